This is an optimization exercise on Yosys and OpenROAD, whose aim is small area, not a production implementation.
At most, simulation tests tie the RTL to the original design; equivalence was not proved.
The runs stand in the order in which they began. Some may have run side by side, so a run need not build on the results above it, and the first need not be the original design.
The series may have gaps, and a smaller design here may also do less where the tests do not look.
The RTL of run 1 was laid out without a check of its function.
Power figures rest on the tool's default switching activity, not on a simulated workload.

### flow/design.v
module system_bus
	#(parameter DATA_WIDTH = 8, 
	parameter ADDR_WIDTH = 14, 
	parameter NO_OF_MASTER = 4, 
	parameter NO_OF_SLAVE = 8,
	parameter [NO_OF_SLAVE*ADDR_WIDTH-1:0] SLAVE_BASE_ADDR = {14'd10, 14'd20, 14'd30, 14'd40, 14'd50, 14'd60, 14'd70, 14'd80}, 
	parameter [NO_OF_SLAVE*ADDR_WIDTH-1:0] SLAVE_END_ADDR = {14'd19, 14'd29, 14'd39, 14'd49, 14'd59, 14'd69, 14'd79, 14'd89}
	) 
	(
	input clk,
	input reset_n,
	input [ADDR_WIDTH*NO_OF_MASTER-1:0]  addr_avm, 
	output [DATA_WIDTH*NO_OF_MASTER-1:0]  readdata_avm,
	input [DATA_WIDTH*NO_OF_MASTER-1:0]  writedata_avm, 
	input [NO_OF_MASTER-1:0]  readen_avm,
	input [NO_OF_MASTER-1:0]  writeen_avm,
	output [NO_OF_MASTER-1:0]  readvalid_avm,
	output [NO_OF_MASTER-1:0]  writevalid_avm,
	input [NO_OF_MASTER-1:0]  waitrequest_avm,
	input [4*NO_OF_MASTER-1:0]priority_no,
	output [ADDR_WIDTH*NO_OF_SLAVE-1:0]  addr_avs,
	input [DATA_WIDTH*NO_OF_SLAVE-1:0]  readdata_avs,
	output [DATA_WIDTH*NO_OF_SLAVE-1:0]  writedata_avs,
	output [NO_OF_SLAVE-1:0]  readen_avs,
	output [NO_OF_SLAVE-1:0]  writeen_avs,
	input [NO_OF_SLAVE-1:0]  readvalid_avs,
	input [NO_OF_SLAVE-1:0]  writevalid_avs,
	output reg [NO_OF_SLAVE-1:0]  waitrequest_avs
	);
	reg [NO_OF_MASTER-1:0] readen_avm_last, writeen_avm_last, readen_avm_reg, writeen_avm_reg;
	reg [NO_OF_MASTER-1:0]  readvalid_avm_reg, readvalid_avm_reg_out, writevalid_avm_reg_out;
	reg [DATA_WIDTH-1:0]  readdata_avm_reg [NO_OF_MASTER-1:0];
	reg [7:0] readvalid_avs_last, writevalid_avs_last;
	reg [DATA_WIDTH-1:0]  readdata_avs_reg [NO_OF_SLAVE-1:0];
	reg [NO_OF_SLAVE-1:0] readvalid_avs_reg;
	reg [NO_OF_SLAVE-1:0] writevalid_avs_reg;
	wire [NO_OF_SLAVE:0] readvalid_avs_reg_x = {1'b0, readvalid_avs_reg};
	wire [NO_OF_SLAVE:0] writevalid_avs_reg_x = {1'b0, writevalid_avs_reg};
	reg [ADDR_WIDTH-1:0] addr_avs_reg [NO_OF_SLAVE-1:0];
	reg [DATA_WIDTH-1:0]  writedata_avs_reg [NO_OF_SLAVE-1:0];
	reg [NO_OF_SLAVE-1:0]  readen_avs_reg, writeen_avs_reg, readen_avs_reg_out, writeen_avs_reg_out;
	wire [ADDR_WIDTH-1:0] addr_avm_wire [NO_OF_MASTER-1:0];
	wire [DATA_WIDTH-1:0] writedata_avm_wire [NO_OF_MASTER-1:0];
	wire [3:0] priority_wire [NO_OF_MASTER-1:0];
	wire [4*NO_OF_MASTER-1:0] priority_no_with_active;
	reg [7:0] free_slaves;
	reg [3:0] last_state_stage_1_2;
	reg [1:0] master_slave_mux_master;
	reg [7:0] slave_master_demux_slave;
	reg [3:0] counter_s_p_master [NO_OF_MASTER-1:0];
	reg [3:0] value_s_p_master [NO_OF_MASTER-1:0];
	reg [7:0] slave_en_flag;
	reg [4:0] s_p_conversion_counter;
	reg [4:0] s_p_conversion_value;
	reg [3:0] s_p_conversion_counter_4;
	reg [3:0] s_p_conversion_value_4;
	reg stage_2_state;
	reg stage_4_state;
	reg [DATA_WIDTH + 2 - 1:0] shift_reg_slave;
	reg [DATA_WIDTH + ADDR_WIDTH + 2-1:0] shift_reg_master;
	reg [3:0] master_enable;
	reg [7:0] last_state_stage_3_4;
	reg [7:0] last_state_stage_3_4_single;
	reg [7:0] slave_active_stage_3;
	wire [31:0] slave_master_priority;
	wire [31:0] slave_master_priority_with_active;
	wire [3:0] master_enable_wire;
	wire m2s_serial_bus,s2m_serial_bus;
	wire [7:0] master_corresponding_slave [3:0];
	wire [3:0] master_active_stage_1;
	reg [3:0] mux_demux_slave_corresponding_master [7:0] ;
	reg [1:0] mux_demux_slave_corresponding_master_2bit [7:0] ;
	reg [2:0] master_corresponding_slave_3bit [NO_OF_MASTER-1:0];
	reg [4:0] counter_s_p_slave [NO_OF_SLAVE-1:0];
	reg [4:0] value_s_p_slave [NO_OF_SLAVE-1:0];
	reg [1:0] state_master_interface [NO_OF_MASTER-1:0];
	reg [1:0] state_slave_interface [NO_OF_SLAVE-1:0];
	reg [7:0] slave_master_mux_slave;
	reg [3:0] slave_master_mux_slave_3b;
	reg [3:0] slave_master_mux_slave_3b_tem;
	reg [3:0] master_releaser_stage;
	reg [7:0] slave_releaser_stage;
	assign master_active_stage_1=(readen_avm_reg | writeen_avm_reg) & (~last_state_stage_1_2) & (~{((master_corresponding_slave[3] & free_slaves) == 8'b0),((master_corresponding_slave[2] & free_slaves) == 8'b0),((master_corresponding_slave[1] & free_slaves) == 8'b0),((master_corresponding_slave[0] & free_slaves) == 8'b0)});
	assign slave_master_priority={priority_wire[mux_demux_slave_corresponding_master_2bit[7]],priority_wire[mux_demux_slave_corresponding_master_2bit[6]],priority_wire[mux_demux_slave_corresponding_master_2bit[5]],priority_wire[mux_demux_slave_corresponding_master_2bit[4]],priority_wire[mux_demux_slave_corresponding_master_2bit[3]],priority_wire[mux_demux_slave_corresponding_master_2bit[2]],priority_wire[mux_demux_slave_corresponding_master_2bit[1]],priority_wire[mux_demux_slave_corresponding_master_2bit[0]]};
	assign readen_avs = readen_avs_reg_out;
	assign writeen_avs = writeen_avs_reg_out;
	assign readvalid_avm=readvalid_avm_reg_out;
	assign writevalid_avm=writevalid_avm_reg_out;
	assign master_enable_wire=master_enable;
	assign m2s_serial_bus=shift_reg_master[DATA_WIDTH + ADDR_WIDTH + 1];
	assign s2m_serial_bus=shift_reg_slave[DATA_WIDTH + 1];
	genvar i, j, k;
	generate
		for ( i=0;i<NO_OF_MASTER;i=i+1)  
			begin : VECTORIZE_INTERFACE_SIGNALS
				assign priority_wire[i]=priority_no[i*4+3:i*4];
				assign addr_avm_wire[i]=addr_avm[(i+1)*ADDR_WIDTH-1:i*ADDR_WIDTH];
				assign writedata_avm_wire[i]=writedata_avm[(i+1)*DATA_WIDTH-1:i*DATA_WIDTH];
			end
		for ( k=0;k<NO_OF_MASTER;k=k+1)  
			begin : ADDRESS_DECODING_0  
				for ( i=0;i<NO_OF_SLAVE;i=i+1)
					begin : ADDRESS_DECODING_1
						assign master_corresponding_slave[k][i]=(addr_avm[ADDR_WIDTH*k-1+ADDR_WIDTH:ADDR_WIDTH*k] >= SLAVE_BASE_ADDR[(i+1)*ADDR_WIDTH-1:i*ADDR_WIDTH])? ((addr_avm[ADDR_WIDTH*k-1+ADDR_WIDTH:ADDR_WIDTH*k] <= SLAVE_END_ADDR[(i+1)*ADDR_WIDTH-1:i*ADDR_WIDTH])? 1'b1:1'b0):1'b0 ;
					end
			end
		for ( i=0;i<NO_OF_MASTER;i=i+1)  
			begin : BIT_CONVERSION_8_3
				always @(*)
					begin
						case(master_corresponding_slave[i])
							8'b00000001:
								begin
									master_corresponding_slave_3bit[i]=3'b000;
								end
							8'b00000010:
								begin
									master_corresponding_slave_3bit[i]=3'b001;
								end
							8'b00000100:
								begin
									master_corresponding_slave_3bit[i]=3'b010;
								end
							8'b00001000:
								begin
									master_corresponding_slave_3bit[i]=3'b011;
								end
							8'b00010000:
								begin
									master_corresponding_slave_3bit[i]=3'b100;
								end
							8'b00100000:
								begin
									master_corresponding_slave_3bit[i]=3'b101;
								end
							8'b01000000:
								begin
									master_corresponding_slave_3bit[i]=3'b110;
								end
							8'b10000000:
								begin
									master_corresponding_slave_3bit[i]=3'b111;
								end
							default:
								begin
									master_corresponding_slave_3bit[i]=3'b00;
								end
						endcase
					end
			end
		for ( i=0;i<NO_OF_MASTER;i=i+1)  
			begin : IDENTIFY_MASTER_REQUEST_DECTING_WITH_EDGE
				always @(posedge clk or negedge reset_n)
					if (~reset_n)
						begin
							readen_avm_reg[i]<=1'b0;
							writeen_avm_reg[i]<=1'b0;
						end
					else
					begin
						case({((~readen_avm_last[i]) & readen_avm[i]), master_releaser_stage[i]})
							2'b10,2'b11:
								begin
									readen_avm_reg[i]<=1'b1;
								end
							2'b01:
								begin
									readen_avm_reg[i]<=1'b0;
								end
							2'b00:
								begin
									readen_avm_reg[i]<=readen_avm_reg[i];
								end
							default:
								begin
									readen_avm_reg[i]<=1'b0;
								end
						endcase
						case({((~writeen_avm_last[i]) & writeen_avm[i]), master_releaser_stage[i]})
							2'b10,2'b11:
								begin
									writeen_avm_reg[i]<=1'b1;
								end
							2'b01:
								begin
									writeen_avm_reg[i]<=1'b0;
								end
							2'b00:
								begin
									writeen_avm_reg[i]<=writeen_avm_reg[i];
								end
							default:
								begin
									writeen_avm_reg[i]<=1'b0;
								end
						endcase
					end
			end
		for ( i=0;i<NO_OF_SLAVE;i=i+1)  
			begin : BIT_CONVERSION_4_2
				always @(*)
					begin
						case(mux_demux_slave_corresponding_master[i])
							4'b0001:
								begin
									mux_demux_slave_corresponding_master_2bit[i]=2'b00;
								end
							4'b0010:
								begin
									mux_demux_slave_corresponding_master_2bit[i]=2'b01;
								end
							4'b0100:
								begin
									mux_demux_slave_corresponding_master_2bit[i]=2'b10;
								end
							4'b1000:
								begin
									mux_demux_slave_corresponding_master_2bit[i]=2'b11;
								end
							default:
								begin
									mux_demux_slave_corresponding_master_2bit[i]=2'b00;
								end
						endcase
					end
			end
		for ( i=0;i<NO_OF_MASTER;i=i+1)  
			begin : DETECT_MASTER_REQUESTS_WITH_PRIORITY
				assign priority_no_with_active[i*4]=priority_no[i*4] & master_active_stage_1[i];
				assign priority_no_with_active[i*4+1]=priority_no[i*4+1] & master_active_stage_1[i];
				assign priority_no_with_active[i*4+2]=priority_no[i*4+2] & master_active_stage_1[i];
				assign priority_no_with_active[i*4+3]=priority_no[i*4+3] & master_active_stage_1[i];
			end
		for ( i=0;i<NO_OF_SLAVE;i=i+1)  
			begin : DETECT_SLAVE_READY_WITH_PRIORITY
				assign slave_master_priority_with_active[i*4]=slave_master_priority[i*4] & slave_active_stage_3[i];
				assign slave_master_priority_with_active[i*4+1]=slave_master_priority[i*4+1] & slave_active_stage_3[i];
				assign slave_master_priority_with_active[i*4+2]=slave_master_priority[i*4+2] & slave_active_stage_3[i];
				assign slave_master_priority_with_active[i*4+3]=slave_master_priority[i*4+3] & slave_active_stage_3[i];
			end
		for (i=0;i<NO_OF_SLAVE;i=i+1)  
			begin : SAMPLE_DATA_FROM_SLAVE_INTERFACE
				assign writedata_avs[(i+1)*DATA_WIDTH-1:i*DATA_WIDTH] = writedata_avs_reg[i];
				assign addr_avs[(i+1)*ADDR_WIDTH-1:i*ADDR_WIDTH]=addr_avs_reg[i]-SLAVE_BASE_ADDR[i];
				always @(posedge clk or negedge reset_n)	
					begin
						if (~reset_n)
							begin
								readvalid_avs_reg[i]<=1'b0;
								writevalid_avs_reg[i]<=1'b0;
								readdata_avs_reg[i]<=8'b0;
								waitrequest_avs[i]<=1'b0;
							end
						else	
							begin
								case ({(readvalid_avs[i] & (~readvalid_avs_last[i])),(writevalid_avs[i] & (~writevalid_avs_last[i]))})
									2'b11:
										begin
											readvalid_avs_reg[i]<=readvalid_avs[i];
											writevalid_avs_reg[i]<=writevalid_avs[i];
											readdata_avs_reg[i]<=readdata_avs[i*8+7:i*8];
											waitrequest_avs[i]<=1'b1;
										end
									2'b10:
										begin
											readvalid_avs_reg[i]<=readvalid_avs[i];
											writevalid_avs_reg[i]<=writevalid_avs[i];
											readdata_avs_reg[i]<=readdata_avs[i*8+7:i*8];
											waitrequest_avs[i]<=1'b1;
										end
									2'b01:
										begin
											readvalid_avs_reg[i]<=readvalid_avs[i];
											writevalid_avs_reg[i]<=writevalid_avs[i];
											readdata_avs_reg[i]<=readdata_avs_reg[i];
											waitrequest_avs[i]<=1'b1;
										end
									2'b00:
										begin
											readvalid_avs_reg[i]<=readvalid_avs_reg[i];
											writevalid_avs_reg[i]<=writevalid_avs_reg[i];
											readdata_avs_reg[i]<=readdata_avs_reg[i];
											waitrequest_avs[i]<=1'b0;
										end
									default:
										begin
											readvalid_avs_reg[i]<=1'b0;
											writevalid_avs_reg[i]<=1'b0;
											readdata_avs_reg[i]<=8'b0;
											waitrequest_avs[i]<=1'b0;
										end
								endcase
							end
					end
			end
		for (j=0;j<NO_OF_SLAVE;j=j+1)  
			begin : SERIAL_TO_PARALLEL_CONVERSION_AT_SLAVE_INTERFACES
				always @(posedge clk or negedge reset_n) 
					begin
						if(~reset_n)
							begin
								counter_s_p_slave[j]<=5'b0;
								value_s_p_slave[j]<=5'b0;	
								state_slave_interface[j]<=2'b0;
								writeen_avs_reg[j] <= 1'b0;
								readen_avs_reg[j] <= 1'b0;
								addr_avs_reg[j]<={ADDR_WIDTH{1'b0}};
								writedata_avs_reg[j]<=8'b0;
								writeen_avs_reg_out[j]<=1'b0;
								readen_avs_reg_out[j] <=1'b0;
							end
						else	
							begin
								case(state_slave_interface[j])
									2'b0:
										begin
											writeen_avs_reg[j] <= writeen_avs_reg[j];
											counter_s_p_slave[j]<=5'b0;
											writedata_avs_reg[j]<=writedata_avs_reg[j];
											addr_avs_reg[j]<=addr_avs_reg[j];
											value_s_p_slave[j]<=value_s_p_slave[j];
											if (slave_en_flag[j])
												begin
													state_slave_interface[j] <=2'b1;
													readen_avs_reg[j] <= m2s_serial_bus;
												end
											else
												begin
													state_slave_interface[j] <=2'b0;
													readen_avs_reg[j] <= 1'b0;
												end
											if (writeen_avs_reg_out[j] & writevalid_avs[j])
												begin
													writeen_avs_reg_out[j]<=1'b0;
												end
											else
												begin
													writeen_avs_reg_out[j]<=writeen_avs_reg_out[j];
												end
											if (readen_avs_reg_out[j] & readvalid_avs[j])
												begin
													readen_avs_reg_out[j] <=1'b0;
												end
											else
												begin
													readen_avs_reg_out[j] <=readen_avs_reg_out[j];
												end		
										end
									2'b01:
										begin
											writeen_avs_reg[j] <= m2s_serial_bus;
											readen_avs_reg[j] <= readen_avs_reg[j];			
											counter_s_p_slave[j]<=5'b0;
											state_slave_interface[j] <=2'b10;			
											writedata_avs_reg[j]<=writedata_avs_reg[j];
											addr_avs_reg[j]<=addr_avs_reg[j];			
											if(readen_avs_reg[j])
												begin
													value_s_p_slave[j]<=ADDR_WIDTH-1'b1;
												end
											else
												begin
													value_s_p_slave[j]<=ADDR_WIDTH+DATA_WIDTH-1'b1;
												end
											if (writeen_avs_reg_out[j] & writevalid_avs[j])
												begin
													writeen_avs_reg_out[j]<=1'b0;
												end
											else
												begin
													writeen_avs_reg_out[j]<=writeen_avs_reg_out[j];
												end
											if (readen_avs_reg_out[j] & readvalid_avs[j])
												begin
													readen_avs_reg_out[j] <=1'b0;
												end
											else
												begin
													readen_avs_reg_out[j] <=readen_avs_reg_out[j];
												end
										end
									2'b10:
										begin
											writeen_avs_reg[j] <= writeen_avs_reg[j];
											readen_avs_reg[j] <= readen_avs_reg[j];
											value_s_p_slave[j]<=value_s_p_slave[j];
											writedata_avs_reg[j]<={writedata_avs_reg[j],addr_avs_reg[j][ADDR_WIDTH-1]};			
											addr_avs_reg[j]<={addr_avs_reg[j],m2s_serial_bus};			
										if(value_s_p_slave[j] == counter_s_p_slave[j] )
											begin
												counter_s_p_slave[j]<=5'd0;
												writeen_avs_reg_out[j]<=writeen_avs_reg[j];
												readen_avs_reg_out[j] <= readen_avs_reg[j];
												state_slave_interface[j] <=2'b0;
											end
										else			
											begin
												counter_s_p_slave[j]<=counter_s_p_slave[j]+5'd1;
												writeen_avs_reg_out[j]<=writeen_avs_reg_out[j];
												readen_avs_reg_out[j] <=readen_avs_reg_out[j];
												state_slave_interface[j] <=2'b10;
											end					
										end
									default:
										begin
											counter_s_p_slave[j]<=5'b0;
											value_s_p_slave[j]<=5'b0;	
											state_slave_interface[j]<=2'b0;
											writeen_avs_reg[j] <= 1'b0;
											readen_avs_reg[j] <= 1'b0;
											addr_avs_reg[j]<={ADDR_WIDTH{1'b0}};
											writedata_avs_reg[j]<=8'b0;
											writeen_avs_reg_out[j]<=1'b0;
											readen_avs_reg_out[j] <=1'b0;
										end		
								endcase
							end
					end
		end
		for (j=0;j<NO_OF_MASTER;j=j+1) 
			begin : SERIAL_TO_PARALLEL_CONVERSION_AT_MASTER_INTERFACES
				assign readdata_avm[(j+1)*DATA_WIDTH-1:j*DATA_WIDTH]=readdata_avm_reg[j];
				always @(posedge clk or negedge reset_n) 
					begin
						if(~reset_n)
							begin
								counter_s_p_master[j]<=4'b0;
								value_s_p_master[j]<=4'b0;	
								state_master_interface[j]<=2'b0;
								readdata_avm_reg[j] <= 8'b0;
								readvalid_avm_reg[j] <= 1'b0;
								readvalid_avm_reg_out[j] <= 1'b0;
								writevalid_avm_reg_out[j] <= 1'b0;
							end
						else	
							begin
								case(state_master_interface[j])
									2'b0:
										begin
											counter_s_p_master[j]<=4'b0;
											value_s_p_master[j]<=value_s_p_master[j];
											readdata_avm_reg[j] <= readdata_avm_reg[j];
											if (master_enable_wire[j])
												begin
													state_master_interface[j] <=2'b1;
												end
											else
												begin
													state_master_interface[j] <=2'b0;
												end
											casex({master_enable_wire[j],(readen_avm[j] | writeen_avm[j] | waitrequest_avm[j])})
												2'b1x:
													begin
														readvalid_avm_reg[j] <= s2m_serial_bus;
														readvalid_avm_reg_out[j] <= 1'b0;
														writevalid_avm_reg_out[j] <= 1'b0;
													end
												2'b01:
													begin
														readvalid_avm_reg[j] <= readvalid_avm_reg[j];
														readvalid_avm_reg_out[j] <= readvalid_avm_reg_out[j];
														writevalid_avm_reg_out[j] <= writevalid_avm_reg_out[j];
													end
												2'b00:
													begin
														readvalid_avm_reg[j] <= 1'b0;
														readvalid_avm_reg_out[j] <= 1'b0;
														writevalid_avm_reg_out[j] <= 1'b0;
													end
												default:
													begin
														readvalid_avm_reg[j] <= 1'b0;
														readvalid_avm_reg_out[j] <= 1'b0;
														writevalid_avm_reg_out[j] <= 1'b0;
													end
											endcase
										end
									2'b01:
										begin
											counter_s_p_master[j]<=4'b0;
											readvalid_avm_reg[j] <= readvalid_avm_reg[j];
											if(readvalid_avm_reg[j])
												begin
													value_s_p_master[j]<=DATA_WIDTH-1'b1;
													state_master_interface[j] <=2'b10;
													writevalid_avm_reg_out[j] <= s2m_serial_bus;
												end
											else													
												begin
													value_s_p_master[j]<=4'd0;
													state_master_interface[j] <=2'b0;
													writevalid_avm_reg_out[j] <= s2m_serial_bus;
												end
											readvalid_avm_reg_out[j] <= 1'b0;
											readdata_avm_reg[j] <= readdata_avm_reg[j];
										end
									2'b10:
										begin
											value_s_p_master[j]<=value_s_p_master[j];
											readvalid_avm_reg[j] <= readvalid_avm_reg[j];
											readdata_avm_reg[j] <= {readdata_avm_reg[j],s2m_serial_bus}; 
											writevalid_avm_reg_out[j] <= 1'b0;
											if(value_s_p_master[j] == counter_s_p_master[j] )
												begin
													counter_s_p_master[j]<=4'd0;
													readvalid_avm_reg_out[j] <= readvalid_avm_reg[j];
													state_master_interface[j] <=2'b0;
												end
											else
												begin
													counter_s_p_master[j]<=counter_s_p_master[j]+4'd1;
													readvalid_avm_reg_out[j] <= 1'b0;
													state_master_interface[j] <=2'b10;
												end	
										end
									default:
										begin
											readdata_avm_reg[j] <= 8'b0;
											counter_s_p_master[j]<=4'b0;
											value_s_p_master[j]<=4'b0;	
											state_master_interface[j]<=2'b0;
											readvalid_avm_reg[j] <= 1'b0;
											readvalid_avm_reg_out[j] <= 1'b0;
											writevalid_avm_reg_out[j] <= 1'b0;
										end
								endcase
							end
					end
		end
	endgenerate
	always @(posedge clk or negedge reset_n)
		begin
			if(~reset_n)
				begin
					readvalid_avs_last<=8'b0;
					writevalid_avs_last<=8'b0;
					readen_avm_last<=8'b0;
					writeen_avm_last<=8'b0;
				end
			else
				begin
					readvalid_avs_last<=readvalid_avs;
					writevalid_avs_last<=writevalid_avs;
					readen_avm_last<=readen_avm;
					writeen_avm_last<=writeen_avm;
				end
		end
	always @(posedge clk or negedge reset_n) 
		begin
			if (~reset_n)
				begin
					master_slave_mux_master <=2'b0;
					slave_master_demux_slave<=8'b0;
					mux_demux_slave_corresponding_master[0] <= 4'b0;
					mux_demux_slave_corresponding_master[1] <= 4'b0;
					mux_demux_slave_corresponding_master[2] <= 4'b0;
					mux_demux_slave_corresponding_master[3] <= 4'b0;
					mux_demux_slave_corresponding_master[4] <= 4'b0;
					mux_demux_slave_corresponding_master[5] <= 4'b0;
					mux_demux_slave_corresponding_master[6] <= 4'b0;
					mux_demux_slave_corresponding_master[7] <= 4'b0;
				end
			else
				begin      
					casex({priority_no_with_active}) 
						16'b1000xxxxxxxxxxxx:
							begin
								master_slave_mux_master <=2'b11;
								slave_master_demux_slave<=master_corresponding_slave[3];
								mux_demux_slave_corresponding_master[master_corresponding_slave_3bit[3]] <= 4'b1000; 
							end
						16'b0xxx1000xxxxxxxx:
							begin
								master_slave_mux_master <=2'b10;
								slave_master_demux_slave<=master_corresponding_slave[2];
								mux_demux_slave_corresponding_master[master_corresponding_slave_3bit[2]] <= 4'b0100;
							end
						16'b0xxx0xxx1000xxxx:
							begin
								master_slave_mux_master <=2'b01;
								slave_master_demux_slave<=master_corresponding_slave[1];
								mux_demux_slave_corresponding_master[master_corresponding_slave_3bit[1]] <= 4'b0010;
							end
						16'b0xxx0xxx0xxx1000:
							begin
								master_slave_mux_master <=2'b0;
								slave_master_demux_slave<=master_corresponding_slave[0];
								mux_demux_slave_corresponding_master[master_corresponding_slave_3bit[0]] <= 4'b0001;
							end
						16'b01000xxx0xxx0xxx:
							begin
								master_slave_mux_master <=2'b11;
								slave_master_demux_slave<=master_corresponding_slave[3];
								mux_demux_slave_corresponding_master[master_corresponding_slave_3bit[3]] <= 4'b1000;
							end
						16'b00xx01000xxx0xxx:
							begin
								master_slave_mux_master <=2'b10;
								slave_master_demux_slave<=master_corresponding_slave[2];
								mux_demux_slave_corresponding_master[master_corresponding_slave_3bit[2]] <= 4'b0100;
							end
						16'b00xx00xx01000xxx:
							begin
								master_slave_mux_master <=2'b01;
								slave_master_demux_slave<=master_corresponding_slave[1];
								mux_demux_slave_corresponding_master[master_corresponding_slave_3bit[1]] <= 4'b0010;
							end
						16'b00xx00xx00xx0100:
							begin
								master_slave_mux_master <=2'b0;
								slave_master_demux_slave<=master_corresponding_slave[0];
								mux_demux_slave_corresponding_master[master_corresponding_slave_3bit[0]] <= 4'b0001;
							end
						16'b001000xx00xx00xx:
							begin
								master_slave_mux_master <=2'b11;
								slave_master_demux_slave<=master_corresponding_slave[3];
								mux_demux_slave_corresponding_master[master_corresponding_slave_3bit[3]] <= 4'b1000;
							end
						16'b000x001000xx00xx:
							begin
								master_slave_mux_master <=2'b10;
								slave_master_demux_slave<=master_corresponding_slave[2];
								mux_demux_slave_corresponding_master[master_corresponding_slave_3bit[2]] <= 4'b0100;
							end
						16'b000x000x001000xx:
							begin
								master_slave_mux_master <=2'b01;
								slave_master_demux_slave<=master_corresponding_slave[1];
								mux_demux_slave_corresponding_master[master_corresponding_slave_3bit[1]] <= 4'b0010;
							end
						16'b000x000x000x0010:
							begin
								master_slave_mux_master <=2'b0;
								slave_master_demux_slave<=master_corresponding_slave[0];
								mux_demux_slave_corresponding_master[master_corresponding_slave_3bit[0]] <= 4'b0001;
							end
						16'b0001000x000x000x:
							begin
								master_slave_mux_master <=2'b11;
								slave_master_demux_slave<=master_corresponding_slave[3];
								mux_demux_slave_corresponding_master[master_corresponding_slave_3bit[3]] <= 4'b1000;
							end
						16'b00000001000x000x:
							begin
								master_slave_mux_master <=2'b10;
								slave_master_demux_slave<=master_corresponding_slave[2];
								mux_demux_slave_corresponding_master[master_corresponding_slave_3bit[2]] <= 4'b0100;
							end
						16'b000000000001000x:
							begin
								master_slave_mux_master <=2'b01;  
								slave_master_demux_slave<=master_corresponding_slave[1];
								mux_demux_slave_corresponding_master[master_corresponding_slave_3bit[1]] <= 4'b0010;
							end
						16'b0000000000000001:
							begin
								master_slave_mux_master <=2'b0;
								slave_master_demux_slave<=master_corresponding_slave[0];
								mux_demux_slave_corresponding_master[master_corresponding_slave_3bit[0]] <= 4'b0001;
							end
						default:
							begin
								master_slave_mux_master <=2'b0;
								slave_master_demux_slave<=8'b0;
							end
					endcase
				end
		end
	always @(posedge clk or negedge reset_n) 
		begin
			if(~reset_n)
				begin
					slave_en_flag <= 8'b0;
					s_p_conversion_counter <= 5'b0;
					s_p_conversion_value<=5'b0;
					shift_reg_master<={(DATA_WIDTH+ADDR_WIDTH+2){1'b0}};
					last_state_stage_1_2<=4'b0;
					stage_2_state<=1'b0;
					free_slaves<=8'hff;
				end
			else
				begin
					case(stage_2_state)
						1'b0:  
							begin
								s_p_conversion_counter <= 5'b0;
								if (writeen_avm[master_slave_mux_master])
									begin
										s_p_conversion_value <= DATA_WIDTH+ADDR_WIDTH+1'b1; 
										shift_reg_master <= {readen_avm[master_slave_mux_master],writeen_avm[master_slave_mux_master] ,writedata_avm_wire[master_slave_mux_master], addr_avm_wire[master_slave_mux_master]};
									end
								else
									begin
										s_p_conversion_value <= ADDR_WIDTH+1'b1;
										shift_reg_master <= {readen_avm[master_slave_mux_master],writeen_avm[master_slave_mux_master] , addr_avm_wire[master_slave_mux_master], {DATA_WIDTH{1'b0}}};
									end
								if(slave_master_demux_slave!=8'b0)  
									begin 
										slave_en_flag <= slave_master_demux_slave;
										last_state_stage_1_2 <= (last_state_stage_1_2 ^ master_releaser_stage) | (1'b1 << master_slave_mux_master);
										stage_2_state <= 1'b1;
										free_slaves <= ((free_slaves|slave_releaser_stage) ^ slave_master_demux_slave);
									end
								else
									begin
										slave_en_flag<=8'b0;
										stage_2_state <= stage_2_state;
										last_state_stage_1_2 <= (last_state_stage_1_2 ^ master_releaser_stage);
										free_slaves <=(free_slaves|slave_releaser_stage);
									end
							end
						1'b1:
							begin
								s_p_conversion_value<=s_p_conversion_value;  
								slave_en_flag<=8'b0;
								last_state_stage_1_2 <= (last_state_stage_1_2 ^ master_releaser_stage);
								free_slaves<=(free_slaves|slave_releaser_stage);
								shift_reg_master<= {shift_reg_master[DATA_WIDTH+ADDR_WIDTH:0],1'b0};
								if(s_p_conversion_counter == s_p_conversion_value)
									begin
										stage_2_state <= 1'b0;
										s_p_conversion_counter <= 5'b0;
									end
								else
									begin
										stage_2_state <= stage_2_state;
										s_p_conversion_counter <= s_p_conversion_counter + 5'b1;
									end
							end
						default:
							begin
								slave_en_flag <= 8'b0;
								s_p_conversion_counter <= 5'b0;
								s_p_conversion_value<=5'b0;
								shift_reg_master<={(DATA_WIDTH+ADDR_WIDTH+2){1'b0}};
								last_state_stage_1_2<=4'b0;
								stage_2_state<=1'b0;
								free_slaves<=8'hff;
							end
					endcase
				end
		end
	always @(posedge clk or negedge reset_n)
		begin 
			if (~reset_n)
				begin
					slave_active_stage_3<=8'b0;
				end
			else
				begin
					slave_active_stage_3<=(slave_active_stage_3|(((~readvalid_avs_last) & readvalid_avs) |  ((~writevalid_avs_last) & writevalid_avs))) & (~last_state_stage_3_4);
				end
		end
	always @(posedge clk or negedge reset_n) 
		begin
			if (~reset_n)
				begin
					slave_master_mux_slave<=8'b0;
					slave_master_mux_slave_3b <= 4'b0;
				end
			else
				begin          
					if ((slave_master_priority_with_active & 32'b11110000000000000000000000000000) == 32'b10000000000000000000000000000000)
						begin
							slave_master_mux_slave<=8'b10000000; slave_master_mux_slave_3b <= 4'b111;
						end
					else if ((slave_master_priority_with_active & 32'b10001111000000000000000000000000) == 32'b00001000000000000000000000000000)
						begin
							slave_master_mux_slave<=8'b01000000; slave_master_mux_slave_3b <= 4'b110;
						end
					else if ((slave_master_priority_with_active & 32'b10001000111100000000000000000000) == 32'b00000000100000000000000000000000)
						begin
							slave_master_mux_slave<=8'b00100000; slave_master_mux_slave_3b <= 4'b101;
						end
					else if ((slave_master_priority_with_active & 32'b10001000100011110000000000000000) == 32'b00000000000010000000000000000000)
						begin
							slave_master_mux_slave<=8'b00010000; slave_master_mux_slave_3b <= 4'b100;
						end
					else if ((slave_master_priority_with_active & 32'b10001000100010001111000000000000) == 32'b00000000000000001000000000000000)
						begin
							slave_master_mux_slave<=8'b00001000; slave_master_mux_slave_3b <= 4'b011;
						end
					else if ((slave_master_priority_with_active & 32'b10001000100010001000111100000000) == 32'b00000000000000000000100000000000)
						begin
							slave_master_mux_slave<=8'b00000100; slave_master_mux_slave_3b <= 4'b010;
						end
					else if ((slave_master_priority_with_active & 32'b10001000100010001000100011110000) == 32'b00000000000000000000000010000000)
						begin
							slave_master_mux_slave<=8'b00000010; slave_master_mux_slave_3b <= 4'b001;
						end
					else if ((slave_master_priority_with_active & 32'b10001000100010001000100010001111) == 32'b00000000000000000000000000001000)
						begin
							slave_master_mux_slave<=8'b00000001; slave_master_mux_slave_3b <= 4'b000;
						end
					else if ((slave_master_priority_with_active & 32'b11111000100010001000100010001000) == 32'b01000000000000000000000000000000)
						begin
							slave_master_mux_slave<=8'b10000000; slave_master_mux_slave_3b <= 4'b111;
						end
					else if ((slave_master_priority_with_active & 32'b11001111100010001000100010001000) == 32'b00000100000000000000000000000000)
						begin
							slave_master_mux_slave<=8'b01000000; slave_master_mux_slave_3b <= 4'b110;
						end
					else if ((slave_master_priority_with_active & 32'b11001100111110001000100010001000) == 32'b00000000010000000000000000000000)
						begin
							slave_master_mux_slave<=8'b00100000; slave_master_mux_slave_3b <= 4'b101;
						end
					else if ((slave_master_priority_with_active & 32'b11001100110011111000100010001000) == 32'b00000000000001000000000000000000)
						begin
							slave_master_mux_slave<=8'b00010000; slave_master_mux_slave_3b <= 4'b100;
						end
					else if ((slave_master_priority_with_active & 32'b11001100110011001111100010001000) == 32'b00000000000000000100000000000000)
						begin
							slave_master_mux_slave<=8'b00001000; slave_master_mux_slave_3b <= 4'b011;
						end
					else if ((slave_master_priority_with_active & 32'b11001100110011001100111110001000) == 32'b00000000000000000000010000000000)
						begin
							slave_master_mux_slave<=8'b00000100; slave_master_mux_slave_3b <= 4'b010;
						end
					else if ((slave_master_priority_with_active & 32'b11001100110011001100110011111000) == 32'b00000000000000000000000001000000)
						begin
							slave_master_mux_slave<=8'b00000010; slave_master_mux_slave_3b <= 4'b001;
						end
					else if ((slave_master_priority_with_active & 32'b11001100110011001100110011001111) == 32'b00000000000000000000000000000100)
						begin
							slave_master_mux_slave<=8'b00000001; slave_master_mux_slave_3b <= 4'b000;
						end
					else if ((slave_master_priority_with_active & 32'b11111100110011001100110011001100) == 32'b00100000000000000000000000000000)
						begin
							slave_master_mux_slave<=8'b10000000; slave_master_mux_slave_3b <= 4'b111;
						end
					else if ((slave_master_priority_with_active & 32'b11101111110011001100110011001100) == 32'b00000010000000000000000000000000)
						begin
							slave_master_mux_slave<=8'b01000000; slave_master_mux_slave_3b <= 4'b110;
						end
					else if ((slave_master_priority_with_active & 32'b11101110111111001100110011001100) == 32'b00000000001000000000000000000000)
						begin
							slave_master_mux_slave<=8'b00100000; slave_master_mux_slave_3b <= 4'b101;
						end
					else if ((slave_master_priority_with_active & 32'b11101110111011111100110011001100) == 32'b00000000000000100000000000000000)
						begin
							slave_master_mux_slave<=8'b00010000; slave_master_mux_slave_3b <= 4'b100;
						end
					else if ((slave_master_priority_with_active & 32'b11101110111011101111110011001100) == 32'b00000000000000000010000000000000)
						begin
							slave_master_mux_slave<=8'b00001000; slave_master_mux_slave_3b <= 4'b011;
						end
					else if ((slave_master_priority_with_active & 32'b11101110111011101110111111001100) == 32'b00000000000000000000001000000000)
						begin
							slave_master_mux_slave<=8'b00000100; slave_master_mux_slave_3b <= 4'b010;
						end
					else if ((slave_master_priority_with_active & 32'b11101110111011101110111011111100) == 32'b00000000000000000000000000100000)
						begin
							slave_master_mux_slave<=8'b00000010; slave_master_mux_slave_3b <= 4'b001;
						end
					else if ((slave_master_priority_with_active & 32'b11101110111011101110111011101111) == 32'b00000000000000000000000000000010)
						begin
							slave_master_mux_slave<=8'b00000001; slave_master_mux_slave_3b <= 4'b000;
						end
					else if ((slave_master_priority_with_active & 32'b11111110111011101110111011101110) == 32'b00010000000000000000000000000000)
						begin
							slave_master_mux_slave<=8'b10000000; slave_master_mux_slave_3b <= 4'b111;
						end
					else if ((slave_master_priority_with_active & 32'b11111111111011101110111011101110) == 32'b00000001000000000000000000000000)
						begin
							slave_master_mux_slave<=8'b01000000; slave_master_mux_slave_3b <= 4'b110;
						end
					else if ((slave_master_priority_with_active & 32'b11111111111111101110111011101110) == 32'b00000000000100000000000000000000)
						begin
							slave_master_mux_slave<=8'b00100000; slave_master_mux_slave_3b <= 4'b101;
						end
					else if ((slave_master_priority_with_active & 32'b11111111111111111110111011101110) == 32'b00000000000000010000000000000000)
						begin
							slave_master_mux_slave<=8'b00010000; slave_master_mux_slave_3b <= 4'b100;
						end
					else if ((slave_master_priority_with_active & 32'b11111111111111111111111011101110) == 32'b00000000000000000001000000000000)
						begin
							slave_master_mux_slave<=8'b00001000; slave_master_mux_slave_3b <= 4'b011;
						end
					else if ((slave_master_priority_with_active & 32'b11111111111111111111111111101110) == 32'b00000000000000000000000100000000)
						begin
							slave_master_mux_slave<=8'b00000100; slave_master_mux_slave_3b <= 4'b010;
						end
					else if ((slave_master_priority_with_active & 32'b11111111111111111111111111111110) == 32'b00000000000000000000000000010000)
						begin
							slave_master_mux_slave<=8'b00000010; slave_master_mux_slave_3b <= 4'b001;
						end
					else if ((slave_master_priority_with_active & 32'b11111111111111111111111111111111) == 32'b00000000000000000000000000000001)
						begin
							slave_master_mux_slave<=8'b00000001; slave_master_mux_slave_3b <= 4'b000;
						end
					else
						begin
							slave_master_mux_slave<=8'b0; slave_master_mux_slave_3b <= 4'b1000;
						end
				end
		end
	always @(posedge clk or negedge reset_n) 
		begin
			if(!reset_n)
				begin
					s_p_conversion_counter_4 <= 4'b0;
					s_p_conversion_value_4 <= 4'b0;
					stage_4_state <= 1'b0;
					shift_reg_slave <= {(DATA_WIDTH + 2){1'b0}}; 
					last_state_stage_3_4<=8'b0;
					last_state_stage_3_4_single<=8'b0;
					master_enable<=4'b0;
					slave_master_mux_slave_3b_tem<=4'b0;
				end
			else
				begin
					case(stage_4_state)
						1'b0:
							begin
								last_state_stage_3_4_single<=8'b0;
								s_p_conversion_counter_4 <= 4'b0;
								if (readvalid_avs_reg_x[slave_master_mux_slave_3b])
									begin
										shift_reg_slave <= {readvalid_avs_reg_x[slave_master_mux_slave_3b], writevalid_avs_reg_x[slave_master_mux_slave_3b], readdata_avs_reg[slave_master_mux_slave_3b]};
										s_p_conversion_value_4 <= DATA_WIDTH+1'b1;
									end
								else
									begin
										shift_reg_slave <= {readvalid_avs_reg_x[slave_master_mux_slave_3b], writevalid_avs_reg_x[slave_master_mux_slave_3b],{DATA_WIDTH{1'b0}}};
										s_p_conversion_value_4 <= 4'd1;
									end
								if(slave_master_mux_slave!=8'b0)
									begin
										stage_4_state <= 1'b1;
										last_state_stage_3_4<=(last_state_stage_3_4^slave_releaser_stage)| (1'b1 << slave_master_mux_slave_3b);
										master_enable<=mux_demux_slave_corresponding_master[slave_master_mux_slave_3b];
									end
								else
									begin
										stage_4_state <= stage_4_state;
										last_state_stage_3_4<=(last_state_stage_3_4^slave_releaser_stage);
										master_enable<=4'b0;
									end
								slave_master_mux_slave_3b_tem<=slave_master_mux_slave_3b;
							end
						1'b1:
							begin
								slave_master_mux_slave_3b_tem<=slave_master_mux_slave_3b_tem;
								master_enable<=4'b0;
								shift_reg_slave[DATA_WIDTH + 1:0] <= {shift_reg_slave[DATA_WIDTH:0],1'b0};
								last_state_stage_3_4<=(last_state_stage_3_4^slave_releaser_stage);
								if(s_p_conversion_counter_4 == s_p_conversion_value_4)
									begin
										stage_4_state <= 1'b0;
										s_p_conversion_counter_4 <= 4'b0;
										last_state_stage_3_4_single<=(1'b1 << slave_master_mux_slave_3b_tem);
									end
								else
									begin
										stage_4_state <= stage_4_state;
										s_p_conversion_counter_4 <= s_p_conversion_counter_4 + 4'b1;
										last_state_stage_3_4_single<=8'b0;
									end
							end
					endcase
				end
		end
		always @(posedge clk or negedge reset_n)  
			begin
				if (~reset_n)
					begin
						master_releaser_stage<=4'b0;
						slave_releaser_stage<=8'b0;
					end
				else
					begin
						case(last_state_stage_3_4_single)
							8'b10000000:
								begin
									master_releaser_stage<=mux_demux_slave_corresponding_master[7];
									slave_releaser_stage<=8'b10000000;
								end
							8'b01000000:
								begin
									master_releaser_stage<=mux_demux_slave_corresponding_master[6];
									slave_releaser_stage<=8'b01000000;
								end
							8'b00100000:
								begin
									master_releaser_stage<=mux_demux_slave_corresponding_master[5];
									slave_releaser_stage<=8'b00100000;
								end
							8'b00010000:
								begin
									master_releaser_stage<=mux_demux_slave_corresponding_master[4];
									slave_releaser_stage<=8'b00010000;
								end
							8'b00001000:
								begin
									master_releaser_stage<=mux_demux_slave_corresponding_master[3];
									slave_releaser_stage<=8'b00001000;
								end
							8'b00000100:
								begin
									master_releaser_stage<=mux_demux_slave_corresponding_master[2];
									slave_releaser_stage<=8'b00000100;
								end
							8'b00000010:
								begin
									master_releaser_stage<=mux_demux_slave_corresponding_master[1];
									slave_releaser_stage<=8'b00000010;
								end
							8'b00000001:
								begin
									master_releaser_stage<=mux_demux_slave_corresponding_master[0];
									slave_releaser_stage<=8'b00000001;
								end
							default:
								begin
									master_releaser_stage<=4'b0;
									slave_releaser_stage<=8'b0;
								end
						endcase		
					end
			end
endmodule
### flow/run.sh
#!/bin/bash
# synth_recipe.tcl (not shown) runs the flow's synth.tcl, then flattens the netlist and writes it again
# the make line also repeats each setting of config.mk as NAME=value (left out here)
make -C /OpenROAD-flow-scripts/flow DESIGN_CONFIG=/design/flow/config.mk WORK_HOME=/design/flow/orfs CLKGATE_MAP_FILE= SYNTH_SCRIPT=/design/flow/synth_recipe.tcl finish
### flow/config.mk
export PLATFORM = sky130hd
export DESIGN_NAME = system_bus
export DESIGN_NICKNAME = system_bus
export VERILOG_FILES = /design/flow/design.v
export SDC_FILE = /design/flow/constraint.sdc
export NUM_CORES = 4
export LEC_CHECK = 0
export CAP_MARGIN = 20
export CORE_MARGIN = 2
export CORE_UTILIZATION = 40
export PLACE_DENSITY = 0.6
export SLEW_MARGIN = 20
### flow/constraint.sdc
create_clock -name core_clock -period 7.0 [get_ports {clk}]
set_input_delay 1.4000 -clock core_clock [delete_from_list [all_inputs] [get_ports {clk}]]
set_output_delay 1.4000 -clock core_clock [all_outputs]
set_load 0.01 [all_outputs]
==> out/summary.txt, run 1 <==
dpl cells: 4746
unrepaired setup endpoints after global routing: no
CTS max path bufs: 3
endpoint class of the critical path: flop
CTS Hold Buffers Added: 0
TritonRoute pass-1 iters: 7
fin. max-slew vios: 0
Setup Skew: 0.0590 ns
clock root buffer: clkbuf_16
vias per inst: 5.35
Final Hold Viols: 0
sinks on the clock net: 648
DP HPWL: 68500 um
# DRC: 0
Reg-to-Reg Start: mux_demux_slave_corresponding_master[6][3]
Seq pwr share: 0.440
WP buf/inv: 1
drt first-iter violations: 2258
post-synthesis register bit count: 648
final std cells w/o fill: 4886
Arrival @ worst endpoint: 5.49 ns
worst r2r dst: slave_master_mux_slave_3b[3]
Hold Path End: slave_active_stage_3[2]
num rows: 103
startpoint type of the worst setup path: input port
status: timing/DRC/antenna clean
syn_nets: 3678
Hold Crit Class: reg -> reg
Placed Area: 0.0372 mm2
Final Instance Area: 0.0398 mm2
io pins: 438
clock latency (worst-skew pair): 0.63 ns
Mapped Avg Cell Area: 9.37 um2
setup violators final: 0
power share of the combinational group: 0.159
delay of the slowest critical-path stage: 0.82 ns
post-synth cell types: 104
worst path required time: 7.50 ns
H-tree Lvls: 3
Clock transition at path regs: 0.06 ns
Crit path max-delay family: compound AO/OA/AOI/OAI gates
cells after synthesis: 3416
routed wire length: 94800 um
Resized cells post-CTS: 0
die area: 0.0823 mm2
share of the yosys chip area belonging to registers: 0.507
largest net degree at the start of global routing: 161
layout cells sized above 1: 0.0687
ys flop type: dfrtp_1
P&R area growth vs syn: 24.3%
Final #Nets: 4033
Syn. warnings: 14
all-layer global routing usage: 0.227
setup repair bufs after CTS: 0
Final period util: 0.713
PortBufs: 437
ANT nets after route: 0
Starting Density: 0.405
initial antenna violation count: 8
Crit Path Class: in -> reg
WHS Path Cells: 1
asr flop ratio synth: 1.00
clock share of power: 0.400
mapped cell area: 0.0320 mm2
Placer Congestion: 0.897
Hold Startpoint: last_state_stage_3_4[2]
CP Cell Sequence: clkdlybuf4s50_1 -> and2_1 -> a2111oi_1 -> a32oi_1 -> a31oi_4 -> a21oi_1 -> a31oi_1 -> o221a_2 -> nor2_1 -> a2111oi_4 -> mux2_1
switching part of the total power: 0.292
relative slew slack: 0.264
first-pass GRT wire length: 147000 um
Max Cap Viol: 0
number of synthesized flops with an enable pin: 0
R2R depth: 11
Worst path slowest cell: a2111oi_1
internal power: 7.03 mW
fmax: 200 MHz
grt total ovfl: 0
Pwr Density: 250 mW/mm2
Lkg Pwr: 18.2 nW
CTS tree: built
WL/cell: 19.4 um
vias: 26100
reg2reg setup slack: 3.09 ns
core area: 0.0791 mm2
Period minus WS final: 4.99 ns
Chip Width: 287 um
Worst-Margin Slew: 1.10 ns
max reg flops: 112
number of buffers created by CTS: 73
Sw Pwr: 2.90 mW
Setup TNS: 0 ns
Die Span Y: 287 um
critical path fanouts, max: 12
VDD IR-drop max: 0.000188 V
vias in the first global route: 25000
## layout make-up
class	instances	area, um2
Clock inverter	30	460
Multi-Input combinational cell	2493	14700
Inverter	91	342
Antenna cell	8	20.0
Sequential cell	648	16200
Timing Repair Buffer	464	4620
Clock buffer	102	2070
Fill cell	7440	39300
Tap cell	1050	1310
## layout by cell type (no fill, tap or decap), drive strengths merged, types with 27 or more instances in the layout
| cell type | n |
|---|---|
| nor2 | 219 |
| nand3 | 254 |
| nor4 | 28 |
| inv | 92 |
| mux2i | 33 |
| dfrtp | 640 |
| a22oi | 31 |
| nand2b | 65 |
| a22o | 39 |
| clkbuf | 102 |
| ha | 64 |
| o21ai | 179 |
| mux4 | 35 |
| mux2 | 27 |
| a21oi | 94 |
| xor2 | 44 |
| nor3 | 50 |
| nand2 | 820 |
| nor2b | 61 |
| nand3b | 34 |
| xnor2 | 61 |
| clkdlybuf4s50 | 436 |
| and2 | 29 |
| buf | 28 |
## cell usage after synthesis, types with 19 or more instances
| library cell | instances | area (um2) |
|---|---|---|
| a21oi_1 | 94 | 470 |
| mux4_2 | 35 | 788 |
| nand2b_1 | 64 | 400 |
| dfrtp_1 | 640 | 16000 |
| nand2_1 | 820 | 3080 |
| nor2_1 | 218 | 818 |
| xor2_1 | 44 | 385 |
| o21ai_0 | 166 | 831 |
| a22o_1 | 39 | 342 |
| and2_1 | 28 | 175 |
| clkbuf_1 | 152 | 571 |
| a22oi_1 | 28 | 210 |
| mux2i_1 | 33 | 330 |
| nor4_1 | 26 | 163 |
| xnor2_1 | 61 | 534 |
| and3_1 | 20 | 125 |
| nor3_1 | 50 | 250 |
| mux2_2 | 24 | 270 |
| nand3_1 | 252 | 1260 |
| a222oi_1 | 19 | 190 |
| nand3b_1 | 34 | 255 |
| inv_1 | 91 | 342 |
| nor2b_1 | 61 | 382 |
| ha_1 | 64 | 801 |
## worst max path at each step
| stage | end | startpoint | slack [ns] | cells after the start |
|---|---|---|---|---|
| 5_1_grt | mux_demux_slave_corresponding_master[0][2] | addr_avm[6] | 1.75 | 12 |
| 6_report | mux_demux_slave_corresponding_master[0][2] | addr_avm[31] | 2.01 | 11 |
| 3_5_place_dp | mux_demux_slave_corresponding_master[0][2] | addr_avm[31] | 1.47 | 11 |
| 4_1_cts | mux_demux_slave_corresponding_master[0][2] | addr_avm[31] | 2.11 | 11 |
| 3_3_place_gp | mux_demux_slave_corresponding_master[0][2] | addr_avm[31] | 1.52 | 11 |
| 2_1_floorplan | mux_demux_slave_corresponding_master[0][2] | addr_avm[40] | 2.59 | 11 |
## metrics by stage
| stage | power, mW | utilization | setup slack (ns) | hold slack [ns] |
|---|---|---|---|---|
| after CTS | 10.0 | 0.502 | 2.11 | 0.429 |
| final | 9.94 | 0.503 | 2.01 | 0.429 |
| after detailed placement | 6.02 | 0.470 | 1.47 | 0.421 |
| after floorplan | 5.31 | - | 2.59 | 0.410 |
| after global routing | 10.4 | 0.503 | 1.75 | 0.436 |
| after global placement | 6.00 | 0.470 | 1.52 | 0.415 |
## logic make-up (layout without fill, tap and decap cells)
| kind of cell | Yosys count | in the layout | synth area share |
|---|---|---|---|
| AO/OA/AOI/OAI | 537 | 537 | 0.115 |
| XOR/XNOR | 105 | 105 | 0.0287 |
| adder cells (fa/ha/maj) | 64 | 64 | 0.0250 |
| buffers and inverters | 275 | 687 | 0.0334 |
| flip-flops | 648 | 648 | 0.507 |
| multiplexers | 95 | 95 | 0.0446 |
| other | 0 | 8 | 0 |
| AND/OR/NAND/NOR | 1692 | 1692 | 0.246 |
## metal layers
metal,share of wire,track usage,up-vias,wire (um)
met2,0.47,0.361,719,45000
met1,0.45,0.320,12700,42700
met4,0.022,0.0637,2,2070
li1,-,-,12500,-
met5,0.00013,0,-,12
met3,0.053,0.0367,135,5020
## power groups by stage
stage / combinational, mW / clock (mW) / sequential [mW]
after CTS: 1.59 / 4.07 / 4.37
after detailed placement: 1.59 / 0 / 4.43
after global placement: 1.57 / 0 / 4.43
after floorplan: 1.05 / 0 / 4.26
final: 1.58 / 3.98 / 4.38
after global routing: 1.77 / 4.23 / 4.41
==> run 2, diff against run 1 <==
==> flow/design.v (replaced) <==
module system_bus
	#(parameter DATA_WIDTH = 8,
	parameter ADDR_WIDTH = 14,
	parameter NO_OF_MASTER = 4,
	parameter NO_OF_SLAVE = 8,
	parameter [NO_OF_SLAVE*ADDR_WIDTH-1:0] SLAVE_BASE_ADDR = {14'd10, 14'd20, 14'd30, 14'd40, 14'd50, 14'd60, 14'd70, 14'd80},
	parameter [NO_OF_SLAVE*ADDR_WIDTH-1:0] SLAVE_END_ADDR = {14'd19, 14'd29, 14'd39, 14'd49, 14'd59, 14'd69, 14'd79, 14'd89}
	)
	(
	input clk,
	input reset_n,
	input [ADDR_WIDTH*NO_OF_MASTER-1:0]  addr_avm,
	output [DATA_WIDTH*NO_OF_MASTER-1:0]  readdata_avm,
	input [DATA_WIDTH*NO_OF_MASTER-1:0]  writedata_avm,
	input [NO_OF_MASTER-1:0]  readen_avm,
	input [NO_OF_MASTER-1:0]  writeen_avm,
	output [NO_OF_MASTER-1:0]  readvalid_avm,
	output [NO_OF_MASTER-1:0]  writevalid_avm,
	input [NO_OF_MASTER-1:0]  waitrequest_avm,
	input [4*NO_OF_MASTER-1:0] priority_no,
	output [ADDR_WIDTH*NO_OF_SLAVE-1:0]  addr_avs,
	input [DATA_WIDTH*NO_OF_SLAVE-1:0]  readdata_avs,
	output [DATA_WIDTH*NO_OF_SLAVE-1:0]  writedata_avs,
	output [NO_OF_SLAVE-1:0]  readen_avs,
	output [NO_OF_SLAVE-1:0]  writeen_avs,
	input [NO_OF_SLAVE-1:0]  readvalid_avs,
	input [NO_OF_SLAVE-1:0]  writevalid_avs,
	output reg [NO_OF_SLAVE-1:0]  waitrequest_avs
	);
	genvar i;
	reg [3:0] readen_avm_last, writeen_avm_last;
	reg [7:0] readvalid_avs_last, writevalid_avs_last;
	always @(posedge clk or negedge reset_n)
		if (~reset_n) begin
			readen_avm_last <= 4'b0; writeen_avm_last <= 4'b0;
			readvalid_avs_last <= 8'b0; writevalid_avs_last <= 8'b0;
		end else begin
			readen_avm_last <= readen_avm; writeen_avm_last <= writeen_avm;
			readvalid_avs_last <= readvalid_avs; writevalid_avs_last <= writevalid_avs;
		end
	wire [7:0] rv_rise = readvalid_avs & ~readvalid_avs_last;
	wire [7:0] wv_rise = writevalid_avs & ~writevalid_avs_last;
	wire [7:0] v_rise = rv_rise | wv_rise;
	reg [3:0] master_rel;           
	reg       srel_v;               
	reg [2:0] srel_i;               
	wire [7:0] slave_rel = srel_v ? (8'b1 << srel_i) : 8'b0;
	reg [3:0] readen_avm_reg, writeen_avm_reg;
	always @(posedge clk or negedge reset_n)
		if (~reset_n) begin
			readen_avm_reg <= 4'b0; writeen_avm_reg <= 4'b0;
		end else begin
			readen_avm_reg <= (readen_avm & ~readen_avm_last) | (readen_avm_reg & ~master_rel);
			writeen_avm_reg <= (writeen_avm & ~writeen_avm_last) | (writeen_avm_reg & ~master_rel);
		end
	wire [7:0] mcs [0:3];           
	wire [2:0] mcs_idx [0:3];
	generate
		for (i = 0; i < 4; i = i + 1) begin : DEC
			wire [13:0] a = addr_avm[i*14 +: 14];
			assign mcs[i][0] = (a >= 14'd80) && (a <= 14'd89);
			assign mcs[i][1] = (a >= 14'd70) && (a <= 14'd79);
			assign mcs[i][2] = (a >= 14'd60) && (a <= 14'd69);
			assign mcs[i][3] = (a >= 14'd50) && (a <= 14'd59);
			assign mcs[i][4] = (a >= 14'd40) && (a <= 14'd49);
			assign mcs[i][5] = (a >= 14'd30) && (a <= 14'd39);
			assign mcs[i][6] = (a >= 14'd20) && (a <= 14'd29);
			assign mcs[i][7] = (a >= 14'd10) && (a <= 14'd19);
			assign mcs_idx[i] = {mcs[i][4] | mcs[i][5] | mcs[i][6] | mcs[i][7],
			                     mcs[i][2] | mcs[i][3] | mcs[i][6] | mcs[i][7],
			                     mcs[i][1] | mcs[i][3] | mcs[i][5] | mcs[i][7]};
		end
	endgenerate
	reg [3:0] ls12;                 
	reg [7:0] free_slaves;
	wire [3:0] act1;
	generate
		for (i = 0; i < 4; i = i + 1) begin : ACT1
			assign act1[i] = (readen_avm_reg[i] | writeen_avm_reg[i]) & ~ls12[i] & (|(mcs[i] & free_slaves));
		end
	endgenerate
	wire [15:0] pna = priority_no & {{4{act1[3]}}, {4{act1[2]}}, {4{act1[1]}}, {4{act1[0]}}};
	reg       g1;
	reg [1:0] gm1;
	always @(*) begin
		g1 = 1'b1;
		casex (pna)
			16'b1000xxxxxxxxxxxx: gm1 = 2'd3;
			16'b0xxx1000xxxxxxxx: gm1 = 2'd2;
			16'b0xxx0xxx1000xxxx: gm1 = 2'd1;
			16'b0xxx0xxx0xxx1000: gm1 = 2'd0;
			16'b01000xxx0xxx0xxx: gm1 = 2'd3;
			16'b00xx01000xxx0xxx: gm1 = 2'd2;
			16'b00xx00xx01000xxx: gm1 = 2'd1;
			16'b00xx00xx00xx0100: gm1 = 2'd0;
			16'b001000xx00xx00xx: gm1 = 2'd3;
			16'b000x001000xx00xx: gm1 = 2'd2;
			16'b000x000x001000xx: gm1 = 2'd1;
			16'b000x000x000x0010: gm1 = 2'd0;
			16'b0001000x000x000x: gm1 = 2'd3;
			16'b00000001000x000x: gm1 = 2'd2;
			16'b000000000001000x: gm1 = 2'd1;
			16'b0000000000000001: gm1 = 2'd0;
			default: begin g1 = 1'b0; gm1 = 2'd0; end
		endcase
	end
	reg [1:0] msm;                  
	reg       sdd_v;                
	reg [2:0] sdd_i;                
	reg [7:0] mdm_v;                
	reg [1:0] mdm_m [0:7];          
	wire [2:0] g_slave = mcs_idx[gm1];
	always @(posedge clk or negedge reset_n)
		if (~reset_n) begin
			msm <= 2'b0; sdd_v <= 1'b0;
		end else begin
			msm <= gm1; sdd_v <= g1;
		end
	always @(posedge clk) sdd_i <= g_slave;
	generate
		for (i = 0; i < 8; i = i + 1) begin : MDM
			always @(posedge clk or negedge reset_n)
				if (~reset_n) begin
					mdm_v[i] <= 1'b0; mdm_m[i] <= 2'b0;
				end else if (g1 && g_slave == i) begin
					mdm_v[i] <= 1'b1; mdm_m[i] <= gm1;
				end
		end
	endgenerate
	reg        s2_busy;
	reg [4:0]  s2_cnt;
	reg        s2_w;                
	reg [23:0] sr_m;
	reg [2:0]  cur_tgt;
	reg        cur_ren;
	reg        cur_ok;
	wire m2s = sr_m[23];
	wire [13:0] sel_addr = addr_avm[msm*14 +: 14];
	wire [7:0]  sel_wd = writedata_avm[msm*8 +: 8];
	wire        sel_ren = readen_avm[msm];
	wire        sel_wen = writeen_avm[msm];
	wire        s2_last = (s2_cnt == {s2_w, ~s2_w, 3'b111});    
	wire        s2_start = ~s2_busy & sdd_v;
	always @(posedge clk or negedge reset_n)
		if (~reset_n) begin
			s2_busy <= 1'b0;
			ls12 <= 4'b0;
			free_slaves <= 8'hff;
		end else begin
			if (s2_start) begin
				s2_busy <= 1'b1;
				ls12 <= (ls12 ^ master_rel) | (4'b1 << msm);
				free_slaves <= (free_slaves | slave_rel) & ~(8'b1 << sdd_i);
			end else begin
				if (s2_busy && s2_last) s2_busy <= 1'b0;
				ls12 <= ls12 ^ master_rel;
				free_slaves <= free_slaves | slave_rel;
			end
		end
	always @(posedge clk) begin
		if (~s2_busy) begin
			s2_cnt <= 5'd0;
			s2_w <= sel_wen;
			sr_m <= sel_wen ? {sel_ren, sel_wen, sel_wd, sel_addr} : {sel_ren, sel_wen, sel_addr, 8'b0};
			cur_ren <= sel_ren;
			cur_tgt <= sdd_i;
		end else begin
			s2_cnt <= s2_cnt + 5'd1;
			sr_m <= {sr_m[22:0], 1'b0};
		end
	end
	reg       ov_act;
	reg [2:0] ov_tgt;
	reg [2:0] ov_cnt;
	wire s2_cnt0 = s2_busy & (s2_cnt == 5'd0);
	wire ov_start = s2_busy & cur_ok & ~s2_w & ~cur_ren & (s2_cnt == 5'd15);
	always @(posedge clk or negedge reset_n)
		if (~reset_n) ov_act <= 1'b0;
		else ov_act <= ov_start | (ov_act & (ov_cnt != 3'd7));
	always @(posedge clk) begin
		if (s2_cnt0) cur_ok <= ~(ov_act & (ov_tgt == cur_tgt));
		if (ov_start) begin
			ov_tgt <= cur_tgt; ov_cnt <= 3'd0;
		end else
			ov_cnt <= ov_cnt + 3'd1;
	end
	wire cur_on = s2_busy & cur_ok;
	wire cur_shift = cur_on & (s2_cnt >= 5'd2) & (~cur_ren | (s2_cnt <= 5'd15));
	wire cur_end = cur_on & (cur_ren ? (s2_cnt == 5'd15) : (s2_w & (s2_cnt == 5'd23)));
	wire ov_end = ov_act & (ov_cnt == 3'd7);
	reg [13:0] addr_avs_reg [0:7];
	reg [7:0]  writedata_avs_reg [0:7];
	reg [7:0]  readen_avs_reg_out, writeen_avs_reg_out;
	reg [7:0]  readvalid_avs_reg, writevalid_avs_reg;
	reg [7:0]  readdata_avs_reg [0:7];
	reg [7:0]  slave_active;
	reg [7:0]  ls34;                
	assign readen_avs = readen_avs_reg_out;
	assign writeen_avs = writeen_avs_reg_out;
	generate
		for (i = 0; i < 8; i = i + 1) begin : SLV
			wire is_cur = (cur_tgt == i);
			wire is_ov = ov_act & (ov_tgt == i);
			wire shift = (cur_shift & is_cur) | is_ov;
			wire endc = cur_end & is_cur;
			wire endo = ov_end & (ov_tgt == i);
			always @(posedge clk or negedge reset_n)
				if (~reset_n) begin
					addr_avs_reg[i] <= 14'b0;
					writedata_avs_reg[i] <= 8'b0;
					readen_avs_reg_out[i] <= 1'b0;
					writeen_avs_reg_out[i] <= 1'b0;
				end else begin
					if (shift) begin
						writedata_avs_reg[i] <= {writedata_avs_reg[i][6:0], addr_avs_reg[i][13]};
						addr_avs_reg[i] <= {addr_avs_reg[i][12:0], m2s};
					end
					if (endc) begin
						readen_avs_reg_out[i] <= cur_ren;
						writeen_avs_reg_out[i] <= s2_w;
					end else if (endo) begin
						readen_avs_reg_out[i] <= 1'b0;
						writeen_avs_reg_out[i] <= 1'b0;
					end else if (~shift) begin
						readen_avs_reg_out[i] <= readen_avs_reg_out[i] & ~readvalid_avs[i];
						writeen_avs_reg_out[i] <= writeen_avs_reg_out[i] & ~writevalid_avs[i];
					end
				end
			assign writedata_avs[i*8 +: 8] = writedata_avs_reg[i];
			assign addr_avs[i*14 +: 14] = addr_avs_reg[i] - SLAVE_BASE_ADDR[i];
			always @(posedge clk or negedge reset_n)
				if (~reset_n) begin
					readvalid_avs_reg[i] <= 1'b0;
					writevalid_avs_reg[i] <= 1'b0;
					waitrequest_avs[i] <= 1'b0;
				end else begin
					waitrequest_avs[i] <= v_rise[i];
					if (v_rise[i]) begin
						readvalid_avs_reg[i] <= readvalid_avs[i];
						writevalid_avs_reg[i] <= writevalid_avs[i];
					end
				end
			always @(posedge clk)
				if (rv_rise[i]) readdata_avs_reg[i] <= readdata_avs[i*8 +: 8];
		end
	endgenerate
	always @(posedge clk or negedge reset_n)
		if (~reset_n) slave_active <= 8'b0;
		else slave_active <= (slave_active | v_rise) & ~ls34;
	wire [31:0] smpa;
	generate
		for (i = 0; i < 8; i = i + 1) begin : SMP
			assign smpa[i*4 +: 4] = priority_no[mdm_m[i]*4 +: 4] & {4{slave_active[i]}};
		end
	endgenerate
	reg       g3;
	reg [2:0] gs3;
	always @(*) begin
		g3 = 1'b1;
		if      ((smpa & 32'b11110000000000000000000000000000) == 32'b10000000000000000000000000000000) gs3 = 3'd7;
		else if ((smpa & 32'b10001111000000000000000000000000) == 32'b00001000000000000000000000000000) gs3 = 3'd6;
		else if ((smpa & 32'b10001000111100000000000000000000) == 32'b00000000100000000000000000000000) gs3 = 3'd5;
		else if ((smpa & 32'b10001000100011110000000000000000) == 32'b00000000000010000000000000000000) gs3 = 3'd4;
		else if ((smpa & 32'b10001000100010001111000000000000) == 32'b00000000000000001000000000000000) gs3 = 3'd3;
		else if ((smpa & 32'b10001000100010001000111100000000) == 32'b00000000000000000000100000000000) gs3 = 3'd2;
		else if ((smpa & 32'b10001000100010001000100011110000) == 32'b00000000000000000000000010000000) gs3 = 3'd1;
		else if ((smpa & 32'b10001000100010001000100010001111) == 32'b00000000000000000000000000001000) gs3 = 3'd0;
		else if ((smpa & 32'b11111000100010001000100010001000) == 32'b01000000000000000000000000000000) gs3 = 3'd7;
		else if ((smpa & 32'b11001111100010001000100010001000) == 32'b00000100000000000000000000000000) gs3 = 3'd6;
		else if ((smpa & 32'b11001100111110001000100010001000) == 32'b00000000010000000000000000000000) gs3 = 3'd5;
		else if ((smpa & 32'b11001100110011111000100010001000) == 32'b00000000000001000000000000000000) gs3 = 3'd4;
		else if ((smpa & 32'b11001100110011001111100010001000) == 32'b00000000000000000100000000000000) gs3 = 3'd3;
		else if ((smpa & 32'b11001100110011001100111110001000) == 32'b00000000000000000000010000000000) gs3 = 3'd2;
		else if ((smpa & 32'b11001100110011001100110011111000) == 32'b00000000000000000000000001000000) gs3 = 3'd1;
		else if ((smpa & 32'b11001100110011001100110011001111) == 32'b00000000000000000000000000000100) gs3 = 3'd0;
		else if ((smpa & 32'b11111100110011001100110011001100) == 32'b00100000000000000000000000000000) gs3 = 3'd7;
		else if ((smpa & 32'b11101111110011001100110011001100) == 32'b00000010000000000000000000000000) gs3 = 3'd6;
		else if ((smpa & 32'b11101110111111001100110011001100) == 32'b00000000001000000000000000000000) gs3 = 3'd5;
		else if ((smpa & 32'b11101110111011111100110011001100) == 32'b00000000000000100000000000000000) gs3 = 3'd4;
		else if ((smpa & 32'b11101110111011101111110011001100) == 32'b00000000000000000010000000000000) gs3 = 3'd3;
		else if ((smpa & 32'b11101110111011101110111111001100) == 32'b00000000000000000000001000000000) gs3 = 3'd2;
		else if ((smpa & 32'b11101110111011101110111011111100) == 32'b00000000000000000000000000100000) gs3 = 3'd1;
		else if ((smpa & 32'b11101110111011101110111011101111) == 32'b00000000000000000000000000000010) gs3 = 3'd0;
		else if ((smpa & 32'b11111110111011101110111011101110) == 32'b00010000000000000000000000000000) gs3 = 3'd7;
		else if ((smpa & 32'b11111111111011101110111011101110) == 32'b00000001000000000000000000000000) gs3 = 3'd6;
		else if ((smpa & 32'b11111111111111101110111011101110) == 32'b00000000000100000000000000000000) gs3 = 3'd5;
		else if ((smpa & 32'b11111111111111111110111011101110) == 32'b00000000000000010000000000000000) gs3 = 3'd4;
		else if ((smpa & 32'b11111111111111111111111011101110) == 32'b00000000000000000001000000000000) gs3 = 3'd3;
		else if ((smpa & 32'b11111111111111111111111111101110) == 32'b00000000000000000000000100000000) gs3 = 3'd2;
		else if ((smpa & 32'b11111111111111111111111111111110) == 32'b00000000000000000000000000010000) gs3 = 3'd1;
		else if ((smpa & 32'b11111111111111111111111111111111) == 32'b00000000000000000000000000000001) gs3 = 3'd0;
		else begin g3 = 1'b0; gs3 = 3'd0; end
	end
	reg       sms_v;                
	reg [2:0] sms_i;                
	always @(posedge clk or negedge reset_n)
		if (~reset_n) sms_v <= 1'b0;
		else sms_v <= g3;
	always @(posedge clk) sms_i <= gs3;
	reg       s4_busy;
	reg [3:0] s4_cnt;
	reg       s4_rd;                
	reg [9:0] sr_s;
	reg [3:0] me;                   
	reg [2:0] tem;                  
	reg       rel_p;                
	wire s2m = sr_s[9];
	wire       sel_rv = readvalid_avs_reg[sms_i];
	wire       sel_wv = writevalid_avs_reg[sms_i];
	wire [7:0] sel_rd = readdata_avs_reg[sms_i];
	wire [3:0] sel_me = mdm_v[sms_i] ? (4'b1 << mdm_m[sms_i]) : 4'b0;
	wire       s4_last = (s4_cnt == {s4_rd, 2'b00, 1'b1});    
	always @(posedge clk or negedge reset_n)
		if (~reset_n) begin
			s4_busy <= 1'b0;
			ls34 <= 8'b0;
			rel_p <= 1'b0;
		end else begin
			rel_p <= s4_busy & s4_last;
			if (~s4_busy) begin
				if (sms_v) begin
					s4_busy <= 1'b1;
					ls34 <= (ls34 ^ slave_rel) | (8'b1 << sms_i);
				end else
					ls34 <= ls34 ^ slave_rel;
			end else begin
				if (s4_last) s4_busy <= 1'b0;
				ls34 <= ls34 ^ slave_rel;
			end
		end
	always @(posedge clk) begin
		if (~s4_busy) begin
			s4_cnt <= 4'd0;
			s4_rd <= sel_rv;
			sr_s <= sel_rv ? {1'b1, sel_wv, sel_rd} : {1'b0, sel_wv, 8'b0};
			me <= sel_me;
			tem <= sms_i;
		end else begin
			s4_cnt <= s4_cnt + 4'd1;
			sr_s <= {sr_s[8:0], 1'b0};
		end
	end
	wire [3:0] rel_m = mdm_v[tem] ? (4'b1 << mdm_m[tem]) : 4'b0;
	always @(posedge clk or negedge reset_n)
		if (~reset_n) begin
			master_rel <= 4'b0;
			srel_v <= 1'b0;
		end else begin
			master_rel <= rel_p ? rel_m : 4'b0;
			srel_v <= rel_p;
		end
	always @(posedge clk) srel_i <= tem;
	reg [7:0] readdata_avm_reg [0:3];
	reg [3:0] readvalid_avm_reg_out, writevalid_avm_reg_out;
	assign readvalid_avm = readvalid_avm_reg_out;
	assign writevalid_avm = writevalid_avm_reg_out;
	wire s4_c1 = (s4_cnt == 4'd1);
	wire s4_c2p = (s4_cnt >= 4'd2);
	wire s4_c9 = (s4_cnt == 4'd9);
	generate
		for (i = 0; i < 4; i = i + 1) begin : MST
			wire a = s4_busy & me[i];
			wire hold = readen_avm[i] | writeen_avm[i] | waitrequest_avm[i];
			always @(posedge clk or negedge reset_n)
				if (~reset_n) begin
					readdata_avm_reg[i] <= 8'b0;
					readvalid_avm_reg_out[i] <= 1'b0;
					writevalid_avm_reg_out[i] <= 1'b0;
				end else begin
					if (a & s4_c2p) readdata_avm_reg[i] <= {readdata_avm_reg[i][6:0], s2m};
					readvalid_avm_reg_out[i] <= a ? s4_c9 : (hold & readvalid_avm_reg_out[i]);
					writevalid_avm_reg_out[i] <= a ? (s4_c1 & s2m) : (hold & writevalid_avm_reg_out[i]);
				end
			assign readdata_avm[i*8 +: 8] = readdata_avm_reg[i];
		end
	endgenerate
endmodule
==> out/summary.txt, run 2 <==
Mapped Avg Cell Area: 10.9 um2
max reg flops: 112
Period minus WS final: 5.91 ns
grt total ovfl: 0
Die Span Y: 250 um
routed wire length: 77000 um
asr flop ratio synth: 0.722
Final period util: 0.844
H-tree Lvls: 2
Hold Crit Class: reg -> reg
cells after synthesis: 2213
CTS tree: built
sinks on the clock net: 489
all-layer global routing usage: 0.243
Setup Skew: 0.0194 ns
P&R area growth vs syn: 27.7%
Pwr Density: 259 mW/mm2
Chip Width: 250 um
Starting Density: 0.402
layout cells sized above 1: 0.148
Final Hold Viols: 0
Worst-Margin Slew: 1.09 ns
post-synthesis register bit count: 489
Finished Core Util: 0.513
worst path required time: 7.47 ns
CTS max path bufs: 3
Fill cells: 5373
vias per inst: 5.64
CTS Hold Buffers Added: 0
critical path fanouts, max: 16
vias: 19300
core area: 0.0600 mm2
PortBufs: 437
drt first-iter violations: 1396
dpl cells: 3333
final std cells w/o fill: 3426
Placer Congestion: 0.918
number of synthesized flops with an enable pin: 81
TritonRoute pass-1 iters: 5
clock root buffer: clkbuf_16
ant diodes: 0
unrepaired setup endpoints after global routing: no
top post-synthesis cells by area: dfrtp_1, edfxtp_1, mux2_2, mux4_2, nand2_1
# DRC: 0
largest net degree at the start of global routing: 156
Max Cap Viol: 0
ys flop type: dfrtp_1
VDD IR-drop max: 0.000175 V
clock latency (worst-skew pair): 0.60 ns
leading area contributor after synthesis: dfrtp_1
status: timing/DRC/antenna clean
Crit Path Class: in -> reg
fmax: 169 MHz
setup violators final: 0
share of the synthesized area in the top cell type: 0.358
Final #Nets: 2814
startpoint type of the worst setup path: input port
share of the yosys chip area belonging to registers: 0.513
endpoint class of the critical path: flop
Syn. warnings: 6
most frequent cells after synthesis: nand2_1, dfrtp_1, mux2_2
initial antenna violation count: 4
WL/cell: 22.5 um
Min Hold Slack: 0.424 ns
area of the multi-input gates: 0.0110 mm2
flip-flop and latch area: 0.0124 mm2
Setup TNS: 0 ns
Resized cells post-CTS: 0
io pins: 438
most frequent cells in the layout: clkdlybuf4s50_1, nand2_1, dfrtp_1
relative slew slack: 0.272
ANT nets after route: 0
post-synth cell types: 106
num rows: 90
vias in the first global route: 19300
first-pass GRT wire length: 118000 um
die area: 0.0623 mm2
syn_nets: 2422
DP HPWL: 57400 um
fin. max-slew vios: 0
number of buffers created by CTS: 52
most frequent cell after synthesis: nand2_1
pre-CTS setup slack: 0.604 ns
mapped cell area: 0.0241 mm2
setup repair bufs after CTS: 0
Arrival @ worst endpoint: 6.38 ns
PnR worst setup slack: 1.09 ns
Clock transition at path regs: 0.06 ns
Lkg Pwr: 12.9 nW
most common cell after layout, fill and taps aside: clkdlybuf4s50_1
run 2: cell count changes in the layout (fill, tap and decap cells not counted), sizes merged, moves of 53 or more:
cell / before / now
o21ai: 179 / 80
nand2: 820 / 395
mux2: 27 / 170
dfrtp: 640 / 345
ha: 64 / 11
nand3: 254 / 37
edfxtp: 0 / 81
dfxtp: 0 / 55
nor2: 219 / 131
run 2: worst paths after layout:
path	from	endpoint	slack, ns	cells after the start
hold reg to reg	ov_cnt[0]	ov_cnt[0]	0.42	1
max in group asynchronous	reset_n	msm[0]	4.72	2
setup / recovery	addr_avm[31]	mdm_m[2][0]	1.09	12
min in group asynchronous	reset_n	addr_avs_reg[4][12]	0.91	1
hold / removal	ov_cnt[0]	ov_cnt[0]	0.42	1
setup reg to reg	free_slaves[7]	mdm_m[2][0]	2.37	11
run 2: worst max-delay path, cell delays in order:
cell and delay [ns]:
clkdlybuf4s50_1 0.68, and3_1 0.36, a22oi_1 0.21, o22ai_1 0.12
or4b_1 0.84, a32o_1 0.39, o21ai_0 0.55, nand3_1 0.35
and4_2 0.36, a2111oi_4 0.48, nand4_1 0.26, mux2_1 0.36
run 2: power breakdown:
| group | leakage [nW] | switching, mW | internal [mW] |
|---|---|---|---|
| Clock | 0.790 | 1.14 | 1.52 |
| Sequential | 5.88 | 0.349 | 3.25 |
| Combinational | 6.27 | 0.924 | 0.789 |
| Total | 12.9 | 2.41 | 5.56 |
run 2: per-stage QoR:
step           cell area (um2)  total power, mW
2_1_floorplan            24100             4.55
3_3_place_gp             29200             5.33
3_5_place_dp             29200             5.37
4_1_cts                  30800             8.05
5_1_grt                  30800             8.36
6_report                 30800             7.97
run 2: layer usage:
metal / part of all wire / global-route usage / vias up
met4: 0.025 / 0.0654 / 4
met5: 0.00042 / 0 / -
li1: - / - / 8879
met1: 0.42 / 0.319 / 9722
met3: 0.071 / 0.0585 / 122
met2: 0.48 / 0.404 / 607
run 2: area by class of cell:
type / count / area share
flip-flops and latches: 489 / 0.402
multi-input cells: 1525 / 0.357
repair buffers: 456 / 0.147
clock buffers: 84 / 0.0494
well taps: 782 / 0.0318
inverters: 81 / 0.00987
clock inverters: 9 / 0.00329
run 2: logic make-up (layout without fill, tap and decap cells):
family | Yosys count | in the layout | share of synthesized area
buffers and inverters | 199 | 630 | 0.0329
adder cells (fa/ha/maj) | 11 | 11 | 0.00570
AO/OA/AOI/OAI | 372 | 372 | 0.113
multiplexers | 267 | 267 | 0.155
XOR/XNOR | 43 | 43 | 0.0156
AND/OR/NAND/NOR | 832 | 832 | 0.165
flip-flops | 489 | 489 | 0.513
==> run 3, diff against run 2 <==
--- a/flow/design.v
+++ b/flow/design.v
@@ -111,12 +111,11 @@
 	reg [1:0] mdm_m [0:7];          
 	wire [2:0] g_slave = mcs_idx[gm1];
 	always @(posedge clk or negedge reset_n)
-		if (~reset_n) begin
-			msm <= 2'b0; sdd_v <= 1'b0;
-		end else begin
-			msm <= gm1; sdd_v <= g1;
-		end
-	always @(posedge clk) sdd_i <= g_slave;
+		if (~reset_n) sdd_v <= 1'b0;
+		else sdd_v <= g1;
+	always @(posedge clk) begin
+		msm <= gm1; sdd_i <= g_slave;
+	end
 	generate
 		for (i = 0; i < 8; i = i + 1) begin : MDM
 			always @(posedge clk or negedge reset_n)
@@ -134,7 +133,7 @@
 	reg [2:0]  cur_tgt;
 	reg        cur_ren;
 	reg        cur_ok;
-	wire m2s = sr_m[23];
+	wire m2s = (~s2_w & (s2_cnt[4:1] != 4'd0)) ? sr_m[15] : sr_m[23];
 	wire [13:0] sel_addr = addr_avm[msm*14 +: 14];
 	wire [7:0]  sel_wd = writedata_avm[msm*8 +: 8];
 	wire        sel_ren = readen_avm[msm];
@@ -161,7 +160,7 @@
 		if (~s2_busy) begin
 			s2_cnt <= 5'd0;
 			s2_w <= sel_wen;
-			sr_m <= sel_wen ? {sel_ren, sel_wen, sel_wd, sel_addr} : {sel_ren, sel_wen, sel_addr, 8'b0};
+			sr_m <= {sel_ren, sel_wen, sel_wd, sel_addr};
 			cur_ren <= sel_ren;
 			cur_tgt <= sdd_i;
 		end else begin
@@ -229,19 +228,15 @@
 			assign writedata_avs[i*8 +: 8] = writedata_avs_reg[i];
 			assign addr_avs[i*14 +: 14] = addr_avs_reg[i] - SLAVE_BASE_ADDR[i];
 			always @(posedge clk or negedge reset_n)
-				if (~reset_n) begin
-					readvalid_avs_reg[i] <= 1'b0;
-					writevalid_avs_reg[i] <= 1'b0;
-					waitrequest_avs[i] <= 1'b0;
-				end else begin
-					waitrequest_avs[i] <= v_rise[i];
-					if (v_rise[i]) begin
-						readvalid_avs_reg[i] <= readvalid_avs[i];
-						writevalid_avs_reg[i] <= writevalid_avs[i];
-					end
+				if (~reset_n) waitrequest_avs[i] <= 1'b0;
+				else waitrequest_avs[i] <= v_rise[i];
+			always @(posedge clk) begin
+				if (v_rise[i]) begin
+					readvalid_avs_reg[i] <= readvalid_avs[i];
+					writevalid_avs_reg[i] <= writevalid_avs[i];
 				end
-			always @(posedge clk)
 				if (rv_rise[i]) readdata_avs_reg[i] <= readdata_avs[i*8 +: 8];
+			end
 		end
 	endgenerate
 	always @(posedge clk or negedge reset_n)
@@ -332,7 +327,7 @@
 		if (~s4_busy) begin
 			s4_cnt <= 4'd0;
 			s4_rd <= sel_rv;
-			sr_s <= sel_rv ? {1'b1, sel_wv, sel_rd} : {1'b0, sel_wv, 8'b0};
+			sr_s <= {sel_rv, sel_wv, sel_rd};
 			me <= sel_me;
 			tem <= sms_i;
 		end else begin
==> flow/flow/run.sh (new file) <==
#!/bin/bash
# Standard ORFS layout, with every port buffered by the smallest buffer
# (buf_1) instead of the default choice.
set -euo pipefail
export BUFFER_PORTS_ARGS="-buffer_cell sky130_fd_sc_hd__buf_1"
bash standard.sh > standard.log 2>&1
==> flow/standard.sh (new file) <==
#!/bin/bash
# synth_recipe.tcl (not shown) runs the flow's synth.tcl, then flattens the netlist and writes it again
# the make line also repeats each setting of config.mk as NAME=value (left out here)
make -C /OpenROAD-flow-scripts/flow DESIGN_CONFIG=/design/flow/config.mk WORK_HOME=/design/flow/orfs CLKGATE_MAP_FILE= SYNTH_SCRIPT=/design/flow/synth_recipe.tcl "${@:-finish}"
removed: flow/run.sh
==> out/summary.txt, run 3 <==
ant diodes: 0
all-layer global routing usage: 0.244
Fill cells: 5659
PortBufs: 437
Final Instance Area: 0.0283 mm2
core area: 0.0600 mm2
vias in the first global route: 19700
endpoint class of the critical path: flop
post-synth cell types: 100
setup repair bufs after CTS: 0
status: timing/DRC/antenna clean
Period minus WS final: 4.99 ns
most frequent cells after synthesis: nand2_1, dfrtp_1, nor2_1
Max Cap Viol: 0
pre-CTS setup slack: 1.40 ns
number of buffers created by CTS: 53
num rows: 90
fmax: 200 MHz
first-pass GRT wire length: 118000 um
Arrival @ worst endpoint: 5.54 ns
worst path required time: 7.55 ns
most frequent cell after synthesis: nand2_1
P&R area growth vs syn: 17.3%
Min Hold Slack: 0.372 ns
asr flop ratio synth: 0.685
setup violators final: 0
number of synthesized flops with an enable pin: 97
relative slew slack: 0.264
WL/cell: 21.7 um
Final period util: 0.714
DP HPWL: 56900 um
mapped cell area: 0.0241 mm2
VDD IR-drop max: 0.000192 V
Placer Congestion: 0.895
max reg flops: 112
Worst-Margin Slew: 1.10 ns
Pwr Density: 282 mW/mm2
fin. max-slew vios: 0
share of the yosys chip area belonging to registers: 0.516
vias per inst: 5.56
layout cells sized above 1: 0.124
Die Span Y: 250 um
sinks on the clock net: 489
Syn. warnings: 6
syn_nets: 2515
CTS Hold Buffers Added: 0
critical path startpoint: addr_avm[45]
ANT nets after route: 0
largest net degree at the start of global routing: 155
cells after synthesis: 2306
Hold Crit Class: reg -> reg
clock root buffer: clkbuf_16
Mapped Avg Cell Area: 10.5 um2
H-tree Lvls: 2
Chip Width: 250 um
# DRC: 0
clock latency (worst-skew pair): 0.63 ns
PnR worst setup slack: 2.01 ns
unrepaired setup endpoints after global routing: no
routed wire length: 76500 um
initial antenna violation count: 2
vias: 19600
drt first-iter violations: 1534
io pins: 438
Setup TNS: 0 ns
Placed Area: 0.0265 mm2
Setup Skew: 0.0461 ns
Reg-to-Reg Start: free_slaves[3]
CTS max path bufs: 3
leading area contributor after synthesis: dfrtp_1
ys flop type: dfrtp_1
Lkg Pwr: 12.0 nW
Hold Startpoint: rel_p
most frequent cells in the layout: nand2_1, buf_1, dfrtp_1
critical path fanouts, max: 18
Crit Path Class: in -> reg
Resized cells post-CTS: 0
die area: 0.0623 mm2
grt total ovfl: 0
CTS tree: built
Final #Nets: 2907
post-synthesis register bit count: 489
startpoint type of the worst setup path: input port
most common cell after layout, fill and taps aside: nand2_1
Clock transition at path regs: 0.06 ns
top post-synthesis cells by area: dfrtp_1, edfxtp_1, nand2_1, mux4_2, dfxtp_1
share of the synthesized area in the top cell type: 0.339
TritonRoute pass-1 iters: 6
Design Power: 7.98 mW
Starting Density: 0.402
Final Hold Viols: 0
[run 3: cell count changes in the layout (fill, tap and decap cells not counted), sizes merged, moves of 20 or more]
cell / before / now
buf: 20 / 456
nand2: 395 / 534
mux2: 170 / 98
clkdlybuf4s50: 436 / 0
a22o: 22 / 2
inv: 80 / 100
[run 3: cell families (layout without fill, tap and decap cells)]
family / count (synthesis) / count (layout) / synth area share
AOI/OAI and AO/OA: 385 / 385 / 0.119
xor gates and xnor gates: 44 / 44 / 0.0160
adders and majority gates: 11 / 11 / 0.00571
buffers and inverters: 219 / 655 / 0.0353
DFF: 489 / 489 / 0.516
muxes: 206 / 206 / 0.128
and+or+nand+nor: 952 / 952 / 0.179
[run 3: through the flow]
| stage | utilization | cells |
|---|---|---|
| CTS | 0.471 | 3523 |
| detailed placement | 0.441 | 3424 |
| global placement | 0.441 | 3423 |
| floorplan | - | 2306 |
| finish | 0.471 | 3524 |
| global route | 0.471 | 3524 |
[run 3: where the power goes]
part	switching, mW	internal (mW)
clock network	1.21	1.64
registers	0.370	3.27
logic	0.886	0.607
[run 3: cell type report]
cell class                      instances  area (um2)  share of cell area
Timing Repair Buffer                  457        1810              0.0640
Multi-Input combinational cell       1598       10900               0.384
Clock buffer                           72        1480              0.0523
Inverter                               99         372              0.0131
Clock inverter                         27         324              0.0115
Sequential cell                       489       12500               0.440
Tap cell                              782         978              0.0346
[run 3: metal layers]
metal | wire (um) | vias to the layer above | share of wire | GRT usage
li1 | - | 9004 | - | -
met1 | 31900 | 9698 | 0.42 | 0.316
met2 | 36800 | 781 | 0.48 | 0.407
met3 | 5830 | 120 | 0.076 | 0.0561
met4 | 1940 | 4 | 0.025 | 0.0723
met5 | 28 | - | 0.00037 | 0
[run 3: path summary, 6_finish.rpt]
kind,depth (start not counted),slack (ns),endpoint
worst max-delay path,12,2.01,mdm_m[2][0]
worst min-delay path,0,0.37,srel_v
worst max register to register,11,2.94,mdm_m[7][0]
worst min register to register,0,0.37,srel_v
max in group asynchronous,3,4.60,free_slaves[6]
min in group asynchronous,1,0.77,writedata_avs_reg[6][4]
[run 3: worst max-delay path, cell delays in order]
cell,delay [ns]
buf_1,0.55
o21ai_0,0.26
a32oi_1,0.31
o32ai_2,0.16
a2111oi_4,0.72
nor2_2,0.04
a2111o_1,0.46
o221ai_2,0.38
mux2i_1,0.17
a221o_1,0.45
a211oi_2,0.38
mux2i_1,0.24
==> run 4, diff against run 3 <==
==> flow/flow/run.sh (replaced) <==
#!/bin/bash
# Standard ORFS layout, with every port buffered by buf_1, a clock tree of
# clkbuf_4 without dummy loads, and power recovery after global routing.
set -euo pipefail
export BUFFER_PORTS_ARGS="-buffer_cell sky130_fd_sc_hd__buf_1"
export CTS_ARGS="-sink_clustering_enable -repair_clock_nets -dont_use_dummy_load -buf_list sky130_fd_sc_hd__clkbuf_4"
export RECOVER_POWER=100
bash standard.sh > standard.log 2>&1
==> out/summary.txt, run 4 <==
layout cells sized above 1: 0.128
Resized cells post-CTS: 0
Final #Nets: 2990
final std cells w/o fill: 3566
core area: 0.0600 mm2
grt total ovfl: 0
Die Span Y: 250 um
sinks on the clock net: 489
routed wire length: 77000 um
setup violators final: 0
Sw Pwr: 2.30 mW
WP buf/inv: 1
P&R area growth vs syn: 13.4%
most common cell after layout, fill and taps aside: nand2_1
Setup TNS: 0 ns
endpoint class of the critical path: flop
most frequent cells in the layout: nand2_1, buf_1, dfrtp_1
H-tree Lvls: 4
TritonRoute pass-1 iters: 6
die area: 0.0623 mm2
Placer Congestion: 0.895
VDD IR-drop max: 0.000148 V
CTS Hold Buffers Added: 0
most frequent cell after synthesis: nand2_1
delay of the slowest critical-path stage: 0.76 ns
critical path fanouts, max: 19
vias: 20100
Crit Path Class: in -> reg
Seq pwr share: 0.514
ANT nets after route: 0
Syn. warnings: 6
worst path required time: 7.73 ns
share of the synthesized area in the top cell type: 0.339
clock latency (worst-skew pair): 0.93 ns
internal power: 4.77 mW
num rows: 90
initial antenna violation count: 6
max reg flops: 112
CTS tree: built
vias per inst: 5.63
layout violations: max-capacitance violations, max-slew violations
setup repair bufs after CTS: 0
Hold Crit Class: reg -> reg
largest net degree at the start of global routing: 155
ys flop type: dfrtp_1
cells after synthesis: 2306
drt first-iter violations: 1741
power share of the combinational group: 0.211
Final period util: 0.744
startpoint type of the worst setup path: input port
all-layer global routing usage: 0.246
WL/cell: 21.6 um
Final Hold Viols: 0
Starting Density: 0.402
Pwr Density: 259 mW/mm2
Design Power: 7.07 mW
DP HPWL: 56900 um
Setup Skew: 0.114 ns
mapped cell area: 0.0241 mm2
Lkg Pwr: 11.7 nW
Crit path top cell by count: a2111oi_0
Chip Width: 250 um
CTS max path bufs: 3
Crit path max-delay family: compound AO/OA/AOI/OAI gates
Min Hold Slack: 0.382 ns
Mapped Avg Cell Area: 10.5 um2
switching part of the total power: 0.326
most frequent cells after synthesis: nand2_1, dfrtp_1, nor2_1
unrepaired setup endpoints after global routing: no
clock share of power: 0.274
Clock transition at path regs: 0.06 ns
clock root buffer: clkbuf_4
vias in the first global route: 20200
fmax: 192 MHz
fin. max-slew vios: 345
post-synth cell types: 100
io pins: 438
PortBufs: 437
dpl cells: 3424
Worst-Margin Slew: 3.04 ns
# DRC: 0
post-synthesis register bit count: 489
relative slew slack: -1.03
syn_nets: 2515
Arrival @ worst endpoint: 5.95 ns
share of the yosys chip area belonging to registers: 0.516
number of synthesized flops with an enable pin: 97
first-pass GRT wire length: 119000 um
Worst path slowest cell: nor4_1
Max Cap Viol: 9
leading area contributor after synthesis: dfrtp_1
status: finished with violations
CP Cell Sequence: clkbuf_1 -> nor3_1 -> a2111oi_0 -> a211oi_1 -> a21bo_1 -> a2111oi_0 -> o21a_1 -> o311ai_0 -> or3_1 -> o221a_1 -> nor4_1 -> mux2i_1
top post-synthesis cells by area: dfrtp_1, edfxtp_1, nand2_1, mux4_2, dfxtp_1
number of buffers created by CTS: 137
asr flop ratio synth: 0.685
Period minus WS final: 5.21 ns
==> run 4: cell types whose count changed in the layout (fill, tap and decap cells not counted), moves of 8 or more <==
cell	before	now
clkbuf_1	11	29
clkbuf_4	1	137
buf_1	436	422
clkinv_2	9	0
clkbuf_16	53	0
clkbuf_8	8	0
buf_4	18	4
==> run 4: worst register-to-register path, delay by kind of cell, from the launching register on <==
family	cells	cell delay (ns)
compound gates	3	2.03
buf+inv	2	1.16
simple gates	5	0.69
fa+ha+maj	2	0.43
flops	1	0.40
==> run 4: cell type report <==
type | count | area, um2
inverter | 99 | 372
sequential | 489 | 12400
timing repair buffer | 456 | 1740
fill | 5831 | 32700
antenna | 5 | 12.5
clock buffer | 137 | 1030
tap | 782 | 978
multi-input combinational | 1598 | 10800
==> run 4: logic make-up after synthesis <==
kind of cell,synth area share
AO/OA/AOI/OAI,0.119
flip-flops,0.516
adder cells (fa/ha/maj),0.00571
buffers and inverters,0.0353
XOR/XNOR,0.0160
multiplexers,0.128
AND/OR/NAND/NOR,0.179
==> run 4: final timing paths <==
check | from | to | cells past startpoint | slack (ns)
worst min-delay path | rel_p | srel_v | 0 | 0.38
worst min register to register | rel_p | srel_v | 0 | 0.38
worst max-delay path | addr_avm[3] | mdm_m[3][1] | 12 | 1.79
min in group asynchronous | reset_n | writedata_avs_reg[6][5] | 1 | 1.02
max in group asynchronous | reset_n | mdm_m[3][1] | 3 | 2.20
worst max register to register | s2_cnt[1] | writeen_avs_reg_out[7] | 12 | 2.20
==> run 4: metrics by stage <==
stage | setup slack [ns] | area (um2) | util
after floorplan | 2.35 | 24100 | -
after global placement | 1.50 | 26400 | 0.441
after detailed placement | 1.40 | 26500 | 0.441
after CTS | 2.35 | 27500 | 0.458
after global routing | 1.22 | 27300 | 0.456
final | 1.79 | 27300 | 0.456
==> run 4: power groups by stage <==
stage	combinational (mW)	sequential, mW	clock, mW
after global placement	1.46	3.67	0
after detailed placement	1.49	3.69	0
after CTS	1.50	3.64	2.02
final	1.49	3.64	1.94
after global routing	1.66	3.68	2.18
after floorplan	1.03	3.53	0
==> run 4: layer usage <==
layer / wire length (um) / global-route usage / vias up
li1: - / - / 9170
met1: 31700 / 0.310 / 9929
met2: 36800 / 0.400 / 816
met3: 6390 / 0.0791 / 144
met4: 2080 / 0.0867 / 4
met5: 27 / 0 / -
==> run 5, diff against run 4 <==
==> flow/flow/run.sh (replaced) <==
#!/bin/bash
# Standard ORFS layout, with every port buffered by buf_1 and no dummy
# clock loads inserted by CTS.
set -euo pipefail
export BUFFER_PORTS_ARGS="-buffer_cell sky130_fd_sc_hd__buf_1"
export CTS_ARGS="-sink_clustering_enable -repair_clock_nets -dont_use_dummy_load"
bash standard.sh > standard.log 2>&1
==> out/summary.txt, run 5 <==
Final period util: 0.721
die area: 0.0623 mm2
layout cells sized above 1: 0.115
Chip Width: 250 um
status: timing/DRC/antenna clean
number of buffers created by CTS: 53
Clock transition at path regs: 0.06 ns
number of synthesized flops with an enable pin: 97
Resized cells post-CTS: 0
setup repair bufs after CTS: 0
worst path required time: 7.49 ns
CTS Hold Buffers Added: 0
cells after synthesis: 2306
Syn. warnings: 6
share of the synthesized area in the top cell type: 0.339
share of the yosys chip area belonging to registers: 0.516
leading area contributor after synthesis: dfrtp_1
most common cell after layout, fill and taps aside: nand2_1
Setup TNS: 0 ns
Lkg Pwr: 11.8 nW
P&R area growth vs syn: 15.3%
first-pass GRT wire length: 118000 um
sinks on the clock net: 489
# DRC: 0
vias per inst: 5.65
PortBufs: 437
top post-synthesis cells by area: dfrtp_1, edfxtp_1, nand2_1, mux4_2, dfxtp_1
drt first-iter violations: 1567
initial antenna violation count: 2
io pins: 438
TritonRoute pass-1 iters: 6
Arrival @ worst endpoint: 5.54 ns
Period minus WS final: 5.05 ns
Placer Congestion: 0.895
vias in the first global route: 19600
critical path fanouts, max: 18
VDD IR-drop max: 0.000179 V
DP HPWL: 56900 um
Starting Density: 0.402
endpoint class of the critical path: flop
mapped cell area: 0.0241 mm2
post-synthesis register bit count: 489
WL/cell: 22.0 um
post-synth cell types: 100
all-layer global routing usage: 0.243
H-tree Lvls: 2
CTS tree: built
setup violators final: 0
ANT nets after route: 0
num rows: 90
Die Span Y: 250 um
Pwr Density: 269 mW/mm2
grt total ovfl: 0
unrepaired setup endpoints after global routing: no
max reg flops: 112
Crit Path Class: in -> reg
Mapped Avg Cell Area: 10.5 um2
core area: 0.0600 mm2
ant diodes: 0
most frequent cells after synthesis: nand2_1, dfrtp_1, nor2_1
fin. max-slew vios: 0
fmax: 198 MHz
relative slew slack: 0.254
Final Hold Viols: 0
vias: 19600
Finished Core Util: 0.463
CTS max path bufs: 3
Setup Skew: 0.0753 ns
largest net degree at the start of global routing: 155
Hold Crit Class: reg -> reg
ys flop type: dfrtp_1
most frequent cells in the layout: nand2_1, buf_1, dfrtp_1
clock root buffer: clkbuf_16
most frequent cell after synthesis: nand2_1
Final #Nets: 2906
syn_nets: 2515
startpoint type of the worst setup path: input port
asr flop ratio synth: 0.685
clock latency (worst-skew pair): 0.61 ns
Worst-Margin Slew: 1.12 ns
routed wire length: 76500 um
Max Cap Viol: 0
==> run 5: kinds of logic (layout without fill, tap and decap cells) <==
logic type,after synthesis,count (layout),share of synthesized area
xor+xnor,44,44,0.0160
buf+inv,219,608,0.0353
fa+ha+maj,11,11,0.00571
flops,489,489,0.516
mux,206,206,0.128
compound gates,385,385,0.119
simple gates,952,952,0.179
==> run 5: worst paths after layout <==
kind | start | to | slack [ns] | depth (start not counted)
worst max-delay path | addr_avm[45] | mdm_m[2][1] | 1.95 | 12
worst min-delay path | rel_p | srel_v | 0.37 | 0
worst max register to register | free_slaves[3] | mdm_v[2] | 2.93 | 11
worst min register to register | rel_p | srel_v | 0.37 | 0
max in group asynchronous | reset_n | free_slaves[6] | 4.54 | 3
min in group asynchronous | reset_n | writedata_avs_reg[6][4] | 0.79 | 1
==> run 5: area by class of cell <==
type | instances | area (um2)
Multi-Input combinational cell | 1598 | 10900
Timing Repair Buffer | 456 | 1800
Sequential cell | 489 | 12500
Clock buffer | 53 | 1330
Tap cell | 782 | 978
Fill cell | 5698 | 32200
Inverter | 99 | 372
==> run 5: per-stage QoR <==
stage	total power [mW]	worst slack (ns)	hold WS (ns)	cells	area (um2)
finish	7.49	1.95	0.371	3477	27800
global route	7.87	1.46	0.376	3477	27800
CTS	7.56	2.02	0.374	3477	27800
detailed placement	5.18	1.40	0.361	3424	26500
global placement	5.13	1.50	0.365	3423	26400
floorplan	4.56	2.35	0.347	2306	24100
==> run 5: power breakdown <==
part / internal, mW / leakage [nW] / switching [mW]
clock network: 1.32 / 0.653 / 1.04
logic: 0.608 / 5.38 / 0.887
registers: 3.27 / 5.77 / 0.370
==> run 5: worst max-delay path: stages <==
cell,delay [ns]
buf_1,0.53
o21ai_0,0.26
a32oi_1,0.31
o32ai_2,0.16
a2111oi_4,0.73
nor2_2,0.04
a2111o_1,0.46
o221ai_2,0.38
mux2i_1,0.17
a221o_1,0.45
a211oi_2,0.40
mux2i_1,0.24
==> run 5: routing by layer <==
metal | track usage | up-vias | part of all wire
met1 | 0.314 | 9781 | 0.42
met2 | 0.408 | 752 | 0.48
met3 | 0.0562 | 133 | 0.072
li1 | - | 8964 | -
met4 | 0.0680 | 4 | 0.026
met5 | 0 | - | 0.00033
==> run 6, diff against run 5 <==
==> flow/flow/run.sh (replaced) <==
#!/bin/bash
# Standard ORFS layout (standard.sh, unchanged synthesis), except:
#  - every port is buffered with buf_1 rather than the default buffer;
#  - the clock tree is built from clkbuf_4 without dummy loads.
set -euo pipefail
export BUFFER_PORTS_ARGS="-buffer_cell sky130_fd_sc_hd__buf_1"
export CTS_ARGS="-sink_clustering_enable -repair_clock_nets -dont_use_dummy_load -buf_list sky130_fd_sc_hd__clkbuf_4"
bash standard.sh > standard.log 2>&1
==> out/summary.txt, run 6 <==
status: timing/DRC/antenna clean
clock share of power: 0.274
WHS Path Cells: 0
pre-CTS setup slack: 1.40 ns
most frequent cells in the layout: nand2_1, buf_1, dfrtp_1
cells after synthesis: 2306
Die Span Y: 250 um
unrepaired setup endpoints after global routing: no
worst path required time: 7.73 ns
TritonRoute pass-1 iters: 5
post-synthesis register bit count: 489
worst r2r dst: mdm_m[7][0]
num rows: 90
Setup Skew: 0.118 ns
met1 usage: 0.310
io pins: 438
WP depth: 12
initial antenna violation count: 6
die area: 0.0623 mm2
clock latency (worst-skew pair): 0.93 ns
critical path fanouts, max: 18
reg2reg setup slack: 2.90 ns
Placed Area: 0.0265 mm2
WP buf/inv: 1
post-synth cell types: 100
# DRC: 0
fin. max-slew vios: 0
Placer Congestion: 0.895
ANT nets after route: 0
most common cell after layout, fill and taps aside: nand2_1
grt total ovfl: 0
Crit path top cell by count: mux2i_1
power share of the combinational group: 0.211
Setup TNS: 0 ns
Chip Width: 250 um
Mapped Avg Cell Area: 10.5 um2
Period minus WS final: 4.78 ns
P&R area growth vs syn: 14.1%
PortBufs: 437
WL/cell: 21.6 um
Design Power: 7.07 mW
sinks on the clock net: 489
number of synthesized flops with an enable pin: 97
final std cells w/o fill: 3566
Min Hold Slack: 0.382 ns
syn_nets: 2515
Hold Crit Class: reg -> reg
Arrival @ worst endpoint: 5.51 ns
Final period util: 0.682
Max Cap Viol: 0
GRT met2 Usage: 0.400
routed wire length: 77000 um
dpl cells: 3424
most frequent cells after synthesis: nand2_1, dfrtp_1, nor2_1
vias in the first global route: 20200
Final Hold Viols: 0
M3 GR Usage: 0.0791
Final Instance Area: 0.0275 mm2
Crit path max-delay family: compound AO/OA/AOI/OAI gates
layout cells sized above 1: 0.141
Starting Density: 0.402
Reg-to-Reg Start: free_slaves[3]
most frequent cell after synthesis: nand2_1
share of the yosys chip area belonging to registers: 0.516
CP Cell Sequence: buf_1 -> o21ai_0 -> a32oi_1 -> o32ai_2 -> a2111oi_4 -> nor2_2 -> a2111o_1 -> o221ai_2 -> mux2i_1 -> a221o_1 -> nor4_4 -> mux2i_1
DP HPWL: 56900 um
core area: 0.0600 mm2
vias: 20000
CTS Hold Buffers Added: 0
Seq pwr share: 0.514
Lkg Pwr: 11.8 nW
PnR worst setup slack: 2.22 ns
mapped cell area: 0.0241 mm2
Syn. warnings: 6
most used routing layer: met2
CTS max path bufs: 3
Crit Path Class: in -> reg
R2R depth: 11
crit path capture: mdm_m[1][0]
asr flop ratio synth: 0.685
relative slew slack: 0.281
fmax: 209 MHz
all-layer global routing usage: 0.246
leading area contributor after synthesis: dfrtp_1
max reg flops: 112
clock root buffer: clkbuf_4
top post-synthesis cells by area: dfrtp_1, edfxtp_1, nand2_1, mux4_2, dfxtp_1
setup repair bufs after CTS: 0
delay of the slowest critical-path stage: 0.73 ns
Sw Pwr: 2.31 mW
share of the synthesized area in the top cell type: 0.339
critical path startpoint: addr_avm[45]
H-tree Lvls: 4
Clock transition at path regs: 0.06 ns
CTS tree: built
vias per inst: 5.61
VDD IR-drop max: 0.000147 V
internal power: 4.76 mW
endpoint class of the critical path: flop
switching part of the total power: 0.326
first-pass GRT wire length: 119000 um
setup violators final: 0
Worst-Margin Slew: 1.08 ns
number of buffers created by CTS: 137
ys flop type: dfrtp_1
Pwr Density: 257 mW/mm2
largest net degree at the start of global routing: 155
Final #Nets: 2990
Resized cells post-CTS: 0
Worst path slowest cell: a2111oi_4
startpoint type of the worst setup path: input port
drt first-iter violations: 1609
Finished Core Util: 0.459
==> run 6: cell count changes in the layout (fill, tap and decap cells not counted) <==
cell / before / now
o2bb2ai_4: 0 / 1
clkbuf_16: 53 / 0
diode_2: 0 / 5
clkbuf_4: 1 / 138
o2bb2ai_2: 1 / 0
==> run 6: how the worst min path moves through the flow <==
stage | end | slack, ns | start
2_1_floorplan | srel_v | 0.35 | rel_p
3_3_place_gp | srel_v | 0.36 | rel_p
5_1_grt | srel_v | 0.39 | rel_p
3_5_place_dp | srel_v | 0.36 | rel_p
4_1_cts | srel_v | 0.37 | rel_p
6_report | srel_v | 0.38 | rel_p
==> run 6: layout make-up <==
class / count / area (um2)
Fill cell: 5799 / 32500
Sequential cell: 489 / 12500
Multi-Input combinational cell: 1598 / 10900
Timing Repair Buffer: 456 / 1800
Clock buffer: 137 / 1030
Tap cell: 782 / 978
Inverter: 99 / 372
Antenna cell: 5 / 12.5
==> run 6: cell families (layout without fill, tap and decap cells) <==
family	count (synthesis)	count (layout)	synth area share
AOI/OAI and AO/OA	385	385	0.119
xor gates and xnor gates	44	44	0.0160
adders and majority gates	11	11	0.00571
buffers and inverters	219	692	0.0353
DFF	489	489	0.516
muxes	206	206	0.128
other	0	5	0
and+or+nand+nor	952	952	0.179
==> run 6: power by group through the flow <==
stage                     Combinational, mW  Sequential, mW  Clock, mW
after floorplan                        1.03            3.53          0
after global placement                 1.46            3.67          0
after detailed placement               1.49            3.69          0
after CTS                              1.50            3.64       2.02
after global routing                   1.65            3.68       2.18
final                                  1.49            3.64       1.94
==> run 6: worst register-to-register path: cells and delay by family (launching register included) <==
family / cells / cell delay, ns
DFF: 1 / 0.64
buffers and inverters: 1 / 0.06
and+or+nand+nor: 3 / 1.37
muxes: 1 / 0.24
AOI/OAI and AO/OA: 6 / 1.68
==> run 6: layer usage <==
layer	vias to the layer above	share of wire
li1	9158	-
met1	9936	0.41
met2	804	0.48
met3	120	0.082
met4	4	0.026
met5	-	0.00035
==> run 7, diff against run 6 <==
--- a/flow/design.v
+++ b/flow/design.v
@@ -80,30 +80,25 @@
 		end
 	endgenerate
 	wire [15:0] pna = priority_no & {{4{act1[3]}}, {4{act1[2]}}, {4{act1[1]}}, {4{act1[0]}}};
-	reg       g1;
-	reg [1:0] gm1;
-	always @(*) begin
-		g1 = 1'b1;
-		casex (pna)
-			16'b1000xxxxxxxxxxxx: gm1 = 2'd3;
-			16'b0xxx1000xxxxxxxx: gm1 = 2'd2;
-			16'b0xxx0xxx1000xxxx: gm1 = 2'd1;
-			16'b0xxx0xxx0xxx1000: gm1 = 2'd0;
-			16'b01000xxx0xxx0xxx: gm1 = 2'd3;
-			16'b00xx01000xxx0xxx: gm1 = 2'd2;
-			16'b00xx00xx01000xxx: gm1 = 2'd1;
-			16'b00xx00xx00xx0100: gm1 = 2'd0;
-			16'b001000xx00xx00xx: gm1 = 2'd3;
-			16'b000x001000xx00xx: gm1 = 2'd2;
-			16'b000x000x001000xx: gm1 = 2'd1;
-			16'b000x000x000x0010: gm1 = 2'd0;
-			16'b0001000x000x000x: gm1 = 2'd3;
-			16'b00000001000x000x: gm1 = 2'd2;
-			16'b000000000001000x: gm1 = 2'd1;
-			16'b0000000000000001: gm1 = 2'd0;
-			default: begin g1 = 1'b0; gm1 = 2'd0; end
-		endcase
-	end
+	wire [3:0] any1 = pna[3:0] | pna[7:4] | pna[11:8] | pna[15:12];
+	wire [3:0] lvl1 = {any1[3], ~any1[3] & any1[2], ~|any1[3:2] & any1[1], ~|any1[3:1] & any1[0]};
+	wire [3:0] top1, oh1;
+	assign top1[0] = |(pna[3:0] & lvl1);
+	assign oh1[0] = (pna[3:0] == 4'b1000) | (pna[3:0] == 4'b0100) | (pna[3:0] == 4'b0010) | (pna[3:0] == 4'b0001);
+	assign top1[1] = |(pna[7:4] & lvl1);
+	assign oh1[1] = (pna[7:4] == 4'b1000) | (pna[7:4] == 4'b0100) | (pna[7:4] == 4'b0010) | (pna[7:4] == 4'b0001);
+	assign top1[2] = |(pna[11:8] & lvl1);
+	assign oh1[2] = (pna[11:8] == 4'b1000) | (pna[11:8] == 4'b0100) | (pna[11:8] == 4'b0010) | (pna[11:8] == 4'b0001);
+	assign top1[3] = |(pna[15:12] & lvl1);
+	assign oh1[3] = (pna[15:12] == 4'b1000) | (pna[15:12] == 4'b0100) | (pna[15:12] == 4'b0010) | (pna[15:12] == 4'b0001);
+	wire [3:0] first1;
+	assign first1[0] = top1[0] & ~(top1[1] | top1[2] | top1[3]);
+	assign first1[1] = top1[1] & ~(top1[2] | top1[3]);
+	assign first1[2] = top1[2] & ~(top1[3]);
+	assign first1[3] = top1[3] & ~(1'b0);
+	wire g1 = |(first1 & oh1);
+	wire [1:0] idx1 = {first1[2] | first1[3], first1[1] | first1[3]};
+	wire [1:0] gm1 = g1 ? idx1 : 2'd0;
 	reg [1:0] msm;                  
 	reg       sdd_v;                
 	reg [2:0] sdd_i;                
@@ -242,50 +237,37 @@
 	always @(posedge clk or negedge reset_n)
 		if (~reset_n) slave_active <= 8'b0;
 		else slave_active <= (slave_active | v_rise) & ~ls34;
-	wire [31:0] smpa;
+	wire [3:0] act_m;
 	generate
-		for (i = 0; i < 8; i = i + 1) begin : SMP
-			assign smpa[i*4 +: 4] = priority_no[mdm_m[i]*4 +: 4] & {4{slave_active[i]}};
+		for (i = 0; i < 4; i = i + 1) begin : ACTM
+			wire [7:0] d;
+			genvar j;
+			for (j = 0; j < 8; j = j + 1) begin : D
+				assign d[j] = slave_active[j] & (mdm_m[j] == i);
+			end
+			assign act_m[i] = |d;
 		end
 	endgenerate
-	reg       g3;
-	reg [2:0] gs3;
-	always @(*) begin
-		g3 = 1'b1;
-		if      ((smpa & 32'b11110000000000000000000000000000) == 32'b10000000000000000000000000000000) gs3 = 3'd7;
-		else if ((smpa & 32'b10001111000000000000000000000000) == 32'b00001000000000000000000000000000) gs3 = 3'd6;
-		else if ((smpa & 32'b10001000111100000000000000000000) == 32'b00000000100000000000000000000000) gs3 = 3'd5;
-		else if ((smpa & 32'b10001000100011110000000000000000) == 32'b00000000000010000000000000000000) gs3 = 3'd4;
-		else if ((smpa & 32'b10001000100010001111000000000000) == 32'b00000000000000001000000000000000) gs3 = 3'd3;
-		else if ((smpa & 32'b10001000100010001000111100000000) == 32'b00000000000000000000100000000000) gs3 = 3'd2;
-		else if ((smpa & 32'b10001000100010001000100011110000) == 32'b00000000000000000000000010000000) gs3 = 3'd1;
-		else if ((smpa & 32'b10001000100010001000100010001111) == 32'b00000000000000000000000000001000) gs3 = 3'd0;
-		else if ((smpa & 32'b11111000100010001000100010001000) == 32'b01000000000000000000000000000000) gs3 = 3'd7;
-		else if ((smpa & 32'b11001111100010001000100010001000) == 32'b00000100000000000000000000000000) gs3 = 3'd6;
-		else if ((smpa & 32'b11001100111110001000100010001000) == 32'b00000000010000000000000000000000) gs3 = 3'd5;
-		else if ((smpa & 32'b11001100110011111000100010001000) == 32'b00000000000001000000000000000000) gs3 = 3'd4;
-		else if ((smpa & 32'b11001100110011001111100010001000) == 32'b00000000000000000100000000000000) gs3 = 3'd3;
-		else if ((smpa & 32'b11001100110011001100111110001000) == 32'b00000000000000000000010000000000) gs3 = 3'd2;
-		else if ((smpa & 32'b11001100110011001100110011111000) == 32'b00000000000000000000000001000000) gs3 = 3'd1;
-		else if ((smpa & 32'b11001100110011001100110011001111) == 32'b00000000000000000000000000000100) gs3 = 3'd0;
-		else if ((smpa & 32'b11111100110011001100110011001100) == 32'b00100000000000000000000000000000) gs3 = 3'd7;
-		else if ((smpa & 32'b11101111110011001100110011001100) == 32'b00000010000000000000000000000000) gs3 = 3'd6;
-		else if ((smpa & 32'b11101110111111001100110011001100) == 32'b00000000001000000000000000000000) gs3 = 3'd5;
-		else if ((smpa & 32'b11101110111011111100110011001100) == 32'b00000000000000100000000000000000) gs3 = 3'd4;
-		else if ((smpa & 32'b11101110111011101111110011001100) == 32'b00000000000000000010000000000000) gs3 = 3'd3;
-		else if ((smpa & 32'b11101110111011101110111111001100) == 32'b00000000000000000000001000000000) gs3 = 3'd2;
-		else if ((smpa & 32'b11101110111011101110111011111100) == 32'b00000000000000000000000000100000) gs3 = 3'd1;
-		else if ((smpa & 32'b11101110111011101110111011101111) == 32'b00000000000000000000000000000010) gs3 = 3'd0;
-		else if ((smpa & 32'b11111110111011101110111011101110) == 32'b00010000000000000000000000000000) gs3 = 3'd7;
-		else if ((smpa & 32'b11111111111011101110111011101110) == 32'b00000001000000000000000000000000) gs3 = 3'd6;
-		else if ((smpa & 32'b11111111111111101110111011101110) == 32'b00000000000100000000000000000000) gs3 = 3'd5;
-		else if ((smpa & 32'b11111111111111111110111011101110) == 32'b00000000000000010000000000000000) gs3 = 3'd4;
-		else if ((smpa & 32'b11111111111111111111111011101110) == 32'b00000000000000000001000000000000) gs3 = 3'd3;
-		else if ((smpa & 32'b11111111111111111111111111101110) == 32'b00000000000000000000000100000000) gs3 = 3'd2;
-		else if ((smpa & 32'b11111111111111111111111111111110) == 32'b00000000000000000000000000010000) gs3 = 3'd1;
-		else if ((smpa & 32'b11111111111111111111111111111111) == 32'b00000000000000000000000000000001) gs3 = 3'd0;
-		else begin g3 = 1'b0; gs3 = 3'd0; end
-	end
+	wire [3:0] any3 = (priority_no[15:12] & {4{act_m[3]}}) | (priority_no[11:8] & {4{act_m[2]}}) |
+	                  (priority_no[7:4] & {4{act_m[1]}}) | (priority_no[3:0] & {4{act_m[0]}});
+	wire [3:0] lvl3 = {any3[3], ~any3[3] & any3[2], ~|any3[3:2] & any3[1], ~|any3[3:1] & any3[0]};
+	wire [3:0] tm, ohm;
+	generate
+		for (i = 0; i < 4; i = i + 1) begin : TM
+			wire [3:0] p = priority_no[i*4 +: 4];
+			assign tm[i] = |(p & lvl3);
+			assign ohm[i] = (p == 4'b1000) | (p == 4'b0100) | (p == 4'b0010) | (p == 4'b0001);
+		end
+	endgenerate
+	wire [7:0] top3;
+	generate
+		for (i = 0; i < 8; i = i + 1) begin : TOP3
+			assign top3[i] = slave_active[i] & tm[mdm_m[i]];
+		end
+	endgenerate
+	wire [2:0] gs3 = top3[7] ? 3'd7 : top3[6] ? 3'd6 : top3[5] ? 3'd5 : top3[4] ? 3'd4 :
+	                 top3[3] ? 3'd3 : top3[2] ? 3'd2 : top3[1] ? 3'd1 : 3'd0;
+	wire       g3 = |top3 & ohm[mdm_m[gs3]];
 	reg       sms_v;                
 	reg [2:0] sms_i;                
 	always @(posedge clk or negedge reset_n)
==> flow/flow/run.sh (replaced) <==
#!/bin/bash
# Standard ORFS layout (standard.sh, unchanged synthesis), except that every
# port is buffered with buf_1 and the clock tree is built without dummy loads.
set -euo pipefail
export BUFFER_PORTS_ARGS="-buffer_cell sky130_fd_sc_hd__buf_1"
export CTS_ARGS="-sink_clustering_enable -repair_clock_nets -dont_use_dummy_load -buf_list sky130_fd_sc_hd__clkbuf_2"

bash standard.sh > standard.log 2>&1
==> out/summary.txt, run 7 <==
Compound-Gate Fraction of Synth Area: 0.112
critical path fanouts, max: 9
main combinational cell family by area after synthesis: simple AND/OR/NAND/NOR gates
clock latency (worst-skew pair): 1.29 ns
Max Cap Viol: 0
fmax: 205 MHz
Final Instance Area: 0.0257 mm2
worst path required time: 8.06 ns
Hold Crit Class: in -> async
Setup Skew: 0.153 ns
initial antenna violation count: 7
ANT nets after route: 0
Mapped Avg Cell Area: 10.6 um2
Worst path slowest cell: or4_1
top post-synthesis cells by area: dfrtp_1, edfxtp_1, nand2_1, mux2_2, dfxtp_1
met1 usage: 0.301
dpl cells: 3253
largest net degree at the start of global routing: 147
most frequent cells in the layout: nand2_1, buf_1, dfrtp_1
multiplexer share of the synthesized area: 0.106
vias in the first global route: 18800
startpoint type of the worst setup path: flop
Setup TNS: 0 ns
pre-CTS setup slack: 1.36 ns
critical path startpoint: mdm_m[7][1]
ys flop type: dfrtp_1
CTS Hold Buffers Added: 0
VDD IR-drop max: 0.000127 V
Placer Congestion: 0.928
H-tree Lvls: 4
Final #Nets: 2840
Finished Core Util: 0.457
Adder-Cell Fraction of Synth Area: 0.00606
post-synthesis register bit count: 489
sinks on the clock net: 489
relative slew slack: 0.260
io pins: 438
layout cells sized above 1: 0.137
Final Hold Viols: 0
# DRC: 0
Starting Density: 0.403
die area: 0.0587 mm2
most frequent cells after synthesis: nand2_1, dfrtp_1, nor2_1
delay of the slowest critical-path stage: 0.65 ns
vias per inst: 5.48
CP Cell Sequence: nor3b_1 -> or4_1 -> o21ai_1 -> and4_1 -> a311oi_1 -> o22ai_2 -> o221ai_2 -> o211ai_1 -> nor3_2 -> a221oi_1 -> o21ai_2 -> o32ai_4 -> mux2i_1 -> o2bb2ai_1
Min Hold Slack: 0.323 ns
endpoint class of the critical path: flop
vias: 18600
Syn. warnings: 6
post-synth cell types: 100
unrepaired setup endpoints after global routing: no
most common cell after layout, fill and taps aside: nand2_1
Resized cells post-CTS: 0
routed wire length: 70000 um
most used routing layer: met2
number of buffers created by CTS: 132
Chip Width: 242 um
Simple-Gate Fraction of Synth Area: 0.177
Clock transition at path regs: 0.09 ns
Arrival @ worst endpoint: 5.93 ns
Crit path max-delay family: compound AO/OA/AOI/OAI gates
Lkg Pwr: 11.3 nW
PnR worst setup slack: 2.12 ns
GRT met2 Usage: 0.382
TritonRoute pass-1 iters: 8
DP HPWL: 51200 um
PortBufs: 437
M3 GR Usage: 0.0767
grt total ovfl: 0
Crit Path Class: reg -> reg
CTS tree: built
asr flop ratio synth: 0.685
Pwr Density: 256 mW/mm2
drt first-iter violations: 1209
cells after synthesis: 2146
Fill cells: 5462
core area: 0.0563 mm2
syn_nets: 2355
Die Span Y: 242 um
most frequent cell after synthesis: nand2_1
WL/cell: 20.6 um
first-pass GRT wire length: 109000 um
Final period util: 0.697
share of the yosys chip area belonging to registers: 0.548
all-layer global routing usage: 0.239
Reg-to-Reg Start: mdm_m[7][1]
mapped cell area: 0.0227 mm2
CTS max path bufs: 3
Placed Area: 0.0250 mm2
P&R area growth vs syn: 13.2%
max reg flops: 112
Post-Synth XOR/XNOR Area: 0.0185
WP buf/inv: 0
leading area contributor after synthesis: dfrtp_1
Worst-Margin Slew: 1.11 ns
num rows: 87
clock root buffer: clkbuf_2
setup repair bufs after CTS: 0
share of the synthesized area in the top cell type: 0.360
fin. max-slew vios: 0
Design Power: 6.58 mW
Period minus WS final: 4.88 ns
status: timing/DRC/antenna clean
number of synthesized flops with an enable pin: 97
final std cells w/o fill: 3391
setup violators final: 0
## run 7: cell count changes in the layout (fill, tap and decap cells not counted), moves of 11 or more
cell / change
and2_1: -13
mux2i_1: -19
nand3b_1: +11
mux2_2: +21
clkbuf_4: -137
clkbuf_2: +132
nand2_1: -23
inv_1: -16
nor2_1: -12
mux4_2: -34
nor3_1: -13
## run 7: area by class of cell
| type | instances | area (um2) | share of cell area |
|---|---|---|---|
| diodes | 6 | 15.0 | 0.000584 |
| clock buffers | 132 | 661 | 0.0257 |
| inverters | 84 | 315 | 0.0123 |
| multi-input cells | 1472 | 9550 | 0.371 |
| flip-flops and latches | 489 | 12400 | 0.484 |
| well taps | 756 | 946 | 0.0368 |
| repair buffers | 452 | 1770 | 0.0690 |
## run 7: logic make-up after synthesis
logic type | after synthesis
buffers and inverters | 185
AND/OR/NAND/NOR | 884
multiplexers | 175
flip-flops | 489
adder cells (fa/ha/maj) | 11
AO/OA/AOI/OAI | 354
XOR/XNOR | 48
## run 7: path summary, 6_finish.rpt
| path | cells past startpoint | to | slack, ns |
|---|---|---|---|
| worst min register to register | 0 | srel_v | 0.38 |
| worst max-delay path | 14 | sms_v | 2.12 |
| worst min-delay path | 1 | writedata_avs_reg[2][3] | 0.32 |
| max in group asynchronous | 2 | mdm_v[2] | 5.23 |
| min in group core_clock | 1 | readdata_avs_reg[7][0] | 0.35 |
| worst max register to register | 14 | sms_v | 2.12 |
## run 7: where the power goes
group / internal, mW / switching, mW / leakage, nW / total [mW]
Sequential: 3.24 / 0.316 / 5.87 / 3.55
Clock: 0.491 / 1.05 / 0.548 / 1.54
Combinational: 0.591 / 0.893 / 4.93 / 1.48
Total: 4.32 / 2.26 / 11.3 / 6.58
## run 7: per-layer routing
metal / vias up / wire length [um]
met2: 756 / 33300
met5: - / 54
met3: 145 / 6020
met4: 8 / 1930
li1: 8523 / -
met1: 9153 / 28700
==> run 8, diff against run 7 <==
==> flow/flow/run.sh (replaced) <==
#!/bin/bash
# Standard ORFS layout (standard.sh, unchanged synthesis), except that every
# port is buffered with buf_1 and the clock tree is built without dummy loads.
set -euo pipefail
export BUFFER_PORTS_ARGS="-buffer_cell sky130_fd_sc_hd__buf_1"
export CTS_ARGS="-sink_clustering_enable -repair_clock_nets -dont_use_dummy_load -buf_list sky130_fd_sc_hd__clkbuf_8 -sink_clustering_size 30"

bash standard.sh > standard.log 2>&1
==> out/summary.txt, run 8 <==
relative slew slack: 0.234
CTS Hold Buffers Added: 0
worst path required time: 7.50 ns
endpoint class of the critical path: flop
Reg-to-Reg Start: mdm_m[7][1]
met1 usage: 0.306
Placer Congestion: 0.928
initial antenna violation count: 6
number of synthesized flops with an enable pin: 97
setup repair bufs after CTS: 0
routed wire length: 69800 um
Arrival @ worst endpoint: 5.61 ns
io pins: 438
unrepaired setup endpoints after global routing: no
most common cell after layout, fill and taps aside: nand2_1
PortBufs: 437
Finished Core Util: 0.466
sinks on the clock net: 489
fin. max-slew vios: 0
Worst-Margin Slew: 1.15 ns
Setup Skew: 0.0757 ns
post-synth cell types: 100
setup violators final: 0
drt first-iter violations: 1236
# DRC: 0
reg2reg setup slack: 2.12 ns
leading area contributor after synthesis: dfrtp_1
Clock transition at path regs: 0.06 ns
most frequent cell after synthesis: nand2_1
status: timing/DRC/antenna clean
WL/cell: 20.9 um
VDD IR-drop max: 0.000151 V
all-layer global routing usage: 0.236
P&R area growth vs syn: 15.5%
Die Span Y: 242 um
GRT met2 Usage: 0.383
Hold Startpoint: rel_p
num rows: 87
TritonRoute pass-1 iters: 5
grt total ovfl: 0
vias in the first global route: 18400
Min Hold Slack: 0.372 ns
clock latency (worst-skew pair): 0.68 ns
Final period util: 0.730
Final Hold Viols: 0
dpl cells: 3253
most frequent cells after synthesis: nand2_1, dfrtp_1, nor2_1
first-pass GRT wire length: 109000 um
vias per inst: 5.46
Crit Path Class: in -> reg
Crit path max-delay family: simple AND/OR/NAND/NOR gates
share of the yosys chip area belonging to registers: 0.548
share of the synthesized area in the top cell type: 0.360
ANT nets after route: 0
die area: 0.0587 mm2
Hold Crit Class: reg -> reg
top post-synthesis cells by area: dfrtp_1, edfxtp_1, nand2_1, mux2_2, dfxtp_1
number of buffers created by CTS: 86
Hold Path End: srel_v
delay of the slowest critical-path stage: 0.64 ns
cells after synthesis: 2146
WHS Path Cells: 0
Worst path slowest cell: nor4b_2
largest net degree at the start of global routing: 147
vias: 18300
Mapped Avg Cell Area: 10.6 um2
Starting Density: 0.403
Setup TNS: 0 ns
mapped cell area: 0.0227 mm2
critical path startpoint: addr_avm[44]
clock root buffer: clkbuf_8
WP buf/inv: 1
Fill cells: 5377
ys flop type: dfrtp_1
Design Power: 7.19 mW
layout cells sized above 1: 0.122
fmax: 196 MHz
worst r2r dst: sms_v
most frequent cells in the layout: nand2_1, buf_1, dfrtp_1
syn_nets: 2355
startpoint type of the worst setup path: input port
DP HPWL: 51200 um
max reg flops: 112
M3 GR Usage: 0.0668
R2R depth: 14
CTS max path bufs: 3
CP Cell Sequence: buf_1 -> nor3_1 -> a21o_1 -> a32oi_1 -> o2111ai_1 -> o211ai_1 -> a41oi_1 -> o31ai_1 -> and2_1 -> nor4b_2 -> nor2_1 -> o21ai_0 -> nand2b_1 -> nor3b_2 -> mux2_2
Pwr Density: 274 mW/mm2
most used routing layer: met2
Resized cells post-CTS: 0
Final #Nets: 2794
Syn. warnings: 6
asr flop ratio synth: 0.685
final std cells w/o fill: 3343
H-tree Lvls: 3
CTS tree: built
Lkg Pwr: 11.4 nW
Period minus WS final: 5.11 ns
Max Cap Viol: 0
critical path fanouts, max: 15
post-synthesis register bit count: 489
core area: 0.0563 mm2
Chip Width: 242 um
==> run 8: cell counts after synthesis <==
Identical to the previous run, type by type.
==> run 8: cell type report <==
class	instances	area, um2	share of cell area
sequential	489	12400	0.475
timing repair buffer	452	1770	0.0676
inverter	84	315	0.0120
tap	756	946	0.0361
multi-input combinational	1472	9550	0.364
clock buffer	86	1180	0.0451
antenna	4	10.0	0.000382
==> run 8: worst max-delay path by stage <==
| stage | to | cells past startpoint |
|---|---|---|
| CTS | mdm_m[4][1] | 15 |
| detailed placement | mdm_m[4][1] | 15 |
| global placement | mdm_m[5][0] | 13 |
| global route | mdm_m[4][1] | 15 |
| finish | mdm_m[5][0] | 15 |
| floorplan | mdm_m[4][0] | 14 |
==> run 8: per-stage QoR <==
step	instance area [um2]	worst slack (ns)
2_1_floorplan	22700	2.16
3_5_place_dp	25000	1.36
6_report	26200	1.89
5_1_grt	26200	1.47
3_3_place_gp	25000	1.59
4_1_cts	26200	2.03
==> run 8: power breakdown <==
part | internal (mW) | switching, mW | total, mW
registers | 3.25 | 0.318 | 3.56
logic | 0.591 | 0.895 | 1.49
clock network | 1.08 | 1.06 | 2.14
==> run 8: kinds of logic (layout without fill, tap and decap cells) <==
| family | Yosys count | after routing | synth area share |
|---|---|---|---|
| AND/OR/NAND/NOR | 884 | 884 | 0.177 |
| flip-flops | 489 | 489 | 0.548 |
| AO/OA/AOI/OAI | 354 | 354 | 0.112 |
| buffers and inverters | 185 | 622 | 0.0327 |
| multiplexers | 175 | 175 | 0.106 |
| XOR/XNOR | 48 | 48 | 0.0185 |
| adder cells (fa/ha/maj) | 11 | 11 | 0.00606 |
| other | 0 | 4 | 0 |
==> run 8: per-layer routing <==
layer / part of all wire / vias to the layer above
met5: 0.00076 / -
met2: 0.47 / 648
met1: 0.42 / 9036
met4: 0.029 / 8
li1: - / 8413
met3: 0.079 / 149
==> run 9, diff against run 8 <==
==> flow/flow/run.sh (replaced) <==
#!/bin/bash
# ORFS layout through standard.sh, with three changes to how the
# layout is made:
#  - synthesis maps the logic with an area-oriented ABC script
#    (flow/abc_map.script) in place of ORFS's speed script; everything else
#    in synthesis, including flip-flop mapping, is ORFS's own;
#  - every port is buffered with buf_1 rather than the default buffer;
#  - the clock tree is built from clkbuf_4 without dummy loads.
set -euo pipefail
rm -rf scripts_local
cp -r "$FLOW_HOME/scripts" scripts_local
cp flow/abc_map.script scripts_local/abc_speed.script
export SCRIPTS_DIR="$PWD/scripts_local"
export BUFFER_PORTS_ARGS="-buffer_cell sky130_fd_sc_hd__buf_1"
export CTS_ARGS="-sink_clustering_enable -repair_clock_nets -dont_use_dummy_load -buf_list sky130_fd_sc_hd__clkbuf_4"
bash standard.sh > standard.log 2>&1
==> flow/flow/abc_map.script (new file) <==
strash
dc2
dch -f
map -a
strash
dch -f
map -a
topo
==> out/summary.txt, run 9 <==
status: timing/DRC/antenna clean
Lkg Pwr: 10.6 nW
unrepaired setup endpoints after global routing: no
ys flop type: dfrtp_1
number of buffers created by CTS: 136
setup repair bufs after CTS: 0
Worst-Margin Slew: 1.30 ns
CTS tree: built
Setup Skew: 0.0938 ns
all-layer global routing usage: 0.252
setup violators final: 0
worst path required time: 7.74 ns
routed wire length: 71200 um
share of the yosys chip area belonging to registers: 0.573
post-synth cell types: 46
H-tree Lvls: 4
fin. max-slew vios: 0
share of the synthesized area in the top cell type: 0.377
largest net degree at the start of global routing: 179
io pins: 438
Placer Congestion: 0.971
startpoint type of the worst setup path: input port
die area: 0.0562 mm2
delay of the slowest critical-path stage: 0.47 ns
Crit path top cell by count: nand2_1
cells after synthesis: 2426
Period minus WS final: 6.12 ns
TritonRoute pass-1 iters: 6
Die Span Y: 237 um
most common cell after layout, fill and taps aside: nand2_1
Final #Nets: 3237
core area: 0.0537 mm2
number of synthesized flops with an enable pin: 97
Mapped Avg Cell Area: 8.95 um2
vias: 20100
endpoint class of the critical path: flop
top post-synthesis cells by area: dfrtp_1, edfxtp_1, nand2_1, clkinv_1, dfxtp_1
drt first-iter violations: 1544
Setup TNS: 0 ns
Final period util: 0.874
most frequent cells in the layout: nand2_1, buf_1, dfrtp_1
Resized cells post-CTS: 0
syn_nets: 2635
P&R area growth vs syn: 17.6%
first-pass GRT wire length: 110000 um
grt total ovfl: 0
initial antenna violation count: 7
num rows: 85
WL/cell: 19.1 um
Crit Path Class: in -> reg
sinks on the clock net: 489
PortBufs: 437
fmax: 163 MHz
Final Hold Viols: 0
asr flop ratio synth: 0.685
Hold Crit Class: reg -> reg
CTS Hold Buffers Added: 0
leading area contributor after synthesis: dfrtp_1
# DRC: 0
most frequent cells after synthesis: nand2_1, dfrtp_1, clkinv_1
VDD IR-drop max: 0.000129 V
relative slew slack: 0.127
Finished Core Util: 0.476
mapped cell area: 0.0217 mm2
vias per inst: 5.40
Arrival @ worst endpoint: 6.86 ns
post-synthesis register bit count: 489
DP HPWL: 53000 um
most frequent cell after synthesis: nand2_1
vias in the first global route: 19800
Chip Width: 237 um
clock root buffer: clkbuf_4
clock latency (worst-skew pair): 0.94 ns
Starting Density: 0.404
Worst path slowest cell: o21ai_0
max reg flops: 112
CTS max path bufs: 3
Clock transition at path regs: 0.06 ns
Pwr Density: 271 mW/mm2
Max Cap Viol: 0
layout cells sized above 1: 0.0691
Syn. warnings: 6
ANT nets after route: 0
critical path fanouts, max: 7
-- run 9: changes by cell type in the layout (fill, tap and decap cells not counted), moves of 51 or more --
cell      previous run  this run
o21ai_0             80       136
nand2_1            511       598
a21oi_1             56       107
inv_1               82         0
a22oi_1              8        73
clkinv_1             1       316
clkbuf_4             1       137
mux2_2             119         8
clkbuf_8            86         0
nor2_1             133       243
-- run 9: power breakdown --
| part | internal (mW) | leakage (nW) | switching [mW] |
|---|---|---|---|
| clock | 0.878 | 0.626 | 1.05 |
| combinational | 0.445 | 4.13 | 0.990 |
| sequential | 3.27 | 5.80 | 0.292 |
-- run 9: worst max-delay path, delay by kind of cell --
family	cells	cell delay (ns)
AND/OR/NAND/NOR	20	3.53
buffers and inverters	5	0.59
AO/OA/AOI/OAI	6	1.33
-- run 9: path summary, 6_finish.rpt --
| kind | start | end | slack [ns] | cells past startpoint |
|---|---|---|---|---|
| max in group asynchronous | reset_n | writedata_avs_reg[7][2] | 4.77 | 3 |
| min in group asynchronous | reset_n | readdata_avm_reg[2][0] | 0.66 | 1 |
| min reg2reg | rel_p | srel_v | 0.37 | 0 |
| max | addr_avm[41] | mdm_m[4][0] | 0.88 | 31 |
| max reg2reg | mdm_m[7][1] | sms_v | 1.24 | 25 |
| min | rel_p | srel_v | 0.37 | 0 |
-- run 9: cells by family after synthesis --
group                    Yosys count  synth area share
buffers and inverters            316            0.0546
AO/OA/AOI/OAI                    516             0.151
flip-flops                       489             0.573
adder cells (fa/ha/maj)           11           0.00634
XOR/XNOR                          23           0.00927
AND/OR/NAND/NOR                 1061             0.200
multiplexers                      10           0.00507
-- run 9: cell type report --
type | instances | area (um2)
fillers | 5324 | 28200
diodes | 7 | 17.5
well taps | 696 | 871
multi-input cells | 1621 | 8110
clock buffers | 136 | 1020
inverters | 316 | 1190
repair buffers | 464 | 1900
flip-flops and latches | 489 | 12400
-- run 9: through the flow --
| stage | instance area, um2 | cells | setup slack, ns | hold WS (ns) | power, mW |
|---|---|---|---|---|---|
| finish | 25500 | 3729 | 0.880 | 0.371 | 6.93 |
| global route | 25500 | 3728 | 0.231 | 0.388 | 7.35 |
| CTS | 25500 | 3720 | 1.06 | 0.371 | 7.00 |
| detailed placement | 24500 | 3584 | 0.105 | 0.377 | 5.03 |
| global placement | 24500 | 3584 | 0.328 | 0.384 | 5.00 |
| floorplan | 21700 | 2426 | 0.945 | 0.354 | 4.36 |
-- run 9: per-layer routing --
| layer | GRT usage | part of all wire | wire length, um | vias up |
|---|---|---|---|---|
| li1 | - | - | - | 9583 |
| met1 | 0.317 | 0.42 | 29700 | 9633 |
| met2 | 0.413 | 0.48 | 34000 | 768 |
| met3 | 0.0766 | 0.082 | 5870 | 129 |
| met4 | 0.0898 | 0.023 | 1630 | 6 |
| met5 | 0 | 0.00062 | 44 | - |
==> run 10, diff against run 9 <==
==> flow/flow/run.sh (replaced) <==
#!/bin/bash
# ORFS layout through standard.sh, with three changes to how the
# layout is made:
#  - synthesis maps the logic with an area-oriented ABC script
#    (flow/abc_map.script) in place of ORFS's speed script; everything else
#    in synthesis, including flip-flop mapping, is ORFS's own;
#  - every port is buffered with buf_1 rather than the default buffer;
#  - the clock tree is built from clkbuf_2 without dummy loads.
set -euo pipefail
rm -rf scripts_local
cp -r "$FLOW_HOME/scripts" scripts_local
cp flow/abc_map.script scripts_local/abc_speed.script
export SCRIPTS_DIR="$PWD/scripts_local"
export BUFFER_PORTS_ARGS="-buffer_cell sky130_fd_sc_hd__buf_1"
export CTS_ARGS="-sink_clustering_enable -repair_clock_nets -dont_use_dummy_load -buf_list sky130_fd_sc_hd__clkbuf_2"
bash standard.sh > standard.log 2>&1
==> flow/flow/abc_map.script (replaced) <==
&get -n
&st
&syn2
&dch -f
&nf -a -R 1000
&put
&get -n
&st
&syn2
&dch -f
&nf -a -R 1000
&put
==> out/summary.txt, run 10 <==
status: timing/DRC/antenna clean
most frequent cells after synthesis: dfrtp_1, nand2_1, mux2_1
Lkg Pwr: 10.7 nW
top post-synthesis cells by area: dfrtp_1, edfxtp_1, mux2_1, dfxtp_1, nand2_1
mapped cell area: 0.0214 mm2
P&R area growth vs syn: 16.2%
Compound-Gate Fraction of Synth Area: 0.108
Hold Crit Class: in -> async
number of synthesized flops with an enable pin: 97
initial antenna violation count: 9
CTS tree: built
Clock transition at path regs: 0.09 ns
setup repair bufs after CTS: 0
ANT nets after route: 0
critical path fanouts, max: 9
DP HPWL: 47300 um
num rows: 84
vias: 17200
vias per inst: 5.46
most frequent cell after synthesis: dfrtp_1
Adder-Cell Fraction of Synth Area: 0.00642
Resized cells post-CTS: 0
Fill cells: 4971
Placer Congestion: 0.935
unrepaired setup endpoints after global routing: no
Worst-Margin Slew: 1.07 ns
asr flop ratio synth: 0.685
leading area contributor after synthesis: dfrtp_1
io pins: 438
Chip Width: 235 um
core area: 0.0528 mm2
Max Cap Viol: 0
first-pass GRT wire length: 101000 um
share of the synthesized area in the top cell type: 0.382
Final Hold Viols: 0
Crit Path Class: reg -> reg
cells after synthesis: 1852
Post-Synth XOR/XNOR Area: 0.0172
TritonRoute pass-1 iters: 5
PortBufs: 437
syn_nets: 2061
layout cells sized above 1: 0.0841
sinks on the clock net: 489
post-synthesis register bit count: 489
share of the yosys chip area belonging to registers: 0.581
Placed Area: 0.0242 mm2
most common cell after layout, fill and taps aside: buf_1
VDD IR-drop max: 0.000146 V
# DRC: 0
worst path required time: 8.07 ns
H-tree Lvls: 4
CTS max path bufs: 3
startpoint type of the worst setup path: flop
most frequent cells in the layout: buf_1, dfrtp_1, nand2_1
Syn. warnings: 6
fmax: 169 MHz
final std cells w/o fill: 3145
Pwr Density: 273 mW/mm2
vias in the first global route: 17800
multiplexer share of the synthesized area: 0.142
relative slew slack: 0.287
largest net degree at the start of global routing: 161
routed wire length: 64700 um
Final #Nets: 2660
all-layer global routing usage: 0.234
clock latency (worst-skew pair): 1.27 ns
max reg flops: 112
WL/cell: 20.6 um
ys flop type: dfrtp_1
Die Span Y: 235 um
Final period util: 0.845
fin. max-slew vios: 0
die area: 0.0554 mm2
Starting Density: 0.406
number of buffers created by CTS: 134
Final Instance Area: 0.0249 mm2
grt total ovfl: 0
setup violators final: 0
CTS Hold Buffers Added: 0
Mapped Avg Cell Area: 11.6 um2
main combinational cell family by area after synthesis: multiplexers
Setup Skew: 0.159 ns
Period minus WS final: 5.92 ns
Setup TNS: 0 ns
endpoint class of the critical path: flop
Arrival @ worst endpoint: 6.98 ns
clock root buffer: clkbuf_2
dpl cells: 3001
post-synth cell types: 60
drt first-iter violations: 1248
Simple-Gate Fraction of Synth Area: 0.132
## run 10: metrics by stage
stage | power (mW) | hold WS [ns] | setup WS [ns] | util
final | 6.80 | 0.241 | 1.08 | 0.472
after global routing | 7.25 | 0.202 | 0.624 | 0.472
after CTS | 6.88 | 0.0952 | 1.18 | 0.471
after detailed placement | 5.28 | 0.404 | 0.0124 | 0.458
after global placement | 5.23 | 0.403 | 0.155 | 0.458
after floorplan | 4.56 | 0.348 | 0.419 | -
## run 10: cells by family (layout without fill, tap and decap cells)
kind of cell / count (synthesis) / in the layout
compound gates: 357 / 357
xor+xnor: 42 / 42
fa+ha+maj: 11 / 11
buf+inv: 76 / 673
flops: 489 / 489
mux: 244 / 244
other cells: 0 / 8
simple gates: 633 / 633
## run 10: worst paths after layout
kind	from	to	slack, ns	cells past startpoint
worst max-delay path	mdm_m[3][1]	sms_v	1.08	22
worst max register to register	mdm_m[3][1]	sms_v	1.08	22
worst min register to register	sr_m[18]	sr_m[19]	0.32	2
max in group asynchronous	reset_n	waitrequest_avs[7]	5.32	2
min in group core_clock	readvalid_avs[1]	readvalid_avs_last[1]	0.29	1
worst min-delay path	reset_n	addr_avs_reg[0][9]	0.24	1
## run 10: worst max-delay path, stage by stage (launching register included)
cell,delay [ns]
dfrtp_1,0.46
clkinv_1,0.31
nand2_1,0.13
o32ai_1,0.08
a221oi_1,0.31
nand2_1,0.19
a222oi_1,0.36
a21boi_0,0.21
buf_4,0.19
nand2_1,0.06
nor3_1,0.34
nand2_1,0.11
nand2_1,0.30
o21ai_0,0.11
o21ai_0,0.29
a22oi_1,0.18
o21ai_0,0.71
a22o_1,0.23
nand2_1,0.06
a2bb2oi_1,0.42
mux2_1,0.39
mux2i_1,0.21
nor2_1,0.12
## run 10: area by class of cell
| class | count | area [um2] | area share |
|---|---|---|---|
| flip-flops and latches | 489 | 12500 | 0.500 |
| inverters | 76 | 285 | 0.0115 |
| multi-input cells | 1287 | 8750 | 0.351 |
| diodes | 8 | 20.0 | 0.000804 |
| clock buffers | 134 | 671 | 0.0269 |
| well taps | 688 | 861 | 0.0346 |
| repair buffers | 463 | 1860 | 0.0747 |
## run 10: power breakdown
part	switching [mW]	internal, mW	leakage [nW]
sequential	0.365	3.27	5.83
clock	1.06	0.499	0.557
combinational	1.01	0.592	4.34
total	2.44	4.36	10.7
## run 10: layer usage
layer	global-route usage	share of wire
met5	0	0.00082
met4	0.0915	0.028
met3	0.0795	0.087
met2	0.377	0.47
met1	0.291	0.41
==> run 11, diff against run 10 <==
--- a/flow/flow/run.sh
+++ b/flow/flow/run.sh
@@ -12,5 +12,5 @@
 cp flow/abc_map.script scripts_local/abc_speed.script
 export SCRIPTS_DIR="$PWD/scripts_local"
 export BUFFER_PORTS_ARGS="-buffer_cell sky130_fd_sc_hd__buf_1"
-export CTS_ARGS="-sink_clustering_enable -repair_clock_nets -dont_use_dummy_load -buf_list sky130_fd_sc_hd__clkbuf_2"
+export CTS_ARGS="-sink_clustering_enable -repair_clock_nets -dont_use_dummy_load -buf_list sky130_fd_sc_hd__clkbuf_2 -root_buf sky130_fd_sc_hd__clkbuf_8"
 bash standard.sh > standard.log 2>&1
==> flow/flow/abc_map.script (replaced) <==
&get -n
&st
&syn2
&dch -f
&nf -a -R 1000 -F 4 -A 4
&put
&get -n
&st
&syn2
&dch -f
&nf -a -R 1000 -F 4 -A 4
&put
==> out/summary.txt, run 11 <==
Pwr Density: 262 mW/mm2
DP HPWL: 45400 um
first-pass GRT wire length: 95600 um
Die Span Y: 234 um
Worst-Margin Slew: 1.09 ns
relative slew slack: 0.269
Mapped Avg Cell Area: 12.0 um2
Hold Path End: sr_m[22]
share of the yosys chip area belonging to registers: 0.586
post-synth cell types: 58
most frequent cells after synthesis: dfrtp_1, nand2_1, mux2_1
vias: 16700
all-layer global routing usage: 0.228
pre-CTS setup slack: -0.0251 ns
initial antenna violation count: 5
sinks on the clock net: 489
P&R area growth vs syn: 16.8%
final std cells w/o fill: 3073
clock root buffer: clkbuf_8
VDD IR-drop max: 0.000120 V
# DRC: 0
syn_nets: 1981
Max Cap Viol: 0
Starting Density: 0.404
Syn. warnings: 6
met1 usage: 0.283
most frequent cells in the layout: buf_1, dfrtp_1, nand2_1
R2R depth: 23
GRT met2 Usage: 0.365
WHS Path Cells: 1
most frequent cell after synthesis: dfrtp_1
asr flop ratio synth: 0.685
H-tree Lvls: 4
io pins: 438
Final Instance Area: 0.0248 mm2
grt total ovfl: 0
drt first-iter violations: 1311
number of buffers created by CTS: 135
ANT nets after route: 0
Lkg Pwr: 10.8 nW
Arrival @ worst endpoint: 6.95 ns
vias per inst: 5.43
Crit Path Class: in -> reg
Final Hold Viols: 0
ys flop type: dfrtp_1
reg2reg setup slack: 0.75 ns
top post-synthesis cells by area: dfrtp_1, edfxtp_1, mux2_1, dfxtp_1, nand2_1
worst r2r dst: sms_v
PnR worst setup slack: 0.647 ns
dpl cells: 2933
Clock transition at path regs: 0.11 ns
setup violators final: 0
CTS max path bufs: 3
endpoint class of the critical path: flop
critical path fanouts, max: 6
Chip Width: 234 um
TritonRoute pass-1 iters: 6
CTS Hold Buffers Added: 0
Final #Nets: 2591
Reg-to-Reg Start: slave_active[0]
largest net degree at the start of global routing: 160
cells after synthesis: 1772
Setup Skew: 0.139 ns
fmax: 157 MHz
WL/cell: 20.2 um
Placer Congestion: 0.952
most common cell after layout, fill and taps aside: buf_1
Final period util: 0.908
Resized cells post-CTS: 0
M3 GR Usage: 0.0822
Hold Startpoint: sr_m[21]
num rows: 84
core area: 0.0526 mm2
flip-flop and latch area: 0.0124 mm2
max reg flops: 112
Period minus WS final: 6.35 ns
number of synthesized flops with an enable pin: 97
layout cells sized above 1: 0.0945
Placed Area: 0.0241 mm2
fin. max-slew vios: 0
unrepaired setup endpoints after global routing: no
status: timing/DRC/antenna clean
clock latency (worst-skew pair): 0.82 ns
Finished Core Util: 0.472
worst path required time: 7.60 ns
CTS tree: built
Min Hold Slack: 0.365 ns
post-synthesis register bit count: 489
setup repair bufs after CTS: 0
startpoint type of the worst setup path: input port
most used routing layer: met2
mapped cell area: 0.0212 mm2
vias in the first global route: 17000
routed wire length: 62000 um
Hold Crit Class: reg -> reg
share of the synthesized area in the top cell type: 0.385
area of the multi-input gates: 0.00862 mm2
PortBufs: 437
leading area contributor after synthesis: dfrtp_1
die area: 0.0550 mm2
Fill cells: 5031
[run 11: changes by cell type after synthesis, sizes merged, moves of 6 or more]
cell    previous run  this run
mux2i              9        17
o21ai             93        77
nand2            271       223
nand3b             4        10
clkinv            76        64
o22ai             31        23
mux2             208       217
a21oi             76        64
[run 11: kinds of logic (layout without fill, tap and decap cells)]
group	Yosys count	count (layout)	share of synthesized area
other	0	5	0
DFF	489	489	0.586
and+or+nand+nor	601	601	0.131
muxes	266	266	0.157
AOI/OAI and AO/OA	295	295	0.0898
xor gates and xnor gates	46	46	0.0190
buffers and inverters	64	672	0.0113
adders and majority gates	11	11	0.00648
[run 11: layout make-up]
cell class	instances	share of cell area
Timing Repair Buffer	473	0.0783
Inverter	64	0.00968
Tap cell	688	0.0347
Multi-Input combinational cell	1219	0.347
Sequential cell	489	0.502
Clock buffer	135	0.0276
Antenna cell	5	0.000504
[run 11: metal layers]
layer / wire length (um) / up-vias
met4: 1300 / 2
met2: 29700 / 664
met1: 25700 / 8167
li1: - / 7745
met3: 5310 / 105
met5: 16 / -
[run 11: worst max path at each step]
stage | from | endpoint | slack (ns) | cells past startpoint
global placement | addr_avm[55] | mdm_m[3][0] | 0.15 | 26
detailed placement | addr_avm[55] | mdm_m[1][0] | -0.03 | 27
floorplan | addr_avm[55] | mdm_m[3][0] | 0.11 | 22
CTS | addr_avm[55] | mdm_m[1][0] | 0.78 | 27
global route | addr_avm[55] | mdm_m[3][1] | 0.21 | 28
finish | addr_avm[7] | mdm_m[1][0] | 0.65 | 26
[run 11: through the flow]
step	power, mW	setup TNS (ns)
after floorplan	4.36	0
after global placement	4.95	0
after detailed placement	5.00	-0.0472
after CTS	6.60	0
after global routing	6.95	0
final	6.50	0
[run 11: power breakdown]
| group | total, mW | internal, mW | switching [mW] |
|---|---|---|---|
| logic | 1.38 | 0.524 | 0.856 |
| registers | 3.56 | 3.24 | 0.327 |
| clock network | 1.55 | 0.511 | 1.04 |
[run 11: critical path: stages]
cell and delay, ns:
buf_1 0.09, nor3_1 0.25, nand4b_1 0.27, a2111oi_0 0.53
buf_4 0.22, a22oi_1 0.08, nand3_1 0.09, a21oi_1 0.06
a211oi_1 0.56, nand2_1 0.17, and3_1 0.23, and3_1 0.23
a211o_1 0.31, nand2_1 0.12, and2_0 0.18, nand2_1 0.08
o211ai_1 0.26, a21boi_2 0.28, nand2_1 0.10, a311oi_1 0.29
o21ai_0 0.11, o21ai_0 0.16, clkinv_1 0.14, buf_4 0.16
nor2_1 0.20, mux2_1 0.35
==> run 12, diff against run 11 <==
--- a/flow/flow/run.sh
+++ b/flow/flow/run.sh
@@ -12,5 +12,5 @@
 cp flow/abc_map.script scripts_local/abc_speed.script
 export SCRIPTS_DIR="$PWD/scripts_local"
 export BUFFER_PORTS_ARGS="-buffer_cell sky130_fd_sc_hd__buf_1"
-export CTS_ARGS="-sink_clustering_enable -repair_clock_nets -dont_use_dummy_load -buf_list sky130_fd_sc_hd__clkbuf_2 -root_buf sky130_fd_sc_hd__clkbuf_8"
+export CTS_ARGS="-sink_clustering_enable -repair_clock_nets -dont_use_dummy_load -buf_list \"sky130_fd_sc_hd__clkbuf_2 sky130_fd_sc_hd__clkbuf_4\""
 bash standard.sh > standard.log 2>&1
==> out/summary.txt, run 12 <==
status: timing/DRC/antenna clean
# DRC: 0
most frequent cell after synthesis: dfrtp_1
post-synth cell types: 58
WL/cell: 20.2 um
unrepaired setup endpoints after global routing: no
most used routing layer: met2
CTS max path bufs: 3
PnR worst setup slack: 0.697 ns
pre-CTS setup slack: -0.0251 ns
Worst-Margin Slew: 1.09 ns
largest net degree at the start of global routing: 160
number of buffers created by CTS: 136
post-synthesis register bit count: 489
routed wire length: 62200 um
drt first-iter violations: 1257
DP HPWL: 45400 um
die area: 0.0550 mm2
max reg flops: 112
H-tree Lvls: 4
ANT nets after route: 0
num rows: 84
io pins: 438
setup violators final: 0
PortBufs: 437
Chip Width: 234 um
syn_nets: 1981
all-layer global routing usage: 0.228
Pwr Density: 274 mW/mm2
startpoint type of the worst setup path: flop
Arrival @ worst endpoint: 7.05 ns
VDD IR-drop max: 0.000129 V
Resized cells post-CTS: 0
Mapped Avg Cell Area: 12.0 um2
layout cells sized above 1: 0.0945
leading area contributor after synthesis: dfrtp_1
Placed Area: 0.0241 mm2
grt total ovfl: 0
worst path required time: 7.75 ns
Clock transition at path regs: 0.06 ns
top post-synthesis cells by area: dfrtp_1, edfxtp_1, mux2_1, dfxtp_1, nand2_1
M3 GR Usage: 0.0853
ys flop type: dfrtp_1
first-pass GRT wire length: 95800 um
share of the synthesized area in the top cell type: 0.385
Syn. warnings: 6
Starting Density: 0.404
initial antenna violation count: 7
final std cells w/o fill: 3076
cells after synthesis: 1772
Finished Core Util: 0.479
met1 usage: 0.284
Placer Congestion: 0.952
Final period util: 0.900
clock latency (worst-skew pair): 0.93 ns
P&R area growth vs syn: 18.4%
share of the yosys chip area belonging to registers: 0.586
clock root buffer: clkbuf_4
vias in the first global route: 17000
Final Hold Viols: 0
endpoint class of the critical path: flop
TritonRoute pass-1 iters: 8
fmax: 159 MHz
Min Hold Slack: 0.403 ns
number of synthesized flops with an enable pin: 97
asr flop ratio synth: 0.685
Final Instance Area: 0.0251 mm2
setup repair bufs after CTS: 0
Setup Skew: 0.0814 ns
most frequent cells in the layout: buf_1, dfrtp_1, nand2_1
Lkg Pwr: 10.8 nW
Design Power: 6.89 mW
sinks on the clock net: 489
Hold Crit Class: reg -> reg
Max Cap Viol: 0
most common cell after layout, fill and taps aside: buf_1
vias: 16700
fin. max-slew vios: 0
core area: 0.0526 mm2
Setup TNS: 0 ns
GRT met2 Usage: 0.364
critical path fanouts, max: 9
relative slew slack: 0.271
CTS tree: built
dpl cells: 2933
Die Span Y: 234 um
Final #Nets: 2592
CTS Hold Buffers Added: 0
vias per inst: 5.44
most frequent cells after synthesis: dfrtp_1, nand2_1, mux2_1
Crit Path Class: reg -> reg
mapped cell area: 0.0212 mm2
Period minus WS final: 6.30 ns
run 12: final timing paths:
path / startpoint / endpoint / slack, ns / cells past startpoint
max: slave_active[0] / sms_v / 0.70 / 23
min: sr_m[21] / sr_m[22] / 0.40 / 1
max reg2reg: slave_active[0] / sms_v / 0.70 / 23
min reg2reg: sr_m[21] / sr_m[22] / 0.40 / 1
max in group asynchronous: reset_n / s2_busy / 4.85 / 2
min in group asynchronous: reset_n / writedata_avs_reg[3][1] / 0.67 / 1
run 12: worst max-delay path: stages, from the launching register on:
cell and delay [ns]:
dfrtp_1 0.49, nor3b_1 0.20, nor4_1 0.66, a21oi_1 0.15, a211oi_1 0.75, nand2b_1 0.20
nand3_1 0.07, o21ai_0 0.17, nand2_1 0.27, nand3_1 0.15, nand2_1 0.06, a221oi_1 0.29
and3_1 0.27, clkinv_1 0.09, nor3_1 0.62, clkinv_1 0.27, nor2_1 0.24, nand2_1 0.07
o21ai_0 0.08, and2_0 0.14, o32a_1 0.30, mux2i_1 0.23, mux2i_1 0.13, a41oi_1 0.23
run 12: kinds of logic after synthesis:
group	synth area share
compound gates	0.0898
xor+xnor	0.0190
fa+ha+maj	0.00648
buf+inv	0.0113
flops	0.586
mux	0.157
simple gates	0.131
run 12: area by class of cell:
class,instances,area (um2)
inverter,64,240
antenna,7,17.5
clock buffer,136,1020
fill,4995,27400
sequential,489,12400
timing repair buffer,473,1940
multi-input combinational,1219,8620
tap,688,861
run 12: routing by layer:
| layer | wire length [um] | vias to the layer above |
|---|---|---|
| li1 | - | 7757 |
| met1 | 25700 | 8200 |
| met2 | 29800 | 679 |
| met3 | 5380 | 95 |
| met4 | 1290 | 2 |
| met5 | 16 | - |
run 12: report_power, final:
group          switching, mW  internal [mW]  total, mW
Combinational          0.861          0.524       1.39
Sequential             0.327           3.24       3.57
Clock                   1.06          0.880       1.94
Total                   2.24           4.65       6.89
==> run 13, diff against run 12 <==
--- a/flow/flow/run.sh
+++ b/flow/flow/run.sh
@@ -12,5 +12,5 @@
 cp flow/abc_map.script scripts_local/abc_speed.script
 export SCRIPTS_DIR="$PWD/scripts_local"
 export BUFFER_PORTS_ARGS="-buffer_cell sky130_fd_sc_hd__buf_1"
-export CTS_ARGS="-sink_clustering_enable -repair_clock_nets -dont_use_dummy_load -buf_list \"sky130_fd_sc_hd__clkbuf_2 sky130_fd_sc_hd__clkbuf_4\""
+export CTS_ARGS="-sink_clustering_enable -repair_clock_nets -dont_use_dummy_load -buf_list sky130_fd_sc_hd__clkbuf_2 -root_buf sky130_fd_sc_hd__clkbuf_8"
 bash standard.sh > standard.log 2>&1
--- a/flow/config.mk
+++ b/flow/config.mk
@@ -5,8 +5,8 @@
 export SDC_FILE = /design/flow/constraint.sdc
 export NUM_CORES = 4
 export LEC_CHECK = 0
-export CAP_MARGIN = 20
+export CAP_MARGIN = 5
 export CORE_MARGIN = 2
 export CORE_UTILIZATION = 40
 export PLACE_DENSITY = 0.6
-export SLEW_MARGIN = 20
+export SLEW_MARGIN = 5
==> out/summary.txt, run 13 <==
die area: 0.0550 mm2
most frequent cells in the layout: buf_1, dfrtp_1, nand2_1
grt total ovfl: 0
Starting Density: 0.404
clock latency (worst-skew pair): 0.80 ns
endpoint class of the critical path: flop
CTS tree: built
Period minus WS final: 6.36 ns
Crit Path Class: in -> reg
Final period util: 0.908
setup violators final: 0
fmax: 157 MHz
Hold Crit Class: reg -> reg
drt first-iter violations: 1052
DP HPWL: 45400 um
Lkg Pwr: 10.8 nW
post-synthesis register bit count: 489
Syn. warnings: 6
P&R area growth vs syn: 16.7%
worst path required time: 7.63 ns
vias per inst: 5.46
clock root buffer: clkbuf_8
ys flop type: dfrtp_1
M3 GR Usage: 0.0779
setup repair bufs after CTS: 0
H-tree Lvls: 4
Placed Area: 0.0241 mm2
fin. max-slew vios: 0
most frequent cell after synthesis: dfrtp_1
Final Instance Area: 0.0248 mm2
number of synthesized flops with an enable pin: 97
cells after synthesis: 1772
critical path fanouts, max: 6
Chip Width: 234 um
TritonRoute pass-1 iters: 6
VDD IR-drop max: 0.000118 V
share of the yosys chip area belonging to registers: 0.586
initial antenna violation count: 2
asr flop ratio synth: 0.685
Placer Congestion: 0.952
vias: 16800
ANT nets after route: 0
CTS Hold Buffers Added: 0
Resized cells post-CTS: 0
layout cells sized above 1: 0.0929
sinks on the clock net: 489
Final Hold Viols: 0
Pwr Density: 262 mW/mm2
core area: 0.0526 mm2
syn_nets: 1981
unrepaired setup endpoints after global routing: no
io pins: 438
WL/cell: 20.2 um
Mapped Avg Cell Area: 12.0 um2
most used routing layer: met2
Max Cap Viol: 0
Arrival @ worst endpoint: 6.98 ns
GRT met2 Usage: 0.363
Clock transition at path regs: 0.10 ns
# DRC: 0
mapped cell area: 0.0212 mm2
status: timing/DRC/antenna clean
relative slew slack: 0.203
routed wire length: 61900 um
Worst-Margin Slew: 1.20 ns
all-layer global routing usage: 0.226
first-pass GRT wire length: 95300 um
Setup Skew: 0.108 ns
max reg flops: 112
most frequent cells after synthesis: dfrtp_1, nand2_1, mux2_1
PortBufs: 437
num rows: 84
Die Span Y: 234 um
Design Power: 6.50 mW
number of buffers created by CTS: 136
CTS max path bufs: 3
vias in the first global route: 17000
largest net degree at the start of global routing: 160
post-synth cell types: 58
startpoint type of the worst setup path: input port
met1 usage: 0.283
top post-synthesis cells by area: dfrtp_1, edfxtp_1, mux2_1, dfxtp_1, nand2_1
most common cell after layout, fill and taps aside: buf_1
Final #Nets: 2591
leading area contributor after synthesis: dfrtp_1
share of the synthesized area in the top cell type: 0.385
==> run 13: cell counts after synthesis <==
No cell type changed its count.
==> run 13: cell families (layout without fill, tap and decap cells) <==
| kind of cell | Yosys count | in the layout | synth area share |
|---|---|---|---|
| AOI/OAI and AO/OA | 295 | 295 | 0.0898 |
| xor gates and xnor gates | 46 | 46 | 0.0190 |
| adders and majority gates | 11 | 11 | 0.00648 |
| buffers and inverters | 64 | 672 | 0.0113 |
| DFF | 489 | 489 | 0.586 |
| muxes | 266 | 266 | 0.157 |
| other | 0 | 2 | 0 |
| and+or+nand+nor | 601 | 601 | 0.131 |
==> run 13: area by class of cell <==
class,instances,area (um2)
Fill cell,4943,27800
Clock buffer,136,689
Sequential cell,489,12400
Tap cell,688,861
Inverter,64,240
Antenna cell,2,5.00
Timing Repair Buffer,472,1930
Multi-Input combinational cell,1219,8610
==> run 13: path summary, 6_finish.rpt <==
check | startpoint | to | slack (ns) | cells past startpoint
worst max-delay path | addr_avm[7] | mdm_m[1][0] | 0.64 | 27
worst max register to register | mdm_m[1][0] | sms_v | 0.72 | 25
max in group asynchronous | reset_n | mdm_v[3] | 4.74 | 2
worst min register to register | sr_m[6] | sr_m[7] | 0.36 | 2
min in group asynchronous | reset_n | writedata_avs_reg[3][5] | 0.77 | 1
worst min-delay path | sr_m[6] | sr_m[7] | 0.36 | 2
==> run 13: worst max-delay path, cell delays in order <==
cell and delay (ns):
buf_1 0.09, nor3_1 0.29, nand4b_1 0.29, a2111oi_0 0.51, buf_4 0.21, a22oi_1 0.08
nand3_1 0.09, a21oi_1 0.06, a211oi_1 0.55, nand2_1 0.15, and3_1 0.23, o21ai_0 0.21
a21oi_1 0.08, a211o_1 0.28, nand2_1 0.12, and2_0 0.18, nand2_1 0.08, o211ai_1 0.24
a21boi_2 0.28, nand2_1 0.11, a311oi_1 0.30, o21ai_0 0.10, o21ai_0 0.15, clkinv_1 0.15
buf_4 0.17, nor2_1 0.21, mux2_1 0.35
==> run 13: power breakdown <==
| part | leakage [nW] | switching (mW) | total [mW] | internal, mW |
|---|---|---|---|---|
| logic | 4.35 | 0.854 | 1.38 | 0.523 |
| registers | 5.86 | 0.326 | 3.56 | 3.24 |
| clock network | 0.568 | 1.05 | 1.57 | 0.514 |
==> run 13: routing by layer <==
metal	wire length (um)	vias up
li1	-	7723
met1	25600	8286
met2	29500	642
met3	5300	117
met4	1480	2
met5	12	-
==> run 13: stage by stage <==
step / instances / TNS [ns] / hold slack [ns] / setup slack [ns] / util
after floorplan: 1772 / 0 / 0.347 / 0.109 / -
after global placement: 2932 / 0 / 0.402 / 0.154 / 0.458
after detailed placement: 2932 / -0.330 / 0.407 / -0.0847 / 0.458
after CTS: 3068 / 0 / 0.338 / 0.741 / 0.472
after global routing: 3068 / 0 / 0.392 / 0.125 / 0.472
final: 3070 / 0 / 0.365 / 0.645 / 0.472
==> run 14, diff against run 13 <==
==> flow/config.mk (replaced) <==
export PLATFORM = sky130hd
export DESIGN_NAME = system_bus
export DESIGN_NICKNAME = system_bus
export VERILOG_FILES = /design/flow/design.v
export SDC_FILE = /design/flow/constraint.sdc
export NUM_CORES = 4
export LEC_CHECK = 0
export CAP_MARGIN = 20
export CORE_MARGIN = 2
export CORE_UTILIZATION = 55
export PLACE_DENSITY = 0.7
export SLEW_MARGIN = 20
==> out/summary.txt, run 14 <==
Lkg Pwr: 10.7 nW
Design Power: 6.43 mW
Final #Nets: 2574
mapped cell area: 0.0212 mm2
routed wire length: 57600 um
DP HPWL: 42500 um
share of the synthesized area in the top cell type: 0.385
post-synthesis register bit count: 489
asr flop ratio synth: 0.685
core area: 0.0378 mm2
setup repair bufs after CTS: 0
die area: 0.0402 mm2
Setup Skew: 0.0831 ns
startpoint type of the worst setup path: input port
vias per inst: 5.77
post-synth cell types: 58
most common cell after layout, fill and taps aside: buf_1
vias: 16600
Worst-Margin Slew: 1.14 ns
leading area contributor after synthesis: dfrtp_1
top post-synthesis cells by area: dfrtp_1, edfxtp_1, mux2_1, dfxtp_1, nand2_1
unrepaired setup endpoints after global routing: no
max reg flops: 112
vias in the first global route: 17000
cells after synthesis: 1772
WL/cell: 20.0 um
Crit path top cell by count: buf_4
grt total ovfl: 0
Hold Crit Class: reg -> reg
Pwr Density: 262 mW/mm2
number of synthesized flops with an enable pin: 97
num rows: 71
syn_nets: 1981
fin. max-slew vios: 0
most frequent cells in the layout: buf_1, dfrtp_1, nand2_1
Placer Congestion: 0.962
first-pass GRT wire length: 92400 um
Worst path slowest cell: o21ai_0
area of the multi-input gates: 0.00862 mm2
delay of the slowest critical-path stage: 0.53 ns
Final Hold Viols: 0
drt first-iter violations: 1187
all-layer global routing usage: 0.289
largest net degree at the start of global routing: 161
Chip Width: 201 um
number of buffers created by CTS: 120
fmax: 153 MHz
most frequent cells after synthesis: dfrtp_1, nand2_1, mux2_1
worst path required time: 7.45 ns
clock root buffer: clkbuf_8
CTS tree: built
VDD IR-drop max: 0.000146 V
H-tree Lvls: 3
CTS max path bufs: 3
Final period util: 0.934
TritonRoute pass-1 iters: 5
Crit Path Class: in -> reg
critical path fanouts, max: 8
Starting Density: 0.561
Setup TNS: 0 ns
# DRC: 0
Arrival @ worst endpoint: 6.99 ns
share of the yosys chip area belonging to registers: 0.586
most frequent cell after synthesis: dfrtp_1
Max Cap Viol: 0
sinks on the clock net: 489
endpoint class of the critical path: flop
relative slew slack: 0.238
ANT nets after route: 0
Fill cells: 3142
Mapped Avg Cell Area: 12.0 um2
status: timing/DRC/antenna clean
PortBufs: 437
layout cells sized above 1: 0.0893
initial antenna violation count: 4
ys flop type: dfrtp_1
io pins: 438
setup violators final: 0
Syn. warnings: 6
clock latency (worst-skew pair): 0.64 ns
P&R area growth vs syn: 15.6%
flip-flop and latch area: 0.0124 mm2
Period minus WS final: 6.54 ns
Clock transition at path regs: 0.09 ns
Die Span Y: 201 um
run 14: cell counts after synthesis:
No cell type changed its count.
run 14: power by group:
part,switching (mW),internal (mW),leakage [nW]
Clock,0.983,0.535,0.526
Sequential,0.318,3.24,5.86
Combinational,0.835,0.525,4.35
Total,2.14,4.30,10.7
run 14: cell type report:
class | instances | share of cell area
flip-flops and latches | 489 | 0.507
multi-input cells | 1219 | 0.351
well taps | 511 | 0.0260
repair buffers | 471 | 0.0785
diodes | 3 | 0.000306
inverters | 64 | 0.00978
clock buffers | 120 | 0.0277
run 14: logic make-up (layout without fill, tap and decap cells):
family                   after synthesis  in the layout  share of synthesized area
adder cells (fa/ha/maj)               11             11                    0.00648
other                                  0              3                          0
buffers and inverters                 64            655                     0.0113
AND/OR/NAND/NOR                      601            601                      0.131
multiplexers                         266            266                      0.157
AO/OA/AOI/OAI                        295            295                     0.0898
XOR/XNOR                              46             46                     0.0190
flip-flops                           489            489                      0.586
run 14: layer usage:
metal | up-vias | part of all wire | global-route usage | routed length, um
met2 | 644 | 0.47 | 0.465 | 27300
met5 | - | 0.00023 | 0 | 13
met3 | 118 | 0.081 | 0.0771 | 4640
li1 | 7696 | - | - | -
met4 | 2 | 0.033 | 0.119 | 1870
met1 | 8141 | 0.41 | 0.374 | 23800
run 14: worst paths after layout:
check                                   from                      to  slack (ns)  cells after the start
min in group asynchronous            reset_n      addr_avs_reg[7][7]        0.69                      1
worst min-delay path                sr_m[10]                sr_m[11]        0.40                      2
max in group asynchronous            reset_n  readdata_avm_reg[1][3]        5.12                      2
worst max register to register   mdm_m[0][1]                   sms_v        0.83                     23
worst max-delay path            addr_avm[55]             mdm_m[5][1]        0.46                     27
worst min register to register      sr_m[10]                sr_m[11]        0.40                      2
run 14: critical path: cells and delay by family:
family,cells,cell delay (ns)
and+or+nand+nor,11,2.20
muxes,2,0.38
AOI/OAI and AO/OA,7,1.85
buffers and inverters,7,1.15
run 14: metrics by stage:
stage	utilization	instance area, um2	hold slack [ns]	std cells	setup slack, ns
floorplan	-	21200	0.347	1772	0.109
global placement	0.630	23800	0.401	2753	0.0404
detailed placement	0.630	23800	0.412	2753	-0.0609
CTS	0.648	24500	0.403	2873	0.576
global route	0.649	24600	0.412	2877	0.0127
finish	0.649	24600	0.400	2877	0.459
run 14: timing repair:
| action | CTS | global route |
|---|---|---|
| hold buffers | 0 | 0 |
| setup endpoints to repair | 0 | 12 |
| resized for setup | 0 | 2 |
==> run 15, diff against run 14 <==
--- a/flow/flow/run.sh
+++ b/flow/flow/run.sh
@@ -5,7 +5,8 @@
 #    (flow/abc_map.script) in place of ORFS's speed script; everything else
 #    in synthesis, including flip-flop mapping, is ORFS's own;
 #  - every port is buffered with buf_1 rather than the default buffer;
-#  - the clock tree is built from clkbuf_2 without dummy loads.
+#  - the clock tree is built from clkbuf_2 (clkbuf_8 at the root) without
+#    dummy loads.
 set -euo pipefail
 rm -rf scripts_local
 cp -r "$FLOW_HOME/scripts" scripts_local
--- a/flow/config.mk
+++ b/flow/config.mk
@@ -7,6 +7,6 @@
 export LEC_CHECK = 0
 export CAP_MARGIN = 20
 export CORE_MARGIN = 2
-export CORE_UTILIZATION = 55
-export PLACE_DENSITY = 0.7
+export CORE_UTILIZATION = 40
+export PLACE_DENSITY = 0.6
 export SLEW_MARGIN = 20
==> out/summary.txt, run 15 <==
clock root buffer: clkbuf_8
Final Instance Area: 0.0248 mm2
delay of the slowest critical-path stage: 0.56 ns
mapped cell area: 0.0212 mm2
setup violators final: 0
PnR worst setup slack: 0.647 ns
WP buf/inv: 4
io pins: 438
share of the yosys chip area belonging to registers: 0.586
number of buffers created by CTS: 135
ys flop type: dfrtp_1
internal power: 4.27 mW
Chip Width: 234 um
relative slew slack: 0.269
Hold Crit Class: reg -> reg
R2R depth: 23
Mapped Avg Cell Area: 12.0 um2
H-tree Lvls: 4
Arrival @ worst endpoint: 6.95 ns
leading area contributor after synthesis: dfrtp_1
Sw Pwr: 2.22 mW
CTS Hold Buffers Added: 0
Lkg Pwr: 10.8 nW
worst r2r dst: sms_v
Clock transition at path regs: 0.11 ns
syn_nets: 1981
Placer Congestion: 0.952
die area: 0.0550 mm2
Syn. warnings: 6
critical path fanouts, max: 6
ANT nets after route: 0
worst path required time: 7.60 ns
Hold Path End: sr_m[22]
Setup TNS: 0 ns
first-pass GRT wire length: 95600 um
P&R area growth vs syn: 16.8%
power share of the combinational group: 0.213
sinks on the clock net: 489
WHS Path Cells: 1
grt total ovfl: 0
Max Cap Viol: 0
largest net degree at the start of global routing: 160
num rows: 84
core area: 0.0526 mm2
WL/cell: 20.2 um
critical path startpoint: addr_avm[7]
number of synthesized flops with an enable pin: 97
clock latency (worst-skew pair): 0.82 ns
initial antenna violation count: 5
Crit Path Class: in -> reg
vias: 16700
Reg-to-Reg Start: slave_active[0]
Period minus WS final: 6.35 ns
layout cells sized above 1: 0.0945
Crit path max-delay family: compound AO/OA/AOI/OAI gates
status: timing/DRC/antenna clean
Starting Density: 0.404
Min Hold Slack: 0.365 ns
routed wire length: 62000 um
drt first-iter violations: 1311
VDD IR-drop max: 0.000120 V
setup repair bufs after CTS: 0
DP HPWL: 45400 um
all-layer global routing usage: 0.228
CTS tree: built
unrepaired setup endpoints after global routing: no
final std cells w/o fill: 3073
# DRC: 0
endpoint class of the critical path: flop
post-synth cell types: 58
Hold Startpoint: sr_m[21]
asr flop ratio synth: 0.685
fin. max-slew vios: 0
switching part of the total power: 0.342
reg2reg setup slack: 0.75 ns
pre-CTS setup slack: -0.0251 ns
Final Hold Viols: 0
Worst-Margin Slew: 1.09 ns
Worst path slowest cell: a211oi_1
Pwr Density: 262 mW/mm2
max reg flops: 112
Resized cells post-CTS: 0
most frequent cell after synthesis: dfrtp_1
fmax: 157 MHz
Setup Skew: 0.139 ns
most common cell after layout, fill and taps aside: buf_1
vias per inst: 5.43
Final period util: 0.908
PortBufs: 437
Placed Area: 0.0241 mm2
clock share of power: 0.239
top post-synthesis cells by area: dfrtp_1, edfxtp_1, mux2_1, dfxtp_1, nand2_1
Die Span Y: 234 um
share of the synthesized area in the top cell type: 0.385
Crit path top cell by count: nand2_1
dpl cells: 2933
most frequent cells in the layout: buf_1, dfrtp_1, nand2_1
TritonRoute pass-1 iters: 6
Final #Nets: 2591
cells after synthesis: 1772
startpoint type of the worst setup path: input port
most frequent cells after synthesis: dfrtp_1, nand2_1, mux2_1
Seq pwr share: 0.549
vias in the first global route: 17000
CTS max path bufs: 3
post-synthesis register bit count: 489
[run 15: kinds of logic (layout without fill, tap and decap cells)]
logic type | Yosys count | in the layout | share of synthesized area
AND/OR/NAND/NOR | 601 | 601 | 0.131
flip-flops | 489 | 489 | 0.586
AO/OA/AOI/OAI | 295 | 295 | 0.0898
multiplexers | 266 | 266 | 0.157
buffers and inverters | 64 | 672 | 0.0113
XOR/XNOR | 46 | 46 | 0.0190
adder cells (fa/ha/maj) | 11 | 11 | 0.00648
other | 0 | 5 | 0
[run 15: cell type report]
class	instances	area [um2]
Fill cell	5031	27700
Inverter	64	240
Tap cell	688	861
Clock buffer	135	684
Timing Repair Buffer	473	1940
Multi-Input combinational cell	1219	8620
Antenna cell	5	12.5
Sequential cell	489	12400
[run 15: power by group through the flow]
| stage | sequential (mW) | combinational, mW | clock [mW] |
|---|---|---|---|
| final | 3.56 | 1.38 | 1.55 |
| after global routing | 3.61 | 1.55 | 1.79 |
| after CTS | 3.56 | 1.39 | 1.65 |
| after detailed placement | 3.62 | 1.38 | 0 |
| after global placement | 3.60 | 1.35 | 0 |
| after floorplan | 3.55 | 0.815 | 0 |
[run 15: metrics by stage]
stage	power [mW]	utilization
6_report	6.50	0.472
5_1_grt	6.95	0.472
4_1_cts	6.60	0.472
3_5_place_dp	5.00	0.459
3_3_place_gp	4.95	0.458
2_1_floorplan	4.36	-
[run 15: worst reg2reg max path, delay by kind of cell, from the launching register on]
family	cells	cell delay, ns
and+or+nand+nor	12	2.96
AOI/OAI and AO/OA	7	1.94
DFF	1	0.51
buffers and inverters	2	0.37
muxes	2	0.36
[run 15: how the worst max path moves through the flow]
stage	endpoint	slack, ns	cells past startpoint
after floorplan	mdm_m[3][0]	0.11	22
after global placement	mdm_m[3][0]	0.15	26
after detailed placement	mdm_m[1][0]	-0.03	27
after CTS	mdm_m[1][0]	0.78	27
after global routing	mdm_m[3][1]	0.21	28
final	mdm_m[1][0]	0.65	26
[run 15: per-layer routing]
metal,global-route usage,wire (um),vias up
met5,0,16,-
met4,0.0822,1300,2
met3,0.0822,5310,105
met2,0.365,29700,664
met1,0.283,25700,8167
li1,-,-,7745
==> run 16, diff against run 15 <==
==> flow/flow/abc_map.script (replaced) <==
&get -n
&st
&deepsyn -T 60
&dch -f
&nf -a -R 1000 -F 4 -A 4
&put
&get -n
&st
&syn2
&dch -f
&nf -a -R 1000 -F 4 -A 4
&put
==> out/summary.txt, run 16 <==
syn_nets: 2165
Resized cells post-CTS: 0
TritonRoute pass-1 iters: 5
relative slew slack: 0.236
io pins: 438
Clock transition at path regs: 0.09 ns
leading area contributor after synthesis: dfrtp_1
first-pass GRT wire length: 99700 um
unrepaired setup endpoints after global routing: no
initial antenna violation count: 4
grt total ovfl: 0
vias in the first global route: 17500
clock latency (worst-skew pair): 0.77 ns
Period minus WS final: 6.25 ns
CTS max path bufs: 3
R2R depth: 17
DP HPWL: 47300 um
fin. max-slew vios: 0
post-synth cell types: 62
sinks on the clock net: 489
dpl cells: 3093
critical path fanouts, max: 10
Setup Skew: 0.0754 ns
startpoint type of the worst setup path: input port
WL/cell: 20.1 um
most frequent cell after synthesis: nand2_1
die area: 0.0541 mm2
Syn. warnings: 6
CTS Hold Buffers Added: 0
asr flop ratio synth: 0.685
setup repair bufs after CTS: 0
Reg-to-Reg Start: free_slaves[1]
PortBufs: 437
Placer Congestion: 0.930
mapped cell area: 0.0209 mm2
Final Hold Viols: 0
vias: 17700
all-layer global routing usage: 0.240
Arrival @ worst endpoint: 6.88 ns
share of the yosys chip area belonging to registers: 0.595
Chip Width: 233 um
setup violators final: 0
Pwr Density: 278 mW/mm2
Hold Crit Class: reg -> reg
P&R area growth vs syn: 16.4%
Max Cap Viol: 0
critical path startpoint: addr_avm[32]
number of buffers created by CTS: 133
post-synthesis register bit count: 489
Starting Density: 0.406
Lkg Pwr: 10.7 nW
status: timing/DRC/antenna clean
vias per inst: 5.48
routed wire length: 65000 um
core area: 0.0515 mm2
Final period util: 0.893
Mapped Avg Cell Area: 10.7 um2
Crit Path Class: in -> reg
H-tree Lvls: 4
Final #Nets: 2758
worst r2r dst: mdm_m[3][1]
most frequent cells in the layout: nand2_1, buf_1, dfrtp_1
layout cells sized above 1: 0.0675
top post-synthesis cells by area: dfrtp_1, edfxtp_1, nand2_1, mux2_1, dfxtp_1
ys flop type: dfrtp_1
# DRC: 0
drt first-iter violations: 1241
Setup TNS: 0 ns
share of the synthesized area in the top cell type: 0.391
Finished Core Util: 0.473
num rows: 83
reg2reg setup slack: 1.55 ns
largest net degree at the start of global routing: 103
max reg flops: 112
Die Span Y: 233 um
Worst-Margin Slew: 1.14 ns
worst path required time: 7.64 ns
CTS tree: built
ANT nets after route: 0
crit path capture: mdm_m[3][1]
final std cells w/o fill: 3229
most common cell after layout, fill and taps aside: nand2_1
endpoint class of the critical path: flop
number of synthesized flops with an enable pin: 97
clock root buffer: clkbuf_8
most frequent cells after synthesis: nand2_1, dfrtp_1, nor2_1
fmax: 160 MHz
cells after synthesis: 1956
VDD IR-drop max: 0.000144 V
[run 16: cell types whose count changed after synthesis, moves of 12 or more]
cell / previous run / this run
nand2_1: 223 / 471
mux2_1: 217 / 105
mux4_2: 32 / 0
a22o_1: 5 / 28
a31oi_1: 11 / 28
a32o_1: 3 / 19
nor2b_1: 18 / 33
nand3_1: 43 / 31
[run 16: report_power, final]
group | total (mW) | switching (mW) | internal [mW]
logic | 1.60 | 0.992 | 0.613
registers | 3.62 | 0.335 | 3.29
clock network | 1.54 | 1.04 | 0.504
[run 16: per-layer routing]
metal	GRT usage	wire length [um]	vias up
met5	0	0	-
met4	0.0838	1520	0
met3	0.0722	5030	113
met2	0.394	31900	679
met1	0.302	26500	8689
li1	-	-	8207
[run 16: worst min path at each step]
stage | start | to | slack (ns) | depth (start not counted)
2_1_floorplan | rel_p | srel_v | 0.35 | 0
3_3_place_gp | readen_avm_last[2] | readen_avm_reg[2] | 0.41 | 1
3_5_place_dp | ov_cnt[0] | ov_cnt[0] | 0.41 | 1
4_1_cts | writeen_avm_last[0] | writeen_avm_reg[0] | 0.40 | 1
5_1_grt | sr_s[2] | sr_s[3] | 0.41 | 1
6_report | sr_s[1] | sr_s[2] | 0.37 | 2
[run 16: worst max-delay path, stage by stage]
cell      delay (ns)
buf_1           0.30
nor2b_1         0.24
a21oi_1         0.09
o211ai_1        0.33
o21ai_0         0.16
o211ai_1        0.11
o21ai_0         0.13
a21oi_1         0.13
nor2_1          0.04
o21ai_0         0.20
clkinv_1        0.19
a22oi_1         0.27
a21boi_0        0.27
a21oi_1         0.11
or4_1           0.57
nand2b_1        0.11
or3_1           0.31
nand2_1         0.25
a31oi_1         0.20
o32a_1          0.27
clkinv_1        0.16
nor4_1          0.65
mux2_1          0.38
[run 16: layout make-up]
type | instances | area, um2
multi-input cells | 1395 | 8270
clock buffers | 133 | 674
diodes | 2 | 5.00
well taps | 680 | 851
fillers | 5014 | 27200
flip-flops and latches | 489 | 12400
inverters | 72 | 270
repair buffers | 458 | 1830
[run 16: cell families after synthesis]
group | count (synthesis) | synth area share
buf+inv | 72 | 0.0129
mux | 119 | 0.0632
simple gates | 830 | 0.173
xor+xnor | 42 | 0.0176
compound gates | 393 | 0.131
fa+ha+maj | 11 | 0.00658
flops | 489 | 0.595
[run 16: stage by stage]
stage	worst slack, ns	total power, mW	hold slack (ns)	cell area [um2]
after detailed placement	0.0401	5.28	0.414	23700
after floorplan	1.29	4.58	0.354	20900
after global placement	0.388	5.24	0.406	23600
final	0.752	6.77	0.367	24300
after global routing	0.261	7.23	0.415	24300
after CTS	0.843	6.86	0.398	24300
==> run 17, diff against run 16 <==
==> flow/flow/abc_map.script (replaced) <==
&get -n
&st
&deepsyn -T 60
&dch -f
&nf -a -R 1000 -F 4 -A 4
&put
&get -n
&st
&deepsyn -T 60
&dch -f
&nf -a -R 1000 -F 4 -A 4
&put
==> out/summary.txt, run 17 <==
status: timing/DRC/antenna clean
Hold Crit Class: reg -> reg
asr flop ratio synth: 0.685
ANT nets after route: 0
fin. max-slew vios: 0
H-tree Lvls: 4
TritonRoute pass-1 iters: 9
vias: 17800
layout cells sized above 1: 0.0680
Mapped Avg Cell Area: 10.4 um2
Die Span Y: 231 um
Clock transition at path regs: 0.10 ns
sinks on the clock net: 489
fmax: 171 MHz
startpoint type of the worst setup path: input port
cells after synthesis: 1981
Resized cells post-CTS: 0
routed wire length: 65600 um
top post-synthesis cells by area: dfrtp_1, edfxtp_1, nand2_1, dfxtp_1, mux2_1
vias in the first global route: 17600
Worst-Margin Slew: 1.13 ns
endpoint class of the critical path: flop
most frequent cells in the layout: nand2_1, buf_1, dfrtp_1
critical path fanouts, max: 9
initial antenna violation count: 6
all-layer global routing usage: 0.245
Period minus WS final: 5.85 ns
io pins: 438
Syn. warnings: 6
grt total ovfl: 0
Crit Path Class: in -> reg
first-pass GRT wire length: 101000 um
Min Hold Slack: 0.398 ns
CTS tree: built
Chip Width: 231 um
Crit path max-delay family: compound AO/OA/AOI/OAI gates
ys flop type: dfrtp_1
Final Hold Viols: 0
# DRC: 0
unrepaired setup endpoints after global routing: no
share of the synthesized area in the top cell type: 0.396
delay of the slowest critical-path stage: 0.69 ns
Final period util: 0.836
DP HPWL: 47600 um
core area: 0.0512 mm2
die area: 0.0535 mm2
Starting Density: 0.403
Worst path slowest cell: a221oi_1
Lkg Pwr: 10.8 nW
Max Cap Viol: 0
max reg flops: 112
WL/cell: 20.1 um
Final Instance Area: 0.0241 mm2
clock root buffer: clkbuf_8
Final #Nets: 2786
Placed Area: 0.0234 mm2
Pwr Density: 329 mW/mm2
relative slew slack: 0.245
clock latency (worst-skew pair): 0.83 ns
drt first-iter violations: 1551
Placer Congestion: 0.916
post-synth cell types: 61
most frequent cell after synthesis: nand2_1
most frequent cells after synthesis: nand2_1, dfrtp_1, nor2_1
VDD IR-drop max: 0.000171 V
leading area contributor after synthesis: dfrtp_1
post-synthesis register bit count: 489
mapped cell area: 0.0206 mm2
WP buf/inv: 2
setup violators final: 0
num rows: 83
share of the yosys chip area belonging to registers: 0.603
CTS max path bufs: 3
worst path required time: 7.62 ns
PortBufs: 437
number of synthesized flops with an enable pin: 97
P&R area growth vs syn: 16.7%
most common cell after layout, fill and taps aside: nand2_1
largest net degree at the start of global routing: 164
CTS Hold Buffers Added: 0
setup repair bufs after CTS: 0
Setup TNS: 0 ns
CP Cell Sequence: buf_1 -> o31ai_1 -> a22o_1 -> nor2_1 -> a2111oi_0 -> a21oi_1 -> a221oi_1 -> o21ai_0 -> and3_1 -> a22o_1 -> o31ai_1 -> or2_0 -> nand2b_1 -> nand2b_1 -> a21o_1 -> o22ai_1 -> clkinv_1 -> nor2_1 -> nand2_1 -> mux2_1
Arrival @ worst endpoint: 6.48 ns
vias per inst: 5.46
Setup Skew: 0.141 ns
Design Power: 7.92 mW
syn_nets: 2190
number of buffers created by CTS: 135
-- run 17: changes by cell type in the layout (fill, tap and decap cells not counted), moves of 13 or more --
| cell | delta |
|---|---|
| nand2b_1 | +15 |
| nand2_1 | +110 |
| o21ai_0 | -13 |
| mux2_1 | -32 |
| a22o_1 | -15 |
| a222oi_1 | +33 |
| a21oi_1 | -14 |
-- run 17: kinds of logic after synthesis --
group	count (synthesis)	synth area share
buffers and inverters	68	0.0124
DFF	489	0.603
AOI/OAI and AO/OA	359	0.126
adders and majority gates	11	0.00666
xor gates and xnor gates	32	0.0136
and+or+nand+nor	945	0.197
muxes	77	0.0417
-- run 17: per-stage QoR --
stage                     setup WS, ns  cells  utilization
after detailed placement         0.565   3120        0.457
after global placement           0.685   3119        0.457
after CTS                         1.35   3255        0.470
after floorplan                   1.40   1981            -
final                             1.15   3261        0.471
after global routing             0.826   3260        0.471
-- run 17: worst register-to-register path: stages, from the launching register on --
cell and delay [ns]:
dfrtp_1 0.57, nor3b_1 0.13, nor4_1 0.50, nand2_1 0.22, a222oi_1 0.54, nand2_1 0.23, mux2_1 0.38, a221o_1 0.41
nand2_1 0.12, o211a_1 0.14, o21ai_0 0.14, a211oi_1 0.46, nor2b_1 0.20, o21ai_0 0.15, o21ai_0 0.19, a21oi_1 0.09
o21ai_0 0.43, mux2i_1 0.26, nor2_1 0.05, a21oi_1 0.12, nor2_1 0.09
-- run 17: metal layers --
metal / GRT usage / vias up / wire (um)
met4: 0.0808 / 6 / 1460
met1: 0.313 / 8645 / 27400
li1: - / 8256 / -
met3: 0.0844 / 111 / 5660
met5: 0 / - / 41
met2: 0.390 / 787 / 31100
-- run 17: worst paths after layout --
kind	slack, ns	start	cells after the start	end
max	1.15	addr_avm[17]	20	mdm_m[2][1]
min	0.40	ls34[6]	1	slave_active[6]
max reg2reg	1.49	mdm_m[1][1]	20	sms_v
min reg2reg	0.40	ls34[6]	1	slave_active[6]
max in group asynchronous	4.96	reset_n	2	readen_avs_reg_out[4]
min in group asynchronous	0.62	reset_n	1	addr_avs_reg[1][2]
-- run 17: cell type report --
cell class              count  area, um2
inverters                  68        255
well taps                 680        851
flip-flops and latches    489      12400
fillers                  4946      27100
clock buffers             135        684
repair buffers            459       1830
multi-input cells        1424       8010
diodes                      6       15.0
-- run 17: power by group --
group          total, mW  switching [mW]  internal (mW)
logic               2.34            1.47          0.864
registers           4.02           0.533           3.49
clock network       1.57            1.05          0.511
total               7.92            3.06           4.86
==> run 18, diff against run 17 <==
--- a/flow/design.v
+++ b/flow/design.v
@@ -72,11 +72,11 @@
 		end
 	endgenerate
 	reg [3:0] ls12;                 
-	reg [7:0] free_slaves;
+	reg [7:0] used_slaves;          
 	wire [3:0] act1;
 	generate
 		for (i = 0; i < 4; i = i + 1) begin : ACT1
-			assign act1[i] = (readen_avm_reg[i] | writeen_avm_reg[i]) & ~ls12[i] & (|(mcs[i] & free_slaves));
+			assign act1[i] = (readen_avm_reg[i] | writeen_avm_reg[i]) & ~ls12[i] & (|(mcs[i] & ~used_slaves));
 		end
 	endgenerate
 	wire [15:0] pna = priority_no & {{4{act1[3]}}, {4{act1[2]}}, {4{act1[1]}}, {4{act1[0]}}};
@@ -139,16 +139,16 @@
 		if (~reset_n) begin
 			s2_busy <= 1'b0;
 			ls12 <= 4'b0;
-			free_slaves <= 8'hff;
+			used_slaves <= 8'h00;
 		end else begin
 			if (s2_start) begin
 				s2_busy <= 1'b1;
 				ls12 <= (ls12 ^ master_rel) | (4'b1 << msm);
-				free_slaves <= (free_slaves | slave_rel) & ~(8'b1 << sdd_i);
+				used_slaves <= (used_slaves & ~slave_rel) | (8'b1 << sdd_i);
 			end else begin
 				if (s2_busy && s2_last) s2_busy <= 1'b0;
 				ls12 <= ls12 ^ master_rel;
-				free_slaves <= free_slaves | slave_rel;
+				used_slaves <= used_slaves & ~slave_rel;
 			end
 		end
 	always @(posedge clk) begin
@@ -275,18 +275,17 @@
 		else sms_v <= g3;
 	always @(posedge clk) sms_i <= gs3;
 	reg       s4_busy;
-	reg [3:0] s4_cnt;
-	reg       s4_rd;                
-	reg [9:0] sr_s;
+	reg        s4_f0, s4_f1;        
+	reg [10:0] sr_s;
 	reg [3:0] me;                   
 	reg [2:0] tem;                  
 	reg       rel_p;                
-	wire s2m = sr_s[9];
+	wire s2m = sr_s[10];
 	wire       sel_rv = readvalid_avs_reg[sms_i];
 	wire       sel_wv = writevalid_avs_reg[sms_i];
 	wire [7:0] sel_rd = readdata_avs_reg[sms_i];
 	wire [3:0] sel_me = mdm_v[sms_i] ? (4'b1 << mdm_m[sms_i]) : 4'b0;
-	wire       s4_last = (s4_cnt == {s4_rd, 2'b00, 1'b1});    
+	wire       s4_last = (sr_s[8:0] == 9'd0);    
 	always @(posedge clk or negedge reset_n)
 		if (~reset_n) begin
 			s4_busy <= 1'b0;
@@ -307,14 +306,11 @@
 		end
 	always @(posedge clk) begin
 		if (~s4_busy) begin
-			s4_cnt <= 4'd0;
-			s4_rd <= sel_rv;
-			sr_s <= {sel_rv, sel_wv, sel_rd};
+			sr_s <= sel_rv ? {1'b1, sel_wv, sel_rd, 1'b1} : {1'b0, sel_wv, 9'b100000000};
 			me <= sel_me;
 			tem <= sms_i;
 		end else begin
-			s4_cnt <= s4_cnt + 4'd1;
-			sr_s <= {sr_s[8:0], 1'b0};
+			sr_s <= {sr_s[9:0], 1'b0};
 		end
 	end
 	wire [3:0] rel_m = mdm_v[tem] ? (4'b1 << mdm_m[tem]) : 4'b0;
@@ -331,9 +327,13 @@
 	reg [3:0] readvalid_avm_reg_out, writevalid_avm_reg_out;
 	assign readvalid_avm = readvalid_avm_reg_out;
 	assign writevalid_avm = writevalid_avm_reg_out;
-	wire s4_c1 = (s4_cnt == 4'd1);
-	wire s4_c2p = (s4_cnt >= 4'd2);
-	wire s4_c9 = (s4_cnt == 4'd9);
+	always @(posedge clk) begin
+		s4_f0 <= ~s4_busy;
+		s4_f1 <= s4_busy & s4_f0;
+	end
+	wire s4_c1 = s4_f1;
+	wire s4_c2p = ~s4_f0 & ~s4_f1;
+	wire s4_c9 = s4_last & ~s4_f1;
 	generate
 		for (i = 0; i < 4; i = i + 1) begin : MST
 			wire a = s4_busy & me[i];
--- a/flow/flow/run.sh
+++ b/flow/flow/run.sh
@@ -13,5 +13,5 @@
 cp flow/abc_map.script scripts_local/abc_speed.script
 export SCRIPTS_DIR="$PWD/scripts_local"
 export BUFFER_PORTS_ARGS="-buffer_cell sky130_fd_sc_hd__buf_1"
-export CTS_ARGS="-sink_clustering_enable -repair_clock_nets -dont_use_dummy_load -buf_list sky130_fd_sc_hd__clkbuf_2 -root_buf sky130_fd_sc_hd__clkbuf_8"
+export CTS_ARGS="-sink_clustering_enable -repair_clock_nets -dont_use_dummy_load -buf_list sky130_fd_sc_hd__clkbuf_4 -root_buf sky130_fd_sc_hd__clkbuf_8 -sink_clustering_size 12 -sink_clustering_max_diameter 40"
 bash standard.sh > standard.log 2>&1
--- a/flow/config.mk
+++ b/flow/config.mk
@@ -7,6 +7,6 @@
 export LEC_CHECK = 0
 export CAP_MARGIN = 20
 export CORE_MARGIN = 2
-export CORE_UTILIZATION = 40
-export PLACE_DENSITY = 0.6
+export CORE_UTILIZATION = 55
+export PLACE_DENSITY = 0.7
 export SLEW_MARGIN = 20
==> out/summary.txt, run 18 <==
share of the synthesized area in the top cell type: 0.409
mapped cell area: 0.0205 mm2
H-tree Lvls: 2
startpoint type of the worst setup path: input port
GRT met2 Usage: 0.483
PortBufs: 437
CTS Hold Buffers Added: 0
multiplexer share of the synthesized area: 0.0596
number of buffers created by CTS: 61
Sw Pwr: 2.47 mW
Fill cells: 3077
delay of the slowest critical-path stage: 0.64 ns
Mapped Avg Cell Area: 10.8 um2
cells after synthesis: 1901
Worst-Margin Slew: 1.20 ns
Setup Skew: 0.0936 ns
CP Cell Sequence: buf_1 -> nand2b_1 -> o21ai_0 -> o21bai_1 -> o31ai_1 -> o21ai_0 -> a21oi_1 -> nor3_1 -> nor2_1 -> nor3_1 -> o21ai_0 -> and3_1 -> a221o_1 -> a31oi_1 -> nor2_1 -> mux2i_1 -> or2_0 -> a21oi_1 -> a31oi_1 -> nand2_1 -> nor3b_1 -> mux2_1
setup violators final: 0
drt first-iter violations: 1406
Arrival @ worst endpoint: 7.01 ns
critical path fanouts, max: 9
clock share of power: 0.191
status: timing/DRC/antenna clean
power share of the combinational group: 0.278
top post-synthesis cells by area: dfrtp_1, edfxtp_1, nand2_1, mux2_1, dfxtp_1
Max Cap Viol: 0
CTS max path bufs: 3
setup repair bufs after CTS: 0
endpoint class of the critical path: flop
most frequent cells in the layout: nand2_1, buf_1, dfrtp_1
Design Power: 6.90 mW
main combinational cell family by area after synthesis: simple AND/OR/NAND/NOR gates
# DRC: 0
share of the yosys chip area belonging to registers: 0.605
internal power: 4.43 mW
asr flop ratio synth: 0.688
ant diodes: 0
Seq pwr share: 0.531
leading area contributor after synthesis: dfrtp_1
Final period util: 0.929
Pwr Density: 294 mW/mm2
P&R area growth vs syn: 14.4%
Placer Congestion: 0.936
Post-Synth XOR/XNOR Area: 0.0124
most frequent cell after synthesis: nand2_1
die area: 0.0388 mm2
vias per inst: 5.92
max reg flops: 112
M3 GR Usage: 0.0719
most common cell after layout, fill and taps aside: nand2_1
Min Hold Slack: 0.373 ns
post-synthesis register bit count: 487
Adder-Cell Fraction of Synth Area: 0.00489
largest net degree at the start of global routing: 140
Syn. warnings: 6
switching part of the total power: 0.358
layout cells sized above 1: 0.0376
Clock transition at path regs: 0.11 ns
Starting Density: 0.559
Die Span Y: 197 um
Resized cells post-CTS: 0
most used routing layer: met2
unrepaired setup endpoints after global routing: no
vias in the first global route: 16500
Lkg Pwr: 10.2 nW
Final #Nets: 2630
fin. max-slew vios: 0
clock latency (worst-skew pair): 0.67 ns
syn_nets: 2107
Worst path slowest cell: mux2i_1
DP HPWL: 43200 um
Simple-Gate Fraction of Synth Area: 0.170
Crit Path Class: in -> reg
io pins: 438
TritonRoute pass-1 iters: 6
number of synthesized flops with an enable pin: 96
Crit path top cell by count: o21ai_0
Hold Crit Class: reg -> reg
initial antenna violation count: 0
all-layer global routing usage: 0.301
Chip Width: 197 um
ANT nets after route: 0
grt total ovfl: 0
routed wire length: 58400 um
Final Hold Viols: 0
Compound-Gate Fraction of Synth Area: 0.135
num rows: 70
ys flop type: dfrtp_1
WL/cell: 20.2 um
most frequent cells after synthesis: nand2_1, dfrtp_1, nor2_1
relative slew slack: 0.199
vias: 17100
VDD IR-drop max: 0.000196 V
first-pass GRT wire length: 90700 um
met1 usage: 0.402
core area: 0.0366 mm2
clock root buffer: clkbuf_8
fmax: 154 MHz
worst path required time: 7.51 ns
post-synth cell types: 58
Period minus WS final: 6.50 ns
sinks on the clock net: 487
CTS tree: built
run 18: changes by cell type after synthesis, moves of 16 or more:
cell | before | now
nand2_1 | 581 | 453
nor2_1 | 139 | 115
nor3_1 | 29 | 45
o31ai_1 | 11 | 29
a222oi_1 | 42 | 18
mux2_1 | 73 | 104
o22ai_1 | 23 | 69
run 18: cells by family after synthesis:
logic type	after synthesis
buf+inv	71
simple gates	792
flops	487
mux	109
xor+xnor	29
compound gates	405
fa+ha+maj	8
run 18: cell type report:
| class | count | area [um2] | share of cell area |
|---|---|---|---|
| multi-input cells | 1343 | 7880 | 0.336 |
| inverters | 71 | 267 | 0.0114 |
| repair buffers | 460 | 1830 | 0.0781 |
| well taps | 468 | 586 | 0.0250 |
| clock buffers | 61 | 489 | 0.0209 |
| flip-flops and latches | 487 | 12400 | 0.529 |
run 18: final timing paths:
kind / startpoint / endpoint / slack (ns) / depth (start not counted)
worst max register to register: slave_active[6] / sms_v / 1.60 / 22
worst max-delay path: addr_avm[32] / mdm_m[6][1] / 0.50 / 22
worst min-delay path: sr_s[9] / sr_s[10] / 0.37 / 2
min in group asynchronous: reset_n / readen_avm_last[0] / 0.77 / 1
max in group asynchronous: reset_n / addr_avs_reg[5][11] / 4.48 / 3
worst min register to register: sr_s[9] / sr_s[10] / 0.37 / 2
run 18: critical path: cells and delay by family:
family / cells / cell delay (ns)
simple gates: 9 / 2.40
compound gates: 10 / 1.91
mux: 2 / 1.00
buf+inv: 1 / 0.30
run 18: metal layers:
layer	part of all wire	wire length [um]
met5	0	0
met1	0.41	23900
met3	0.087	5110
met4	0.032	1890
met2	0.47	27500
run 18: power groups by stage:
| stage | Clock, mW | Combinational (mW) | Sequential [mW] |
|---|---|---|---|
| finish | 1.32 | 1.92 | 3.66 |
| global route | 1.46 | 2.14 | 3.71 |
| CTS | 1.36 | 1.92 | 3.65 |
| detailed placement | 0 | 1.91 | 3.71 |
| global placement | 0 | 1.88 | 3.70 |
| floorplan | 0 | 1.12 | 3.67 |
run 18: per-stage QoR:
| step | instance area [um2] | TNS (ns) | instances | utilization | setup WS (ns) |
|---|---|---|---|---|---|
| 6_report | 23400 | 0 | 2890 | 0.640 | 0.497 |
| 5_1_grt | 23400 | 0 | 2890 | 0.640 | 0.0136 |
| 4_1_cts | 23400 | 0 | 2890 | 0.640 | 0.629 |
| 3_5_place_dp | 22900 | -0.0565 | 2829 | 0.626 | -0.0376 |
| 3_3_place_gp | 22900 | 0 | 2829 | 0.626 | 0.271 |
| 2_1_floorplan | 20500 | 0 | 1901 | - | 0.856 |
==> run 19, diff against run 18 <==
--- a/flow/flow/run.sh
+++ b/flow/flow/run.sh
@@ -13,5 +13,5 @@
 cp flow/abc_map.script scripts_local/abc_speed.script
 export SCRIPTS_DIR="$PWD/scripts_local"
 export BUFFER_PORTS_ARGS="-buffer_cell sky130_fd_sc_hd__buf_1"
-export CTS_ARGS="-sink_clustering_enable -repair_clock_nets -dont_use_dummy_load -buf_list sky130_fd_sc_hd__clkbuf_4 -root_buf sky130_fd_sc_hd__clkbuf_8 -sink_clustering_size 12 -sink_clustering_max_diameter 40"
+export CTS_ARGS="-sink_clustering_enable -repair_clock_nets -dont_use_dummy_load -buf_list sky130_fd_sc_hd__clkbuf_2 -root_buf sky130_fd_sc_hd__clkbuf_8"
 bash standard.sh > standard.log 2>&1
==> out/summary.txt, run 19 <==
status: timing/DRC/antenna clean
drt first-iter violations: 1375
PortBufs: 437
ys flop type: dfrtp_1
io pins: 438
worst path required time: 7.49 ns
Design Power: 7.09 mW
ANT nets after route: 0
Arrival @ worst endpoint: 6.89 ns
post-synth cell types: 58
VDD IR-drop max: 0.000189 V
grt total ovfl: 0
GRT met2 Usage: 0.480
top post-synthesis cells by area: dfrtp_1, edfxtp_1, nand2_1, mux2_1, dfxtp_1
most used routing layer: met2
most frequent cells after synthesis: nand2_1, dfrtp_1, nor2_1
setup repair bufs after CTS: 0
Die Span Y: 197 um
Mapped Avg Cell Area: 10.8 um2
# DRC: 0
share of the synthesized area in the top cell type: 0.409
Final #Nets: 2685
clock latency (worst-skew pair): 0.64 ns
Lkg Pwr: 10.4 nW
most frequent cells in the layout: nand2_1, buf_1, dfrtp_1
Final Hold Viols: 0
ant diodes: 0
Placed Area: 0.0229 mm2
Final period util: 0.915
Period minus WS final: 6.40 ns
unrepaired setup endpoints after global routing: no
Resized cells post-CTS: 0
most frequent cell after synthesis: nand2_1
sinks on the clock net: 487
WL/cell: 20.0 um
Hold Crit Class: reg -> reg
Max Cap Viol: 0
syn_nets: 2107
first-pass GRT wire length: 91700 um
vias per inst: 5.88
relative slew slack: 0.234
Final Instance Area: 0.0236 mm2
mapped cell area: 0.0205 mm2
number of synthesized flops with an enable pin: 96
asr flop ratio synth: 0.688
Setup TNS: 0 ns
Hold Startpoint: readen_avm_last[2]
routed wire length: 59000 um
most common cell after layout, fill and taps aside: nand2_1
Crit Path Class: in -> reg
Fill cells: 3082
startpoint type of the worst setup path: input port
layout cells sized above 1: 0.0593
Clock transition at path regs: 0.09 ns
largest net degree at the start of global routing: 140
die area: 0.0388 mm2
fin. max-slew vios: 0
M3 GR Usage: 0.0787
endpoint class of the critical path: flop
fmax: 156 MHz
dpl cells: 2829
H-tree Lvls: 3
area of the multi-input gates: 0.00788 mm2
clock root buffer: clkbuf_8
vias in the first global route: 17000
CTS Hold Buffers Added: 0
critical path startpoint: addr_avm[7]
critical path fanouts, max: 5
initial antenna violation count: 0
met1 usage: 0.401
vias: 17300
Chip Width: 197 um
DP HPWL: 43200 um
num rows: 70
flip-flop and latch area: 0.0124 mm2
Setup Skew: 0.0533 ns
cells after synthesis: 1901
share of the yosys chip area belonging to registers: 0.605
Pwr Density: 300 mW/mm2
all-layer global routing usage: 0.304
TritonRoute pass-1 iters: 7
leading area contributor after synthesis: dfrtp_1
core area: 0.0366 mm2
number of buffers created by CTS: 116
Syn. warnings: 6
CTS tree: built
CTS max path bufs: 3
setup violators final: 0
post-synthesis register bit count: 487
P&R area growth vs syn: 15.3%
Reg-to-Reg Start: slave_active[6]
Worst-Margin Slew: 1.15 ns
max reg flops: 112
Starting Density: 0.559
Placer Congestion: 0.936
final std cells w/o fill: 2945
-- run 19: cell count changes in the layout (fill, tap and decap cells not counted), sizes merged --
cell	delta
clkbuf	+55
-- run 19: logic make-up (layout without fill, tap and decap cells) --
logic type	after synthesis	count (layout)	share of synthesized area
multiplexers	109	109	0.0596
buffers and inverters	71	647	0.0130
flip-flops	487	487	0.605
XOR/XNOR	29	29	0.0124
adder cells (fa/ha/maj)	8	8	0.00489
AO/OA/AOI/OAI	405	405	0.135
AND/OR/NAND/NOR	792	792	0.170
-- run 19: metrics by stage --
stage,utilization,worst slack (ns),hold WS [ns]
floorplan,-,0.856,0.348
global placement,0.626,0.271,0.402
detailed placement,0.626,-0.0376,0.415
CTS,0.644,0.604,0.407
global route,0.645,0.104,0.414
finish,0.645,0.597,0.397
-- run 19: where the power goes --
part	leakage, nW	internal, mW	total, mW	switching [mW]
Clock	0.509	0.521	1.51	0.986
Combinational	4.06	0.696	1.92	1.22
Sequential	5.86	3.30	3.67	0.370
-- run 19: final cells by class --
type                       instances  share of cell area
timing repair buffer             460              0.0775
inverter                          71              0.0113
clock buffer                     116              0.0279
sequential                       487               0.525
multi-input combinational       1343               0.334
tap                              468              0.0248
-- run 19: per-layer routing --
metal / up-vias / wire length, um
met2: 679 / 27900
li1: 8068 / -
met5: - / 0
met3: 104 / 4810
met1: 8470 / 24500
met4: 0 / 1750
-- run 19: final timing paths --
check / endpoint / slack, ns / cells past startpoint
setup / recovery: mdm_m[6][1] / 0.60 / 23
hold / removal: readen_avm_reg[2] / 0.40 / 1
setup reg to reg: sms_v / 1.56 / 22
hold reg to reg: readen_avm_reg[2] / 0.40 / 1
max in group asynchronous: writedata_avs_reg[3][1] / 4.48 / 3
min in group asynchronous: writeen_avm_reg[3] / 0.80 / 1
-- run 19: worst max-delay path, cell delays in order --
cell      delay [ns]
buf_1           0.09
nor4_1          0.35
nand2_1         0.11
or4_1           0.49
clkinv_1        0.12
a41oi_1         0.20
o221ai_1        0.24
a21oi_1         0.09
nor3_1          0.38
a22o_1          0.25
a21oi_1         0.07
a221o_1         0.37
a31oi_1         0.26
nor2_1          0.16
or3_1           0.41
o21ai_0         0.22
clkinv_1        0.18
o21ai_0         0.19
a21oi_1         0.09
a31oi_1         0.30
nand2_1         0.17
nor3b_1         0.39
mux2_1          0.36
==> run 20, diff against run 19 <==
--- a/flow/flow/run.sh
+++ b/flow/flow/run.sh
@@ -13,5 +13,5 @@
 cp flow/abc_map.script scripts_local/abc_speed.script
 export SCRIPTS_DIR="$PWD/scripts_local"
 export BUFFER_PORTS_ARGS="-buffer_cell sky130_fd_sc_hd__buf_1"
-export CTS_ARGS="-sink_clustering_enable -repair_clock_nets -dont_use_dummy_load -buf_list sky130_fd_sc_hd__clkbuf_2 -root_buf sky130_fd_sc_hd__clkbuf_8"
+export CTS_ARGS="-sink_clustering_enable -repair_clock_nets -dont_use_dummy_load -buf_list sky130_fd_sc_hd__clkbuf_4 -root_buf sky130_fd_sc_hd__clkbuf_8 -sink_clustering_size 10 -sink_clustering_max_diameter 35"
 bash standard.sh > standard.log 2>&1
==> out/summary.txt, run 20 <==
Setup Skew: 0.0863 ns
DR WL met3: 4920 um
setup repair bufs after CTS: 0
worst path required time: 7.48 ns
most frequent cells after synthesis: nand2_1, dfrtp_1, nor2_1
vias: 17200
io pins: 438
max layer used: met4
Final #Nets: 2651
WHS Path Cells: 2
largest net degree at the start of global routing: 140
core area: 0.0366 mm2
post-synth cell types: 58
Chip Width: 197 um
Placer Congestion: 0.936
WL/cell: 20.1 um
Pwr Density: 301 mW/mm2
Mapped Avg Cell Area: 10.8 um2
Lkg Pwr: 10.3 nW
Final period util: 0.916
Crit Path Class: in -> reg
setup violators final: 0
top post-synthesis cells by area: dfrtp_1, edfxtp_1, nand2_1, mux2_1, dfxtp_1
critical path fanouts, max: 9
Period minus WS final: 6.41 ns
share of the synthesized area in the top cell type: 0.409
first-pass GRT wire length: 91200 um
number of buffers created by CTS: 82
Clock transition at path regs: 0.08 ns
initial antenna violation count: 0
met2 wire len: 27900 um
max reg flops: 112
Worst path slowest cell: mux2i_1
fmax: 156 MHz
sinks on the clock net: 487
Design Power: 7.10 mW
DP HPWL: 43200 um
Starting Density: 0.559
post-synthesis register bit count: 487
Crit path top cell by count: a21oi_1
most frequent cells in the layout: nand2_1, buf_1, dfrtp_1
mapped cell area: 0.0205 mm2
P&R area growth vs syn: 15.4%
clock root buffer: clkbuf_8
Setup TNS: 0 ns
Arrival @ worst endpoint: 6.89 ns
num rows: 70
vias in the first global route: 16700
CTS tree: built
relative slew slack: 0.240
fin. max-slew vios: 0
Placed Area: 0.0229 mm2
asr flop ratio synth: 0.688
status: timing/DRC/antenna clean
layout cells sized above 1: 0.0463
CP Cell Sequence: buf_1 -> nor4_1 -> nand2_1 -> or4_1 -> clkinv_1 -> a41oi_1 -> o221ai_1 -> a21oi_1 -> nor3_1 -> a22o_1 -> a21oi_1 -> a221o_1 -> a31oi_1 -> nor2_1 -> mux2i_1 -> or2_0 -> a21oi_1 -> a31oi_1 -> nand2_1 -> nor3b_1 -> mux2_1
reg2reg setup slack: 1.54 ns
share of the yosys chip area belonging to registers: 0.605
delay of the slowest critical-path stage: 0.62 ns
WL met1: 24100 um
ys flop type: dfrtp_1
leading area contributor after synthesis: dfrtp_1
clock latency (worst-skew pair): 0.64 ns
drt first-iter violations: 1346
H-tree Lvls: 3
syn_nets: 2107
Hold Crit Class: reg -> reg
VDD IR-drop max: 0.000226 V
die area: 0.0388 mm2
Final Hold Viols: 0
Max Cap Viol: 0
routed wire length: 58600 um
# DRC: 0
Syn. warnings: 6
TritonRoute pass-1 iters: 5
PortBufs: 437
ANT nets after route: 0
Fill cells: 3073
endpoint class of the critical path: flop
unrepaired setup endpoints after global routing: no
most common cell after layout, fill and taps aside: nand2_1
CTS max path bufs: 3
Worst-Margin Slew: 1.14 ns
vias per inst: 5.92
startpoint type of the worst setup path: input port
Final Instance Area: 0.0236 mm2
most frequent cell after synthesis: nand2_1
grt total ovfl: 0
Die Span Y: 197 um
R2R depth: 22
all-layer global routing usage: 0.302
number of synthesized flops with an enable pin: 96
cells after synthesis: 1901
==> run 20: cell counts after synthesis <==
Identical to the previous run, type by type.
==> run 20: kinds of logic (layout without fill, tap and decap cells) <==
family | count (synthesis) | count (layout) | share of synthesized area
adder cells (fa/ha/maj) | 8 | 8 | 0.00489
AO/OA/AOI/OAI | 405 | 405 | 0.135
flip-flops | 487 | 487 | 0.605
AND/OR/NAND/NOR | 792 | 792 | 0.170
buffers and inverters | 71 | 613 | 0.0130
multiplexers | 109 | 109 | 0.0596
XOR/XNOR | 29 | 29 | 0.0124
other | 0 | 1 | 0
==> run 20: through the flow <==
step                       util  hold slack (ns)  setup slack (ns)  std cells
after floorplan               -            0.348             0.856       1901
after global placement    0.626            0.402             0.271       2829
after detailed placement  0.626            0.415           -0.0376       2829
after CTS                 0.645            0.401             0.602       2911
after global routing      0.645            0.413             0.101       2911
final                     0.645            0.398             0.587       2912
==> run 20: layer usage <==
layer	vias up	global-route usage
met5	-	0
met4	0	0.106
met3	98	0.0760
met2	700	0.485
met1	8432	0.402
li1	8010	-
==> run 20: path summary, 6_finish.rpt <==
check / startpoint / to
setup / recovery: addr_avm[7] / mdm_m[6][1]
max in group asynchronous: reset_n / addr_avs_reg[5][11]
hold reg to reg: sr_m[7] / sr_m[8]
setup reg to reg: mdm_m[6][1] / sms_v
hold / removal: sr_m[7] / sr_m[8]
min in group asynchronous: reset_n / mdm_m[7][1]
==> run 20: worst max-delay path, delay by kind of cell <==
| family | cells | cell delay, ns |
|---|---|---|
| AOI/OAI and AO/OA | 9 | 1.90 |
| buffers and inverters | 2 | 0.20 |
| muxes | 2 | 0.98 |
| and+or+nand+nor | 8 | 2.39 |
==> run 20: repair_timing <==
item / in CTS / in global routing
gates resized for setup: 0 / 1
endpoints found under the setup margin: 0 / 1
hold buffers: 0 / 0
==> run 20: area by class of cell <==
type                            instances  area (um2)  area share
Inverter                               71         267      0.0113
Antenna cell                            1        2.50    0.000106
Timing Repair Buffer                  460        1830      0.0774
Sequential cell                       487       12400       0.524
Tap cell                              468         586      0.0248
Multi-Input combinational cell       1343        7880       0.334
Clock buffer                           82         672      0.0284
==> run 20: power by group <==
group	internal, mW	switching [mW]
Combinational	0.696	1.22
Clock	0.597	0.919
Sequential	3.30	0.366
Total	4.59	2.51
==> run 21, diff against run 20 <==
--- a/flow/flow/run.sh
+++ b/flow/flow/run.sh
@@ -13,5 +13,5 @@
 cp flow/abc_map.script scripts_local/abc_speed.script
 export SCRIPTS_DIR="$PWD/scripts_local"
 export BUFFER_PORTS_ARGS="-buffer_cell sky130_fd_sc_hd__buf_1"
-export CTS_ARGS="-sink_clustering_enable -repair_clock_nets -dont_use_dummy_load -buf_list sky130_fd_sc_hd__clkbuf_4 -root_buf sky130_fd_sc_hd__clkbuf_8 -sink_clustering_size 10 -sink_clustering_max_diameter 35"
+export CTS_ARGS="-sink_clustering_enable -repair_clock_nets -dont_use_dummy_load -buf_list sky130_fd_sc_hd__clkbuf_4 -root_buf sky130_fd_sc_hd__clkbuf_8 -sink_clustering_size 12 -sink_clustering_max_diameter 35"
 bash standard.sh > standard.log 2>&1
==> out/summary.txt, run 21 <==
first-pass GRT wire length: 91200 um
Setup Skew: 0.0926 ns
Placer Congestion: 0.936
Die Span Y: 197 um
post-synthesis register bit count: 487
R2R depth: 22
critical path fanouts, max: 9
post-synth cell types: 58
mapped cell area: 0.0205 mm2
Starting Density: 0.559
Final period util: 0.924
TritonRoute pass-1 iters: 9
syn_nets: 2107
initial antenna violation count: 0
multiplexer share of the synthesized area: 0.0596
ant diodes: 0
Crit path max-delay family: simple AND/OR/NAND/NOR gates
Adder-Cell Fraction of Synth Area: 0.00489
VDD IR-drop max: 0.000226 V
WL/cell: 20.1 um
Final Instance Area: 0.0236 mm2
WHS Path Cells: 2
fmax: 155 MHz
Period minus WS final: 6.47 ns
num rows: 70
Setup TNS: 0 ns
main combinational cell family by area after synthesis: simple AND/OR/NAND/NOR gates
most frequent cell after synthesis: nand2_1
number of buffers created by CTS: 82
Arrival @ worst endpoint: 6.98 ns
clock latency (worst-skew pair): 0.64 ns
power share of the combinational group: 0.270
number of synthesized flops with an enable pin: 96
Syn. warnings: 6
CP Cell Sequence: buf_1 -> nand2b_1 -> o21ai_0 -> o21bai_1 -> o31ai_1 -> o21ai_0 -> a21oi_1 -> nor3_1 -> nor2_1 -> nor3_1 -> o21ai_0 -> and3_1 -> a221o_1 -> a31oi_1 -> nor2_1 -> mux2i_1 -> or2_0 -> a21oi_1 -> a31oi_1 -> nand2_1 -> nor3b_1 -> mux2_1
startpoint type of the worst setup path: input port
share of the synthesized area in the top cell type: 0.409
switching part of the total power: 0.353
leading area contributor after synthesis: dfrtp_1
Final #Nets: 2651
status: timing/DRC/antenna clean
sinks on the clock net: 487
DP HPWL: 43200 um
io pins: 438
ys flop type: dfrtp_1
Compound-Gate Fraction of Synth Area: 0.135
Crit path top cell by count: o21ai_0
setup violators final: 0
top post-synthesis cells by area: dfrtp_1, edfxtp_1, nand2_1, mux2_1, dfxtp_1
all-layer global routing usage: 0.302
H-tree Lvls: 3
Max Cap Viol: 0
internal power: 4.59 mW
share of the yosys chip area belonging to registers: 0.605
vias per inst: 5.92
most frequent cells after synthesis: nand2_1, dfrtp_1, nor2_1
fin. max-slew vios: 0
WP depth: 22
# DRC: 0
Resized cells post-CTS: 0
Placed Area: 0.0229 mm2
clock share of power: 0.213
Pwr Density: 300 mW/mm2
cells after synthesis: 1901
CTS Hold Buffers Added: 0
setup repair bufs after CTS: 0
Clock transition at path regs: 0.11 ns
drt first-iter violations: 1393
CTS max path bufs: 3
vias in the first global route: 16700
Mapped Avg Cell Area: 10.8 um2
Post-Synth XOR/XNOR Area: 0.0124
most frequent cells in the layout: nand2_1, buf_1, dfrtp_1
vias: 17200
ANT nets after route: 0
Seq pwr share: 0.516
Crit Path Class: in -> reg
Sw Pwr: 2.50 mW
unrepaired setup endpoints after global routing: no
most common cell after layout, fill and taps aside: nand2_1
Simple-Gate Fraction of Synth Area: 0.170
Worst path slowest cell: mux2i_1
PortBufs: 437
Final Hold Viols: 0
largest net degree at the start of global routing: 140
core area: 0.0366 mm2
routed wire length: 58500 um
CTS tree: built
Lkg Pwr: 10.3 nW
asr flop ratio synth: 0.688
worst path required time: 7.51 ns
Worst-Margin Slew: 1.15 ns
layout cells sized above 1: 0.0463
endpoint class of the critical path: flop
die area: 0.0388 mm2
Hold Crit Class: reg -> reg
max reg flops: 112
WP buf/inv: 1
relative slew slack: 0.234
P&R area growth vs syn: 15.3%
grt total ovfl: 0
clock root buffer: clkbuf_8
delay of the slowest critical-path stage: 0.63 ns
Chip Width: 197 um
-- run 21: cell count changes in the layout (fill, tap and decap cells not counted), sizes merged --
cell   previous run  this run
diode             1         0
-- run 21: layer usage --
layer / global-route usage / routed length [um] / vias up
met1: 0.402 / 24300 / 8451
li1: - / - / 7995
met4: 0.107 / 1760 / 0
met3: 0.0767 / 4760 / 111
met2: 0.484 / 27700 / 678
met5: 0 / 0 / -
-- run 21: power groups by stage --
stage / sequential, mW / combinational [mW] / clock (mW)
after floorplan: 3.67 / 1.12 / 0
after global placement: 3.70 / 1.88 / 0
after detailed placement: 3.71 / 1.91 / 0
after CTS: 3.66 / 1.92 / 1.57
after global routing: 3.71 / 2.13 / 1.67
final: 3.66 / 1.92 / 1.51
-- run 21: logic make-up after synthesis --
family                   Yosys count
AO/OA/AOI/OAI                    405
AND/OR/NAND/NOR                  792
multiplexers                     109
adder cells (fa/ha/maj)            8
XOR/XNOR                          29
flip-flops                       487
buffers and inverters             71
-- run 21: worst paths after layout --
kind | start | endpoint | slack [ns]
setup / recovery | addr_avm[32] | mdm_m[6][1] | 0.53
hold / removal | sr_s[9] | sr_s[10] | 0.39
setup reg to reg | mdm_m[6][1] | sms_v | 1.56
hold reg to reg | sr_s[9] | sr_s[10] | 0.39
max in group asynchronous | reset_n | addr_avs_reg[5][11] | 4.44
min in group asynchronous | reset_n | mdm_m[6][1] | 0.81
-- run 21: final cells by class --
class                   count  area (um2)
well taps                 468         586
inverters                  71         267
fillers                  3067       13000
flip-flops and latches    487       12400
repair buffers            460        1830
multi-input cells        1343        7880
clock buffers              82         672
-- run 21: metrics by stage --
step           total power [mW]  std cells   util  hold slack (ns)  setup WS [ns]
3_3_place_gp               5.58       2829  0.626            0.402          0.271
4_1_cts                    7.14       2911  0.645            0.390          0.642
5_1_grt                    7.52       2911  0.645            0.413         0.0339
2_1_floorplan              4.78       1901      -            0.348          0.856
6_report                   7.10       2911  0.645            0.394          0.529
3_5_place_dp               5.61       2829  0.626            0.415        -0.0376
-- run 21: worst register-to-register path, stage by stage, from the launching register on --
cell and delay, ns:
dfrtp_1 0.54, nand3b_1 0.18, o221ai_1 0.13, or3_1 0.44, nand2_1 0.11, nand4_1 0.22
a211oi_1 0.47, and2_0 0.21, a21boi_0 0.35, a211oi_1 0.30, o22ai_1 0.30, o21bai_1 0.19
a21oi_1 0.10, a21boi_0 0.15, o31ai_1 0.46, nand2_1 0.15, nor2_1 0.15, nand2_1 0.07
a31oi_1 0.16, a21oi_1 0.11, nand2b_1 0.19, a22oi_1 0.26, a21oi_1 0.09
==> run 22, diff against run 21 <==
--- a/flow/design.v
+++ b/flow/design.v
@@ -278,7 +278,6 @@
 	reg        s4_f0, s4_f1;        
 	reg [10:0] sr_s;
 	reg [3:0] me;                   
-	reg [2:0] tem;                  
 	reg       rel_p;                
 	wire s2m = sr_s[10];
 	wire       sel_rv = readvalid_avs_reg[sms_i];
@@ -308,11 +307,11 @@
 		if (~s4_busy) begin
 			sr_s <= sel_rv ? {1'b1, sel_wv, sel_rd, 1'b1} : {1'b0, sel_wv, 9'b100000000};
 			me <= sel_me;
-			tem <= sms_i;
 		end else begin
 			sr_s <= {sr_s[9:0], 1'b0};
 		end
 	end
+	wire [2:0] tem = {|ls34[7:4], |{ls34[7:6], ls34[3:2]}, |{ls34[7], ls34[5], ls34[3], ls34[1]}};
 	wire [3:0] rel_m = mdm_v[tem] ? (4'b1 << mdm_m[tem]) : 4'b0;
 	always @(posedge clk or negedge reset_n)
 		if (~reset_n) begin
--- a/flow/flow/run.sh
+++ b/flow/flow/run.sh
@@ -13,5 +13,5 @@
 cp flow/abc_map.script scripts_local/abc_speed.script
 export SCRIPTS_DIR="$PWD/scripts_local"
 export BUFFER_PORTS_ARGS="-buffer_cell sky130_fd_sc_hd__buf_1"
-export CTS_ARGS="-sink_clustering_enable -repair_clock_nets -dont_use_dummy_load -buf_list sky130_fd_sc_hd__clkbuf_4 -root_buf sky130_fd_sc_hd__clkbuf_8 -sink_clustering_size 12 -sink_clustering_max_diameter 35"
+export CTS_ARGS="-sink_clustering_enable -repair_clock_nets -dont_use_dummy_load -buf_list sky130_fd_sc_hd__clkbuf_2 -root_buf sky130_fd_sc_hd__clkbuf_8"
 bash standard.sh > standard.log 2>&1
==> out/summary.txt, run 22 <==
status: timing/DRC/antenna clean
pre-CTS setup slack: 0.445 ns
Resized cells post-CTS: 0
Mapped Avg Cell Area: 10.7 um2
DP HPWL: 43100 um
area of the multi-input gates: 0.00799 mm2
PnR worst setup slack: 1.01 ns
initial antenna violation count: 1
vias in the first global route: 16900
vias per inst: 5.88
TritonRoute pass-1 iters: 8
VDD IR-drop max: 0.000285 V
setup repair bufs after CTS: 0
post-synthesis register bit count: 484
critical path fanouts, max: 5
leading area contributor after synthesis: dfrtp_1
Setup Skew: 0.0820 ns
Hold Startpoint: readen_avm_last[0]
flip-flop and latch area: 0.0123 mm2
number of synthesized flops with an enable pin: 93
WL/cell: 19.8 um
Crit Path Class: in -> reg
dpl cells: 2843
Placer Congestion: 0.927
Pwr Density: 334 mW/mm2
ANT nets after route: 0
ys flop type: dfrtp_1
all-layer global routing usage: 0.303
Period minus WS final: 5.99 ns
Reg-to-Reg Start: mdm_m[3][0]
Chip Width: 197 um
final std cells w/o fill: 2961
fin. max-slew vios: 0
first-pass GRT wire length: 91800 um
top post-synthesis cells by area: dfrtp_1, edfxtp_1, nand2_1, mux2_1, dfxtp_1
Lkg Pwr: 10.6 nW
Setup TNS: 0 ns
critical path startpoint: addr_avm[7]
most frequent cell after synthesis: nand2_1
Final Hold Viols: 0
most frequent cells in the layout: nand2_1, buf_1, dfrtp_1
max reg flops: 112
Die Span Y: 197 um
Worst-Margin Slew: 1.10 ns
share of the yosys chip area belonging to registers: 0.599
Starting Density: 0.560
Fill cells: 3102
drt first-iter violations: 1358
relative slew slack: 0.264
clock root buffer: clkbuf_8
unrepaired setup endpoints after global routing: no
die area: 0.0389 mm2
vias: 17400
io pins: 438
core area: 0.0367 mm2
Arrival @ worst endpoint: 6.49 ns
most frequent cells after synthesis: nand2_1, dfrtp_1, nor2_1
endpoint class of the critical path: flop
startpoint type of the worst setup path: input port
Max Cap Viol: 0
cells after synthesis: 1920
clock latency (worst-skew pair): 0.62 ns
asr flop ratio synth: 0.692
PortBufs: 437
P&R area growth vs syn: 14.9%
Hold Crit Class: reg -> reg
number of buffers created by CTS: 116
routed wire length: 58500 um
# DRC: 0
Syn. warnings: 6
mapped cell area: 0.0205 mm2
setup violators final: 0
sinks on the clock net: 484
Final #Nets: 2699
CTS max path bufs: 3
layout cells sized above 1: 0.0562
CTS tree: built
share of the synthesized area in the top cell type: 0.408
post-synth cell types: 64
Clock transition at path regs: 0.10 ns
Final period util: 0.855
CTS Hold Buffers Added: 0
syn_nets: 2126
H-tree Lvls: 3
largest net degree at the start of global routing: 140
most common cell after layout, fill and taps aside: nand2_1
fmax: 167 MHz
worst path required time: 7.50 ns
num rows: 70
grt total ovfl: 0
## run 22: area by class of cell
cell class | instances | share of cell area
antenna | 2 | 0.000212
clock buffer | 116 | 0.0279
inverter | 73 | 0.0116
multi-input combinational | 1363 | 0.338
sequential | 484 | 0.521
tap | 468 | 0.0248
timing repair buffer | 455 | 0.0762
## run 22: stage by stage
stage / power (mW) / utilization / hold slack [ns] / cell area, um2
after floorplan: 5.39 / - / 0.353 / 20500
after global placement: 6.37 / 0.625 / 0.402 / 22900
after detailed placement: 6.43 / 0.625 / 0.411 / 22900
after CTS: 7.94 / 0.643 / 0.407 / 23600
after global routing: 8.43 / 0.643 / 0.433 / 23600
final: 7.88 / 0.643 / 0.411 / 23600
## run 22: critical path, cell delays in order
cell      delay [ns]
buf_1           0.11
nor4_1          0.34
buf_4           0.19
nand2_1         0.06
or4b_1          0.51
or2_0           0.28
o22ai_1         0.17
a211oi_1        0.08
a211oi_1        0.39
nand2_1         0.13
nand2_1         0.10
a21oi_1         0.06
nand2_1         0.09
clkinv_1        0.09
a221o_1         0.37
nand4b_1        0.16
clkinv_1        0.10
nor2_1          0.18
nand3_1         0.20
nand3_1         0.20
nor2_1          0.06
nor3_1          0.30
clkinv_1        0.16
nor4_1          0.29
buf_4           0.17
mux2_1          0.31
## run 22: path summary, 6_finish.rpt
check	to	slack, ns	depth (start not counted)
max in group asynchronous	writedata_avs_reg[1][1]	5.08	2
setup reg to reg	sms_v	1.60	20
hold reg to reg	readen_avm_reg[0]	0.41	1
hold / removal	readen_avm_reg[0]	0.41	1
setup / recovery	mdm_m[0][1]	1.01	26
min in group asynchronous	master_rel[0]	0.76	1
## run 22: kinds of logic (layout without fill, tap and decap cells)
family	after synthesis	in the layout	share of synthesized area
fa+ha+maj	8	8	0.00487
flops	484	484	0.599
xor+xnor	22	22	0.00938
other cells	0	2	0
buf+inv	73	644	0.0133
simple gates	820	820	0.177
mux	110	110	0.0600
compound gates	403	403	0.137
## run 22: per-layer routing
layer | GRT usage | part of all wire | up-vias
met5 | 0 | 0 | -
met4 | 0.105 | 0.027 | 0
met3 | 0.0879 | 0.090 | 107
met2 | 0.487 | 0.48 | 719
met1 | 0.396 | 0.41 | 8475
li1 | - | - | 8108
## run 22: power breakdown
group	switching [mW]	internal, mW
Sequential	0.510	3.41
Clock	0.966	0.521
Combinational	1.55	0.916
Total	3.03	4.85
==> run 23, diff against run 22 <==
--- a/flow/config.mk
+++ b/flow/config.mk
@@ -7,6 +7,6 @@
 export LEC_CHECK = 0
 export CAP_MARGIN = 20
 export CORE_MARGIN = 2
-export CORE_UTILIZATION = 55
-export PLACE_DENSITY = 0.7
+export CORE_UTILIZATION = 65
+export PLACE_DENSITY = 0.8
 export SLEW_MARGIN = 20
==> out/summary.txt, run 23 <==
status: timing/DRC/antenna clean
P&R area growth vs syn: 14.6%
Min Hold Slack: 0.414 ns
CTS tree: built
most used routing layer: met2
mapped cell area: 0.0205 mm2
share of the synthesized area in the top cell type: 0.408
asr flop ratio synth: 0.692
vias per inst: 6.14
Final Hold Viols: 0
setup violators final: 0
relative slew slack: 0.229
TritonRoute pass-1 iters: 7
Starting Density: 0.656
Placer Congestion: 0.951
H-tree Lvls: 3
unrepaired setup endpoints after global routing: no
top post-synthesis cells by area: dfrtp_1, edfxtp_1, nand2_1, mux2_1, dfxtp_1
post-synth cell types: 64
Final period util: 0.901
most frequent cells in the layout: nand2_1, buf_1, dfrtp_1
number of synthesized flops with an enable pin: 93
Period minus WS final: 6.31 ns
Lkg Pwr: 10.6 nW
number of buffers created by CTS: 115
clock root buffer: clkbuf_8
GRT met2 Usage: 0.616
# DRC: 0
drt first-iter violations: 1772
Syn. warnings: 6
CTS Hold Buffers Added: 0
DP HPWL: 44900 um
Crit Path Class: in -> reg
ANT nets after route: 0
largest net degree at the start of global routing: 194
Max Cap Viol: 0
M3 GR Usage: 0.0919
Pwr Density: 338 mW/mm2
most frequent cells after synthesis: nand2_1, dfrtp_1, nor2_1
VDD IR-drop max: 0.000294 V
WL/cell: 21.0 um
num rows: 65
syn_nets: 2126
first-pass GRT wire length: 94500 um
fin. max-slew vios: 0
vias: 17800
Fill cells: 2218
layout cells sized above 1: 0.0566
Final #Nets: 2700
worst path required time: 7.46 ns
all-layer global routing usage: 0.369
met1 usage: 0.459
endpoint class of the critical path: flop
max reg flops: 112
fmax: 159 MHz
post-synthesis register bit count: 484
most frequent cell after synthesis: nand2_1
Clock transition at path regs: 0.08 ns
most common cell after layout, fill and taps aside: nand2_1
Arrival @ worst endpoint: 6.77 ns
sinks on the clock net: 484
initial antenna violation count: 4
setup repair bufs after CTS: 0
CTS max path bufs: 3
PortBufs: 437
critical path fanouts, max: 5
Worst-Margin Slew: 1.15 ns
grt total ovfl: 0
routed wire length: 60800 um
share of the yosys chip area belonging to registers: 0.599
Die Span Y: 182 um
io pins: 438
Hold Crit Class: reg -> reg
Setup TNS: 0 ns
clock latency (worst-skew pair): 0.64 ns
core area: 0.0313 mm2
ys flop type: dfrtp_1
Setup Skew: 0.0642 ns
Chip Width: 182 um
Resized cells post-CTS: 0
cells after synthesis: 1920
die area: 0.0330 mm2
Mapped Avg Cell Area: 10.7 um2
leading area contributor after synthesis: dfrtp_1
vias in the first global route: 17700
startpoint type of the worst setup path: input port
run 23: power by group:
| group | internal, mW | leakage (nW) | switching [mW] |
|---|---|---|---|
| sequential | 3.41 | 5.74 | 0.531 |
| clock | 0.517 | 0.505 | 0.966 |
| combinational | 0.923 | 4.32 | 1.61 |
run 23: cell type report:
type,count,area (um2),share of cell area
Multi-Input combinational cell,1363,7990,0.339
Clock buffer,115,654,0.0278
Antenna cell,3,7.51,0.000319
Timing Repair Buffer,457,1830,0.0776
Sequential cell,484,12300,0.522
Inverter,73,274,0.0116
Tap cell,402,503,0.0214
run 23: logic make-up after synthesis:
kind of cell | Yosys count | share of synthesized area
XOR/XNOR | 22 | 0.00938
multiplexers | 110 | 0.0600
flip-flops | 484 | 0.599
AND/OR/NAND/NOR | 820 | 0.177
adder cells (fa/ha/maj) | 8 | 0.00487
buffers and inverters | 73 | 0.0133
AO/OA/AOI/OAI | 403 | 0.137
run 23: routing by layer:
layer | vias up | part of all wire
met1 | 8578 | 0.38
met5 | - | 0.00021
met2 | 931 | 0.49
met3 | 167 | 0.088
li1 | 8101 | -
met4 | 2 | 0.040
run 23: worst paths after layout:
| check | startpoint | end | cells after the start | slack, ns |
|---|---|---|---|---|
| setup / recovery | addr_avm[7] | mdm_m[6][0] | 22 | 0.69 |
| hold / removal | rel_p | srel_v | 0 | 0.41 |
| setup reg to reg | slave_active[0] | sms_v | 20 | 1.75 |
| hold reg to reg | rel_p | srel_v | 0 | 0.41 |
| max in group asynchronous | reset_n | mdm_m[5][1] | 3 | 4.81 |
| min in group asynchronous | reset_n | writedata_avs_reg[2][6] | 1 | 0.76 |
run 23: per-stage QoR:
step | utilization | setup WS (ns) | area (um2) | power (mW) | cells
floorplan | - | 1.05 | 20500 | 5.39 | 1920
global route | 0.752 | 0.102 | 23600 | 8.42 | 2897
CTS | 0.751 | 0.704 | 23500 | 7.95 | 2893
finish | 0.752 | 0.693 | 23600 | 7.96 | 2897
detailed placement | 0.730 | 0.0580 | 22900 | 6.48 | 2778
global placement | 0.730 | 0.387 | 22900 | 6.37 | 2778
run 23: critical path, cell delays in order:
cell,delay [ns]
buf_1,0.10
nor4_1,0.50
nand2_1,0.12
or4b_1,0.51
or2_0,0.30
o22ai_1,0.20
a211oi_1,0.07
a211oi_1,0.53
o21ai_0,0.20
o21a_1,0.19
a31o_1,0.22
a221o_1,0.30
nand4b_1,0.15
clkinv_1,0.10
nor2_1,0.17
nand3_1,0.20
nand3_1,0.23
nor3b_1,0.10
a21oi_1,0.32
and2_0,0.27
and2_0,0.25
mux2_1,0.34

-- what the ideal ports hide --
How much do the figures lean on ideal ports? The routed layouts below were timed once more, with nothing changed but the port constraints.
Step 1: set_driving_cell puts a clkbuf_16 on clk and a buf_2 on each other input, an assumption about the parent block.
Step 2, shift: input delay + t, output delay - t, t = (earliest + latest rising clock arrival at the registers) / 2. This alone moves slack from input paths to output paths.
Slacks: ideal ports / drivers / drivers and shift; pairs: ideal ports / drivers.
run	shift t [ns]	setup WS [ns]	hold WS [ns]	worst setup path at the end	worst register clock-pin slew, ns
run 1	0.663	2.007 / 2.045 / 1.382	0.429 / 0.429 / 0.429	input to register	0.06 / 0.06
run 2	0.652	1.093 / 1.126 / 0.474	0.424 / 0.424 / 0.424	input to register	0.07 / 0.07
run 3	0.672	2.005 / 2.041 / 1.369	0.372 / 0.372 / 0.372	input to register	0.07 / 0.07
run 4	0.932	1.789 / 1.814 / 0.882	0.382 / 0.382 / 0.382	input to register	0.07 / 0.07
run 5	0.639	1.954 / 1.978 / 1.339	0.371 / 0.371 / 0.371	input to register	0.06 / 0.06
run 6	0.929	2.224 / 2.248 / 1.319	0.382 / 0.382 / 0.382	input to register	0.07 / 0.07
run 7	1.249	2.123 / 2.122 / 1.204	0.323 / 0.306 / 0.380	input to register	0.11 / 0.11
run 8	0.695	1.888 / 1.925 / 1.230	0.372 / 0.372 / 0.372	input to register	0.06 / 0.06
run 9	0.954	0.880 / 0.911 / -0.043	0.371 / 0.371 / 0.371	input to register	0.07 / 0.07
run 10	1.248	1.083 / 1.083 / -0.106	0.241 / 0.208 / 0.321	input to register	0.12 / 0.12
run 11	0.787	0.647 / 0.676 / -0.111	0.365 / 0.365 / 0.365	input to register	0.11 / 0.11
run 12	0.935	0.697 / 0.697 / -0.105	0.403 / 0.403 / 0.403	input to register	0.07 / 0.07
run 13	0.791	0.645 / 0.676 / -0.115	0.365 / 0.365 / 0.365	input to register	0.11 / 0.11
run 14	0.655	0.459 / 0.483 / -0.172	0.400 / 0.400 / 0.400	input to register	0.10 / 0.10
run 15	0.787	0.647 / 0.676 / -0.111	0.365 / 0.365 / 0.365	input to register	0.11 / 0.11
run 16	0.784	0.752 / 0.758 / -0.027	0.367 / 0.367 / 0.367	input to register	0.10 / 0.10
run 17	0.818	1.145 / 1.182 / 0.364	0.398 / 0.398 / 0.398	input to register	0.10 / 0.10
run 18	0.677	0.497 / 0.494 / -0.184	0.373 / 0.373 / 0.373	input to register	0.12 / 0.12
run 19	0.669	0.597 / 0.617 / -0.052	0.397 / 0.397 / 0.397	input to register	0.11 / 0.11
run 20	0.640	0.587 / 0.611 / -0.029	0.398 / 0.398 / 0.398	input to register	0.11 / 0.11
run 21	0.646	0.529 / 0.529 / -0.117	0.394 / 0.394 / 0.394	input to register	0.11 / 0.11
run 22	0.637	1.013 / 1.046 / 0.408	0.411 / 0.411 / 0.411	input to register	0.11 / 0.11
run 23	0.652	0.693 / 0.721 / 0.068	0.414 / 0.414 / 0.414	input to register	0.12 / 0.12
With both steps, setup timing fails in 12 of these runs, where it was met with ideal ports. For run 10, which loses most, drivers alone change the setup slack by 0.000 ns; drivers and shift together by -1.189 ns.
